From an optimization exercise on the open Yosys and OpenROAD flow, aimed at small area; shortcuts taken in it are not production practice.
Only simulation tests tie the RTL to the original design; equivalence was not proved.
The runs stand in the order in which they began. Some may have run side by side, so a run need not build on the results above it, and the first need not be the original design.
Not every run is shown, and edits may drop behaviour that the tests do not exercise.
Power is estimated from default activity; no workload was simulated.

--- design/flow/design.v ---
module PE #(
	parameter DATA_WIDTH = 16
) (
	input                           clk          ,
	input                           rst_n        ,
	input                           reset_pe     ,
	input                           write_out_en ,
	input      [DATA_WIDTH - 1 : 0] top_in       ,
	input      [DATA_WIDTH - 1 : 0] left_in      ,
	input      [DATA_WIDTH - 1 : 0] mac_in       ,
	output reg [DATA_WIDTH - 1 : 0] bottom_out   ,
	output reg [DATA_WIDTH - 1 : 0] right_out    ,
	output reg [DATA_WIDTH - 1 : 0] mac_out
);
	reg  [DATA_WIDTH - 1 : 0] result ;
	wire [DATA_WIDTH - 1 : 0] mult   ;
	always @(posedge clk or negedge rst_n) begin
		if (!rst_n) begin
			result     <= {DATA_WIDTH{1'b0}} ;
			bottom_out <= {DATA_WIDTH{1'b0}} ;
			right_out  <= {DATA_WIDTH{1'b0}} ;
			mac_out    <= {DATA_WIDTH{1'b0}} ;
		end
		else begin
			result     <= (reset_pe) ? {DATA_WIDTH{1'b0}} : (mult + result) ;  
			bottom_out <= top_in                                            ;
			right_out  <= left_in                                           ;
			mac_out    <= (write_out_en) ? mac_in : result                  ;
		end
	end
	assign mult = $signed(top_in) * $signed(left_in) ;
endmodule
module PE_array #(
    parameter DATA_WIDTH    = 16 , 
    parameter SYSTOLIC_SIZE = 8
) (
    input                                       clk          ,
    input                                       rst_n        ,
    input                                       reset_pe     ,
    input                                       write_out_en ,
    input  [SYSTOLIC_SIZE * DATA_WIDTH - 1 : 0] wgt_in       ,
    input  [SYSTOLIC_SIZE * DATA_WIDTH - 1 : 0] ifm_in       ,
    output [SYSTOLIC_SIZE * DATA_WIDTH - 1 : 0] ofm_out
);
    wire [SYSTOLIC_SIZE * SYSTOLIC_SIZE * DATA_WIDTH - 1 : 0] right_out  ;  
    wire [SYSTOLIC_SIZE * SYSTOLIC_SIZE * DATA_WIDTH - 1 : 0] bottom_out ;
    wire [SYSTOLIC_SIZE * SYSTOLIC_SIZE * DATA_WIDTH - 1 : 0] mac_out    ;
    genvar i, j;
    generate
        for (i = 0; i < SYSTOLIC_SIZE; i = i + 1) begin : row
            for (j = 0; j < SYSTOLIC_SIZE; j = j + 1) begin : col
                PE #(.DATA_WIDTH (DATA_WIDTH)) pe_inst (
                    .clk          ( clk                                                                                                                                ) ,
                    .rst_n        ( rst_n                                                                                                                              ) ,
                    .write_out_en ( write_out_en                                                                                                                       ) , 
                    .reset_pe     ( reset_pe                                                                                                                           ) ,
                    .top_in       ( (i == 0                ) ? wgt_in [j*DATA_WIDTH +: DATA_WIDTH] : bottom_out [((i-1)*SYSTOLIC_SIZE + j) * DATA_WIDTH +: DATA_WIDTH] ) ,
                    .left_in      ( (j == 0                ) ? ifm_in [i*DATA_WIDTH +: DATA_WIDTH] : right_out  [(i*SYSTOLIC_SIZE + (j-1)) * DATA_WIDTH +: DATA_WIDTH] ) ,
                    .mac_in       ( (j == SYSTOLIC_SIZE - 1) ? {DATA_WIDTH{1'b0}}                  : mac_out    [(i*SYSTOLIC_SIZE + (j+1)) * DATA_WIDTH +: DATA_WIDTH] ) ,
                    .bottom_out   ( bottom_out [(i*SYSTOLIC_SIZE + j) * DATA_WIDTH +: DATA_WIDTH]                                                                      ) ,
                    .right_out    ( right_out  [(i*SYSTOLIC_SIZE + j) * DATA_WIDTH +: DATA_WIDTH]                                                                      ) ,
                    .mac_out      ( mac_out    [(i*SYSTOLIC_SIZE + j) * DATA_WIDTH +: DATA_WIDTH]                                                                      )
                );
            end
        end
    endgenerate
    generate
        for (i = 0; i < SYSTOLIC_SIZE; i = i + 1) begin : ofm
            assign ofm_out[i*DATA_WIDTH +: DATA_WIDTH] = mac_out[i*SYSTOLIC_SIZE*DATA_WIDTH +: DATA_WIDTH] ;
        end
    endgenerate
endmodule
--- design/flow/run.sh ---
#!/bin/bash
# synth_recipe.tcl (not shown) runs the flow's synth.tcl, then flattens the netlist and writes it again
# the make line also repeats each setting of config.mk as NAME=value (left out here)
make -C /OpenROAD-flow-scripts/flow DESIGN_CONFIG=/design/flow/config.mk WORK_HOME=/design/flow/orfs CLKGATE_MAP_FILE= SYNTH_SCRIPT=/design/flow/synth_recipe.tcl finish
--- design/flow/config.mk ---
export PLATFORM = sky130hd
export DESIGN_NAME = PE_array
export DESIGN_NICKNAME = PE_array
export VERILOG_FILES = /design/flow/design.v
export SDC_FILE = /design/flow/constraint.sdc
export NUM_CORES = 4
export LEC_CHECK = 0
export CAP_MARGIN = 20
export CORE_MARGIN = 2
export CORE_UTILIZATION = 40
export SLEW_MARGIN = 20
--- design/flow/constraint.sdc ---
create_clock -name core_clock -period 8.0 [get_ports {clk}]
set_input_delay 1.6000 -clock core_clock [delete_from_list [all_inputs] [get_ports {clk}]]
set_output_delay 1.6000 -clock core_clock [all_outputs]
set_load 0.01 [all_outputs]
==> results.toml, run 1 <==
[run_status]
status = "complete, no violations"

[worst_hold_path]
hold_class = "flop to flop"

[cells_and_area]
final_cells = 55860
drive_gt1_frac = 0.0474
syn_to_final_growth_pct = 8.20
fin_nets = 52165

[synthesis]
synthFlopType = "dfrtp_1"
yosysSeqAreaShare = 0.231
syn_area_um2 = 415000
syn_inst = 41870
synthArstFlopShare = 1.00
synth_warnings = 1
yosys.area.top_type_share = 0.287
synth_edf_count = 0
yosys_register_bits = 3840
yosysMostFrequentCell = "inv_1"
yosys-top-cells-area = "fa_1 29%, dfrtp_1 23%, ha_1 13%"
yosys.area.top_type = "fa_1"
avgSynthCellArea_um2 = 9.92
netlist_top_cells_count = "11,015 x inv_1, 5,952 x fa_1, 5,184 x and2_1"
synth.distinct_cells = 44

[clocking]
htreeDepth = 5
cts_tree = "done"
ctsHoldBuffers = 0
numCtsBuffers = 460
cts-root-buf = "clkbuf_16"
path_clk_slew_ps = 60
cts_num_sinks = 3840
cts_repair_resize_count = 0
clkLatencyLatePin_ps = 1080
cts_buffer_depth = 5
cts_setup_buffers = 0

[routing]
vias_per_cell = 4.86
detail_route.wl_per_cell_um = 20.0
postRouteAntennaNets = 0
num_vias = 271222
wirelength_mm = 1110
drt-pass1-iter-count = 6
drc = 0
first_iter_violations = 15077

[global_route]
grt_first_pass_wirelength_mm = 1780
grt_busiest_layer = "met2"
grt_max_degree = 169
grt_pass1_vias = 303340
use_met2 = 0.377
antenna_found_initial = 87
use_met1 = 0.287
grt_usage = 0.218
use_met3 = 0.0255
overflow = 0

[setup_path]
cpMaxStageDelayCell = "clkdlybuf4s50_1"
path_cells = "clkdlybuf4s50_1 > and2_1 > fa_1 > inv_1 > fa_1 > fa_1 > fa_1 > inv_1 > fa_1 > inv_1 > fa_1 > inv_1 > ha_1 > a21o_1 > a21o_1 > a21oi_1 > nor2b_1 > a211oi_1 > xnor2_1 > nor2_1"
crit_fanout = 16
crit_top_cell = "fa_1"
crit_type = "primary input to flop"
cpPeakStageDelay_ps = 700
worstSetupEndpointType = "flop"
cp.required_ps = 8950
cp_num_buf_inv = 5
critPathArrivalTime_ps = 7410
cp-start-kind = "primary input"
crit_family = "adder cells"

[floorplanning]
boundaryPins = 388
die_w_mm = 1.02
initial_core_util = 0.401
core_um2 = 1040000
dieArea_um2 = 1050000
die_h_mm = 1.02
fp-row-count = 374

[timing]
setup_violations = 0
drv_slew = 0
worst_pin_slew_ps = 1030
slew-limit-headroom = 0.311
skew_ps = 66.4
fin_crit_sh = 0.808
fmax_mhz = 155
finalHoldViolCount = 0
whs_ps = 381
tns_ps = 0
rsz0062_at_grt = "false"
period_needed_ps = 6460

[placed_design]
gp_congestion = 0.895
dp.cells = 54991
port_buffers = 387
post-dp-hpwl_mm = 876

[flow_run]
drv_cap = 0
## sequential cells by signal, summed over array words and instances (netlist names)
signal and count:
row.col.pe_inst.bottom_out 896, row.col.pe_inst.mac_out 1024, row.col.pe_inst.result 1024, row.col.pe_inst.right_out 896
## cells in the final DEF (no fill, tap or decap), types with 55 or more instances in the layout
master | netlist | layout
a21o_1 | 505 | 505
a21oi_1 | 479 | 479
a31oi_1 | 99 | 99
and2_1 | 5184 | 5184
and4_1 | 63 | 63
buf_4 | 129 | 171
bufinv_16 | 0 | 55
clkbuf_16 | 0 | 463
clkbuf_8 | 0 | 75
clkdlybuf4s50_1 | 0 | 384
clkinv_2 | 0 | 68
dfrtp_1 | 3840 | 3840
fa_1 | 5952 | 5952
ha_1 | 4224 | 4224
inv_1 | 11015 | 11015
mux2_2 | 896 | 896
nand2_1 | 3423 | 3423
nand2b_1 | 153 | 153
nand3_1 | 68 | 68
nor2_1 | 786 | 786
nor2b_1 | 509 | 509
nor3_1 | 62 | 62
o21ai_0 | 284 | 284
o311a_1 | 62 | 62
xnor2_1 | 1829 | 1829
xnor3_1 | 128 | 128
xor2_1 | 666 | 666
## through the flow
step	util	area [µm²]	worst slack [ps]
floorplan	-	415000	1490
global route	0.434	449000	1370
detailed placement	0.418	434000	482
global placement	0.418	434000	408
finish	0.434	449000	1540
CTS	0.434	449000	1600
## worst paths after layout
| path | startpoint | endpoint | depth (start not counted) | slack [ps] |
|---|---|---|---|---|
| max reg2reg | row[5].col[0].pe_inst.right_out[1]$_DFF_PN0_ | row[5].col[1].pe_inst.result[15]$_DFF_PN0_ | 19 | 1670 |
| min reg2reg | row[5].col[1].pe_inst.bottom_out[15]$_DFF_PN0_ | row[6].col[1].pe_inst.bottom_out[15]$_DFF_PN0_ | 0 | 380 |
| min | row[5].col[1].pe_inst.bottom_out[15]$_DFF_PN0_ | row[6].col[1].pe_inst.bottom_out[15]$_DFF_PN0_ | 0 | 380 |
| max | ifm_in[65] | row[4].col[0].pe_inst.result[15]$_DFF_PN0_ | 20 | 1540 |
| max in group asynchronous | rst_n | row[7].col[5].pe_inst.result[10]$_DFF_PN0_ | 3 | 5570 |
| min in group asynchronous | rst_n | row[3].col[3].pe_inst.result[2]$_DFF_PN0_ | 1 | 510 |
## cell families after synthesis
kind of cell / Yosys count / share of synthesized area
xor gates and xnor gates: 2624 / 0.0596
buffers and inverters: 12217 / 0.112
AOI/OAI and AO/OA: 1689 / 0.0267
DFF: 3840 / 0.231
muxes: 896 / 0.0243
adders and majority gates: 10176 / 0.414
and+or+nand+nor: 10428 / 0.132
## metal layers
metal  part of all wire  wire length (µm)  up-vias
met1               0.43            475000   141033
met2               0.49            550000     6305
met5            0.00011               119        -
met3              0.046             51200     1806
met4              0.035             39200       20
li1                   -                 -   122058
## area by class of cell
class / count / area, µm²
Clock buffer: 589 / 12800
Tap cell: 13724 / 17200
Fill cell: 99196 / 587000
Sequential cell: 3840 / 96100
Inverter: 11015 / 41300
Multi-Input combinational cell: 25813 / 273000
Timing Repair Buffer: 599 / 6010
Antenna cell: 41 / 103
Clock inverter: 239 / 3030
Power of run 1 is not shown: the default activity estimate is doubtful for this run.
==> inputs of run 2 (changes only) <==
==> design/flow/design.v (replaced) <==
module PE (
    input  [15:0] a   ,   
    input  [15:0] bn  ,   
    input  [15:0] acc ,
    input         clr ,
    output [15:0] d
);
    wire one_n0, two_n0;
    assign one_n0 = ~a[0];
    assign two_n0 = ~(a[1] & ~a[0]);
    wire p1;
    NR u2 (.a(one_n0), .b(bn[0]), .y(p1));
    wire x3;
    XR u4 (.a(p1), .b(a[1]), .y(x3));
    wire p5;
    BSEL u6 (.one_n(one_n0), .two_n(two_n0), .bn0(bn[1]), .bn1(bn[0]), .sel(p5));
    wire x7;
    XR u8 (.a(p5), .b(a[1]), .y(x7));
    wire p9;
    BSEL u10 (.one_n(one_n0), .two_n(two_n0), .bn0(bn[2]), .bn1(bn[1]), .sel(p9));
    wire x11;
    XR u12 (.a(p9), .b(a[1]), .y(x11));
    wire p13;
    BSEL u14 (.one_n(one_n0), .two_n(two_n0), .bn0(bn[3]), .bn1(bn[2]), .sel(p13));
    wire x15;
    XR u16 (.a(p13), .b(a[1]), .y(x15));
    wire p17;
    BSEL u18 (.one_n(one_n0), .two_n(two_n0), .bn0(bn[4]), .bn1(bn[3]), .sel(p17));
    wire x19;
    XR u20 (.a(p17), .b(a[1]), .y(x19));
    wire p21;
    BSEL u22 (.one_n(one_n0), .two_n(two_n0), .bn0(bn[5]), .bn1(bn[4]), .sel(p21));
    wire x23;
    XR u24 (.a(p21), .b(a[1]), .y(x23));
    wire p25;
    BSEL u26 (.one_n(one_n0), .two_n(two_n0), .bn0(bn[6]), .bn1(bn[5]), .sel(p25));
    wire x27;
    XR u28 (.a(p25), .b(a[1]), .y(x27));
    wire p29;
    BSEL u30 (.one_n(one_n0), .two_n(two_n0), .bn0(bn[7]), .bn1(bn[6]), .sel(p29));
    wire x31;
    XR u32 (.a(p29), .b(a[1]), .y(x31));
    wire p33;
    BSEL u34 (.one_n(one_n0), .two_n(two_n0), .bn0(bn[8]), .bn1(bn[7]), .sel(p33));
    wire x35;
    XR u36 (.a(p33), .b(a[1]), .y(x35));
    wire p37;
    BSEL u38 (.one_n(one_n0), .two_n(two_n0), .bn0(bn[9]), .bn1(bn[8]), .sel(p37));
    wire x39;
    XR u40 (.a(p37), .b(a[1]), .y(x39));
    wire p41;
    BSEL u42 (.one_n(one_n0), .two_n(two_n0), .bn0(bn[10]), .bn1(bn[9]), .sel(p41));
    wire x43;
    XR u44 (.a(p41), .b(a[1]), .y(x43));
    wire p45;
    BSEL u46 (.one_n(one_n0), .two_n(two_n0), .bn0(bn[11]), .bn1(bn[10]), .sel(p45));
    wire x47;
    XR u48 (.a(p45), .b(a[1]), .y(x47));
    wire p49;
    BSEL u50 (.one_n(one_n0), .two_n(two_n0), .bn0(bn[12]), .bn1(bn[11]), .sel(p49));
    wire x51;
    XR u52 (.a(p49), .b(a[1]), .y(x51));
    wire p53;
    BSEL u54 (.one_n(one_n0), .two_n(two_n0), .bn0(bn[13]), .bn1(bn[12]), .sel(p53));
    wire x55;
    XR u56 (.a(p53), .b(a[1]), .y(x55));
    wire p57;
    BSEL u58 (.one_n(one_n0), .two_n(two_n0), .bn0(bn[14]), .bn1(bn[13]), .sel(p57));
    wire x59;
    XR u60 (.a(p57), .b(a[1]), .y(x59));
    wire p61;
    BSEL u62 (.one_n(one_n0), .two_n(two_n0), .bn0(bn[15]), .bn1(bn[14]), .sel(p61));
    wire x63;
    XR u64 (.a(p61), .b(a[1]), .y(x63));
    wire one_n1, two_n1;
    BENC u65 (.hi(a[3]), .mid(a[2]), .lo(a[1]), .one_n(one_n1), .two_n(two_n1));
    wire p66;
    NR u67 (.a(one_n1), .b(bn[0]), .y(p66));
    wire x68;
    XR u69 (.a(p66), .b(a[3]), .y(x68));
    wire p70;
    BSEL u71 (.one_n(one_n1), .two_n(two_n1), .bn0(bn[1]), .bn1(bn[0]), .sel(p70));
    wire x72;
    XR u73 (.a(p70), .b(a[3]), .y(x72));
    wire p74;
    BSEL u75 (.one_n(one_n1), .two_n(two_n1), .bn0(bn[2]), .bn1(bn[1]), .sel(p74));
    wire x76;
    XR u77 (.a(p74), .b(a[3]), .y(x76));
    wire p78;
    BSEL u79 (.one_n(one_n1), .two_n(two_n1), .bn0(bn[3]), .bn1(bn[2]), .sel(p78));
    wire x80;
    XR u81 (.a(p78), .b(a[3]), .y(x80));
    wire p82;
    BSEL u83 (.one_n(one_n1), .two_n(two_n1), .bn0(bn[4]), .bn1(bn[3]), .sel(p82));
    wire x84;
    XR u85 (.a(p82), .b(a[3]), .y(x84));
    wire p86;
    BSEL u87 (.one_n(one_n1), .two_n(two_n1), .bn0(bn[5]), .bn1(bn[4]), .sel(p86));
    wire x88;
    XR u89 (.a(p86), .b(a[3]), .y(x88));
    wire p90;
    BSEL u91 (.one_n(one_n1), .two_n(two_n1), .bn0(bn[6]), .bn1(bn[5]), .sel(p90));
    wire x92;
    XR u93 (.a(p90), .b(a[3]), .y(x92));
    wire p94;
    BSEL u95 (.one_n(one_n1), .two_n(two_n1), .bn0(bn[7]), .bn1(bn[6]), .sel(p94));
    wire x96;
    XR u97 (.a(p94), .b(a[3]), .y(x96));
    wire p98;
    BSEL u99 (.one_n(one_n1), .two_n(two_n1), .bn0(bn[8]), .bn1(bn[7]), .sel(p98));
    wire x100;
    XR u101 (.a(p98), .b(a[3]), .y(x100));
    wire p102;
    BSEL u103 (.one_n(one_n1), .two_n(two_n1), .bn0(bn[9]), .bn1(bn[8]), .sel(p102));
    wire x104;
    XR u105 (.a(p102), .b(a[3]), .y(x104));
    wire p106;
    BSEL u107 (.one_n(one_n1), .two_n(two_n1), .bn0(bn[10]), .bn1(bn[9]), .sel(p106));
    wire x108;
    XR u109 (.a(p106), .b(a[3]), .y(x108));
    wire p110;
    BSEL u111 (.one_n(one_n1), .two_n(two_n1), .bn0(bn[11]), .bn1(bn[10]), .sel(p110));
    wire x112;
    XR u113 (.a(p110), .b(a[3]), .y(x112));
    wire p114;
    BSEL u115 (.one_n(one_n1), .two_n(two_n1), .bn0(bn[12]), .bn1(bn[11]), .sel(p114));
    wire x116;
    XR u117 (.a(p114), .b(a[3]), .y(x116));
    wire p118;
    BSEL u119 (.one_n(one_n1), .two_n(two_n1), .bn0(bn[13]), .bn1(bn[12]), .sel(p118));
    wire x120;
    XR u121 (.a(p118), .b(a[3]), .y(x120));
    wire one_n2, two_n2;
    BENC u122 (.hi(a[5]), .mid(a[4]), .lo(a[3]), .one_n(one_n2), .two_n(two_n2));
    wire p123;
    NR u124 (.a(one_n2), .b(bn[0]), .y(p123));
    wire x125;
    XR u126 (.a(p123), .b(a[5]), .y(x125));
    wire p127;
    BSEL u128 (.one_n(one_n2), .two_n(two_n2), .bn0(bn[1]), .bn1(bn[0]), .sel(p127));
    wire x129;
    XR u130 (.a(p127), .b(a[5]), .y(x129));
    wire p131;
    BSEL u132 (.one_n(one_n2), .two_n(two_n2), .bn0(bn[2]), .bn1(bn[1]), .sel(p131));
    wire x133;
    XR u134 (.a(p131), .b(a[5]), .y(x133));
    wire p135;
    BSEL u136 (.one_n(one_n2), .two_n(two_n2), .bn0(bn[3]), .bn1(bn[2]), .sel(p135));
    wire x137;
    XR u138 (.a(p135), .b(a[5]), .y(x137));
    wire p139;
    BSEL u140 (.one_n(one_n2), .two_n(two_n2), .bn0(bn[4]), .bn1(bn[3]), .sel(p139));
    wire x141;
    XR u142 (.a(p139), .b(a[5]), .y(x141));
    wire p143;
    BSEL u144 (.one_n(one_n2), .two_n(two_n2), .bn0(bn[5]), .bn1(bn[4]), .sel(p143));
    wire x145;
    XR u146 (.a(p143), .b(a[5]), .y(x145));
    wire p147;
    BSEL u148 (.one_n(one_n2), .two_n(two_n2), .bn0(bn[6]), .bn1(bn[5]), .sel(p147));
    wire x149;
    XR u150 (.a(p147), .b(a[5]), .y(x149));
    wire p151;
    BSEL u152 (.one_n(one_n2), .two_n(two_n2), .bn0(bn[7]), .bn1(bn[6]), .sel(p151));
    wire x153;
    XR u154 (.a(p151), .b(a[5]), .y(x153));
    wire p155;
    BSEL u156 (.one_n(one_n2), .two_n(two_n2), .bn0(bn[8]), .bn1(bn[7]), .sel(p155));
    wire x157;
    XR u158 (.a(p155), .b(a[5]), .y(x157));
    wire p159;
    BSEL u160 (.one_n(one_n2), .two_n(two_n2), .bn0(bn[9]), .bn1(bn[8]), .sel(p159));
    wire x161;
    XR u162 (.a(p159), .b(a[5]), .y(x161));
    wire p163;
    BSEL u164 (.one_n(one_n2), .two_n(two_n2), .bn0(bn[10]), .bn1(bn[9]), .sel(p163));
    wire x165;
    XR u166 (.a(p163), .b(a[5]), .y(x165));
    wire p167;
    BSEL u168 (.one_n(one_n2), .two_n(two_n2), .bn0(bn[11]), .bn1(bn[10]), .sel(p167));
    wire x169;
    XR u170 (.a(p167), .b(a[5]), .y(x169));
    wire one_n3, two_n3;
    BENC u171 (.hi(a[7]), .mid(a[6]), .lo(a[5]), .one_n(one_n3), .two_n(two_n3));
    wire p172;
    NR u173 (.a(one_n3), .b(bn[0]), .y(p172));
    wire x174;
    XR u175 (.a(p172), .b(a[7]), .y(x174));
    wire p176;
    BSEL u177 (.one_n(one_n3), .two_n(two_n3), .bn0(bn[1]), .bn1(bn[0]), .sel(p176));
    wire x178;
    XR u179 (.a(p176), .b(a[7]), .y(x178));
    wire p180;
    BSEL u181 (.one_n(one_n3), .two_n(two_n3), .bn0(bn[2]), .bn1(bn[1]), .sel(p180));
    wire x182;
    XR u183 (.a(p180), .b(a[7]), .y(x182));
    wire p184;
    BSEL u185 (.one_n(one_n3), .two_n(two_n3), .bn0(bn[3]), .bn1(bn[2]), .sel(p184));
    wire x186;
    XR u187 (.a(p184), .b(a[7]), .y(x186));
    wire p188;
    BSEL u189 (.one_n(one_n3), .two_n(two_n3), .bn0(bn[4]), .bn1(bn[3]), .sel(p188));
    wire x190;
    XR u191 (.a(p188), .b(a[7]), .y(x190));
    wire p192;
    BSEL u193 (.one_n(one_n3), .two_n(two_n3), .bn0(bn[5]), .bn1(bn[4]), .sel(p192));
    wire x194;
    XR u195 (.a(p192), .b(a[7]), .y(x194));
    wire p196;
    BSEL u197 (.one_n(one_n3), .two_n(two_n3), .bn0(bn[6]), .bn1(bn[5]), .sel(p196));
    wire x198;
    XR u199 (.a(p196), .b(a[7]), .y(x198));
    wire p200;
    BSEL u201 (.one_n(one_n3), .two_n(two_n3), .bn0(bn[7]), .bn1(bn[6]), .sel(p200));
    wire x202;
    XR u203 (.a(p200), .b(a[7]), .y(x202));
    wire p204;
    BSEL u205 (.one_n(one_n3), .two_n(two_n3), .bn0(bn[8]), .bn1(bn[7]), .sel(p204));
    wire x206;
    XR u207 (.a(p204), .b(a[7]), .y(x206));
    wire p208;
    BSEL u209 (.one_n(one_n3), .two_n(two_n3), .bn0(bn[9]), .bn1(bn[8]), .sel(p208));
    wire x210;
    XR u211 (.a(p208), .b(a[7]), .y(x210));
    wire one_n4, two_n4;
    BENC u212 (.hi(a[9]), .mid(a[8]), .lo(a[7]), .one_n(one_n4), .two_n(two_n4));
    wire p213;
    NR u214 (.a(one_n4), .b(bn[0]), .y(p213));
    wire x215;
    XR u216 (.a(p213), .b(a[9]), .y(x215));
    wire p217;
    BSEL u218 (.one_n(one_n4), .two_n(two_n4), .bn0(bn[1]), .bn1(bn[0]), .sel(p217));
    wire x219;
    XR u220 (.a(p217), .b(a[9]), .y(x219));
    wire p221;
    BSEL u222 (.one_n(one_n4), .two_n(two_n4), .bn0(bn[2]), .bn1(bn[1]), .sel(p221));
    wire x223;
    XR u224 (.a(p221), .b(a[9]), .y(x223));
    wire p225;
    BSEL u226 (.one_n(one_n4), .two_n(two_n4), .bn0(bn[3]), .bn1(bn[2]), .sel(p225));
    wire x227;
    XR u228 (.a(p225), .b(a[9]), .y(x227));
    wire p229;
    BSEL u230 (.one_n(one_n4), .two_n(two_n4), .bn0(bn[4]), .bn1(bn[3]), .sel(p229));
    wire x231;
    XR u232 (.a(p229), .b(a[9]), .y(x231));
    wire p233;
    BSEL u234 (.one_n(one_n4), .two_n(two_n4), .bn0(bn[5]), .bn1(bn[4]), .sel(p233));
    wire x235;
    XR u236 (.a(p233), .b(a[9]), .y(x235));
    wire p237;
    BSEL u238 (.one_n(one_n4), .two_n(two_n4), .bn0(bn[6]), .bn1(bn[5]), .sel(p237));
    wire x239;
    XR u240 (.a(p237), .b(a[9]), .y(x239));
    wire p241;
    BSEL u242 (.one_n(one_n4), .two_n(two_n4), .bn0(bn[7]), .bn1(bn[6]), .sel(p241));
    wire x243;
    XR u244 (.a(p241), .b(a[9]), .y(x243));
    wire one_n5, two_n5;
    BENC u245 (.hi(a[11]), .mid(a[10]), .lo(a[9]), .one_n(one_n5), .two_n(two_n5));
    wire p246;
    NR u247 (.a(one_n5), .b(bn[0]), .y(p246));
    wire x248;
    XR u249 (.a(p246), .b(a[11]), .y(x248));
    wire p250;
    BSEL u251 (.one_n(one_n5), .two_n(two_n5), .bn0(bn[1]), .bn1(bn[0]), .sel(p250));
    wire x252;
    XR u253 (.a(p250), .b(a[11]), .y(x252));
    wire p254;
    BSEL u255 (.one_n(one_n5), .two_n(two_n5), .bn0(bn[2]), .bn1(bn[1]), .sel(p254));
    wire x256;
    XR u257 (.a(p254), .b(a[11]), .y(x256));
    wire p258;
    BSEL u259 (.one_n(one_n5), .two_n(two_n5), .bn0(bn[3]), .bn1(bn[2]), .sel(p258));
    wire x260;
    XR u261 (.a(p258), .b(a[11]), .y(x260));
    wire p262;
    BSEL u263 (.one_n(one_n5), .two_n(two_n5), .bn0(bn[4]), .bn1(bn[3]), .sel(p262));
    wire x264;
    XR u265 (.a(p262), .b(a[11]), .y(x264));
    wire p266;
    BSEL u267 (.one_n(one_n5), .two_n(two_n5), .bn0(bn[5]), .bn1(bn[4]), .sel(p266));
    wire x268;
    XR u269 (.a(p266), .b(a[11]), .y(x268));
    wire one_n6, two_n6;
    BENC u270 (.hi(a[13]), .mid(a[12]), .lo(a[11]), .one_n(one_n6), .two_n(two_n6));
    wire p271;
    NR u272 (.a(one_n6), .b(bn[0]), .y(p271));
    wire x273;
    XR u274 (.a(p271), .b(a[13]), .y(x273));
    wire p275;
    BSEL u276 (.one_n(one_n6), .two_n(two_n6), .bn0(bn[1]), .bn1(bn[0]), .sel(p275));
    wire x277;
    XR u278 (.a(p275), .b(a[13]), .y(x277));
    wire p279;
    BSEL u280 (.one_n(one_n6), .two_n(two_n6), .bn0(bn[2]), .bn1(bn[1]), .sel(p279));
    wire x281;
    XR u282 (.a(p279), .b(a[13]), .y(x281));
    wire p283;
    BSEL u284 (.one_n(one_n6), .two_n(two_n6), .bn0(bn[3]), .bn1(bn[2]), .sel(p283));
    wire x285;
    XR u286 (.a(p283), .b(a[13]), .y(x285));
    wire one_n7, two_n7;
    BENC u287 (.hi(a[15]), .mid(a[14]), .lo(a[13]), .one_n(one_n7), .two_n(two_n7));
    wire p288;
    NR u289 (.a(one_n7), .b(bn[0]), .y(p288));
    wire x290;
    XR u291 (.a(p288), .b(a[15]), .y(x290));
    wire p292;
    BSEL u293 (.one_n(one_n7), .two_n(two_n7), .bn0(bn[1]), .bn1(bn[0]), .sel(p292));
    wire x294;
    XR u295 (.a(p292), .b(a[15]), .y(x294));
    wire s296, c297;
    FA u298 (.a(acc[0]), .b(a[1]), .c(x3), .s(s296), .co(c297));
    wire s299, c300;
    FA u301 (.a(acc[1]), .b(x7), .c(c297), .s(s299), .co(c300));
    wire s302, c303;
    FA u304 (.a(acc[2]), .b(a[3]), .c(x11), .s(s302), .co(c303));
    wire s305, c306;
    FA u307 (.a(x68), .b(s302), .c(c300), .s(s305), .co(c306));
    wire s308, c309;
    FA u310 (.a(acc[3]), .b(x15), .c(x72), .s(s308), .co(c309));
    wire s311, c312;
    FA u313 (.a(c303), .b(s308), .c(c306), .s(s311), .co(c312));
    wire s314, c315;
    FA u316 (.a(acc[4]), .b(a[5]), .c(x125), .s(s314), .co(c315));
    wire s317, c318;
    FA u319 (.a(x19), .b(x76), .c(c309), .s(s317), .co(c318));
    wire s320, c321;
    FA u322 (.a(s314), .b(s317), .c(c312), .s(s320), .co(c321));
    wire s323, c324;
    FA u325 (.a(acc[5]), .b(x129), .c(x23), .s(s323), .co(c324));
    wire s326, c327;
    FA u328 (.a(x80), .b(c315), .c(s323), .s(s326), .co(c327));
    wire s329, c330;
    FA u331 (.a(c318), .b(s326), .c(c321), .s(s329), .co(c330));
    wire s332, c333;
    FA u334 (.a(acc[6]), .b(a[7]), .c(x133), .s(s332), .co(c333));
    wire s335, c336;
    FA u337 (.a(x174), .b(x27), .c(x84), .s(s335), .co(c336));
    wire s338, c339;
    FA u340 (.a(c324), .b(s332), .c(s335), .s(s338), .co(c339));
    wire s341, c342;
    FA u343 (.a(c327), .b(s338), .c(c330), .s(s341), .co(c342));
    wire s344, c345;
    FA u346 (.a(acc[7]), .b(x137), .c(x178), .s(s344), .co(c345));
    wire s347, c348;
    FA u349 (.a(x31), .b(x88), .c(c333), .s(s347), .co(c348));
    wire s350, c351;
    FA u352 (.a(c336), .b(s344), .c(c339), .s(s350), .co(c351));
    wire s353, c354;
    FA u355 (.a(s347), .b(s350), .c(c342), .s(s353), .co(c354));
    wire s356, c357;
    FA u358 (.a(acc[8]), .b(a[9]), .c(x141), .s(s356), .co(c357));
    wire s359, c360;
    FA u361 (.a(x182), .b(x215), .c(x35), .s(s359), .co(c360));
    wire s362, c363;
    FA u364 (.a(x92), .b(c345), .c(s356), .s(s362), .co(c363));
    wire s365, c366;
    FA u367 (.a(s359), .b(c348), .c(s362), .s(s365), .co(c366));
    wire s368, c369;
    FA u370 (.a(c351), .b(s365), .c(c354), .s(s368), .co(c369));
    wire s371, c372;
    FA u373 (.a(acc[9]), .b(x145), .c(x186), .s(s371), .co(c372));
    wire s374, c375;
    FA u376 (.a(x219), .b(x39), .c(x96), .s(s374), .co(c375));
    wire s377, c378;
    FA u379 (.a(c357), .b(c360), .c(s371), .s(s377), .co(c378));
    wire s380, c381;
    FA u382 (.a(s374), .b(c363), .c(s377), .s(s380), .co(c381));
    wire s383, c384;
    FA u385 (.a(c366), .b(s380), .c(c369), .s(s383), .co(c384));
    wire s386, c387;
    FA u388 (.a(acc[10]), .b(a[11]), .c(x100), .s(s386), .co(c387));
    wire s389, c390;
    FA u391 (.a(x149), .b(x190), .c(x223), .s(s389), .co(c390));
    wire s392, c393;
    FA u394 (.a(x248), .b(x43), .c(c372), .s(s392), .co(c393));
    wire s395, c396;
    FA u397 (.a(c375), .b(s386), .c(s389), .s(s395), .co(c396));
    wire s398, c399;
    FA u400 (.a(c378), .b(s392), .c(s395), .s(s398), .co(c399));
    wire s401, c402;
    FA u403 (.a(c381), .b(s398), .c(c384), .s(s401), .co(c402));
    wire s404, c405;
    FA u406 (.a(acc[11]), .b(x104), .c(x153), .s(s404), .co(c405));
    wire s407, c408;
    FA u409 (.a(x194), .b(x227), .c(x252), .s(s407), .co(c408));
    wire s410, c411;
    FA u412 (.a(x47), .b(c387), .c(c390), .s(s410), .co(c411));
    wire s413, c414;
    FA u415 (.a(s404), .b(s407), .c(c393), .s(s413), .co(c414));
    wire s416, c417;
    FA u418 (.a(c396), .b(s410), .c(s413), .s(s416), .co(c417));
    wire s419, c420;
    FA u421 (.a(c399), .b(s416), .c(c402), .s(s419), .co(c420));
    wire s422, c423;
    FA u424 (.a(acc[12]), .b(a[13]), .c(x108), .s(s422), .co(c423));
    wire s425, c426;
    FA u427 (.a(x157), .b(x198), .c(x231), .s(s425), .co(c426));
    wire s428, c429;
    FA u430 (.a(x256), .b(x273), .c(x51), .s(s428), .co(c429));
    wire s431, c432;
    FA u433 (.a(c405), .b(c408), .c(s422), .s(s431), .co(c432));
    wire s434, c435;
    FA u436 (.a(s425), .b(s428), .c(c411), .s(s434), .co(c435));
    wire s437, c438;
    FA u439 (.a(s431), .b(c414), .c(s434), .s(s437), .co(c438));
    wire s440, c441;
    FA u442 (.a(c417), .b(s437), .c(c420), .s(s440), .co(c441));
    wire s443, c444;
    FA u445 (.a(acc[13]), .b(x112), .c(x161), .s(s443), .co(c444));
    wire s446, c447;
    FA u448 (.a(x202), .b(x235), .c(x260), .s(s446), .co(c447));
    wire s449, c450;
    FA u451 (.a(x277), .b(x55), .c(c423), .s(s449), .co(c450));
    wire s452, c453;
    FA u454 (.a(c426), .b(c429), .c(s443), .s(s452), .co(c453));
    wire s455, c456;
    FA u457 (.a(s446), .b(c432), .c(s449), .s(s455), .co(c456));
    wire s458, c459;
    FA u460 (.a(s452), .b(c435), .c(s455), .s(s458), .co(c459));
    wire s461, c462;
    FA u463 (.a(c438), .b(s458), .c(c441), .s(s461), .co(c462));
    wire s464, c465;
    FA u466 (.a(acc[14]), .b(a[15]), .c(x116), .s(s464), .co(c465));
    wire s467, c468;
    FA u469 (.a(x165), .b(x206), .c(x239), .s(s467), .co(c468));
    wire s470, c471;
    FA u472 (.a(x264), .b(x281), .c(x290), .s(s470), .co(c471));
    wire s473, c474;
    FA u475 (.a(x59), .b(c444), .c(c447), .s(s473), .co(c474));
    wire s476, c477;
    FA u478 (.a(s464), .b(s467), .c(s470), .s(s476), .co(c477));
    wire s479, c480;
    FA u481 (.a(c450), .b(c453), .c(s473), .s(s479), .co(c480));
    wire s482, c483;
    FA u484 (.a(s476), .b(c456), .c(s479), .s(s482), .co(c483));
    wire s485, c486;
    FA u487 (.a(c459), .b(s482), .c(c462), .s(s485), .co(c486));
    wire x488;
    XR u489 (.a(acc[15]), .b(x120), .y(x488));
    wire x490;
    XR u491 (.a(x169), .b(x210), .y(x490));
    wire x492;
    XR u493 (.a(x243), .b(x268), .y(x492));
    wire x494;
    XR u495 (.a(x285), .b(x294), .y(x494));
    wire x496;
    XR u497 (.a(x63), .b(x488), .y(x496));
    wire x498;
    XR u499 (.a(x490), .b(x492), .y(x498));
    wire x500;
    XR u501 (.a(x494), .b(x496), .y(x500));
    wire x502;
    XR u503 (.a(x498), .b(c465), .y(x502));
    wire x504;
    XR u505 (.a(c468), .b(c471), .y(x504));
    wire x506;
    XR u507 (.a(x500), .b(x502), .y(x506));
    wire x508;
    XR u509 (.a(x504), .b(x506), .y(x508));
    wire x510;
    XR u511 (.a(c474), .b(c477), .y(x510));
    wire x512;
    XR u513 (.a(x508), .b(x510), .y(x512));
    wire x514;
    XR u515 (.a(x512), .b(c480), .y(x514));
    wire x516;
    XR u517 (.a(x514), .b(c483), .y(x516));
    wire x518;
    XR u519 (.a(x516), .b(c486), .y(x518));
    wire [15:0] sum = {x518, s485, s461, s440, s419, s401, s383, s368, s353, s341, s329, s320, s311, s305, s299, s296};
    assign d = {16{~clr}} & sum;
endmodule
module PE_F (
    input  [15:0] a   ,   
    input  [15:0] bn  ,   
    input  [15:0] acc ,
    input         clr ,
    output [15:0] d
);
    wire one_n0, two_n0;
    assign one_n0 = ~a[0];
    assign two_n0 = ~(a[1] & ~a[0]);
    wire p1;
    NR u2 (.a(one_n0), .b(bn[0]), .y(p1));
    wire x3;
    XR u4 (.a(p1), .b(a[1]), .y(x3));
    wire p5;
    BSEL u6 (.one_n(one_n0), .two_n(two_n0), .bn0(bn[1]), .bn1(bn[0]), .sel(p5));
    wire x7;
    XR u8 (.a(p5), .b(a[1]), .y(x7));
    wire p9;
    BSEL u10 (.one_n(one_n0), .two_n(two_n0), .bn0(bn[2]), .bn1(bn[1]), .sel(p9));
    wire x11;
    XR u12 (.a(p9), .b(a[1]), .y(x11));
    wire p13;
    BSEL u14 (.one_n(one_n0), .two_n(two_n0), .bn0(bn[3]), .bn1(bn[2]), .sel(p13));
    wire x15;
    XR u16 (.a(p13), .b(a[1]), .y(x15));
    wire p17;
    BSEL u18 (.one_n(one_n0), .two_n(two_n0), .bn0(bn[4]), .bn1(bn[3]), .sel(p17));
    wire x19;
    XR u20 (.a(p17), .b(a[1]), .y(x19));
    wire p21;
    BSEL u22 (.one_n(one_n0), .two_n(two_n0), .bn0(bn[5]), .bn1(bn[4]), .sel(p21));
    wire x23;
    XR u24 (.a(p21), .b(a[1]), .y(x23));
    wire p25;
    BSEL u26 (.one_n(one_n0), .two_n(two_n0), .bn0(bn[6]), .bn1(bn[5]), .sel(p25));
    wire x27;
    XR u28 (.a(p25), .b(a[1]), .y(x27));
    wire p29;
    BSEL u30 (.one_n(one_n0), .two_n(two_n0), .bn0(bn[7]), .bn1(bn[6]), .sel(p29));
    wire x31;
    XR u32 (.a(p29), .b(a[1]), .y(x31));
    wire p33;
    BSEL u34 (.one_n(one_n0), .two_n(two_n0), .bn0(bn[8]), .bn1(bn[7]), .sel(p33));
    wire x35;
    XR u36 (.a(p33), .b(a[1]), .y(x35));
    wire p37;
    BSEL u38 (.one_n(one_n0), .two_n(two_n0), .bn0(bn[9]), .bn1(bn[8]), .sel(p37));
    wire x39;
    XR u40 (.a(p37), .b(a[1]), .y(x39));
    wire p41;
    BSEL u42 (.one_n(one_n0), .two_n(two_n0), .bn0(bn[10]), .bn1(bn[9]), .sel(p41));
    wire x43;
    XR u44 (.a(p41), .b(a[1]), .y(x43));
    wire p45;
    BSEL u46 (.one_n(one_n0), .two_n(two_n0), .bn0(bn[11]), .bn1(bn[10]), .sel(p45));
    wire x47;
    XR u48 (.a(p45), .b(a[1]), .y(x47));
    wire p49;
    BSEL u50 (.one_n(one_n0), .two_n(two_n0), .bn0(bn[12]), .bn1(bn[11]), .sel(p49));
    wire x51;
    XR u52 (.a(p49), .b(a[1]), .y(x51));
    wire p53;
    BSEL u54 (.one_n(one_n0), .two_n(two_n0), .bn0(bn[13]), .bn1(bn[12]), .sel(p53));
    wire x55;
    XR u56 (.a(p53), .b(a[1]), .y(x55));
    wire p57;
    BSEL u58 (.one_n(one_n0), .two_n(two_n0), .bn0(bn[14]), .bn1(bn[13]), .sel(p57));
    wire x59;
    XR u60 (.a(p57), .b(a[1]), .y(x59));
    wire p61;
    BSEL u62 (.one_n(one_n0), .two_n(two_n0), .bn0(bn[15]), .bn1(bn[14]), .sel(p61));
    wire x63;
    XR u64 (.a(p61), .b(a[1]), .y(x63));
    wire one_n1, two_n1;
    BENC u65 (.hi(a[3]), .mid(a[2]), .lo(a[1]), .one_n(one_n1), .two_n(two_n1));
    wire p66;
    NR u67 (.a(one_n1), .b(bn[0]), .y(p66));
    wire x68;
    XR u69 (.a(p66), .b(a[3]), .y(x68));
    wire p70;
    BSEL u71 (.one_n(one_n1), .two_n(two_n1), .bn0(bn[1]), .bn1(bn[0]), .sel(p70));
    wire x72;
    XR u73 (.a(p70), .b(a[3]), .y(x72));
    wire p74;
    BSEL u75 (.one_n(one_n1), .two_n(two_n1), .bn0(bn[2]), .bn1(bn[1]), .sel(p74));
    wire x76;
    XR u77 (.a(p74), .b(a[3]), .y(x76));
    wire p78;
    BSEL u79 (.one_n(one_n1), .two_n(two_n1), .bn0(bn[3]), .bn1(bn[2]), .sel(p78));
    wire x80;
    XR u81 (.a(p78), .b(a[3]), .y(x80));
    wire p82;
    BSEL u83 (.one_n(one_n1), .two_n(two_n1), .bn0(bn[4]), .bn1(bn[3]), .sel(p82));
    wire x84;
    XR u85 (.a(p82), .b(a[3]), .y(x84));
    wire p86;
    BSEL u87 (.one_n(one_n1), .two_n(two_n1), .bn0(bn[5]), .bn1(bn[4]), .sel(p86));
    wire x88;
    XR u89 (.a(p86), .b(a[3]), .y(x88));
    wire p90;
    BSEL u91 (.one_n(one_n1), .two_n(two_n1), .bn0(bn[6]), .bn1(bn[5]), .sel(p90));
    wire x92;
    XR u93 (.a(p90), .b(a[3]), .y(x92));
    wire p94;
    BSEL u95 (.one_n(one_n1), .two_n(two_n1), .bn0(bn[7]), .bn1(bn[6]), .sel(p94));
    wire x96;
    XR u97 (.a(p94), .b(a[3]), .y(x96));
    wire p98;
    BSEL u99 (.one_n(one_n1), .two_n(two_n1), .bn0(bn[8]), .bn1(bn[7]), .sel(p98));
    wire x100;
    XR u101 (.a(p98), .b(a[3]), .y(x100));
    wire p102;
    BSEL u103 (.one_n(one_n1), .two_n(two_n1), .bn0(bn[9]), .bn1(bn[8]), .sel(p102));
    wire x104;
    XR u105 (.a(p102), .b(a[3]), .y(x104));
    wire p106;
    BSEL u107 (.one_n(one_n1), .two_n(two_n1), .bn0(bn[10]), .bn1(bn[9]), .sel(p106));
    wire x108;
    XR u109 (.a(p106), .b(a[3]), .y(x108));
    wire p110;
    BSEL u111 (.one_n(one_n1), .two_n(two_n1), .bn0(bn[11]), .bn1(bn[10]), .sel(p110));
    wire x112;
    XR u113 (.a(p110), .b(a[3]), .y(x112));
    wire p114;
    BSEL u115 (.one_n(one_n1), .two_n(two_n1), .bn0(bn[12]), .bn1(bn[11]), .sel(p114));
    wire x116;
    XR u117 (.a(p114), .b(a[3]), .y(x116));
    wire p118;
    BSEL u119 (.one_n(one_n1), .two_n(two_n1), .bn0(bn[13]), .bn1(bn[12]), .sel(p118));
    wire x120;
    XR u121 (.a(p118), .b(a[3]), .y(x120));
    wire one_n2, two_n2;
    BENC u122 (.hi(a[5]), .mid(a[4]), .lo(a[3]), .one_n(one_n2), .two_n(two_n2));
    wire p123;
    NR u124 (.a(one_n2), .b(bn[0]), .y(p123));
    wire x125;
    XR u126 (.a(p123), .b(a[5]), .y(x125));
    wire p127;
    BSEL u128 (.one_n(one_n2), .two_n(two_n2), .bn0(bn[1]), .bn1(bn[0]), .sel(p127));
    wire x129;
    XR u130 (.a(p127), .b(a[5]), .y(x129));
    wire p131;
    BSEL u132 (.one_n(one_n2), .two_n(two_n2), .bn0(bn[2]), .bn1(bn[1]), .sel(p131));
    wire x133;
    XR u134 (.a(p131), .b(a[5]), .y(x133));
    wire p135;
    BSEL u136 (.one_n(one_n2), .two_n(two_n2), .bn0(bn[3]), .bn1(bn[2]), .sel(p135));
    wire x137;
    XR u138 (.a(p135), .b(a[5]), .y(x137));
    wire p139;
    BSEL u140 (.one_n(one_n2), .two_n(two_n2), .bn0(bn[4]), .bn1(bn[3]), .sel(p139));
    wire x141;
    XR u142 (.a(p139), .b(a[5]), .y(x141));
    wire p143;
    BSEL u144 (.one_n(one_n2), .two_n(two_n2), .bn0(bn[5]), .bn1(bn[4]), .sel(p143));
    wire x145;
    XR u146 (.a(p143), .b(a[5]), .y(x145));
    wire p147;
    BSEL u148 (.one_n(one_n2), .two_n(two_n2), .bn0(bn[6]), .bn1(bn[5]), .sel(p147));
    wire x149;
    XR u150 (.a(p147), .b(a[5]), .y(x149));
    wire p151;
    BSEL u152 (.one_n(one_n2), .two_n(two_n2), .bn0(bn[7]), .bn1(bn[6]), .sel(p151));
    wire x153;
    XR u154 (.a(p151), .b(a[5]), .y(x153));
    wire p155;
    BSEL u156 (.one_n(one_n2), .two_n(two_n2), .bn0(bn[8]), .bn1(bn[7]), .sel(p155));
    wire x157;
    XR u158 (.a(p155), .b(a[5]), .y(x157));
    wire p159;
    BSEL u160 (.one_n(one_n2), .two_n(two_n2), .bn0(bn[9]), .bn1(bn[8]), .sel(p159));
    wire x161;
    XR u162 (.a(p159), .b(a[5]), .y(x161));
    wire p163;
    BSEL u164 (.one_n(one_n2), .two_n(two_n2), .bn0(bn[10]), .bn1(bn[9]), .sel(p163));
    wire x165;
    XR u166 (.a(p163), .b(a[5]), .y(x165));
    wire p167;
    BSEL u168 (.one_n(one_n2), .two_n(two_n2), .bn0(bn[11]), .bn1(bn[10]), .sel(p167));
    wire x169;
    XR u170 (.a(p167), .b(a[5]), .y(x169));
    wire one_n3, two_n3;
    BENC u171 (.hi(a[7]), .mid(a[6]), .lo(a[5]), .one_n(one_n3), .two_n(two_n3));
    wire p172;
    NR u173 (.a(one_n3), .b(bn[0]), .y(p172));
    wire x174;
    XR u175 (.a(p172), .b(a[7]), .y(x174));
    wire p176;
    BSEL u177 (.one_n(one_n3), .two_n(two_n3), .bn0(bn[1]), .bn1(bn[0]), .sel(p176));
    wire x178;
    XR u179 (.a(p176), .b(a[7]), .y(x178));
    wire p180;
    BSEL u181 (.one_n(one_n3), .two_n(two_n3), .bn0(bn[2]), .bn1(bn[1]), .sel(p180));
    wire x182;
    XR u183 (.a(p180), .b(a[7]), .y(x182));
    wire p184;
    BSEL u185 (.one_n(one_n3), .two_n(two_n3), .bn0(bn[3]), .bn1(bn[2]), .sel(p184));
    wire x186;
    XR u187 (.a(p184), .b(a[7]), .y(x186));
    wire p188;
    BSEL u189 (.one_n(one_n3), .two_n(two_n3), .bn0(bn[4]), .bn1(bn[3]), .sel(p188));
    wire x190;
    XR u191 (.a(p188), .b(a[7]), .y(x190));
    wire p192;
    BSEL u193 (.one_n(one_n3), .two_n(two_n3), .bn0(bn[5]), .bn1(bn[4]), .sel(p192));
    wire x194;
    XR u195 (.a(p192), .b(a[7]), .y(x194));
    wire p196;
    BSEL u197 (.one_n(one_n3), .two_n(two_n3), .bn0(bn[6]), .bn1(bn[5]), .sel(p196));
    wire x198;
    XR u199 (.a(p196), .b(a[7]), .y(x198));
    wire p200;
    BSEL u201 (.one_n(one_n3), .two_n(two_n3), .bn0(bn[7]), .bn1(bn[6]), .sel(p200));
    wire x202;
    XR u203 (.a(p200), .b(a[7]), .y(x202));
    wire p204;
    BSEL u205 (.one_n(one_n3), .two_n(two_n3), .bn0(bn[8]), .bn1(bn[7]), .sel(p204));
    wire x206;
    XR u207 (.a(p204), .b(a[7]), .y(x206));
    wire p208;
    BSEL u209 (.one_n(one_n3), .two_n(two_n3), .bn0(bn[9]), .bn1(bn[8]), .sel(p208));
    wire x210;
    XR u211 (.a(p208), .b(a[7]), .y(x210));
    wire one_n4, two_n4;
    BENC u212 (.hi(a[9]), .mid(a[8]), .lo(a[7]), .one_n(one_n4), .two_n(two_n4));
    wire p213;
    NR u214 (.a(one_n4), .b(bn[0]), .y(p213));
    wire x215;
    XR u216 (.a(p213), .b(a[9]), .y(x215));
    wire p217;
    BSEL u218 (.one_n(one_n4), .two_n(two_n4), .bn0(bn[1]), .bn1(bn[0]), .sel(p217));
    wire x219;
    XR u220 (.a(p217), .b(a[9]), .y(x219));
    wire p221;
    BSEL u222 (.one_n(one_n4), .two_n(two_n4), .bn0(bn[2]), .bn1(bn[1]), .sel(p221));
    wire x223;
    XR u224 (.a(p221), .b(a[9]), .y(x223));
    wire p225;
    BSEL u226 (.one_n(one_n4), .two_n(two_n4), .bn0(bn[3]), .bn1(bn[2]), .sel(p225));
    wire x227;
    XR u228 (.a(p225), .b(a[9]), .y(x227));
    wire p229;
    BSEL u230 (.one_n(one_n4), .two_n(two_n4), .bn0(bn[4]), .bn1(bn[3]), .sel(p229));
    wire x231;
    XR u232 (.a(p229), .b(a[9]), .y(x231));
    wire p233;
    BSEL u234 (.one_n(one_n4), .two_n(two_n4), .bn0(bn[5]), .bn1(bn[4]), .sel(p233));
    wire x235;
    XR u236 (.a(p233), .b(a[9]), .y(x235));
    wire p237;
    BSEL u238 (.one_n(one_n4), .two_n(two_n4), .bn0(bn[6]), .bn1(bn[5]), .sel(p237));
    wire x239;
    XR u240 (.a(p237), .b(a[9]), .y(x239));
    wire p241;
    BSEL u242 (.one_n(one_n4), .two_n(two_n4), .bn0(bn[7]), .bn1(bn[6]), .sel(p241));
    wire x243;
    XR u244 (.a(p241), .b(a[9]), .y(x243));
    wire one_n5, two_n5;
    BENC u245 (.hi(a[11]), .mid(a[10]), .lo(a[9]), .one_n(one_n5), .two_n(two_n5));
    wire p246;
    NR u247 (.a(one_n5), .b(bn[0]), .y(p246));
    wire x248;
    XR u249 (.a(p246), .b(a[11]), .y(x248));
    wire p250;
    BSEL u251 (.one_n(one_n5), .two_n(two_n5), .bn0(bn[1]), .bn1(bn[0]), .sel(p250));
    wire x252;
    XR u253 (.a(p250), .b(a[11]), .y(x252));
    wire p254;
    BSEL u255 (.one_n(one_n5), .two_n(two_n5), .bn0(bn[2]), .bn1(bn[1]), .sel(p254));
    wire x256;
    XR u257 (.a(p254), .b(a[11]), .y(x256));
    wire p258;
    BSEL u259 (.one_n(one_n5), .two_n(two_n5), .bn0(bn[3]), .bn1(bn[2]), .sel(p258));
    wire x260;
    XR u261 (.a(p258), .b(a[11]), .y(x260));
    wire p262;
    BSEL u263 (.one_n(one_n5), .two_n(two_n5), .bn0(bn[4]), .bn1(bn[3]), .sel(p262));
    wire x264;
    XR u265 (.a(p262), .b(a[11]), .y(x264));
    wire p266;
    BSEL u267 (.one_n(one_n5), .two_n(two_n5), .bn0(bn[5]), .bn1(bn[4]), .sel(p266));
    wire x268;
    XR u269 (.a(p266), .b(a[11]), .y(x268));
    wire one_n6, two_n6;
    BENC u270 (.hi(a[13]), .mid(a[12]), .lo(a[11]), .one_n(one_n6), .two_n(two_n6));
    wire p271;
    NR u272 (.a(one_n6), .b(bn[0]), .y(p271));
    wire x273;
    XR u274 (.a(p271), .b(a[13]), .y(x273));
    wire p275;
    BSEL u276 (.one_n(one_n6), .two_n(two_n6), .bn0(bn[1]), .bn1(bn[0]), .sel(p275));
    wire x277;
    XR u278 (.a(p275), .b(a[13]), .y(x277));
    wire p279;
    BSEL u280 (.one_n(one_n6), .two_n(two_n6), .bn0(bn[2]), .bn1(bn[1]), .sel(p279));
    wire x281;
    XR u282 (.a(p279), .b(a[13]), .y(x281));
    wire p283;
    BSEL u284 (.one_n(one_n6), .two_n(two_n6), .bn0(bn[3]), .bn1(bn[2]), .sel(p283));
    wire x285;
    XR u286 (.a(p283), .b(a[13]), .y(x285));
    wire one_n7, two_n7;
    BENC u287 (.hi(a[15]), .mid(a[14]), .lo(a[13]), .one_n(one_n7), .two_n(two_n7));
    wire p288;
    NR u289 (.a(one_n7), .b(bn[0]), .y(p288));
    wire x290;
    XR u291 (.a(p288), .b(a[15]), .y(x290));
    wire p292;
    BSEL u293 (.one_n(one_n7), .two_n(two_n7), .bn0(bn[1]), .bn1(bn[0]), .sel(p292));
    wire x294;
    XR u295 (.a(p292), .b(a[15]), .y(x294));
    wire s296, c297;
    FA u298 (.a(acc[0]), .b(a[1]), .c(x3), .s(s296), .co(c297));
    wire s299, c300;
    FA u301 (.a(acc[1]), .b(x7), .c(c297), .s(s299), .co(c300));
    wire s302, c303;
    FA u304 (.a(acc[2]), .b(a[3]), .c(x11), .s(s302), .co(c303));
    wire s305, c306;
    FA u307 (.a(x68), .b(s302), .c(c300), .s(s305), .co(c306));
    wire s308, c309;
    FA u310 (.a(acc[3]), .b(x15), .c(x72), .s(s308), .co(c309));
    wire s311, c312;
    FA u313 (.a(c303), .b(s308), .c(c306), .s(s311), .co(c312));
    wire s314, c315;
    FA u316 (.a(acc[4]), .b(a[5]), .c(x125), .s(s314), .co(c315));
    wire s317, c318;
    FA u319 (.a(x19), .b(x76), .c(c309), .s(s317), .co(c318));
    wire s320, c321;
    FA u322 (.a(s314), .b(s317), .c(c312), .s(s320), .co(c321));
    wire s323, c324;
    FA u325 (.a(acc[5]), .b(x129), .c(x23), .s(s323), .co(c324));
    wire s326, c327;
    FA u328 (.a(x80), .b(c315), .c(s323), .s(s326), .co(c327));
    wire s329, c330;
    FA u331 (.a(c318), .b(s326), .c(c321), .s(s329), .co(c330));
    wire s332, c333;
    FA u334 (.a(acc[6]), .b(a[7]), .c(x133), .s(s332), .co(c333));
    wire s335, c336;
    FA u337 (.a(x174), .b(x27), .c(x84), .s(s335), .co(c336));
    wire s338, c339;
    FA u340 (.a(c324), .b(s332), .c(s335), .s(s338), .co(c339));
    wire s341, c342;
    FA u343 (.a(c327), .b(s338), .c(c330), .s(s341), .co(c342));
    wire s344, c345;
    FA u346 (.a(acc[7]), .b(x137), .c(x178), .s(s344), .co(c345));
    wire s347, c348;
    FA u349 (.a(x31), .b(x88), .c(c333), .s(s347), .co(c348));
    wire s350, c351;
    FA u352 (.a(c336), .b(s344), .c(c339), .s(s350), .co(c351));
    wire s353, c354;
    FA u355 (.a(s347), .b(s350), .c(c342), .s(s353), .co(c354));
    wire s356, c357;
    FA u358 (.a(acc[8]), .b(a[9]), .c(x141), .s(s356), .co(c357));
    wire s359, c360;
    FA u361 (.a(x182), .b(x215), .c(x35), .s(s359), .co(c360));
    wire s362, c363;
    FA u364 (.a(x92), .b(c345), .c(s356), .s(s362), .co(c363));
    wire s365, c366;
    FA u367 (.a(s359), .b(c348), .c(s362), .s(s365), .co(c366));
    wire s368, c369;
    FA u370 (.a(c351), .b(s365), .c(c354), .s(s368), .co(c369));
    wire s371, c372;
    FA u373 (.a(acc[9]), .b(x145), .c(x186), .s(s371), .co(c372));
    wire s374, c375;
    FA u376 (.a(x219), .b(x39), .c(x96), .s(s374), .co(c375));
    wire s377, c378;
    FA u379 (.a(c357), .b(c360), .c(s371), .s(s377), .co(c378));
    wire s380, c381;
    FA u382 (.a(s374), .b(c363), .c(s377), .s(s380), .co(c381));
    wire s383, c384;
    FA u385 (.a(c366), .b(s380), .c(c369), .s(s383), .co(c384));
    wire s386, c387;
    FA u388 (.a(acc[10]), .b(a[11]), .c(x100), .s(s386), .co(c387));
    wire s389, c390;
    FA u391 (.a(x149), .b(x190), .c(x223), .s(s389), .co(c390));
    wire s392, c393;
    FA u394 (.a(x248), .b(x43), .c(c372), .s(s392), .co(c393));
    wire s395, c396;
    FA u397 (.a(c375), .b(s386), .c(s389), .s(s395), .co(c396));
    wire s398, c399;
    FA u400 (.a(c378), .b(s392), .c(s395), .s(s398), .co(c399));
    wire s401, c402;
    FA u403 (.a(c381), .b(s398), .c(c384), .s(s401), .co(c402));
    wire s404, c405;
    FA u406 (.a(acc[11]), .b(x104), .c(x153), .s(s404), .co(c405));
    wire s407, c408;
    FA u409 (.a(x194), .b(x227), .c(x252), .s(s407), .co(c408));
    wire s410, c411;
    FA u412 (.a(x47), .b(c387), .c(c390), .s(s410), .co(c411));
    wire s413, c414;
    FA u415 (.a(s404), .b(s407), .c(c393), .s(s413), .co(c414));
    wire s416, c417;
    FA u418 (.a(c396), .b(s410), .c(s413), .s(s416), .co(c417));
    wire x419;
    XR u420 (.a(c399), .b(s416), .y(x419));
    wire g421;
    AN u422 (.a(c399), .b(s416), .y(g421));
    wire x423;
    XR u424 (.a(x419), .b(c402), .y(x423));
    wire c425;
    AO u426 (.a1(x419), .a2(c402), .b(g421), .y(c425));
    wire s427, c428;
    FA u429 (.a(acc[12]), .b(a[13]), .c(x108), .s(s427), .co(c428));
    wire s430, c431;
    FA u432 (.a(x157), .b(x198), .c(x231), .s(s430), .co(c431));
    wire s433, c434;
    FA u435 (.a(x256), .b(x273), .c(x51), .s(s433), .co(c434));
    wire s436, c437;
    FA u438 (.a(c405), .b(c408), .c(s427), .s(s436), .co(c437));
    wire s439, c440;
    FA u441 (.a(s430), .b(s433), .c(c411), .s(s439), .co(c440));
    wire s442, c443;
    FA u444 (.a(s436), .b(c414), .c(s439), .s(s442), .co(c443));
    wire x445;
    XR u446 (.a(c417), .b(s442), .y(x445));
    wire g447;
    AN u448 (.a(c417), .b(s442), .y(g447));
    wire x449;
    XR u450 (.a(x445), .b(c425), .y(x449));
    wire c451;
    AO u452 (.a1(x445), .a2(c425), .b(g447), .y(c451));
    wire s453, c454;
    FA u455 (.a(acc[13]), .b(x112), .c(x161), .s(s453), .co(c454));
    wire s456, c457;
    FA u458 (.a(x202), .b(x235), .c(x260), .s(s456), .co(c457));
    wire s459, c460;
    FA u461 (.a(x277), .b(x55), .c(c428), .s(s459), .co(c460));
    wire s462, c463;
    FA u464 (.a(c431), .b(c434), .c(s453), .s(s462), .co(c463));
    wire s465, c466;
    FA u467 (.a(s456), .b(c437), .c(s459), .s(s465), .co(c466));
    wire s468, c469;
    FA u470 (.a(s462), .b(c440), .c(s465), .s(s468), .co(c469));
    wire x471;
    XR u472 (.a(c443), .b(s468), .y(x471));
    wire g473;
    AN u474 (.a(c443), .b(s468), .y(g473));
    wire x475;
    XR u476 (.a(x471), .b(c451), .y(x475));
    wire c477;
    AO u478 (.a1(x471), .a2(c451), .b(g473), .y(c477));
    wire s479, c480;
    FA u481 (.a(acc[14]), .b(a[15]), .c(x116), .s(s479), .co(c480));
    wire s482, c483;
    FA u484 (.a(x165), .b(x206), .c(x239), .s(s482), .co(c483));
    wire s485, c486;
    FA u487 (.a(x264), .b(x281), .c(x290), .s(s485), .co(c486));
    wire s488, c489;
    FA u490 (.a(x59), .b(c454), .c(c457), .s(s488), .co(c489));
    wire s491, c492;
    FA u493 (.a(s479), .b(s482), .c(s485), .s(s491), .co(c492));
    wire s494, c495;
    FA u496 (.a(c460), .b(c463), .c(s488), .s(s494), .co(c495));
    wire s497, c498;
    FA u499 (.a(s491), .b(c466), .c(s494), .s(s497), .co(c498));
    wire x500;
    XR u501 (.a(c469), .b(s497), .y(x500));
    wire g502;
    AN u503 (.a(c469), .b(s497), .y(g502));
    wire x504;
    XR u505 (.a(x500), .b(c477), .y(x504));
    wire c506;
    AO u507 (.a1(x500), .a2(c477), .b(g502), .y(c506));
    wire x508;
    XR u509 (.a(acc[15]), .b(x120), .y(x508));
    wire x510;
    XR u511 (.a(x169), .b(x210), .y(x510));
    wire x512;
    XR u513 (.a(x243), .b(x268), .y(x512));
    wire x514;
    XR u515 (.a(x285), .b(x294), .y(x514));
    wire x516;
    XR u517 (.a(x63), .b(x508), .y(x516));
    wire x518;
    XR u519 (.a(x510), .b(x512), .y(x518));
    wire x520;
    XR u521 (.a(x514), .b(x516), .y(x520));
    wire x522;
    XR u523 (.a(x518), .b(c480), .y(x522));
    wire x524;
    XR u525 (.a(c483), .b(c486), .y(x524));
    wire x526;
    XR u527 (.a(x520), .b(x522), .y(x526));
    wire x528;
    XR u529 (.a(x524), .b(x526), .y(x528));
    wire x530;
    XR u531 (.a(c489), .b(c492), .y(x530));
    wire x532;
    XR u533 (.a(x528), .b(x530), .y(x532));
    wire x534;
    XR u535 (.a(x532), .b(c495), .y(x534));
    wire x536;
    XR u537 (.a(x534), .b(c498), .y(x536));
    wire x538;
    XR u539 (.a(x536), .b(c506), .y(x538));
    wire [15:0] sum = {x538, x504, x475, x449, x423, s401, s383, s368, s353, s341, s329, s320, s311, s305, s299, s296};
    assign d = {16{~clr}} & sum;
endmodule
module BENC (
    input  hi ,
    input  mid ,
    input  lo ,
    output one_n ,
    output two_n
);
    wire d ;
    XNR u_one (.a(mid), .b(lo), .y(one_n));
    XR  u_d   (.a(hi), .b(mid), .y(d));
    ND  u_two (.a(d), .b(one_n), .y(two_n));
endmodule
module BSEL (
    input  one_n ,
    input  two_n ,
    input  bn0 ,    
    input  bn1 ,    
    output sel
);
    assign sel = ~((one_n | bn0) & (two_n | bn1)) ;
endmodule
module XR (input a, input b, output y);
    assign y = a ^ b ;
endmodule
module XNR (input a, input b, output y);
    assign y = ~(a ^ b) ;
endmodule
module ND (input a, input b, output y);
    assign y = ~(a & b) ;
endmodule
module NR (input a, input b, output y);
    assign y = ~(a | b) ;
endmodule
module AN (input a, input b, output y);
    assign y = a & b ;
endmodule
module AO (input a1, input a2, input b, output y);
    assign y = (a1 & a2) | b ;
endmodule
module HA (input a, input b, output s, output co);
    assign s  = a ^ b ;
    assign co = a & b ;
endmodule
module FA (input a, input b, input c, output s, output co);
    assign s  = a ^ b ^ c ;
    assign co = (a & b) | (a & c) | (b & c) ;
endmodule
module PE_array #(
    parameter DATA_WIDTH    = 16 ,
    parameter SYSTOLIC_SIZE = 8
) (
    input                                       clk          ,
    input                                       rst_n        ,
    input                                       reset_pe     ,
    input                                       write_out_en ,
    input  [SYSTOLIC_SIZE * DATA_WIDTH - 1 : 0] wgt_in       ,
    input  [SYSTOLIC_SIZE * DATA_WIDTH - 1 : 0] ifm_in       ,
    output [SYSTOLIC_SIZE * DATA_WIDTH - 1 : 0] ofm_out
);
    localparam S  = SYSTOLIC_SIZE ;
    localparam DW = DATA_WIDTH ;
    reg  [2 : 0]     cnt ;
    reg  [S - 1 : 1] mac_ok ;
    wire             acc_ok = (cnt != 3'd0) ;
    always @(posedge clk or negedge rst_n) begin
        if (!rst_n) begin
            cnt    <= 3'd0 ;
            mac_ok <= {(S - 1){1'b0}} ;
        end
        else begin
            if (cnt != 3'd7) cnt <= cnt + 3'd1 ;
            mac_ok <= write_out_en ? {1'b1, mac_ok[S - 1 : 2]} : {(S - 1){acc_ok}} ;
        end
    end
    wire [S - 1 : 0] clr_m ;
    genvar i, j, k;
    generate
        for (i = 0; i < S; i = i + 1) begin : g_clr
            assign clr_m[i] = reset_pe | (cnt < i) ;
        end
    endgenerate
    wire sel_mac  = write_out_en ;
    wire sel_acc  = ~write_out_en ;
    wire sel_mac0 = write_out_en & mac_ok[1] ;
    wire sel_acc0 = ~write_out_en & acc_ok ;
    wire [S * S * DW - 1 : 0] bottom_q ;
    wire [S * S * DW - 1 : 0] right_q  ;
    wire [S * S * DW - 1 : 0] mac_q    ;
    generate
        for (i = 0; i < S; i = i + 1) begin : row
            for (j = 0; j < S; j = j + 1) begin : col
                reg  [DW - 1 : 0] bottom ;
                reg  [DW - 1 : 0] right ;
                reg  [DW - 1 : 0] acc ;
                reg  [DW - 1 : 0] mac ;
                wire [DW - 1 : 0] acc_d ;
                wire [DW - 1 : 0] mac_d ;
                wire [DW - 1 : 0] a      = (i == 0)     ? wgt_in[j*DW +: DW] : bottom_q[((i-1)*S + j)*DW +: DW] ;
                wire [DW - 1 : 0] bn     = (j == 0)     ? ~ifm_in[i*DW +: DW] : right_q[(i*S + j-1)*DW +: DW] ;
                assign bottom_q[(i*S + j)*DW +: DW] = bottom ;
                assign right_q[(i*S + j)*DW +: DW]  = right ;
                assign mac_q[(i*S + j)*DW +: DW]    = mac ;
                if (i == 0 || j == 0) begin : g_fast
                    PE_F pe_inst (.a (a), .bn (bn), .acc (acc), .clr (clr_m[(i > j) ? i : j]), .d (acc_d));
                end else begin : g_pe
                    PE   pe_inst (.a (a), .bn (bn), .acc (acc), .clr (clr_m[(i > j) ? i : j]), .d (acc_d));
                end
                if (j == S - 1) begin : g_sel_last
                    assign mac_d = {DW{sel_acc}} & acc ;
                end else begin : g_sel
                    wire [DW - 1 : 0] mac_in = mac_q[(i*S + j+1)*DW +: DW] ;
                    for (k = 0; k < DW; k = k + 1) begin : g_bit
                        MS u_ms (
                            .s1 ( (j == 0) ? sel_mac0 : sel_mac ) ,
                            .a1 ( mac_in[k] ) ,
                            .s2 ( (j == 0) ? sel_acc0 : sel_acc ) ,
                            .a2 ( acc[k] ) ,
                            .y  ( mac_d[k] )
                        );
                    end
                end
                always @(posedge clk) begin
                    bottom <= a ;
                    right  <= bn ;
                end
                if (i == 0 && j == 0) begin : g_acc_rst
                    always @(posedge clk or negedge rst_n)
                        if (!rst_n) acc <= {DW{1'b0}} ;
                        else        acc <= acc_d ;
                end else begin : g_acc
                    always @(posedge clk)
                        acc <= acc_d ;
                end
                if (j == 0) begin : g_mac_rst
                    always @(posedge clk or negedge rst_n)
                        if (!rst_n) mac <= {DW{1'b0}} ;
                        else        mac <= mac_d ;
                end else begin : g_mac
                    always @(posedge clk)
                        mac <= mac_d ;
                end
            end
        end
    endgenerate
    generate
        for (i = 0; i < S; i = i + 1) begin : ofm
            assign ofm_out[i*DW +: DW] = mac_q[i*S*DW +: DW] ;
        end
    endgenerate
endmodule
module MS (
    input  s1 ,
    input  a1 ,
    input  s2 ,
    input  a2 ,
    output y
);
    assign y = (s1 & a1) | (s2 & a2) ;
endmodule
--- a/design/flow/config.mk
+++ b/design/flow/config.mk
@@ -9,3 +9,5 @@
 export CORE_MARGIN = 2
 export CORE_UTILIZATION = 40
 export SLEW_MARGIN = 20
+export SYNTH_HIERARCHICAL = 1
+export SYNTH_MINIMUM_KEEP_SIZE = 0
==> run 2 against run 1 <==
The layout now fails its checks (antenna rules). Global-route usage rose by 0.66 points. Final area fell by 33%. Clock skew rose by 3.6 ps. Critical path depth fell by 1. First-iteration DRC count rose by 6.6%. Cell count fell by 41%. Count of clock-buffer cells in the layout fell by 52. Register-to-register slack got worse by 1200 ps. Non-clock buffer count rose by 820. Setup slack got worse by 1100 ps. Sequential share of layout area rose by 4.3 points. Hold slack got worse by 23 ps.
==> results.toml, run 2 <==
[setup_path]
crit_family = "adder cells"
crit_fanout = 15
crit_type = "flop to flop"
reg2reg_depth = 19
critPathArrivalTime_ps = 8470
cpPeakStageDelay_ps = 530
r2r_start = "row[3].col[1].bottom[1]$_DFF_P_"
crit_top_cell = "fa_1"
path_depth = 19
cpMaxStageDelayCell = "dfxtp_1"
worstSetupEndpointType = "flop"
cp_num_buf_inv = 0
rrSetupSlack_ps = 460
cp.required_ps = 8930
r2r-end = "row[4].col[1].acc[15]$_DFF_P_"
cp-start-kind = "flop"
path_cells = "nand2b_1 > o22ai_1 > xor2_1 > fa_1 > fa_1 > fa_1 > fa_1 > fa_1 > fa_1 > fa_1 > fa_1 > fa_1 > fa_1 > fa_1 > fa_1 > fa_1 > fa_1 > xor2_1 > and2b_2"

[power_and_ir_drop]
internal_power_mw = 84.4
p_sw_mw = 55.5
power_mw = 140
switching_share = 0.397
irDropWorstVdd_mv = 0.381
p_leak_nw = 123
powerDensity_nw_per_um2 = 462
seqPwrFrac = 0.207
combPwrFrac = 0.647
pwr-share-clk = 0.146

[global_route]
antenna_found_initial = 50
grt_max_degree = 149
overflow = 0
grt_pass1_vias = 191265
grt_first_pass_wirelength_mm = 1190
grt_usage = 0.224

[cells_and_area]
syn_to_final_growth_pct = 13.4
top_regs = "row.col.acc (1024), row.col.mac (1024)"
drive_gt1_frac = 0.106
num-fill-cells = 61190
fin_nets = 28168
final_cell_mix = "6,200 x xor2_1, 4,096 x o22ai_1, 4,036 x fa_1"
layout_commonest_cell = "xor2_1"

[clocking]
cts_tree = "done"
htreeDepth = 5
cts_repair_resize_count = 0
cts_buffer_depth = 4
path_clk_slew_ps = 60
cts_setup_buffers = 0
ctsHoldBuffers = 0
cts-root-buf = "clkbuf_16"
cts_num_sinks = 3850
clkLatencyLatePin_ps = 1050
numCtsBuffers = 399

[timing]
setup_violations = 0
rsz0062_at_grt = "false"
worst_pin_slew_ps = 1090
drv_slew = 0
whs_ps = 359
skew_ps = 70.0
period_needed_ps = 7540
slew-limit-headroom = 0.275
finalHoldViolCount = 0
fmax_mhz = 133
fin_crit_sh = 0.943

[synthesis]
yosys-top-cells-area = "fa_1 30%, dfxtp_1 28%, xor2_1 20%"
synth_warnings = 7
synthArstFlopShare = 0.0400
yosysSeqAreaShare = 0.291
netlist_top_cells_count = "6,200 x xor2_1, 4,096 x o22ai_1, 4,036 x fa_1"
syn_area_um2 = 267000
yosys.area.top_type_share = 0.302
yosysMostFrequentCell = "xor2_1"
syn_inst = 22256
yosys.area.top_type = "fa_1"
yosys_register_bits = 3850
synth.distinct_cells = 30
avgSynthCellArea_um2 = 12.0
synth_edf_count = 0
synthFlopType = "dfxtp_1"

[run_status]
status = "complete, but fails checks"
checkFailReasons = "antenna rules"

[floorplanning]
initial_core_util = 0.401
fp-row-count = 300
dieArea_um2 = 674000
boundaryPins = 388
core_um2 = 666000
die_w_um = 821
die_h_um = 821

[routing]
drc = 0
detail_route.wl_per_cell_um = 23.3
first_iter_violations = 16069
num_vias = 181686
vias_per_cell = 5.48
wirelength_mm = 772
drt-pass1-iter-count = 8
postRouteAntennaNets = 1

[flow_run]
drv_cap = 0

[worst_hold_path]
min_from = "row[3].col[3].right[15]$_DFF_P_"
hold_path_end = "row[3].col[4].right[15]$_DFF_P_"
whs_path_depth = 0
hold_class = "flop to flop"

[placed_design]
port_buffers = 387
post-dp-hpwl_mm = 586
gp_congestion = 0.894
run 2: changes by cell type after synthesis, moves of 3696 or more:
cell     change
inv_1    -10811
xor2_1    +5534
and2_1    -5123
ha_1      -4221
o22ai_1   +4096
dfxtp_1   +3696
run 2: worst max-delay path by stage:
stage,end,from
after floorplan,row[0].col[1].mac[0]$_DFF_P_,write_out_en
after global placement,row[0].col[7].acc[15]$_DFF_P_,wgt_in[112]
after detailed placement,row[0].col[2].acc[15]$_DFF_P_,wgt_in[32]
after CTS,row[4].col[1].acc[15]$_DFF_P_,row[3].col[1].bottom[1]$_DFF_P_
after global routing,row[1].col[7].acc[15]$_DFF_P_,row[0].col[7].bottom[3]$_DFF_P_
final,row[4].col[1].acc[15]$_DFF_P_,row[3].col[1].bottom[1]$_DFF_P_
run 2: cell families (layout without fill, tap and decap cells):
logic type	count (synthesis)	in the layout	share of synthesized area
AOI/OAI and AO/OA	5063	5063	0.127
xor gates and xnor gates	6649	6649	0.218
adders and majority gates	4039	4039	0.303
buffers and inverters	411	2370	0.00944
DFF	3850	3850	0.291
muxes	2	2	0.0000843
other	0	39	0
and+or+nand+nor	2242	2242	0.0513
run 2: stage by stage:
| step | TNS [ps] | area, µm² | setup slack [ps] | std cells | util |
|---|---|---|---|---|---|
| 2_1_floorplan | -1255470 | 267000 | -1630 | 22256 | - |
| 3_3_place_gp | -32.9 | 289000 | -32.9 | 32377 | 0.433 |
| 3_5_place_dp | -205 | 289000 | -71.7 | 32377 | 0.433 |
| 4_1_cts | 0 | 303000 | 493 | 33124 | 0.455 |
| 5_1_grt | 0 | 303000 | 78.8 | 33133 | 0.455 |
| 6_report | 0 | 303000 | 456 | 33163 | 0.455 |
run 2: modules after synthesis (local to each module, per instance), a selection:
module | flip-flops and latches | cells inside
PE | 0 | 19
PE_F | 0 | 19
XNR | 0 | 1
NR | 0 | 1
XR | 0 | 1
AN | 0 | 1
PE_array | 3850 | 4284
run 2: power groups by stage:
stage	Sequential, mW	Combinational, mW	Clock (mW)
after global routing	29.5	104	21.6
after CTS	29.1	91.5	20.9
after detailed placement	29.5	90.0	0
after floorplan	27.7	70.0	0
after global placement	29.4	88.6	0
final	28.9	90.5	20.5
run 2: final cells by class:
class | count | area, µm² | area share
clock buffers | 537 | 11400 | 0.0378
diodes | 39 | 97.6 | 0.000322
flip-flops and latches | 3850 | 77800 | 0.257
inverters | 204 | 774 | 0.00256
well taps | 8909 | 11100 | 0.0368
clock inverters | 210 | 2960 | 0.00977
repair buffers | 1419 | 11900 | 0.0392
multi-input cells | 17995 | 187000 | 0.617
run 2: metal layers:
layer  vias up  share of wire  routed length (µm)  track usage
met4         4          0.034               26400       0.0685
met3      1336          0.054               41300       0.0258
li1      80833              -                   -            -
met5         -       0.000039                  30            0
met2      6694           0.49              376000        0.379
met1     92819           0.42              328000        0.303
run 2: worst reg2reg max path, delay by kind of cell (launching register included):
family	cells	cell delay, ps
flops	1	530
simple gates	2	600
compound gates	1	280
xor+xnor	2	400
fa+ha+maj	14	5630
==> inputs of run 3 (changes only) <==
--- a/design/flow/config.mk
+++ b/design/flow/config.mk
@@ -8,6 +8,8 @@
 export CAP_MARGIN = 20
 export CORE_MARGIN = 2
 export CORE_UTILIZATION = 40
+export CTS_BUF_LIST = sky130_fd_sc_hd__clkbuf_4 sky130_fd_sc_hd__clkbuf_8
+export CTS_CLUSTER_SIZE = 30
 export SLEW_MARGIN = 20
 export SYNTH_HIERARCHICAL = 1
 export SYNTH_MINIMUM_KEEP_SIZE = 0
==> run 3 against run 2 <==
Still fails the layout checks on antenna rules. Hold slack worse by 78 ps. Maximum frequency up 0.20%. Final area about the same. Utilization about the same. Highest routed layer unchanged.
==> results.toml, run 3 <==
[global_route]
use_met3 = 0.0272
grt_busiest_layer = "met2"
grt_usage = 0.225
use_met1 = 0.303
use_met2 = 0.379
grt_first_pass_wirelength_mm = 1200
overflow = 0
antenna_found_initial = 57
grt_pass1_vias = 193722
grt_max_degree = 149

[setup_path]
worstSetupEndpointType = "flop"
crit_start = "row[3].col[1].bottom[1]$_DFF_P_"
cp.required_ps = 9200
cp_num_buf_inv = 0
cp-start-kind = "flop"
reg2reg_depth = 19
crit_top_cell = "fa_1"
crit_fanout = 15
crit_end = "row[4].col[1].acc[15]$_DFF_P_"
rrSetupSlack_ps = 470
path_cells = "nand2b_1 > o22ai_1 > xor2_1 > fa_1 > fa_1 > fa_1 > fa_1 > fa_1 > fa_1 > fa_1 > fa_1 > fa_1 > fa_1 > fa_1 > fa_1 > fa_1 > fa_1 > xor2_1 > and2b_2"
critPathArrivalTime_ps = 8730
r2r_start = "row[3].col[1].bottom[1]$_DFF_P_"
path_depth = 19
crit_type = "flop to flop"
r2r-end = "row[4].col[1].acc[15]$_DFF_P_"
crit_family = "adder cells"
cpMaxStageDelayCell = "dfxtp_1"
cpPeakStageDelay_ps = 530

[clocking]
htreeDepth = 6
clkLatencyLatePin_ps = 1320
cts_buffer_depth = 4
cts_tree = "done"
cts_setup_buffers = 0
numCtsBuffers = 629
cts-root-buf = "clkbuf_8"
path_clk_slew_ps = 60
ctsHoldBuffers = 0
cts_num_sinks = 3850
cts_repair_resize_count = 0

[placed_design]
port_buffers = 387
postPlaceCellArea_um2 = 289000
gp_congestion = 0.894
post-dp-hpwl_mm = 586

[synthesis]
yosys-top-cells-area = "fa_1 30%, dfxtp_1 28%, xor2_1 20%"
yosysMostFrequentCell = "xor2_1"
yosys_register_bits = 3850
synthArstFlopShare = 0.0400
yosys.area.top_type = "fa_1"
netlist_top_cells_count = "6,200 x xor2_1, 4,096 x o22ai_1, 4,036 x fa_1"
synth_warnings = 7
syn_area_um2 = 267000
synth.distinct_cells = 30
synth_edf_count = 0
synthFlopType = "dfxtp_1"
yosysSeqAreaShare = 0.291
yosys.area.top_type_share = 0.302
avgSynthCellArea_um2 = 12.0
syn_inst = 22256

[timing]
whs_ps = 280
drv_slew = 0
period_needed_ps = 7530
rsz0062_at_grt = "false"
fin_crit_sh = 0.941
finalHoldViolCount = 0
worst_pin_slew_ps = 1050
tns_ps = 0
skew_ps = 99.0
fmax_mhz = 133
setup_violations = 0
slew-limit-headroom = 0.303

[routing]
vias_per_cell = 5.46
wirelength_mm = 775
num_vias = 183166
first_iter_violations = 16411
drt-pass1-iter-count = 9
detail_route.wl_per_cell_um = 23.1
postRouteAntennaNets = 1
drc = 0

[cells_and_area]
utilization = 0.455
drive_gt1_frac = 0.122
fin_nets = 28398
syn_to_final_growth_pct = 13.5
top_regs = "row.col.acc (1024), row.col.mac (1024)"
finalInstanceArea_um2 = 303000
layout_commonest_cell = "xor2_1"
final_cell_mix = "6,200 x xor2_1, 4,096 x o22ai_1, 4,036 x fa_1"

[power_and_ir_drop]
p_leak_nw = 124
irDropWorstVdd_mv = 0.381
power_mw = 139
powerDensity_nw_per_um2 = 460

[flow_run]
drv_cap = 0

[floorplanning]
boundaryPins = 388
dieArea_um2 = 674000
die_h_um = 821
fp-row-count = 300
core_um2 = 666000
initial_core_util = 0.401
die_w_um = 821

[run_status]
status = "complete, but fails checks"
checkFailReasons = "antenna rules"

[worst_hold_path]
hold_class = "primary input to asynchronous set/reset pin"
run 3: through the flow:
stage | std cells | setup slack (ps)
finish | 33557 | 471
global route | 33521 | 106
CTS | 33512 | 497
detailed placement | 32377 | -71.7
global placement | 32377 | -32.9
floorplan | 22256 | -1630
run 3: cell families (layout without fill, tap and decap cells):
family / after synthesis / count (layout) / share of synthesized area
AO/OA/AOI/OAI: 5063 / 5063 / 0.127
multiplexers: 2 / 2 / 0.0000843
AND/OR/NAND/NOR: 2242 / 2242 / 0.0513
other: 0 / 45 / 0
flip-flops: 3850 / 3850 / 0.291
adder cells (fa/ha/maj): 4039 / 4039 / 0.303
XOR/XNOR: 6649 / 6649 / 0.218
buffers and inverters: 411 / 2758 / 0.00944
run 3: per-module statistics from Yosys, one instance, submodules excluded, a selection:
module / times used / area (µm²)
PE: 49 / 154
MS: 896 / 8.76
XR: 6200 / 8.76
XNR: 448 / 8.76
AN: 60 / 6.26
ND: 448 / 3.75
BSEL: 4096 / 6.26
PE_array: 1 / 80400
run 3: where the power goes:
part           switching, mW  total (mW)  internal [mW]
combinational           42.6        90.5           47.8
clock                   8.56        19.9           11.4
sequential              4.34        29.0           24.6
total                   55.5         139           83.8
run 3: layout make-up:
cell class                      count  area (µm²)
Fill cell                       61479      363000
Clock inverter                    233        2990
Clock buffer                      902       11600
Tap cell                         8909       11100
Inverter                          204         774
Antenna cell                       45         113
Timing Repair Buffer             1419       11900
Multi-Input combinational cell  17995      187000
Sequential cell                  3850       77800
run 3: worst min-delay path by stage:
stage                                       to  slack (ps)  cells after the start
3_3_place_gp   row[7].col[1].right[15]$_DFF_P_         350                      0
4_1_cts        row[7].col[0].mac[13]$_DFF_PN0_         170                      1
6_report       row[7].col[0].mac[13]$_DFF_PN0_         280                      1
2_1_floorplan  row[0].col[1].right[15]$_DFF_P_         330                      0
3_5_place_dp   row[7].col[1].right[15]$_DFF_P_         350                      0
5_1_grt         row[6].col[0].mac[0]$_DFF_PN0_         280                      1
run 3: worst register-to-register path: cells and delay by family (launching register included):
kind | cells | cell delay, ps
adders and majority gates | 14 | 5620
DFF | 1 | 530
and+or+nand+nor | 2 | 590
xor gates and xnor gates | 2 | 400
AOI/OAI and AO/OA | 1 | 270
run 3: routing by layer:
metal,up-vias,share of wire
li1,81358,-
met2,7033,0.49
met4,8,0.034
met3,1416,0.055
met5,-,0.000075
met1,93351,0.42
==> inputs of run 4 (changes only) <==
==> design/flow/config.mk (replaced) <==
export PLATFORM = sky130hd
export DESIGN_NAME = PE_array
export DESIGN_NICKNAME = PE_array
export VERILOG_FILES = /design/flow/design.v
export SDC_FILE = /design/flow/constraint.sdc
export NUM_CORES = 4
export LEC_CHECK = 0
export CAP_MARGIN = 20
export CORE_MARGIN = 2
export CORE_UTILIZATION = 55
export SLEW_MARGIN = 20
export SYNTH_HIERARCHICAL = 1
export SYNTH_MINIMUM_KEEP_SIZE = 0
==> run 4 against run 3 <==
The run now finishes clean. Die area is 27% lower. Count of clock-buffer cells in the layout shrank 366. Cell count shrank 8.4%. Setup slack improved by 0.80 ps. Via count shrank 1.5%. Sequential power is essentially flat. Maximum frequency about the same. Sequential cell count did not move. Critical path type unchanged.
==> results.toml, run 4 <==
[run_status]
status = "complete, no violations"

[synthesis]
yosysSeqAreaShare = 0.291
yosysMostFrequentCell = "xor2_1"
yosys.area.top_type_share = 0.302
synth_top_family_by_area = "adder cells"
synth-simple-area-share = 0.0513
synthArstFlopShare = 0.0400
synthFlopType = "dfxtp_1"
synth-xor-area-share = 0.218
avgSynthCellArea_um2 = 12.0
synth_mux_area_frac = 0.0000843
synthAdderAreaFrac = 0.303
synth_warnings = 7
synth.distinct_cells = 30
synth_compound_area_frac = 0.127
syn_inst = 22256
synth_edf_count = 0
yosys-top-cells-area = "fa_1 30%, dfxtp_1 28%, xor2_1 20%"
netlist_top_cells_count = "6,200 x xor2_1, 4,096 x o22ai_1, 4,036 x fa_1"
syn_area_um2 = 267000
yosys_register_bits = 3850
yosys.area.top_type = "fa_1"

[cells_and_area]
num-fill-cells = 39421
syn_to_final_growth_pct = 12.4
finalInstanceArea_um2 = 300000
register_area_um2 = 77800
multiInputGateArea_um2 = 187000
layout_commonest_cell = "xor2_1"
fin_nets = 28233
utilization = 0.622
drive_gt1_frac = 0.109
final_cell_mix = "6,200 x xor2_1, 4,096 x o22ai_1, 4,036 x fa_1"
top_regs = "row.col.acc (1024), row.col.mac (1024)"

[placed_design]
post-dp-hpwl_mm = 577
port_buffers = 387
postPlaceCellArea_um2 = 286000
gp_congestion = 0.903

[flow_run]
drv_cap = 0

[clocking]
cts_num_sinks = 3850
ctsHoldBuffers = 0
cts-root-buf = "clkbuf_16"
path_clk_slew_ps = 70
cts_tree = "done"
clkLatencyLatePin_ps = 1030
cts_setup_buffers = 0
htreeDepth = 5
cts_buffer_depth = 4
cts_repair_resize_count = 0
numCtsBuffers = 415

[worst_hold_path]
hold_class = "flop to flop"

[timing]
fin_crit_sh = 0.941
finalHoldViolCount = 0
slew-limit-headroom = 0.230
skew_ps = 39.7
setup_violations = 0
period_needed_ps = 7530
worst_pin_slew_ps = 1150
rsz0062_at_grt = "false"
drv_slew = 0
fmax_mhz = 133

[setup_path]
crit_type = "flop to flop"
crit_family = "adder cells"
cp-start-kind = "flop"
path_depth = 20
cp_num_buf_inv = 1
rrSetupSlack_ps = 470
crit_end = "row[1].col[6].acc[15]$_DFF_P_"
r2r_start = "row[0].col[6].bottom[1]$_DFF_P_"
crit_fanout = 15
crit_top_cell = "fa_1"
cpMaxStageDelayCell = "dfxtp_1"
cp.required_ps = 8910
path_cells = "nand2b_1 > buf_4 > o22ai_1 > xor2_1 > fa_1 > fa_1 > fa_1 > fa_1 > fa_1 > fa_1 > fa_1 > fa_1 > fa_1 > fa_1 > fa_1 > fa_1 > fa_1 > fa_1 > xor2_1 > and2b_2"
critPathArrivalTime_ps = 8430
r2r-end = "row[1].col[6].acc[15]$_DFF_P_"
cpPeakStageDelay_ps = 680
reg2reg_depth = 20
crit_start = "row[0].col[6].bottom[1]$_DFF_P_"
worstSetupEndpointType = "flop"

[global_route]
grt_usage = 0.308
grt_pass1_vias = 188490
antenna_found_initial = 28
grt_max_degree = 150
grt_first_pass_wirelength_mm = 1180
overflow = 0

[routing]
vias_per_cell = 5.87
first_iter_violations = 15052
num_vias = 180427
drt-pass1-iter-count = 6
wirelength_mm = 761
detail_route.wl_per_cell_um = 24.8
drc = 0
postRouteAntennaNets = 0

[floorplanning]
boundaryPins = 388
die_h_um = 701
initial_core_util = 0.553
die_w_um = 701
fp-row-count = 255
core_um2 = 483000
dieArea_um2 = 491000

[power_and_ir_drop]
p_leak_nw = 124
irDropWorstVdd_mv = 0.785
powerDensity_nw_per_um2 = 467
==> run 4: through the flow <==
step	total power [mW]	setup TNS, ps	cells	setup slack [ps]	hold WS [ps]
floorplan	97.7	-1255470	22256	-1630	331
finish	140	0	30730	471	354
global placement	118	-116	29942	-94.9	351
detailed placement	120	-299	29942	-182	356
global route	155	0	30717	111	360
CTS	142	0	30712	487	349
==> run 4: routing by layer <==
metal	up-vias	wire length [µm]	global-route usage
met4	8	26400	0.0947
li1	80856	-	-
met3	1254	35600	0.0280
met2	6245	385000	0.534
met5	-	74	0
met1	92064	315000	0.412
==> run 4: kinds of logic after synthesis <==
group	after synthesis
adders and majority gates	4039
AOI/OAI and AO/OA	5063
and+or+nand+nor	2242
DFF	3850
xor gates and xnor gates	6649
muxes	2
buffers and inverters	411
==> run 4: cell type report <==
type / count / area share
Multi-Input combinational cell: 17995 / 0.622
Sequential cell: 3850 / 0.259
Timing Repair Buffer: 1468 / 0.0405
Clock buffer: 536 / 0.0386
Tap cell: 6425 / 0.0268
Clock inverter: 234 / 0.0101
Inverter: 204 / 0.00258
Antenna cell: 18 / 0.000150
==> run 4: worst reg2reg max path, delay by kind of cell, from the launching register on <==
kind                     cells  cell delay [ps]
adder cells (fa/ha/maj)     14             5690
XOR/XNOR                     2              380
AND/OR/NAND/NOR              2              310
buffers and inverters        1              220
flip-flops                   1              680
AO/OA/AOI/OAI                1              160
==> run 4: worst min-delay path by stage <==
stage                                               start                         endpoint  depth (start not counted)
after floorplan           row[0].col[0].right[15]$_DFF_P_  row[0].col[1].right[15]$_DFF_P_                          0
after global placement    row[1].col[5].bottom[0]$_DFF_P_  row[2].col[5].bottom[0]$_DFF_P_                          0
after detailed placement  row[1].col[5].bottom[0]$_DFF_P_  row[2].col[5].bottom[0]$_DFF_P_                          0
after CTS                 row[4].col[0].right[15]$_DFF_P_  row[4].col[1].right[15]$_DFF_P_                          0
after global routing      row[4].col[0].right[15]$_DFF_P_  row[4].col[1].right[15]$_DFF_P_                          0
final                     row[3].col[0].right[15]$_DFF_P_  row[3].col[1].right[15]$_DFF_P_                          0
==> run 4: Yosys stat by module, one instance, submodules excluded, excerpt <==
module,area (µm²),times used,flops+latches
PE_F,154,15,0
FA,20.0,4036,0
XNR,8.76,448,0
XR,8.76,6200,0
AO,7.51,60,0
BSEL,6.26,4096,0
AN,6.26,60,0
NR,3.75,512,0
==> run 4: report_power, final <==
group | internal [mW] | total, mW | switching [mW]
sequential | 24.6 | 28.9 | 4.24
clock | 12.0 | 20.6 | 8.62
combinational | 48.0 | 90.8 | 42.8
total | 84.6 | 140 | 55.6
==> inputs of run 5 (changes only) <==
==> design/flow/design.v (replaced) <==
module PE (
    input  [7:0]  one_n ,   
    input  [7:0]  two_n ,   
    input  [7:0]  neg   ,   
    input  [15:0] bn    ,   
    input  [15:0] acc   ,
    input         clr   ,
    output [15:0] d
);
    wire p1;
    NR u2 (.a(one_n[0]), .b(bn[0]), .y(p1));
    wire x3;
    XR u4 (.a(p1), .b(neg[0]), .y(x3));
    wire p5;
    BSEL u6 (.one_n(one_n[0]), .two_n(two_n[0]), .bn0(bn[1]), .bn1(bn[0]), .sel(p5));
    wire x7;
    XR u8 (.a(p5), .b(neg[0]), .y(x7));
    wire p9;
    BSEL u10 (.one_n(one_n[0]), .two_n(two_n[0]), .bn0(bn[2]), .bn1(bn[1]), .sel(p9));
    wire x11;
    XR u12 (.a(p9), .b(neg[0]), .y(x11));
    wire p13;
    BSEL u14 (.one_n(one_n[0]), .two_n(two_n[0]), .bn0(bn[3]), .bn1(bn[2]), .sel(p13));
    wire x15;
    XR u16 (.a(p13), .b(neg[0]), .y(x15));
    wire p17;
    BSEL u18 (.one_n(one_n[0]), .two_n(two_n[0]), .bn0(bn[4]), .bn1(bn[3]), .sel(p17));
    wire x19;
    XR u20 (.a(p17), .b(neg[0]), .y(x19));
    wire p21;
    BSEL u22 (.one_n(one_n[0]), .two_n(two_n[0]), .bn0(bn[5]), .bn1(bn[4]), .sel(p21));
    wire x23;
    XR u24 (.a(p21), .b(neg[0]), .y(x23));
    wire p25;
    BSEL u26 (.one_n(one_n[0]), .two_n(two_n[0]), .bn0(bn[6]), .bn1(bn[5]), .sel(p25));
    wire x27;
    XR u28 (.a(p25), .b(neg[0]), .y(x27));
    wire p29;
    BSEL u30 (.one_n(one_n[0]), .two_n(two_n[0]), .bn0(bn[7]), .bn1(bn[6]), .sel(p29));
    wire x31;
    XR u32 (.a(p29), .b(neg[0]), .y(x31));
    wire p33;
    BSEL u34 (.one_n(one_n[0]), .two_n(two_n[0]), .bn0(bn[8]), .bn1(bn[7]), .sel(p33));
    wire x35;
    XR u36 (.a(p33), .b(neg[0]), .y(x35));
    wire p37;
    BSEL u38 (.one_n(one_n[0]), .two_n(two_n[0]), .bn0(bn[9]), .bn1(bn[8]), .sel(p37));
    wire x39;
    XR u40 (.a(p37), .b(neg[0]), .y(x39));
    wire p41;
    BSEL u42 (.one_n(one_n[0]), .two_n(two_n[0]), .bn0(bn[10]), .bn1(bn[9]), .sel(p41));
    wire x43;
    XR u44 (.a(p41), .b(neg[0]), .y(x43));
    wire p45;
    BSEL u46 (.one_n(one_n[0]), .two_n(two_n[0]), .bn0(bn[11]), .bn1(bn[10]), .sel(p45));
    wire x47;
    XR u48 (.a(p45), .b(neg[0]), .y(x47));
    wire p49;
    BSEL u50 (.one_n(one_n[0]), .two_n(two_n[0]), .bn0(bn[12]), .bn1(bn[11]), .sel(p49));
    wire x51;
    XR u52 (.a(p49), .b(neg[0]), .y(x51));
    wire p53;
    BSEL u54 (.one_n(one_n[0]), .two_n(two_n[0]), .bn0(bn[13]), .bn1(bn[12]), .sel(p53));
    wire x55;
    XR u56 (.a(p53), .b(neg[0]), .y(x55));
    wire p57;
    BSEL u58 (.one_n(one_n[0]), .two_n(two_n[0]), .bn0(bn[14]), .bn1(bn[13]), .sel(p57));
    wire x59;
    XR u60 (.a(p57), .b(neg[0]), .y(x59));
    wire p61;
    BSEL u62 (.one_n(one_n[0]), .two_n(two_n[0]), .bn0(bn[15]), .bn1(bn[14]), .sel(p61));
    wire x63;
    XR u64 (.a(p61), .b(neg[0]), .y(x63));
    wire p65;
    NR u66 (.a(one_n[1]), .b(bn[0]), .y(p65));
    wire x67;
    XR u68 (.a(p65), .b(neg[1]), .y(x67));
    wire p69;
    BSEL u70 (.one_n(one_n[1]), .two_n(two_n[1]), .bn0(bn[1]), .bn1(bn[0]), .sel(p69));
    wire x71;
    XR u72 (.a(p69), .b(neg[1]), .y(x71));
    wire p73;
    BSEL u74 (.one_n(one_n[1]), .two_n(two_n[1]), .bn0(bn[2]), .bn1(bn[1]), .sel(p73));
    wire x75;
    XR u76 (.a(p73), .b(neg[1]), .y(x75));
    wire p77;
    BSEL u78 (.one_n(one_n[1]), .two_n(two_n[1]), .bn0(bn[3]), .bn1(bn[2]), .sel(p77));
    wire x79;
    XR u80 (.a(p77), .b(neg[1]), .y(x79));
    wire p81;
    BSEL u82 (.one_n(one_n[1]), .two_n(two_n[1]), .bn0(bn[4]), .bn1(bn[3]), .sel(p81));
    wire x83;
    XR u84 (.a(p81), .b(neg[1]), .y(x83));
    wire p85;
    BSEL u86 (.one_n(one_n[1]), .two_n(two_n[1]), .bn0(bn[5]), .bn1(bn[4]), .sel(p85));
    wire x87;
    XR u88 (.a(p85), .b(neg[1]), .y(x87));
    wire p89;
    BSEL u90 (.one_n(one_n[1]), .two_n(two_n[1]), .bn0(bn[6]), .bn1(bn[5]), .sel(p89));
    wire x91;
    XR u92 (.a(p89), .b(neg[1]), .y(x91));
    wire p93;
    BSEL u94 (.one_n(one_n[1]), .two_n(two_n[1]), .bn0(bn[7]), .bn1(bn[6]), .sel(p93));
    wire x95;
    XR u96 (.a(p93), .b(neg[1]), .y(x95));
    wire p97;
    BSEL u98 (.one_n(one_n[1]), .two_n(two_n[1]), .bn0(bn[8]), .bn1(bn[7]), .sel(p97));
    wire x99;
    XR u100 (.a(p97), .b(neg[1]), .y(x99));
    wire p101;
    BSEL u102 (.one_n(one_n[1]), .two_n(two_n[1]), .bn0(bn[9]), .bn1(bn[8]), .sel(p101));
    wire x103;
    XR u104 (.a(p101), .b(neg[1]), .y(x103));
    wire p105;
    BSEL u106 (.one_n(one_n[1]), .two_n(two_n[1]), .bn0(bn[10]), .bn1(bn[9]), .sel(p105));
    wire x107;
    XR u108 (.a(p105), .b(neg[1]), .y(x107));
    wire p109;
    BSEL u110 (.one_n(one_n[1]), .two_n(two_n[1]), .bn0(bn[11]), .bn1(bn[10]), .sel(p109));
    wire x111;
    XR u112 (.a(p109), .b(neg[1]), .y(x111));
    wire p113;
    BSEL u114 (.one_n(one_n[1]), .two_n(two_n[1]), .bn0(bn[12]), .bn1(bn[11]), .sel(p113));
    wire x115;
    XR u116 (.a(p113), .b(neg[1]), .y(x115));
    wire p117;
    BSEL u118 (.one_n(one_n[1]), .two_n(two_n[1]), .bn0(bn[13]), .bn1(bn[12]), .sel(p117));
    wire x119;
    XR u120 (.a(p117), .b(neg[1]), .y(x119));
    wire p121;
    NR u122 (.a(one_n[2]), .b(bn[0]), .y(p121));
    wire x123;
    XR u124 (.a(p121), .b(neg[2]), .y(x123));
    wire p125;
    BSEL u126 (.one_n(one_n[2]), .two_n(two_n[2]), .bn0(bn[1]), .bn1(bn[0]), .sel(p125));
    wire x127;
    XR u128 (.a(p125), .b(neg[2]), .y(x127));
    wire p129;
    BSEL u130 (.one_n(one_n[2]), .two_n(two_n[2]), .bn0(bn[2]), .bn1(bn[1]), .sel(p129));
    wire x131;
    XR u132 (.a(p129), .b(neg[2]), .y(x131));
    wire p133;
    BSEL u134 (.one_n(one_n[2]), .two_n(two_n[2]), .bn0(bn[3]), .bn1(bn[2]), .sel(p133));
    wire x135;
    XR u136 (.a(p133), .b(neg[2]), .y(x135));
    wire p137;
    BSEL u138 (.one_n(one_n[2]), .two_n(two_n[2]), .bn0(bn[4]), .bn1(bn[3]), .sel(p137));
    wire x139;
    XR u140 (.a(p137), .b(neg[2]), .y(x139));
    wire p141;
    BSEL u142 (.one_n(one_n[2]), .two_n(two_n[2]), .bn0(bn[5]), .bn1(bn[4]), .sel(p141));
    wire x143;
    XR u144 (.a(p141), .b(neg[2]), .y(x143));
    wire p145;
    BSEL u146 (.one_n(one_n[2]), .two_n(two_n[2]), .bn0(bn[6]), .bn1(bn[5]), .sel(p145));
    wire x147;
    XR u148 (.a(p145), .b(neg[2]), .y(x147));
    wire p149;
    BSEL u150 (.one_n(one_n[2]), .two_n(two_n[2]), .bn0(bn[7]), .bn1(bn[6]), .sel(p149));
    wire x151;
    XR u152 (.a(p149), .b(neg[2]), .y(x151));
    wire p153;
    BSEL u154 (.one_n(one_n[2]), .two_n(two_n[2]), .bn0(bn[8]), .bn1(bn[7]), .sel(p153));
    wire x155;
    XR u156 (.a(p153), .b(neg[2]), .y(x155));
    wire p157;
    BSEL u158 (.one_n(one_n[2]), .two_n(two_n[2]), .bn0(bn[9]), .bn1(bn[8]), .sel(p157));
    wire x159;
    XR u160 (.a(p157), .b(neg[2]), .y(x159));
    wire p161;
    BSEL u162 (.one_n(one_n[2]), .two_n(two_n[2]), .bn0(bn[10]), .bn1(bn[9]), .sel(p161));
    wire x163;
    XR u164 (.a(p161), .b(neg[2]), .y(x163));
    wire p165;
    BSEL u166 (.one_n(one_n[2]), .two_n(two_n[2]), .bn0(bn[11]), .bn1(bn[10]), .sel(p165));
    wire x167;
    XR u168 (.a(p165), .b(neg[2]), .y(x167));
    wire p169;
    NR u170 (.a(one_n[3]), .b(bn[0]), .y(p169));
    wire x171;
    XR u172 (.a(p169), .b(neg[3]), .y(x171));
    wire p173;
    BSEL u174 (.one_n(one_n[3]), .two_n(two_n[3]), .bn0(bn[1]), .bn1(bn[0]), .sel(p173));
    wire x175;
    XR u176 (.a(p173), .b(neg[3]), .y(x175));
    wire p177;
    BSEL u178 (.one_n(one_n[3]), .two_n(two_n[3]), .bn0(bn[2]), .bn1(bn[1]), .sel(p177));
    wire x179;
    XR u180 (.a(p177), .b(neg[3]), .y(x179));
    wire p181;
    BSEL u182 (.one_n(one_n[3]), .two_n(two_n[3]), .bn0(bn[3]), .bn1(bn[2]), .sel(p181));
    wire x183;
    XR u184 (.a(p181), .b(neg[3]), .y(x183));
    wire p185;
    BSEL u186 (.one_n(one_n[3]), .two_n(two_n[3]), .bn0(bn[4]), .bn1(bn[3]), .sel(p185));
    wire x187;
    XR u188 (.a(p185), .b(neg[3]), .y(x187));
    wire p189;
    BSEL u190 (.one_n(one_n[3]), .two_n(two_n[3]), .bn0(bn[5]), .bn1(bn[4]), .sel(p189));
    wire x191;
    XR u192 (.a(p189), .b(neg[3]), .y(x191));
    wire p193;
    BSEL u194 (.one_n(one_n[3]), .two_n(two_n[3]), .bn0(bn[6]), .bn1(bn[5]), .sel(p193));
    wire x195;
    XR u196 (.a(p193), .b(neg[3]), .y(x195));
    wire p197;
    BSEL u198 (.one_n(one_n[3]), .two_n(two_n[3]), .bn0(bn[7]), .bn1(bn[6]), .sel(p197));
    wire x199;
    XR u200 (.a(p197), .b(neg[3]), .y(x199));
    wire p201;
    BSEL u202 (.one_n(one_n[3]), .two_n(two_n[3]), .bn0(bn[8]), .bn1(bn[7]), .sel(p201));
    wire x203;
    XR u204 (.a(p201), .b(neg[3]), .y(x203));
    wire p205;
    BSEL u206 (.one_n(one_n[3]), .two_n(two_n[3]), .bn0(bn[9]), .bn1(bn[8]), .sel(p205));
    wire x207;
    XR u208 (.a(p205), .b(neg[3]), .y(x207));
    wire p209;
    NR u210 (.a(one_n[4]), .b(bn[0]), .y(p209));
    wire x211;
    XR u212 (.a(p209), .b(neg[4]), .y(x211));
    wire p213;
    BSEL u214 (.one_n(one_n[4]), .two_n(two_n[4]), .bn0(bn[1]), .bn1(bn[0]), .sel(p213));
    wire x215;
    XR u216 (.a(p213), .b(neg[4]), .y(x215));
    wire p217;
    BSEL u218 (.one_n(one_n[4]), .two_n(two_n[4]), .bn0(bn[2]), .bn1(bn[1]), .sel(p217));
    wire x219;
    XR u220 (.a(p217), .b(neg[4]), .y(x219));
    wire p221;
    BSEL u222 (.one_n(one_n[4]), .two_n(two_n[4]), .bn0(bn[3]), .bn1(bn[2]), .sel(p221));
    wire x223;
    XR u224 (.a(p221), .b(neg[4]), .y(x223));
    wire p225;
    BSEL u226 (.one_n(one_n[4]), .two_n(two_n[4]), .bn0(bn[4]), .bn1(bn[3]), .sel(p225));
    wire x227;
    XR u228 (.a(p225), .b(neg[4]), .y(x227));
    wire p229;
    BSEL u230 (.one_n(one_n[4]), .two_n(two_n[4]), .bn0(bn[5]), .bn1(bn[4]), .sel(p229));
    wire x231;
    XR u232 (.a(p229), .b(neg[4]), .y(x231));
    wire p233;
    BSEL u234 (.one_n(one_n[4]), .two_n(two_n[4]), .bn0(bn[6]), .bn1(bn[5]), .sel(p233));
    wire x235;
    XR u236 (.a(p233), .b(neg[4]), .y(x235));
    wire p237;
    BSEL u238 (.one_n(one_n[4]), .two_n(two_n[4]), .bn0(bn[7]), .bn1(bn[6]), .sel(p237));
    wire x239;
    XR u240 (.a(p237), .b(neg[4]), .y(x239));
    wire p241;
    NR u242 (.a(one_n[5]), .b(bn[0]), .y(p241));
    wire x243;
    XR u244 (.a(p241), .b(neg[5]), .y(x243));
    wire p245;
    BSEL u246 (.one_n(one_n[5]), .two_n(two_n[5]), .bn0(bn[1]), .bn1(bn[0]), .sel(p245));
    wire x247;
    XR u248 (.a(p245), .b(neg[5]), .y(x247));
    wire p249;
    BSEL u250 (.one_n(one_n[5]), .two_n(two_n[5]), .bn0(bn[2]), .bn1(bn[1]), .sel(p249));
    wire x251;
    XR u252 (.a(p249), .b(neg[5]), .y(x251));
    wire p253;
    BSEL u254 (.one_n(one_n[5]), .two_n(two_n[5]), .bn0(bn[3]), .bn1(bn[2]), .sel(p253));
    wire x255;
    XR u256 (.a(p253), .b(neg[5]), .y(x255));
    wire p257;
    BSEL u258 (.one_n(one_n[5]), .two_n(two_n[5]), .bn0(bn[4]), .bn1(bn[3]), .sel(p257));
    wire x259;
    XR u260 (.a(p257), .b(neg[5]), .y(x259));
    wire p261;
    BSEL u262 (.one_n(one_n[5]), .two_n(two_n[5]), .bn0(bn[5]), .bn1(bn[4]), .sel(p261));
    wire x263;
    XR u264 (.a(p261), .b(neg[5]), .y(x263));
    wire p265;
    NR u266 (.a(one_n[6]), .b(bn[0]), .y(p265));
    wire x267;
    XR u268 (.a(p265), .b(neg[6]), .y(x267));
    wire p269;
    BSEL u270 (.one_n(one_n[6]), .two_n(two_n[6]), .bn0(bn[1]), .bn1(bn[0]), .sel(p269));
    wire x271;
    XR u272 (.a(p269), .b(neg[6]), .y(x271));
    wire p273;
    BSEL u274 (.one_n(one_n[6]), .two_n(two_n[6]), .bn0(bn[2]), .bn1(bn[1]), .sel(p273));
    wire x275;
    XR u276 (.a(p273), .b(neg[6]), .y(x275));
    wire p277;
    BSEL u278 (.one_n(one_n[6]), .two_n(two_n[6]), .bn0(bn[3]), .bn1(bn[2]), .sel(p277));
    wire x279;
    XR u280 (.a(p277), .b(neg[6]), .y(x279));
    wire p281;
    NR u282 (.a(one_n[7]), .b(bn[0]), .y(p281));
    wire x283;
    XR u284 (.a(p281), .b(neg[7]), .y(x283));
    wire p285;
    BSEL u286 (.one_n(one_n[7]), .two_n(two_n[7]), .bn0(bn[1]), .bn1(bn[0]), .sel(p285));
    wire x287;
    XR u288 (.a(p285), .b(neg[7]), .y(x287));
    wire s289, c290;
    FA u291 (.a(acc[0]), .b(neg[0]), .c(x3), .s(s289), .co(c290));
    wire s292, c293;
    FA u294 (.a(acc[1]), .b(x7), .c(c290), .s(s292), .co(c293));
    wire s295, c296;
    FA u297 (.a(acc[2]), .b(neg[1]), .c(x11), .s(s295), .co(c296));
    wire s298, c299;
    FA u300 (.a(x67), .b(s295), .c(c293), .s(s298), .co(c299));
    wire s301, c302;
    FA u303 (.a(acc[3]), .b(x15), .c(x71), .s(s301), .co(c302));
    wire s304, c305;
    FA u306 (.a(c296), .b(s301), .c(c299), .s(s304), .co(c305));
    wire s307, c308;
    FA u309 (.a(acc[4]), .b(neg[2]), .c(x123), .s(s307), .co(c308));
    wire s310, c311;
    FA u312 (.a(x19), .b(x75), .c(c302), .s(s310), .co(c311));
    wire s313, c314;
    FA u315 (.a(s307), .b(s310), .c(c305), .s(s313), .co(c314));
    wire s316, c317;
    FA u318 (.a(acc[5]), .b(x127), .c(x23), .s(s316), .co(c317));
    wire s319, c320;
    FA u321 (.a(x79), .b(c308), .c(s316), .s(s319), .co(c320));
    wire s322, c323;
    FA u324 (.a(c311), .b(s319), .c(c314), .s(s322), .co(c323));
    wire s325, c326;
    FA u327 (.a(acc[6]), .b(neg[3]), .c(x131), .s(s325), .co(c326));
    wire s328, c329;
    FA u330 (.a(x171), .b(x27), .c(x83), .s(s328), .co(c329));
    wire s331, c332;
    FA u333 (.a(c317), .b(s325), .c(s328), .s(s331), .co(c332));
    wire s334, c335;
    FA u336 (.a(c320), .b(s331), .c(c323), .s(s334), .co(c335));
    wire s337, c338;
    FA u339 (.a(acc[7]), .b(x135), .c(x175), .s(s337), .co(c338));
    wire s340, c341;
    FA u342 (.a(x31), .b(x87), .c(c326), .s(s340), .co(c341));
    wire s343, c344;
    FA u345 (.a(c329), .b(s337), .c(c332), .s(s343), .co(c344));
    wire s346, c347;
    FA u348 (.a(s340), .b(s343), .c(c335), .s(s346), .co(c347));
    wire s349, c350;
    FA u351 (.a(acc[8]), .b(neg[4]), .c(x139), .s(s349), .co(c350));
    wire s352, c353;
    FA u354 (.a(x179), .b(x211), .c(x35), .s(s352), .co(c353));
    wire s355, c356;
    FA u357 (.a(x91), .b(c338), .c(s349), .s(s355), .co(c356));
    wire s358, c359;
    FA u360 (.a(s352), .b(c341), .c(s355), .s(s358), .co(c359));
    wire s361, c362;
    FA u363 (.a(c344), .b(s358), .c(c347), .s(s361), .co(c362));
    wire s364, c365;
    FA u366 (.a(acc[9]), .b(x143), .c(x183), .s(s364), .co(c365));
    wire s367, c368;
    FA u369 (.a(x215), .b(x39), .c(x95), .s(s367), .co(c368));
    wire s370, c371;
    FA u372 (.a(c350), .b(c353), .c(s364), .s(s370), .co(c371));
    wire s373, c374;
    FA u375 (.a(s367), .b(c356), .c(s370), .s(s373), .co(c374));
    wire s376, c377;
    FA u378 (.a(c359), .b(s373), .c(c362), .s(s376), .co(c377));
    wire s379, c380;
    FA u381 (.a(acc[10]), .b(neg[5]), .c(x147), .s(s379), .co(c380));
    wire s382, c383;
    FA u384 (.a(x187), .b(x219), .c(x243), .s(s382), .co(c383));
    wire s385, c386;
    FA u387 (.a(x43), .b(x99), .c(c365), .s(s385), .co(c386));
    wire s388, c389;
    FA u390 (.a(c368), .b(s379), .c(s382), .s(s388), .co(c389));
    wire s391, c392;
    FA u393 (.a(c371), .b(s385), .c(s388), .s(s391), .co(c392));
    wire s394, c395;
    FA u396 (.a(c374), .b(s391), .c(c377), .s(s394), .co(c395));
    wire s397, c398;
    FA u399 (.a(acc[11]), .b(x103), .c(x151), .s(s397), .co(c398));
    wire s400, c401;
    FA u402 (.a(x191), .b(x223), .c(x247), .s(s400), .co(c401));
    wire s403, c404;
    FA u405 (.a(x47), .b(c380), .c(c383), .s(s403), .co(c404));
    wire s406, c407;
    FA u408 (.a(s397), .b(s400), .c(c386), .s(s406), .co(c407));
    wire s409, c410;
    FA u411 (.a(c389), .b(s403), .c(s406), .s(s409), .co(c410));
    wire s412, c413;
    FA u414 (.a(c392), .b(s409), .c(c395), .s(s412), .co(c413));
    wire s415, c416;
    FA u417 (.a(acc[12]), .b(neg[6]), .c(x107), .s(s415), .co(c416));
    wire s418, c419;
    FA u420 (.a(x155), .b(x195), .c(x227), .s(s418), .co(c419));
    wire s421, c422;
    FA u423 (.a(x251), .b(x267), .c(x51), .s(s421), .co(c422));
    wire s424, c425;
    FA u426 (.a(c398), .b(c401), .c(s415), .s(s424), .co(c425));
    wire s427, c428;
    FA u429 (.a(s418), .b(s421), .c(c404), .s(s427), .co(c428));
    wire s430, c431;
    FA u432 (.a(s424), .b(c407), .c(s427), .s(s430), .co(c431));
    wire s433, c434;
    FA u435 (.a(c410), .b(s430), .c(c413), .s(s433), .co(c434));
    wire s436, c437;
    FA u438 (.a(acc[13]), .b(x111), .c(x159), .s(s436), .co(c437));
    wire s439, c440;
    FA u441 (.a(x199), .b(x231), .c(x255), .s(s439), .co(c440));
    wire s442, c443;
    FA u444 (.a(x271), .b(x55), .c(c416), .s(s442), .co(c443));
    wire s445, c446;
    FA u447 (.a(c419), .b(c422), .c(s436), .s(s445), .co(c446));
    wire s448, c449;
    FA u450 (.a(s439), .b(c425), .c(s442), .s(s448), .co(c449));
    wire s451, c452;
    FA u453 (.a(s445), .b(c428), .c(s448), .s(s451), .co(c452));
    wire s454, c455;
    FA u456 (.a(c431), .b(s451), .c(c434), .s(s454), .co(c455));
    wire s457, c458;
    FA u459 (.a(acc[14]), .b(neg[7]), .c(x115), .s(s457), .co(c458));
    wire s460, c461;
    FA u462 (.a(x163), .b(x203), .c(x235), .s(s460), .co(c461));
    wire s463, c464;
    FA u465 (.a(x259), .b(x275), .c(x283), .s(s463), .co(c464));
    wire s466, c467;
    FA u468 (.a(x59), .b(c437), .c(c440), .s(s466), .co(c467));
    wire s469, c470;
    FA u471 (.a(s457), .b(s460), .c(s463), .s(s469), .co(c470));
    wire s472, c473;
    FA u474 (.a(c443), .b(c446), .c(s466), .s(s472), .co(c473));
    wire s475, c476;
    FA u477 (.a(s469), .b(c449), .c(s472), .s(s475), .co(c476));
    wire s478, c479;
    FA u480 (.a(c452), .b(s475), .c(c455), .s(s478), .co(c479));
    wire x481;
    XR u482 (.a(acc[15]), .b(x119), .y(x481));
    wire x483;
    XR u484 (.a(x167), .b(x207), .y(x483));
    wire x485;
    XR u486 (.a(x239), .b(x263), .y(x485));
    wire x487;
    XR u488 (.a(x279), .b(x287), .y(x487));
    wire x489;
    XR u490 (.a(x63), .b(x481), .y(x489));
    wire x491;
    XR u492 (.a(x483), .b(x485), .y(x491));
    wire x493;
    XR u494 (.a(x487), .b(x489), .y(x493));
    wire x495;
    XR u496 (.a(x491), .b(c458), .y(x495));
    wire x497;
    XR u498 (.a(c461), .b(c464), .y(x497));
    wire x499;
    XR u500 (.a(x493), .b(x495), .y(x499));
    wire x501;
    XR u502 (.a(x497), .b(x499), .y(x501));
    wire x503;
    XR u504 (.a(c467), .b(c470), .y(x503));
    wire x505;
    XR u506 (.a(x501), .b(x503), .y(x505));
    wire x507;
    XR u508 (.a(x505), .b(c473), .y(x507));
    wire x509;
    XR u510 (.a(x507), .b(c476), .y(x509));
    wire x511;
    XR u512 (.a(x509), .b(c479), .y(x511));
    wire [15:0] sum = {x511, s478, s454, s433, s412, s394, s376, s361, s346, s334, s322, s313, s304, s298, s292, s289};
    assign d = {16{~clr}} & sum;
endmodule
module PE_F (
    input  [7:0]  one_n ,   
    input  [7:0]  two_n ,   
    input  [7:0]  neg   ,   
    input  [15:0] bn    ,   
    input  [15:0] acc   ,
    input         clr   ,
    output [15:0] d
);
    wire p1;
    NR u2 (.a(one_n[0]), .b(bn[0]), .y(p1));
    wire x3;
    XR u4 (.a(p1), .b(neg[0]), .y(x3));
    wire p5;
    BSEL u6 (.one_n(one_n[0]), .two_n(two_n[0]), .bn0(bn[1]), .bn1(bn[0]), .sel(p5));
    wire x7;
    XR u8 (.a(p5), .b(neg[0]), .y(x7));
    wire p9;
    BSEL u10 (.one_n(one_n[0]), .two_n(two_n[0]), .bn0(bn[2]), .bn1(bn[1]), .sel(p9));
    wire x11;
    XR u12 (.a(p9), .b(neg[0]), .y(x11));
    wire p13;
    BSEL u14 (.one_n(one_n[0]), .two_n(two_n[0]), .bn0(bn[3]), .bn1(bn[2]), .sel(p13));
    wire x15;
    XR u16 (.a(p13), .b(neg[0]), .y(x15));
    wire p17;
    BSEL u18 (.one_n(one_n[0]), .two_n(two_n[0]), .bn0(bn[4]), .bn1(bn[3]), .sel(p17));
    wire x19;
    XR u20 (.a(p17), .b(neg[0]), .y(x19));
    wire p21;
    BSEL u22 (.one_n(one_n[0]), .two_n(two_n[0]), .bn0(bn[5]), .bn1(bn[4]), .sel(p21));
    wire x23;
    XR u24 (.a(p21), .b(neg[0]), .y(x23));
    wire p25;
    BSEL u26 (.one_n(one_n[0]), .two_n(two_n[0]), .bn0(bn[6]), .bn1(bn[5]), .sel(p25));
    wire x27;
    XR u28 (.a(p25), .b(neg[0]), .y(x27));
    wire p29;
    BSEL u30 (.one_n(one_n[0]), .two_n(two_n[0]), .bn0(bn[7]), .bn1(bn[6]), .sel(p29));
    wire x31;
    XR u32 (.a(p29), .b(neg[0]), .y(x31));
    wire p33;
    BSEL u34 (.one_n(one_n[0]), .two_n(two_n[0]), .bn0(bn[8]), .bn1(bn[7]), .sel(p33));
    wire x35;
    XR u36 (.a(p33), .b(neg[0]), .y(x35));
    wire p37;
    BSEL u38 (.one_n(one_n[0]), .two_n(two_n[0]), .bn0(bn[9]), .bn1(bn[8]), .sel(p37));
    wire x39;
    XR u40 (.a(p37), .b(neg[0]), .y(x39));
    wire p41;
    BSEL u42 (.one_n(one_n[0]), .two_n(two_n[0]), .bn0(bn[10]), .bn1(bn[9]), .sel(p41));
    wire x43;
    XR u44 (.a(p41), .b(neg[0]), .y(x43));
    wire p45;
    BSEL u46 (.one_n(one_n[0]), .two_n(two_n[0]), .bn0(bn[11]), .bn1(bn[10]), .sel(p45));
    wire x47;
    XR u48 (.a(p45), .b(neg[0]), .y(x47));
    wire p49;
    BSEL u50 (.one_n(one_n[0]), .two_n(two_n[0]), .bn0(bn[12]), .bn1(bn[11]), .sel(p49));
    wire x51;
    XR u52 (.a(p49), .b(neg[0]), .y(x51));
    wire p53;
    BSEL u54 (.one_n(one_n[0]), .two_n(two_n[0]), .bn0(bn[13]), .bn1(bn[12]), .sel(p53));
    wire x55;
    XR u56 (.a(p53), .b(neg[0]), .y(x55));
    wire p57;
    BSEL u58 (.one_n(one_n[0]), .two_n(two_n[0]), .bn0(bn[14]), .bn1(bn[13]), .sel(p57));
    wire x59;
    XR u60 (.a(p57), .b(neg[0]), .y(x59));
    wire p61;
    BSEL u62 (.one_n(one_n[0]), .two_n(two_n[0]), .bn0(bn[15]), .bn1(bn[14]), .sel(p61));
    wire x63;
    XR u64 (.a(p61), .b(neg[0]), .y(x63));
    wire p65;
    NR u66 (.a(one_n[1]), .b(bn[0]), .y(p65));
    wire x67;
    XR u68 (.a(p65), .b(neg[1]), .y(x67));
    wire p69;
    BSEL u70 (.one_n(one_n[1]), .two_n(two_n[1]), .bn0(bn[1]), .bn1(bn[0]), .sel(p69));
    wire x71;
    XR u72 (.a(p69), .b(neg[1]), .y(x71));
    wire p73;
    BSEL u74 (.one_n(one_n[1]), .two_n(two_n[1]), .bn0(bn[2]), .bn1(bn[1]), .sel(p73));
    wire x75;
    XR u76 (.a(p73), .b(neg[1]), .y(x75));
    wire p77;
    BSEL u78 (.one_n(one_n[1]), .two_n(two_n[1]), .bn0(bn[3]), .bn1(bn[2]), .sel(p77));
    wire x79;
    XR u80 (.a(p77), .b(neg[1]), .y(x79));
    wire p81;
    BSEL u82 (.one_n(one_n[1]), .two_n(two_n[1]), .bn0(bn[4]), .bn1(bn[3]), .sel(p81));
    wire x83;
    XR u84 (.a(p81), .b(neg[1]), .y(x83));
    wire p85;
    BSEL u86 (.one_n(one_n[1]), .two_n(two_n[1]), .bn0(bn[5]), .bn1(bn[4]), .sel(p85));
    wire x87;
    XR u88 (.a(p85), .b(neg[1]), .y(x87));
    wire p89;
    BSEL u90 (.one_n(one_n[1]), .two_n(two_n[1]), .bn0(bn[6]), .bn1(bn[5]), .sel(p89));
    wire x91;
    XR u92 (.a(p89), .b(neg[1]), .y(x91));
    wire p93;
    BSEL u94 (.one_n(one_n[1]), .two_n(two_n[1]), .bn0(bn[7]), .bn1(bn[6]), .sel(p93));
    wire x95;
    XR u96 (.a(p93), .b(neg[1]), .y(x95));
    wire p97;
    BSEL u98 (.one_n(one_n[1]), .two_n(two_n[1]), .bn0(bn[8]), .bn1(bn[7]), .sel(p97));
    wire x99;
    XR u100 (.a(p97), .b(neg[1]), .y(x99));
    wire p101;
    BSEL u102 (.one_n(one_n[1]), .two_n(two_n[1]), .bn0(bn[9]), .bn1(bn[8]), .sel(p101));
    wire x103;
    XR u104 (.a(p101), .b(neg[1]), .y(x103));
    wire p105;
    BSEL u106 (.one_n(one_n[1]), .two_n(two_n[1]), .bn0(bn[10]), .bn1(bn[9]), .sel(p105));
    wire x107;
    XR u108 (.a(p105), .b(neg[1]), .y(x107));
    wire p109;
    BSEL u110 (.one_n(one_n[1]), .two_n(two_n[1]), .bn0(bn[11]), .bn1(bn[10]), .sel(p109));
    wire x111;
    XR u112 (.a(p109), .b(neg[1]), .y(x111));
    wire p113;
    BSEL u114 (.one_n(one_n[1]), .two_n(two_n[1]), .bn0(bn[12]), .bn1(bn[11]), .sel(p113));
    wire x115;
    XR u116 (.a(p113), .b(neg[1]), .y(x115));
    wire p117;
    BSEL u118 (.one_n(one_n[1]), .two_n(two_n[1]), .bn0(bn[13]), .bn1(bn[12]), .sel(p117));
    wire x119;
    XR u120 (.a(p117), .b(neg[1]), .y(x119));
    wire p121;
    NR u122 (.a(one_n[2]), .b(bn[0]), .y(p121));
    wire x123;
    XR u124 (.a(p121), .b(neg[2]), .y(x123));
    wire p125;
    BSEL u126 (.one_n(one_n[2]), .two_n(two_n[2]), .bn0(bn[1]), .bn1(bn[0]), .sel(p125));
    wire x127;
    XR u128 (.a(p125), .b(neg[2]), .y(x127));
    wire p129;
    BSEL u130 (.one_n(one_n[2]), .two_n(two_n[2]), .bn0(bn[2]), .bn1(bn[1]), .sel(p129));
    wire x131;
    XR u132 (.a(p129), .b(neg[2]), .y(x131));
    wire p133;
    BSEL u134 (.one_n(one_n[2]), .two_n(two_n[2]), .bn0(bn[3]), .bn1(bn[2]), .sel(p133));
    wire x135;
    XR u136 (.a(p133), .b(neg[2]), .y(x135));
    wire p137;
    BSEL u138 (.one_n(one_n[2]), .two_n(two_n[2]), .bn0(bn[4]), .bn1(bn[3]), .sel(p137));
    wire x139;
    XR u140 (.a(p137), .b(neg[2]), .y(x139));
    wire p141;
    BSEL u142 (.one_n(one_n[2]), .two_n(two_n[2]), .bn0(bn[5]), .bn1(bn[4]), .sel(p141));
    wire x143;
    XR u144 (.a(p141), .b(neg[2]), .y(x143));
    wire p145;
    BSEL u146 (.one_n(one_n[2]), .two_n(two_n[2]), .bn0(bn[6]), .bn1(bn[5]), .sel(p145));
    wire x147;
    XR u148 (.a(p145), .b(neg[2]), .y(x147));
    wire p149;
    BSEL u150 (.one_n(one_n[2]), .two_n(two_n[2]), .bn0(bn[7]), .bn1(bn[6]), .sel(p149));
    wire x151;
    XR u152 (.a(p149), .b(neg[2]), .y(x151));
    wire p153;
    BSEL u154 (.one_n(one_n[2]), .two_n(two_n[2]), .bn0(bn[8]), .bn1(bn[7]), .sel(p153));
    wire x155;
    XR u156 (.a(p153), .b(neg[2]), .y(x155));
    wire p157;
    BSEL u158 (.one_n(one_n[2]), .two_n(two_n[2]), .bn0(bn[9]), .bn1(bn[8]), .sel(p157));
    wire x159;
    XR u160 (.a(p157), .b(neg[2]), .y(x159));
    wire p161;
    BSEL u162 (.one_n(one_n[2]), .two_n(two_n[2]), .bn0(bn[10]), .bn1(bn[9]), .sel(p161));
    wire x163;
    XR u164 (.a(p161), .b(neg[2]), .y(x163));
    wire p165;
    BSEL u166 (.one_n(one_n[2]), .two_n(two_n[2]), .bn0(bn[11]), .bn1(bn[10]), .sel(p165));
    wire x167;
    XR u168 (.a(p165), .b(neg[2]), .y(x167));
    wire p169;
    NR u170 (.a(one_n[3]), .b(bn[0]), .y(p169));
    wire x171;
    XR u172 (.a(p169), .b(neg[3]), .y(x171));
    wire p173;
    BSEL u174 (.one_n(one_n[3]), .two_n(two_n[3]), .bn0(bn[1]), .bn1(bn[0]), .sel(p173));
    wire x175;
    XR u176 (.a(p173), .b(neg[3]), .y(x175));
    wire p177;
    BSEL u178 (.one_n(one_n[3]), .two_n(two_n[3]), .bn0(bn[2]), .bn1(bn[1]), .sel(p177));
    wire x179;
    XR u180 (.a(p177), .b(neg[3]), .y(x179));
    wire p181;
    BSEL u182 (.one_n(one_n[3]), .two_n(two_n[3]), .bn0(bn[3]), .bn1(bn[2]), .sel(p181));
    wire x183;
    XR u184 (.a(p181), .b(neg[3]), .y(x183));
    wire p185;
    BSEL u186 (.one_n(one_n[3]), .two_n(two_n[3]), .bn0(bn[4]), .bn1(bn[3]), .sel(p185));
    wire x187;
    XR u188 (.a(p185), .b(neg[3]), .y(x187));
    wire p189;
    BSEL u190 (.one_n(one_n[3]), .two_n(two_n[3]), .bn0(bn[5]), .bn1(bn[4]), .sel(p189));
    wire x191;
    XR u192 (.a(p189), .b(neg[3]), .y(x191));
    wire p193;
    BSEL u194 (.one_n(one_n[3]), .two_n(two_n[3]), .bn0(bn[6]), .bn1(bn[5]), .sel(p193));
    wire x195;
    XR u196 (.a(p193), .b(neg[3]), .y(x195));
    wire p197;
    BSEL u198 (.one_n(one_n[3]), .two_n(two_n[3]), .bn0(bn[7]), .bn1(bn[6]), .sel(p197));
    wire x199;
    XR u200 (.a(p197), .b(neg[3]), .y(x199));
    wire p201;
    BSEL u202 (.one_n(one_n[3]), .two_n(two_n[3]), .bn0(bn[8]), .bn1(bn[7]), .sel(p201));
    wire x203;
    XR u204 (.a(p201), .b(neg[3]), .y(x203));
    wire p205;
    BSEL u206 (.one_n(one_n[3]), .two_n(two_n[3]), .bn0(bn[9]), .bn1(bn[8]), .sel(p205));
    wire x207;
    XR u208 (.a(p205), .b(neg[3]), .y(x207));
    wire p209;
    NR u210 (.a(one_n[4]), .b(bn[0]), .y(p209));
    wire x211;
    XR u212 (.a(p209), .b(neg[4]), .y(x211));
    wire p213;
    BSEL u214 (.one_n(one_n[4]), .two_n(two_n[4]), .bn0(bn[1]), .bn1(bn[0]), .sel(p213));
    wire x215;
    XR u216 (.a(p213), .b(neg[4]), .y(x215));
    wire p217;
    BSEL u218 (.one_n(one_n[4]), .two_n(two_n[4]), .bn0(bn[2]), .bn1(bn[1]), .sel(p217));
    wire x219;
    XR u220 (.a(p217), .b(neg[4]), .y(x219));
    wire p221;
    BSEL u222 (.one_n(one_n[4]), .two_n(two_n[4]), .bn0(bn[3]), .bn1(bn[2]), .sel(p221));
    wire x223;
    XR u224 (.a(p221), .b(neg[4]), .y(x223));
    wire p225;
    BSEL u226 (.one_n(one_n[4]), .two_n(two_n[4]), .bn0(bn[4]), .bn1(bn[3]), .sel(p225));
    wire x227;
    XR u228 (.a(p225), .b(neg[4]), .y(x227));
    wire p229;
    BSEL u230 (.one_n(one_n[4]), .two_n(two_n[4]), .bn0(bn[5]), .bn1(bn[4]), .sel(p229));
    wire x231;
    XR u232 (.a(p229), .b(neg[4]), .y(x231));
    wire p233;
    BSEL u234 (.one_n(one_n[4]), .two_n(two_n[4]), .bn0(bn[6]), .bn1(bn[5]), .sel(p233));
    wire x235;
    XR u236 (.a(p233), .b(neg[4]), .y(x235));
    wire p237;
    BSEL u238 (.one_n(one_n[4]), .two_n(two_n[4]), .bn0(bn[7]), .bn1(bn[6]), .sel(p237));
    wire x239;
    XR u240 (.a(p237), .b(neg[4]), .y(x239));
    wire p241;
    NR u242 (.a(one_n[5]), .b(bn[0]), .y(p241));
    wire x243;
    XR u244 (.a(p241), .b(neg[5]), .y(x243));
    wire p245;
    BSEL u246 (.one_n(one_n[5]), .two_n(two_n[5]), .bn0(bn[1]), .bn1(bn[0]), .sel(p245));
    wire x247;
    XR u248 (.a(p245), .b(neg[5]), .y(x247));
    wire p249;
    BSEL u250 (.one_n(one_n[5]), .two_n(two_n[5]), .bn0(bn[2]), .bn1(bn[1]), .sel(p249));
    wire x251;
    XR u252 (.a(p249), .b(neg[5]), .y(x251));
    wire p253;
    BSEL u254 (.one_n(one_n[5]), .two_n(two_n[5]), .bn0(bn[3]), .bn1(bn[2]), .sel(p253));
    wire x255;
    XR u256 (.a(p253), .b(neg[5]), .y(x255));
    wire p257;
    BSEL u258 (.one_n(one_n[5]), .two_n(two_n[5]), .bn0(bn[4]), .bn1(bn[3]), .sel(p257));
    wire x259;
    XR u260 (.a(p257), .b(neg[5]), .y(x259));
    wire p261;
    BSEL u262 (.one_n(one_n[5]), .two_n(two_n[5]), .bn0(bn[5]), .bn1(bn[4]), .sel(p261));
    wire x263;
    XR u264 (.a(p261), .b(neg[5]), .y(x263));
    wire p265;
    NR u266 (.a(one_n[6]), .b(bn[0]), .y(p265));
    wire x267;
    XR u268 (.a(p265), .b(neg[6]), .y(x267));
    wire p269;
    BSEL u270 (.one_n(one_n[6]), .two_n(two_n[6]), .bn0(bn[1]), .bn1(bn[0]), .sel(p269));
    wire x271;
    XR u272 (.a(p269), .b(neg[6]), .y(x271));
    wire p273;
    BSEL u274 (.one_n(one_n[6]), .two_n(two_n[6]), .bn0(bn[2]), .bn1(bn[1]), .sel(p273));
    wire x275;
    XR u276 (.a(p273), .b(neg[6]), .y(x275));
    wire p277;
    BSEL u278 (.one_n(one_n[6]), .two_n(two_n[6]), .bn0(bn[3]), .bn1(bn[2]), .sel(p277));
    wire x279;
    XR u280 (.a(p277), .b(neg[6]), .y(x279));
    wire p281;
    NR u282 (.a(one_n[7]), .b(bn[0]), .y(p281));
    wire x283;
    XR u284 (.a(p281), .b(neg[7]), .y(x283));
    wire p285;
    BSEL u286 (.one_n(one_n[7]), .two_n(two_n[7]), .bn0(bn[1]), .bn1(bn[0]), .sel(p285));
    wire x287;
    XR u288 (.a(p285), .b(neg[7]), .y(x287));
    wire s289, c290;
    FA u291 (.a(acc[0]), .b(neg[0]), .c(x3), .s(s289), .co(c290));
    wire s292, c293;
    FA u294 (.a(acc[1]), .b(x7), .c(c290), .s(s292), .co(c293));
    wire s295, c296;
    FA u297 (.a(acc[2]), .b(neg[1]), .c(x11), .s(s295), .co(c296));
    wire s298, c299;
    FA u300 (.a(x67), .b(s295), .c(c293), .s(s298), .co(c299));
    wire s301, c302;
    FA u303 (.a(acc[3]), .b(x15), .c(x71), .s(s301), .co(c302));
    wire s304, c305;
    FA u306 (.a(c296), .b(s301), .c(c299), .s(s304), .co(c305));
    wire s307, c308;
    FA u309 (.a(acc[4]), .b(neg[2]), .c(x123), .s(s307), .co(c308));
    wire s310, c311;
    FA u312 (.a(x19), .b(x75), .c(c302), .s(s310), .co(c311));
    wire s313, c314;
    FA u315 (.a(s307), .b(s310), .c(c305), .s(s313), .co(c314));
    wire s316, c317;
    FA u318 (.a(acc[5]), .b(x127), .c(x23), .s(s316), .co(c317));
    wire s319, c320;
    FA u321 (.a(x79), .b(c308), .c(s316), .s(s319), .co(c320));
    wire s322, c323;
    FA u324 (.a(c311), .b(s319), .c(c314), .s(s322), .co(c323));
    wire s325, c326;
    FA u327 (.a(acc[6]), .b(neg[3]), .c(x131), .s(s325), .co(c326));
    wire s328, c329;
    FA u330 (.a(x171), .b(x27), .c(x83), .s(s328), .co(c329));
    wire s331, c332;
    FA u333 (.a(c317), .b(s325), .c(s328), .s(s331), .co(c332));
    wire s334, c335;
    FA u336 (.a(c320), .b(s331), .c(c323), .s(s334), .co(c335));
    wire s337, c338;
    FA u339 (.a(acc[7]), .b(x135), .c(x175), .s(s337), .co(c338));
    wire s340, c341;
    FA u342 (.a(x31), .b(x87), .c(c326), .s(s340), .co(c341));
    wire s343, c344;
    FA u345 (.a(c329), .b(s337), .c(c332), .s(s343), .co(c344));
    wire s346, c347;
    FA u348 (.a(s340), .b(s343), .c(c335), .s(s346), .co(c347));
    wire s349, c350;
    FA u351 (.a(acc[8]), .b(neg[4]), .c(x139), .s(s349), .co(c350));
    wire s352, c353;
    FA u354 (.a(x179), .b(x211), .c(x35), .s(s352), .co(c353));
    wire s355, c356;
    FA u357 (.a(x91), .b(c338), .c(s349), .s(s355), .co(c356));
    wire s358, c359;
    FA u360 (.a(s352), .b(c341), .c(s355), .s(s358), .co(c359));
    wire s361, c362;
    FA u363 (.a(c344), .b(s358), .c(c347), .s(s361), .co(c362));
    wire s364, c365;
    FA u366 (.a(acc[9]), .b(x143), .c(x183), .s(s364), .co(c365));
    wire s367, c368;
    FA u369 (.a(x215), .b(x39), .c(x95), .s(s367), .co(c368));
    wire s370, c371;
    FA u372 (.a(c350), .b(c353), .c(s364), .s(s370), .co(c371));
    wire s373, c374;
    FA u375 (.a(s367), .b(c356), .c(s370), .s(s373), .co(c374));
    wire s376, c377;
    FA u378 (.a(c359), .b(s373), .c(c362), .s(s376), .co(c377));
    wire s379, c380;
    FA u381 (.a(acc[10]), .b(neg[5]), .c(x147), .s(s379), .co(c380));
    wire s382, c383;
    FA u384 (.a(x187), .b(x219), .c(x243), .s(s382), .co(c383));
    wire s385, c386;
    FA u387 (.a(x43), .b(x99), .c(c365), .s(s385), .co(c386));
    wire s388, c389;
    FA u390 (.a(c368), .b(s379), .c(s382), .s(s388), .co(c389));
    wire s391, c392;
    FA u393 (.a(c371), .b(s385), .c(s388), .s(s391), .co(c392));
    wire s394, c395;
    FA u396 (.a(c374), .b(s391), .c(c377), .s(s394), .co(c395));
    wire s397, c398;
    FA u399 (.a(acc[11]), .b(x103), .c(x151), .s(s397), .co(c398));
    wire s400, c401;
    FA u402 (.a(x191), .b(x223), .c(x247), .s(s400), .co(c401));
    wire s403, c404;
    FA u405 (.a(x47), .b(c380), .c(c383), .s(s403), .co(c404));
    wire s406, c407;
    FA u408 (.a(s397), .b(s400), .c(c386), .s(s406), .co(c407));
    wire s409, c410;
    FA u411 (.a(c389), .b(s403), .c(s406), .s(s409), .co(c410));
    wire x412;
    XR u413 (.a(c392), .b(s409), .y(x412));
    wire g414;
    AN u415 (.a(c392), .b(s409), .y(g414));
    wire x416;
    XR u417 (.a(x412), .b(c395), .y(x416));
    wire c418;
    AO u419 (.a1(x412), .a2(c395), .b(g414), .y(c418));
    wire s420, c421;
    FA u422 (.a(acc[12]), .b(neg[6]), .c(x107), .s(s420), .co(c421));
    wire s423, c424;
    FA u425 (.a(x155), .b(x195), .c(x227), .s(s423), .co(c424));
    wire s426, c427;
    FA u428 (.a(x251), .b(x267), .c(x51), .s(s426), .co(c427));
    wire s429, c430;
    FA u431 (.a(c398), .b(c401), .c(s420), .s(s429), .co(c430));
    wire s432, c433;
    FA u434 (.a(s423), .b(s426), .c(c404), .s(s432), .co(c433));
    wire s435, c436;
    FA u437 (.a(s429), .b(c407), .c(s432), .s(s435), .co(c436));
    wire x438;
    XR u439 (.a(c410), .b(s435), .y(x438));
    wire g440;
    AN u441 (.a(c410), .b(s435), .y(g440));
    wire x442;
    XR u443 (.a(x438), .b(c418), .y(x442));
    wire c444;
    AO u445 (.a1(x438), .a2(c418), .b(g440), .y(c444));
    wire s446, c447;
    FA u448 (.a(acc[13]), .b(x111), .c(x159), .s(s446), .co(c447));
    wire s449, c450;
    FA u451 (.a(x199), .b(x231), .c(x255), .s(s449), .co(c450));
    wire s452, c453;
    FA u454 (.a(x271), .b(x55), .c(c421), .s(s452), .co(c453));
    wire s455, c456;
    FA u457 (.a(c424), .b(c427), .c(s446), .s(s455), .co(c456));
    wire s458, c459;
    FA u460 (.a(s449), .b(c430), .c(s452), .s(s458), .co(c459));
    wire s461, c462;
    FA u463 (.a(s455), .b(c433), .c(s458), .s(s461), .co(c462));
    wire x464;
    XR u465 (.a(c436), .b(s461), .y(x464));
    wire g466;
    AN u467 (.a(c436), .b(s461), .y(g466));
    wire x468;
    XR u469 (.a(x464), .b(c444), .y(x468));
    wire c470;
    AO u471 (.a1(x464), .a2(c444), .b(g466), .y(c470));
    wire s472, c473;
    FA u474 (.a(acc[14]), .b(neg[7]), .c(x115), .s(s472), .co(c473));
    wire s475, c476;
    FA u477 (.a(x163), .b(x203), .c(x235), .s(s475), .co(c476));
    wire s478, c479;
    FA u480 (.a(x259), .b(x275), .c(x283), .s(s478), .co(c479));
    wire s481, c482;
    FA u483 (.a(x59), .b(c447), .c(c450), .s(s481), .co(c482));
    wire s484, c485;
    FA u486 (.a(s472), .b(s475), .c(s478), .s(s484), .co(c485));
    wire s487, c488;
    FA u489 (.a(c453), .b(c456), .c(s481), .s(s487), .co(c488));
    wire s490, c491;
    FA u492 (.a(s484), .b(c459), .c(s487), .s(s490), .co(c491));
    wire x493;
    XR u494 (.a(c462), .b(s490), .y(x493));
    wire g495;
    AN u496 (.a(c462), .b(s490), .y(g495));
    wire x497;
    XR u498 (.a(x493), .b(c470), .y(x497));
    wire c499;
    AO u500 (.a1(x493), .a2(c470), .b(g495), .y(c499));
    wire x501;
    XR u502 (.a(acc[15]), .b(x119), .y(x501));
    wire x503;
    XR u504 (.a(x167), .b(x207), .y(x503));
    wire x505;
    XR u506 (.a(x239), .b(x263), .y(x505));
    wire x507;
    XR u508 (.a(x279), .b(x287), .y(x507));
    wire x509;
    XR u510 (.a(x63), .b(x501), .y(x509));
    wire x511;
    XR u512 (.a(x503), .b(x505), .y(x511));
    wire x513;
    XR u514 (.a(x507), .b(x509), .y(x513));
    wire x515;
    XR u516 (.a(x511), .b(c473), .y(x515));
    wire x517;
    XR u518 (.a(c476), .b(c479), .y(x517));
    wire x519;
    XR u520 (.a(x513), .b(x515), .y(x519));
    wire x521;
    XR u522 (.a(x517), .b(x519), .y(x521));
    wire x523;
    XR u524 (.a(c482), .b(c485), .y(x523));
    wire x525;
    XR u526 (.a(x521), .b(x523), .y(x525));
    wire x527;
    XR u528 (.a(x525), .b(c488), .y(x527));
    wire x529;
    XR u530 (.a(x527), .b(c491), .y(x529));
    wire x531;
    XR u532 (.a(x529), .b(c499), .y(x531));
    wire [15:0] sum = {x531, x497, x468, x442, x416, s394, s376, s361, s346, s334, s322, s313, s304, s298, s292, s289};
    assign d = {16{~clr}} & sum;
endmodule
module ENC (
    input  [15:0] a ,
    output [7:0]  one_n ,
    output [7:0]  two_n ,
    output [7:0]  neg
);
    assign one_n[0] = ~a[0] ;
    assign two_n[0] = ~(a[1] & ~a[0]) ;
    genvar r ;
    generate
        for (r = 1; r < 8; r = r + 1) begin : g_digit
            BENC u_enc (.hi(a[2*r+1]), .mid(a[2*r]), .lo(a[2*r-1]), .one_n(one_n[r]), .two_n(two_n[r]));
        end
        for (r = 0; r < 8; r = r + 1) begin : g_neg
            assign neg[r] = a[2*r+1] ;
        end
    endgenerate
endmodule
module BENC (
    input  hi ,
    input  mid ,
    input  lo ,
    output one_n ,
    output two_n
);
    wire d ;
    XNR u_one (.a(mid), .b(lo), .y(one_n));
    XR  u_d   (.a(hi), .b(mid), .y(d));
    ND  u_two (.a(d), .b(one_n), .y(two_n));
endmodule
module BSEL (
    input  one_n ,
    input  two_n ,
    input  bn0 ,    
    input  bn1 ,    
    output sel
);
    assign sel = ~((one_n | bn0) & (two_n | bn1)) ;
endmodule
module XR (input a, input b, output y);
    assign y = a ^ b ;
endmodule
module XNR (input a, input b, output y);
    assign y = ~(a ^ b) ;
endmodule
module ND (input a, input b, output y);
    assign y = ~(a & b) ;
endmodule
module NR (input a, input b, output y);
    assign y = ~(a | b) ;
endmodule
module AN (input a, input b, output y);
    assign y = a & b ;
endmodule
module AO (input a1, input a2, input b, output y);
    assign y = (a1 & a2) | b ;
endmodule
module HA (input a, input b, output s, output co);
    assign s  = a ^ b ;
    assign co = a & b ;
endmodule
module FA (input a, input b, input c, output s, output co);
    assign s  = a ^ b ^ c ;
    assign co = (a & b) | (a & c) | (b & c) ;
endmodule
module PE_array #(
    parameter DATA_WIDTH    = 16 ,
    parameter SYSTOLIC_SIZE = 8
) (
    input                                       clk          ,
    input                                       rst_n        ,
    input                                       reset_pe     ,
    input                                       write_out_en ,
    input  [SYSTOLIC_SIZE * DATA_WIDTH - 1 : 0] wgt_in       ,
    input  [SYSTOLIC_SIZE * DATA_WIDTH - 1 : 0] ifm_in       ,
    output [SYSTOLIC_SIZE * DATA_WIDTH - 1 : 0] ofm_out
);
    localparam S  = SYSTOLIC_SIZE ;
    localparam DW = DATA_WIDTH ;
    reg  [2 : 0]     cnt ;
    reg  [S - 1 : 1] mac_ok ;
    wire             acc_ok = (cnt != 3'd0) ;
    always @(posedge clk or negedge rst_n) begin
        if (!rst_n) begin
            cnt    <= 3'd0 ;
            mac_ok <= {(S - 1){1'b0}} ;
        end
        else begin
            if (cnt != 3'd7) cnt <= cnt + 3'd1 ;
            mac_ok <= write_out_en ? {1'b1, mac_ok[S - 1 : 2]} : {(S - 1){acc_ok}} ;
        end
    end
    wire [S - 1 : 0] clr_m ;
    genvar i, j, k;
    generate
        for (i = 0; i < S; i = i + 1) begin : g_clr
            assign clr_m[i] = reset_pe | (cnt < i) ;
        end
    endgenerate
    wire sel_mac  = write_out_en ;
    wire sel_acc  = ~write_out_en ;
    wire sel_mac0 = write_out_en & mac_ok[1] ;
    wire sel_acc0 = ~write_out_en & acc_ok ;
    localparam EW = 24 ;   
    wire [S * S * EW - 1 : 0] bottom_q ;
    wire [S * S * DW - 1 : 0] right_q  ;
    wire [S * S * DW - 1 : 0] mac_q    ;
    generate
        for (i = 0; i < S; i = i + 1) begin : row
            for (j = 0; j < S; j = j + 1) begin : col
                reg  [EW - 1 : 0] bottom ;
                reg  [DW - 1 : 0] right ;
                reg  [DW - 1 : 0] acc ;
                reg  [DW - 1 : 0] mac ;
                wire [DW - 1 : 0] acc_d ;
                wire [DW - 1 : 0] mac_d ;
                wire [EW - 1 : 0] enc ;
                if (i == 0) begin : g_enc
                    ENC u_enc (.a (wgt_in[j*DW +: DW]), .one_n (enc[7:0]), .two_n (enc[15:8]), .neg (enc[23:16]));
                end else begin : g_enc_q
                    assign enc = bottom_q[((i-1)*S + j)*EW +: EW] ;
                end
                wire [DW - 1 : 0] bn     = (j == 0)     ? ~ifm_in[i*DW +: DW] : right_q[(i*S + j-1)*DW +: DW] ;
                assign bottom_q[(i*S + j)*EW +: EW] = bottom ;
                assign right_q[(i*S + j)*DW +: DW]  = right ;
                assign mac_q[(i*S + j)*DW +: DW]    = mac ;
                if (i == 0 || j == 0) begin : g_fast
                    PE_F pe_inst (.one_n (enc[7:0]), .two_n (enc[15:8]), .neg (enc[23:16]), .bn (bn), .acc (acc), .clr (clr_m[(i > j) ? i : j]), .d (acc_d));
                end else begin : g_pe
                    PE   pe_inst (.one_n (enc[7:0]), .two_n (enc[15:8]), .neg (enc[23:16]), .bn (bn), .acc (acc), .clr (clr_m[(i > j) ? i : j]), .d (acc_d));
                end
                if (j == S - 1) begin : g_sel_last
                    assign mac_d = {DW{sel_acc}} & acc ;
                end else begin : g_sel
                    wire [DW - 1 : 0] mac_in = mac_q[(i*S + j+1)*DW +: DW] ;
                    for (k = 0; k < DW; k = k + 1) begin : g_bit
                        MS u_ms (
                            .s1 ( (j == 0) ? sel_mac0 : sel_mac ) ,
                            .a1 ( mac_in[k] ) ,
                            .s2 ( (j == 0) ? sel_acc0 : sel_acc ) ,
                            .a2 ( acc[k] ) ,
                            .y  ( mac_d[k] )
                        );
                    end
                end
                always @(posedge clk) begin
                    bottom <= enc ;
                    right  <= bn ;
                end
                if (i == 0 && j == 0) begin : g_acc_rst
                    always @(posedge clk or negedge rst_n)
                        if (!rst_n) acc <= {DW{1'b0}} ;
                        else        acc <= acc_d ;
                end else begin : g_acc
                    always @(posedge clk)
                        acc <= acc_d ;
                end
                if (j == 0) begin : g_mac_rst
                    always @(posedge clk or negedge rst_n)
                        if (!rst_n) mac <= {DW{1'b0}} ;
                        else        mac <= mac_d ;
                end else begin : g_mac
                    always @(posedge clk)
                        mac <= mac_d ;
                end
            end
        end
    endgenerate
    generate
        for (i = 0; i < S; i = i + 1) begin : ofm
            assign ofm_out[i*DW +: DW] = mac_q[i*S*DW +: DW] ;
        end
    endgenerate
endmodule
module MS (
    input  s1 ,
    input  a1 ,
    input  s2 ,
    input  a2 ,
    output y
);
    assign y = (s1 & a1) | (s2 & a2) ;
endmodule
==> run 5 against run 4 <==
Register-to-register slack gained 80 ps. Clock skew is 8.8 ps higher. Count of clock-buffer cells in the layout is 69 higher. Cell count shrank 2.6%. Critical path depth is 2 lower. Sequential share of layout area up 2.9 points. Combinational power is 1% higher. Die area grew 0.21%. Highest routed layer unchanged.
==> results.toml, run 5 <==
[timing]
slew-limit-headroom = 0.238
fin_crit_sh = 0.931
worst_slack_ps = 552
tns_ps = 0
whs_ps = 345
period_needed_ps = 7450
fmax_mhz = 134
setup_violations = 0
rsz0062_at_grt = "false"
finalHoldViolCount = 0
skew_ps = 48.5
drv_slew = 0
worst_pin_slew_ps = 1130

[global_route]
antenna_found_initial = 17
grt_first_pass_wirelength_mm = 1230
grt_pass1_vias = 191972
grt_max_degree = 152
overflow = 0
grt_usage = 0.324

[setup_path]
r2r-end = "row[1].col[1].acc[15]$_DFF_P_"
reg2reg_depth = 18
rrSetupSlack_ps = 550
cpPeakStageDelay_ps = 710
cp.required_ps = 8920
path_cells = "xor2_1 > fa_1 > fa_1 > fa_1 > fa_1 > fa_1 > fa_1 > fa_1 > fa_1 > fa_1 > fa_1 > fa_1 > fa_1 > fa_1 > fa_1 > fa_1 > xor2_1 > and2b_2"
critPathArrivalTime_ps = 8360
worstSetupEndpointType = "flop"
crit_type = "flop to flop"
crit_fanout = 7
r2r_start = "row[0].col[1].bottom[16]$_DFF_P_"
crit_top_cell = "fa_1"
cpMaxStageDelayCell = "dfxtp_1"
cp-start-kind = "flop"

[synthesis]
avgSynthCellArea_um2 = 12.5
netlist_top_cells_count = "5,808 x xor2_1, 4,144 x dfxtp_1, 4,096 x o22ai_1"
synthFlopType = "dfxtp_1"
yosysMostFrequentCell = "xor2_1"
synth_warnings = 7
synth.distinct_cells = 30
yosys_register_bits = 4298
yosysSeqAreaShare = 0.324
syn_inst = 21480
yosys.area.top_type_share = 0.310
syn_area_um2 = 268000
yosys.area.top_type = "dfxtp_1"
synthArstFlopShare = 0.0358
yosys-top-cells-area = "dfxtp_1 31%, fa_1 30%, xor2_1 19%"
synth_edf_count = 0

[clocking]
cts_repair_resize_count = 0
htreeDepth = 5
cts_setup_buffers = 0
cts-root-buf = "clkbuf_16"
clkLatencyLatePin_ps = 1040
cts_buffer_depth = 4
path_clk_slew_ps = 70
cts_num_sinks = 4298
ctsHoldBuffers = 0
numCtsBuffers = 446
cts_tree = "done"

[cells_and_area]
top_register = "row.col.bottom"
finalInstanceArea_um2 = 301000
utilization = 0.620
fin_nets = 27373
layout_commonest_cell = "xor2_1"
drive_gt1_frac = 0.113
num-fill-cells = 39151
final_cells = 29921
top_regs = "row.col.bottom (1344), row.col.acc (1024), row.col.mac (1024)"
largest_reg_flops = 1344
final_cell_mix = "5,808 x xor2_1, 4,144 x dfxtp_1, 4,096 x o22ai_1"
syn_to_final_growth_pct = 12.5

[routing]
num_vias = 180864
vias_per_cell = 6.04
detail_route.wl_per_cell_um = 26.8
wirelength_mm = 802
drt-pass1-iter-count = 6
first_iter_violations = 16380
postRouteAntennaNets = 0
drc = 0

[floorplanning]
die_h_um = 702
initial_core_util = 0.551
dieArea_um2 = 492000
core_um2 = 486000
fp-row-count = 256
boundaryPins = 388
die_w_um = 702

[worst_hold_path]
min_from = "row[3].col[0].right[15]$_DFF_P_"
hold_path_end = "row[3].col[1].right[15]$_DFF_P_"
hold_class = "flop to flop"
whs_path_depth = 0

[placed_design]
postPlaceCellArea_um2 = 285000
post-place-ws_ps = -114
dp.cells = 29075
port_buffers = 387
gp_congestion = 0.919
post-dp-hpwl_mm = 590

[power_and_ir_drop]
power_mw = 146
irDropWorstVdd_mv = 0.933
p_leak_nw = 124
powerDensity_nw_per_um2 = 485

[run_status]
status = "complete, no violations"

[flow_run]
drv_cap = 0
run 5: layout make-up:
class,instances,area (µm²),share of cell area
Inverter,148,564,0.00187
Timing Repair Buffer,1417,11900,0.0395
Clock inverter,224,2650,0.00880
Tap cell,6450,8070,0.0268
Antenna cell,16,40.0,0.000133
Multi-Input combinational cell,16763,178000,0.592
Clock buffer,605,12900,0.0429
Sequential cell,4298,86800,0.288
run 5: logic make-up (layout without fill, tap and decap cells):
family	count (synthesis)	after routing	share of synthesized area
AO/OA/AOI/OAI	5063	5063	0.127
buffers and inverters	419	2394	0.0104
multiplexers	2	2	0.0000841
AND/OR/NAND/NOR	1794	1794	0.0444
other	0	16	0
XOR/XNOR	5865	5865	0.192
flip-flops	4298	4298	0.324
adder cells (fa/ha/maj)	4039	4039	0.302
run 5: worst max-delay path by stage:
stage,from,slack (ps),end,depth (start not counted)
floorplan,write_out_en,-1630,row[0].col[1].mac[0]$_DFF_P_,4
global placement,wgt_in[0],-10,row[0].col[0].acc[15]$_DFF_PN0_,21
detailed placement,wgt_in[1],-110,row[0].col[0].acc[15]$_DFF_PN0_,20
CTS,row[0].col[1].bottom[16]$_DFF_P_,570,row[1].col[1].acc[15]$_DFF_P_,18
global route,row[0].col[7].bottom[0]$_DFF_P_,400,row[1].col[7].acc[15]$_DFF_P_,19
finish,row[0].col[1].bottom[16]$_DFF_P_,550,row[1].col[1].acc[15]$_DFF_P_,18
run 5: modules after synthesis (local to each module, per instance), excerpt:
module	copies in the design	cell area [µm²]	cells inside
PE_array	1	89400	4732
ENC	8	70.1	10
FA	4036	20.0	1
XR	5808	8.76	1
MS	896	8.76	1
XNR	56	8.76	1
AO	60	7.51	1
AN	60	6.26	1
NR	512	3.75	1
run 5: routing by layer:
metal,global-route usage,vias up,share of wire
met5,0,-,0.000040
met4,0.138,4,0.049
met3,0.0359,1698,0.057
met2,0.537,7591,0.49
met1,0.435,93262,0.41
li1,-,78309,-
run 5: power by group:
group,internal [mW],switching [mW]
clock network,12.8,9.18
registers,27.2,5.00
logic,48.4,43.6
total,88.3,57.8
run 5: worst max-delay path, delay by kind of cell, from the launching register on:
kind                       cells  cell delay (ps)
xor gates and xnor gates       2              340
adders and majority gates     15             6100
DFF                            1              710
and+or+nand+nor                1              190
==> inputs of run 6 (changes only) <==
==> design/flow/design.v (replaced) <==
module PE (
    input  [7:0]  one_n ,   
    input  [7:0]  two_n ,   
    input  [7:0]  neg   ,   
    input         negp  ,   
    input  [15:0] bn    ,   
    input  [15:0] acc   ,
    input         clr   ,
    output [15:0] d
);
    wire p1;
    NR u2 (.a(one_n[0]), .b(bn[0]), .y(p1));
    wire x3;
    XR u4 (.a(p1), .b(neg[0]), .y(x3));
    wire p5;
    BSEL u6 (.one_n(one_n[0]), .two_n(two_n[0]), .bn0(bn[1]), .bn1(bn[0]), .sel(p5));
    wire x7;
    XR u8 (.a(p5), .b(neg[0]), .y(x7));
    wire p9;
    BSEL u10 (.one_n(one_n[0]), .two_n(two_n[0]), .bn0(bn[2]), .bn1(bn[1]), .sel(p9));
    wire x11;
    XR u12 (.a(p9), .b(neg[0]), .y(x11));
    wire p13;
    BSEL u14 (.one_n(one_n[0]), .two_n(two_n[0]), .bn0(bn[3]), .bn1(bn[2]), .sel(p13));
    wire x15;
    XR u16 (.a(p13), .b(neg[0]), .y(x15));
    wire p17;
    BSEL u18 (.one_n(one_n[0]), .two_n(two_n[0]), .bn0(bn[4]), .bn1(bn[3]), .sel(p17));
    wire x19;
    XR u20 (.a(p17), .b(neg[0]), .y(x19));
    wire p21;
    BSEL u22 (.one_n(one_n[0]), .two_n(two_n[0]), .bn0(bn[5]), .bn1(bn[4]), .sel(p21));
    wire x23;
    XR u24 (.a(p21), .b(neg[0]), .y(x23));
    wire p25;
    BSEL u26 (.one_n(one_n[0]), .two_n(two_n[0]), .bn0(bn[6]), .bn1(bn[5]), .sel(p25));
    wire x27;
    XR u28 (.a(p25), .b(neg[0]), .y(x27));
    wire p29;
    BSEL u30 (.one_n(one_n[0]), .two_n(two_n[0]), .bn0(bn[7]), .bn1(bn[6]), .sel(p29));
    wire x31;
    XR u32 (.a(p29), .b(neg[0]), .y(x31));
    wire p33;
    BSEL u34 (.one_n(one_n[0]), .two_n(two_n[0]), .bn0(bn[8]), .bn1(bn[7]), .sel(p33));
    wire x35;
    XR u36 (.a(p33), .b(neg[0]), .y(x35));
    wire p37;
    BSEL u38 (.one_n(one_n[0]), .two_n(two_n[0]), .bn0(bn[9]), .bn1(bn[8]), .sel(p37));
    wire x39;
    XR u40 (.a(p37), .b(neg[0]), .y(x39));
    wire p41;
    BSEL u42 (.one_n(one_n[0]), .two_n(two_n[0]), .bn0(bn[10]), .bn1(bn[9]), .sel(p41));
    wire x43;
    XR u44 (.a(p41), .b(neg[0]), .y(x43));
    wire p45;
    BSEL u46 (.one_n(one_n[0]), .two_n(two_n[0]), .bn0(bn[11]), .bn1(bn[10]), .sel(p45));
    wire x47;
    XR u48 (.a(p45), .b(neg[0]), .y(x47));
    wire p49;
    BSEL u50 (.one_n(one_n[0]), .two_n(two_n[0]), .bn0(bn[12]), .bn1(bn[11]), .sel(p49));
    wire x51;
    XR u52 (.a(p49), .b(neg[0]), .y(x51));
    wire p53;
    BSEL u54 (.one_n(one_n[0]), .two_n(two_n[0]), .bn0(bn[13]), .bn1(bn[12]), .sel(p53));
    wire x55;
    XR u56 (.a(p53), .b(neg[0]), .y(x55));
    wire p57;
    BSEL u58 (.one_n(one_n[0]), .two_n(two_n[0]), .bn0(bn[14]), .bn1(bn[13]), .sel(p57));
    wire x59;
    XR u60 (.a(p57), .b(neg[0]), .y(x59));
    wire p61;
    BSEL u62 (.one_n(one_n[0]), .two_n(two_n[0]), .bn0(bn[15]), .bn1(bn[14]), .sel(p61));
    wire p63;
    NR u64 (.a(one_n[1]), .b(bn[0]), .y(p63));
    wire x65;
    XR u66 (.a(p63), .b(neg[1]), .y(x65));
    wire p67;
    BSEL u68 (.one_n(one_n[1]), .two_n(two_n[1]), .bn0(bn[1]), .bn1(bn[0]), .sel(p67));
    wire x69;
    XR u70 (.a(p67), .b(neg[1]), .y(x69));
    wire p71;
    BSEL u72 (.one_n(one_n[1]), .two_n(two_n[1]), .bn0(bn[2]), .bn1(bn[1]), .sel(p71));
    wire x73;
    XR u74 (.a(p71), .b(neg[1]), .y(x73));
    wire p75;
    BSEL u76 (.one_n(one_n[1]), .two_n(two_n[1]), .bn0(bn[3]), .bn1(bn[2]), .sel(p75));
    wire x77;
    XR u78 (.a(p75), .b(neg[1]), .y(x77));
    wire p79;
    BSEL u80 (.one_n(one_n[1]), .two_n(two_n[1]), .bn0(bn[4]), .bn1(bn[3]), .sel(p79));
    wire x81;
    XR u82 (.a(p79), .b(neg[1]), .y(x81));
    wire p83;
    BSEL u84 (.one_n(one_n[1]), .two_n(two_n[1]), .bn0(bn[5]), .bn1(bn[4]), .sel(p83));
    wire x85;
    XR u86 (.a(p83), .b(neg[1]), .y(x85));
    wire p87;
    BSEL u88 (.one_n(one_n[1]), .two_n(two_n[1]), .bn0(bn[6]), .bn1(bn[5]), .sel(p87));
    wire x89;
    XR u90 (.a(p87), .b(neg[1]), .y(x89));
    wire p91;
    BSEL u92 (.one_n(one_n[1]), .two_n(two_n[1]), .bn0(bn[7]), .bn1(bn[6]), .sel(p91));
    wire x93;
    XR u94 (.a(p91), .b(neg[1]), .y(x93));
    wire p95;
    BSEL u96 (.one_n(one_n[1]), .two_n(two_n[1]), .bn0(bn[8]), .bn1(bn[7]), .sel(p95));
    wire x97;
    XR u98 (.a(p95), .b(neg[1]), .y(x97));
    wire p99;
    BSEL u100 (.one_n(one_n[1]), .two_n(two_n[1]), .bn0(bn[9]), .bn1(bn[8]), .sel(p99));
    wire x101;
    XR u102 (.a(p99), .b(neg[1]), .y(x101));
    wire p103;
    BSEL u104 (.one_n(one_n[1]), .two_n(two_n[1]), .bn0(bn[10]), .bn1(bn[9]), .sel(p103));
    wire x105;
    XR u106 (.a(p103), .b(neg[1]), .y(x105));
    wire p107;
    BSEL u108 (.one_n(one_n[1]), .two_n(two_n[1]), .bn0(bn[11]), .bn1(bn[10]), .sel(p107));
    wire x109;
    XR u110 (.a(p107), .b(neg[1]), .y(x109));
    wire p111;
    BSEL u112 (.one_n(one_n[1]), .two_n(two_n[1]), .bn0(bn[12]), .bn1(bn[11]), .sel(p111));
    wire x113;
    XR u114 (.a(p111), .b(neg[1]), .y(x113));
    wire p115;
    BSEL u116 (.one_n(one_n[1]), .two_n(two_n[1]), .bn0(bn[13]), .bn1(bn[12]), .sel(p115));
    wire p117;
    NR u118 (.a(one_n[2]), .b(bn[0]), .y(p117));
    wire x119;
    XR u120 (.a(p117), .b(neg[2]), .y(x119));
    wire p121;
    BSEL u122 (.one_n(one_n[2]), .two_n(two_n[2]), .bn0(bn[1]), .bn1(bn[0]), .sel(p121));
    wire x123;
    XR u124 (.a(p121), .b(neg[2]), .y(x123));
    wire p125;
    BSEL u126 (.one_n(one_n[2]), .two_n(two_n[2]), .bn0(bn[2]), .bn1(bn[1]), .sel(p125));
    wire x127;
    XR u128 (.a(p125), .b(neg[2]), .y(x127));
    wire p129;
    BSEL u130 (.one_n(one_n[2]), .two_n(two_n[2]), .bn0(bn[3]), .bn1(bn[2]), .sel(p129));
    wire x131;
    XR u132 (.a(p129), .b(neg[2]), .y(x131));
    wire p133;
    BSEL u134 (.one_n(one_n[2]), .two_n(two_n[2]), .bn0(bn[4]), .bn1(bn[3]), .sel(p133));
    wire x135;
    XR u136 (.a(p133), .b(neg[2]), .y(x135));
    wire p137;
    BSEL u138 (.one_n(one_n[2]), .two_n(two_n[2]), .bn0(bn[5]), .bn1(bn[4]), .sel(p137));
    wire x139;
    XR u140 (.a(p137), .b(neg[2]), .y(x139));
    wire p141;
    BSEL u142 (.one_n(one_n[2]), .two_n(two_n[2]), .bn0(bn[6]), .bn1(bn[5]), .sel(p141));
    wire x143;
    XR u144 (.a(p141), .b(neg[2]), .y(x143));
    wire p145;
    BSEL u146 (.one_n(one_n[2]), .two_n(two_n[2]), .bn0(bn[7]), .bn1(bn[6]), .sel(p145));
    wire x147;
    XR u148 (.a(p145), .b(neg[2]), .y(x147));
    wire p149;
    BSEL u150 (.one_n(one_n[2]), .two_n(two_n[2]), .bn0(bn[8]), .bn1(bn[7]), .sel(p149));
    wire x151;
    XR u152 (.a(p149), .b(neg[2]), .y(x151));
    wire p153;
    BSEL u154 (.one_n(one_n[2]), .two_n(two_n[2]), .bn0(bn[9]), .bn1(bn[8]), .sel(p153));
    wire x155;
    XR u156 (.a(p153), .b(neg[2]), .y(x155));
    wire p157;
    BSEL u158 (.one_n(one_n[2]), .two_n(two_n[2]), .bn0(bn[10]), .bn1(bn[9]), .sel(p157));
    wire x159;
    XR u160 (.a(p157), .b(neg[2]), .y(x159));
    wire p161;
    BSEL u162 (.one_n(one_n[2]), .two_n(two_n[2]), .bn0(bn[11]), .bn1(bn[10]), .sel(p161));
    wire p163;
    NR u164 (.a(one_n[3]), .b(bn[0]), .y(p163));
    wire x165;
    XR u166 (.a(p163), .b(neg[3]), .y(x165));
    wire p167;
    BSEL u168 (.one_n(one_n[3]), .two_n(two_n[3]), .bn0(bn[1]), .bn1(bn[0]), .sel(p167));
    wire x169;
    XR u170 (.a(p167), .b(neg[3]), .y(x169));
    wire p171;
    BSEL u172 (.one_n(one_n[3]), .two_n(two_n[3]), .bn0(bn[2]), .bn1(bn[1]), .sel(p171));
    wire x173;
    XR u174 (.a(p171), .b(neg[3]), .y(x173));
    wire p175;
    BSEL u176 (.one_n(one_n[3]), .two_n(two_n[3]), .bn0(bn[3]), .bn1(bn[2]), .sel(p175));
    wire x177;
    XR u178 (.a(p175), .b(neg[3]), .y(x177));
    wire p179;
    BSEL u180 (.one_n(one_n[3]), .two_n(two_n[3]), .bn0(bn[4]), .bn1(bn[3]), .sel(p179));
    wire x181;
    XR u182 (.a(p179), .b(neg[3]), .y(x181));
    wire p183;
    BSEL u184 (.one_n(one_n[3]), .two_n(two_n[3]), .bn0(bn[5]), .bn1(bn[4]), .sel(p183));
    wire x185;
    XR u186 (.a(p183), .b(neg[3]), .y(x185));
    wire p187;
    BSEL u188 (.one_n(one_n[3]), .two_n(two_n[3]), .bn0(bn[6]), .bn1(bn[5]), .sel(p187));
    wire x189;
    XR u190 (.a(p187), .b(neg[3]), .y(x189));
    wire p191;
    BSEL u192 (.one_n(one_n[3]), .two_n(two_n[3]), .bn0(bn[7]), .bn1(bn[6]), .sel(p191));
    wire x193;
    XR u194 (.a(p191), .b(neg[3]), .y(x193));
    wire p195;
    BSEL u196 (.one_n(one_n[3]), .two_n(two_n[3]), .bn0(bn[8]), .bn1(bn[7]), .sel(p195));
    wire x197;
    XR u198 (.a(p195), .b(neg[3]), .y(x197));
    wire p199;
    BSEL u200 (.one_n(one_n[3]), .two_n(two_n[3]), .bn0(bn[9]), .bn1(bn[8]), .sel(p199));
    wire p201;
    NR u202 (.a(one_n[4]), .b(bn[0]), .y(p201));
    wire x203;
    XR u204 (.a(p201), .b(neg[4]), .y(x203));
    wire p205;
    BSEL u206 (.one_n(one_n[4]), .two_n(two_n[4]), .bn0(bn[1]), .bn1(bn[0]), .sel(p205));
    wire x207;
    XR u208 (.a(p205), .b(neg[4]), .y(x207));
    wire p209;
    BSEL u210 (.one_n(one_n[4]), .two_n(two_n[4]), .bn0(bn[2]), .bn1(bn[1]), .sel(p209));
    wire x211;
    XR u212 (.a(p209), .b(neg[4]), .y(x211));
    wire p213;
    BSEL u214 (.one_n(one_n[4]), .two_n(two_n[4]), .bn0(bn[3]), .bn1(bn[2]), .sel(p213));
    wire x215;
    XR u216 (.a(p213), .b(neg[4]), .y(x215));
    wire p217;
    BSEL u218 (.one_n(one_n[4]), .two_n(two_n[4]), .bn0(bn[4]), .bn1(bn[3]), .sel(p217));
    wire x219;
    XR u220 (.a(p217), .b(neg[4]), .y(x219));
    wire p221;
    BSEL u222 (.one_n(one_n[4]), .two_n(two_n[4]), .bn0(bn[5]), .bn1(bn[4]), .sel(p221));
    wire x223;
    XR u224 (.a(p221), .b(neg[4]), .y(x223));
    wire p225;
    BSEL u226 (.one_n(one_n[4]), .two_n(two_n[4]), .bn0(bn[6]), .bn1(bn[5]), .sel(p225));
    wire x227;
    XR u228 (.a(p225), .b(neg[4]), .y(x227));
    wire p229;
    BSEL u230 (.one_n(one_n[4]), .two_n(two_n[4]), .bn0(bn[7]), .bn1(bn[6]), .sel(p229));
    wire p231;
    NR u232 (.a(one_n[5]), .b(bn[0]), .y(p231));
    wire x233;
    XR u234 (.a(p231), .b(neg[5]), .y(x233));
    wire p235;
    BSEL u236 (.one_n(one_n[5]), .two_n(two_n[5]), .bn0(bn[1]), .bn1(bn[0]), .sel(p235));
    wire x237;
    XR u238 (.a(p235), .b(neg[5]), .y(x237));
    wire p239;
    BSEL u240 (.one_n(one_n[5]), .two_n(two_n[5]), .bn0(bn[2]), .bn1(bn[1]), .sel(p239));
    wire x241;
    XR u242 (.a(p239), .b(neg[5]), .y(x241));
    wire p243;
    BSEL u244 (.one_n(one_n[5]), .two_n(two_n[5]), .bn0(bn[3]), .bn1(bn[2]), .sel(p243));
    wire x245;
    XR u246 (.a(p243), .b(neg[5]), .y(x245));
    wire p247;
    BSEL u248 (.one_n(one_n[5]), .two_n(two_n[5]), .bn0(bn[4]), .bn1(bn[3]), .sel(p247));
    wire x249;
    XR u250 (.a(p247), .b(neg[5]), .y(x249));
    wire p251;
    BSEL u252 (.one_n(one_n[5]), .two_n(two_n[5]), .bn0(bn[5]), .bn1(bn[4]), .sel(p251));
    wire p253;
    NR u254 (.a(one_n[6]), .b(bn[0]), .y(p253));
    wire x255;
    XR u256 (.a(p253), .b(neg[6]), .y(x255));
    wire p257;
    BSEL u258 (.one_n(one_n[6]), .two_n(two_n[6]), .bn0(bn[1]), .bn1(bn[0]), .sel(p257));
    wire x259;
    XR u260 (.a(p257), .b(neg[6]), .y(x259));
    wire p261;
    BSEL u262 (.one_n(one_n[6]), .two_n(two_n[6]), .bn0(bn[2]), .bn1(bn[1]), .sel(p261));
    wire x263;
    XR u264 (.a(p261), .b(neg[6]), .y(x263));
    wire p265;
    BSEL u266 (.one_n(one_n[6]), .two_n(two_n[6]), .bn0(bn[3]), .bn1(bn[2]), .sel(p265));
    wire p267;
    NR u268 (.a(one_n[7]), .b(bn[0]), .y(p267));
    wire x269;
    XR u270 (.a(p267), .b(neg[7]), .y(x269));
    wire p271;
    BSEL u272 (.one_n(one_n[7]), .two_n(two_n[7]), .bn0(bn[1]), .bn1(bn[0]), .sel(p271));
    wire s273, c274;
    FA u275 (.a(acc[0]), .b(neg[0]), .c(x3), .s(s273), .co(c274));
    wire s276, c277;
    FA u278 (.a(acc[1]), .b(x7), .c(c274), .s(s276), .co(c277));
    wire s279, c280;
    FA u281 (.a(acc[2]), .b(neg[1]), .c(x11), .s(s279), .co(c280));
    wire s282, c283;
    FA u284 (.a(x65), .b(s279), .c(c277), .s(s282), .co(c283));
    wire s285, c286;
    FA u287 (.a(acc[3]), .b(x15), .c(x69), .s(s285), .co(c286));
    wire s288, c289;
    FA u290 (.a(c280), .b(s285), .c(c283), .s(s288), .co(c289));
    wire s291, c292;
    FA u293 (.a(acc[4]), .b(neg[2]), .c(x119), .s(s291), .co(c292));
    wire s294, c295;
    FA u296 (.a(x19), .b(x73), .c(c286), .s(s294), .co(c295));
    wire s297, c298;
    FA u299 (.a(s291), .b(s294), .c(c289), .s(s297), .co(c298));
    wire s300, c301;
    FA u302 (.a(acc[5]), .b(x123), .c(x23), .s(s300), .co(c301));
    wire s303, c304;
    FA u305 (.a(x77), .b(c292), .c(s300), .s(s303), .co(c304));
    wire s306, c307;
    FA u308 (.a(c295), .b(s303), .c(c298), .s(s306), .co(c307));
    wire s309, c310;
    FA u311 (.a(acc[6]), .b(neg[3]), .c(x127), .s(s309), .co(c310));
    wire s312, c313;
    FA u314 (.a(x165), .b(x27), .c(x81), .s(s312), .co(c313));
    wire s315, c316;
    FA u317 (.a(c301), .b(s309), .c(s312), .s(s315), .co(c316));
    wire s318, c319;
    FA u320 (.a(c304), .b(s315), .c(c307), .s(s318), .co(c319));
    wire s321, c322;
    FA u323 (.a(acc[7]), .b(x131), .c(x169), .s(s321), .co(c322));
    wire s324, c325;
    FA u326 (.a(x31), .b(x85), .c(c310), .s(s324), .co(c325));
    wire s327, c328;
    FA u329 (.a(c313), .b(s321), .c(c316), .s(s327), .co(c328));
    wire s330, c331;
    FA u332 (.a(s324), .b(s327), .c(c319), .s(s330), .co(c331));
    wire s333, c334;
    FA u335 (.a(acc[8]), .b(neg[4]), .c(x135), .s(s333), .co(c334));
    wire s336, c337;
    FA u338 (.a(x173), .b(x203), .c(x35), .s(s336), .co(c337));
    wire s339, c340;
    FA u341 (.a(x89), .b(c322), .c(s333), .s(s339), .co(c340));
    wire s342, c343;
    FA u344 (.a(s336), .b(c325), .c(s339), .s(s342), .co(c343));
    wire s345, c346;
    FA u347 (.a(c328), .b(s342), .c(c331), .s(s345), .co(c346));
    wire s348, c349;
    FA u350 (.a(acc[9]), .b(x139), .c(x177), .s(s348), .co(c349));
    wire s351, c352;
    FA u353 (.a(x207), .b(x39), .c(x93), .s(s351), .co(c352));
    wire s354, c355;
    FA u356 (.a(c334), .b(c337), .c(s348), .s(s354), .co(c355));
    wire s357, c358;
    FA u359 (.a(s351), .b(c340), .c(s354), .s(s357), .co(c358));
    wire s360, c361;
    FA u362 (.a(c343), .b(s357), .c(c346), .s(s360), .co(c361));
    wire s363, c364;
    FA u365 (.a(acc[10]), .b(neg[5]), .c(x143), .s(s363), .co(c364));
    wire s366, c367;
    FA u368 (.a(x181), .b(x211), .c(x233), .s(s366), .co(c367));
    wire s369, c370;
    FA u371 (.a(x43), .b(x97), .c(c349), .s(s369), .co(c370));
    wire s372, c373;
    FA u374 (.a(c352), .b(s363), .c(s366), .s(s372), .co(c373));
    wire s375, c376;
    FA u377 (.a(c355), .b(s369), .c(s372), .s(s375), .co(c376));
    wire s378, c379;
    FA u380 (.a(c358), .b(s375), .c(c361), .s(s378), .co(c379));
    wire s381, c382;
    FA u383 (.a(acc[11]), .b(x101), .c(x147), .s(s381), .co(c382));
    wire s384, c385;
    FA u386 (.a(x185), .b(x215), .c(x237), .s(s384), .co(c385));
    wire s387, c388;
    FA u389 (.a(x47), .b(c364), .c(c367), .s(s387), .co(c388));
    wire s390, c391;
    FA u392 (.a(s381), .b(s384), .c(c370), .s(s390), .co(c391));
    wire s393, c394;
    FA u395 (.a(c373), .b(s387), .c(s390), .s(s393), .co(c394));
    wire x396;
    XR u397 (.a(c376), .b(s393), .y(x396));
    wire g398;
    AN u399 (.a(c376), .b(s393), .y(g398));
    wire x400;
    XR u401 (.a(x396), .b(c379), .y(x400));
    wire c402;
    AO u403 (.a1(x396), .a2(c379), .b(g398), .y(c402));
    wire s404, c405;
    FA u406 (.a(acc[12]), .b(neg[6]), .c(x105), .s(s404), .co(c405));
    wire s407, c408;
    FA u409 (.a(x151), .b(x189), .c(x219), .s(s407), .co(c408));
    wire s410, c411;
    FA u412 (.a(x241), .b(x255), .c(x51), .s(s410), .co(c411));
    wire s413, c414;
    FA u415 (.a(c382), .b(c385), .c(s404), .s(s413), .co(c414));
    wire s416, c417;
    FA u418 (.a(s407), .b(s410), .c(c388), .s(s416), .co(c417));
    wire s419, c420;
    FA u421 (.a(s413), .b(c391), .c(s416), .s(s419), .co(c420));
    wire x422;
    XR u423 (.a(c394), .b(s419), .y(x422));
    wire g424;
    AN u425 (.a(c394), .b(s419), .y(g424));
    wire x426;
    XR u427 (.a(x422), .b(c402), .y(x426));
    wire c428;
    AO u429 (.a1(x422), .a2(c402), .b(g424), .y(c428));
    wire s430, c431;
    FA u432 (.a(acc[13]), .b(x109), .c(x155), .s(s430), .co(c431));
    wire s433, c434;
    FA u435 (.a(x193), .b(x223), .c(x245), .s(s433), .co(c434));
    wire s436, c437;
    FA u438 (.a(x259), .b(x55), .c(c405), .s(s436), .co(c437));
    wire s439, c440;
    FA u441 (.a(c408), .b(c411), .c(s430), .s(s439), .co(c440));
    wire s442, c443;
    FA u444 (.a(s433), .b(c414), .c(s436), .s(s442), .co(c443));
    wire s445, c446;
    FA u447 (.a(s439), .b(c417), .c(s442), .s(s445), .co(c446));
    wire x448;
    XR u449 (.a(c420), .b(s445), .y(x448));
    wire g450;
    AN u451 (.a(c420), .b(s445), .y(g450));
    wire x452;
    XR u453 (.a(x448), .b(c428), .y(x452));
    wire c454;
    AO u455 (.a1(x448), .a2(c428), .b(g450), .y(c454));
    wire s456, c457;
    FA u458 (.a(acc[14]), .b(neg[7]), .c(x113), .s(s456), .co(c457));
    wire s459, c460;
    FA u461 (.a(x159), .b(x197), .c(x227), .s(s459), .co(c460));
    wire s462, c463;
    FA u464 (.a(x249), .b(x263), .c(x269), .s(s462), .co(c463));
    wire s465, c466;
    FA u467 (.a(x59), .b(c431), .c(c434), .s(s465), .co(c466));
    wire s468, c469;
    FA u470 (.a(s456), .b(s459), .c(s462), .s(s468), .co(c469));
    wire s471, c472;
    FA u473 (.a(c437), .b(c440), .c(s465), .s(s471), .co(c472));
    wire s474, c475;
    FA u476 (.a(s468), .b(c443), .c(s471), .s(s474), .co(c475));
    wire x477;
    XR u478 (.a(c446), .b(s474), .y(x477));
    wire g479;
    AN u480 (.a(c446), .b(s474), .y(g479));
    wire x481;
    XR u482 (.a(x477), .b(c454), .y(x481));
    wire c483;
    AO u484 (.a1(x477), .a2(c454), .b(g479), .y(c483));
    wire x485;
    XR u486 (.a(acc[15]), .b(negp), .y(x485));
    wire x487;
    XR u488 (.a(x485), .b(p115), .y(x487));
    wire x489;
    XR u490 (.a(p161), .b(p199), .y(x489));
    wire x491;
    XR u492 (.a(p229), .b(p251), .y(x491));
    wire x493;
    XR u494 (.a(p265), .b(p271), .y(x493));
    wire x495;
    XR u496 (.a(p61), .b(x487), .y(x495));
    wire x497;
    XR u498 (.a(x489), .b(x491), .y(x497));
    wire x499;
    XR u500 (.a(x493), .b(x495), .y(x499));
    wire x501;
    XR u502 (.a(x497), .b(x499), .y(x501));
    wire x503;
    XR u504 (.a(c457), .b(c460), .y(x503));
    wire x505;
    XR u506 (.a(c463), .b(x501), .y(x505));
    wire x507;
    XR u508 (.a(x503), .b(x505), .y(x507));
    wire x509;
    XR u510 (.a(c466), .b(x507), .y(x509));
    wire x511;
    XR u512 (.a(c469), .b(x509), .y(x511));
    wire x513;
    XR u514 (.a(x511), .b(c472), .y(x513));
    wire x515;
    XR u516 (.a(x513), .b(c475), .y(x515));
    wire x517;
    XR u518 (.a(x515), .b(c483), .y(x517));
    wire [15:0] sum = {x517, x481, x452, x426, x400, s378, s360, s345, s330, s318, s306, s297, s288, s282, s276, s273};
    assign d = {16{~clr}} & sum;
endmodule
module PE_F (
    input  [7:0]  one_n ,   
    input  [7:0]  two_n ,   
    input  [7:0]  neg   ,   
    input         negp  ,   
    input  [15:0] bn    ,   
    input  [15:0] acc   ,
    input         clr   ,
    output [15:0] d
);
    wire p1;
    NR u2 (.a(one_n[0]), .b(bn[0]), .y(p1));
    wire x3;
    XR u4 (.a(p1), .b(neg[0]), .y(x3));
    wire p5;
    BSEL u6 (.one_n(one_n[0]), .two_n(two_n[0]), .bn0(bn[1]), .bn1(bn[0]), .sel(p5));
    wire x7;
    XR u8 (.a(p5), .b(neg[0]), .y(x7));
    wire p9;
    BSEL u10 (.one_n(one_n[0]), .two_n(two_n[0]), .bn0(bn[2]), .bn1(bn[1]), .sel(p9));
    wire x11;
    XR u12 (.a(p9), .b(neg[0]), .y(x11));
    wire p13;
    BSEL u14 (.one_n(one_n[0]), .two_n(two_n[0]), .bn0(bn[3]), .bn1(bn[2]), .sel(p13));
    wire x15;
    XR u16 (.a(p13), .b(neg[0]), .y(x15));
    wire p17;
    BSEL u18 (.one_n(one_n[0]), .two_n(two_n[0]), .bn0(bn[4]), .bn1(bn[3]), .sel(p17));
    wire x19;
    XR u20 (.a(p17), .b(neg[0]), .y(x19));
    wire p21;
    BSEL u22 (.one_n(one_n[0]), .two_n(two_n[0]), .bn0(bn[5]), .bn1(bn[4]), .sel(p21));
    wire x23;
    XR u24 (.a(p21), .b(neg[0]), .y(x23));
    wire p25;
    BSEL u26 (.one_n(one_n[0]), .two_n(two_n[0]), .bn0(bn[6]), .bn1(bn[5]), .sel(p25));
    wire x27;
    XR u28 (.a(p25), .b(neg[0]), .y(x27));
    wire p29;
    BSEL u30 (.one_n(one_n[0]), .two_n(two_n[0]), .bn0(bn[7]), .bn1(bn[6]), .sel(p29));
    wire x31;
    XR u32 (.a(p29), .b(neg[0]), .y(x31));
    wire p33;
    BSEL u34 (.one_n(one_n[0]), .two_n(two_n[0]), .bn0(bn[8]), .bn1(bn[7]), .sel(p33));
    wire x35;
    XR u36 (.a(p33), .b(neg[0]), .y(x35));
    wire p37;
    BSEL u38 (.one_n(one_n[0]), .two_n(two_n[0]), .bn0(bn[9]), .bn1(bn[8]), .sel(p37));
    wire x39;
    XR u40 (.a(p37), .b(neg[0]), .y(x39));
    wire p41;
    BSEL u42 (.one_n(one_n[0]), .two_n(two_n[0]), .bn0(bn[10]), .bn1(bn[9]), .sel(p41));
    wire x43;
    XR u44 (.a(p41), .b(neg[0]), .y(x43));
    wire p45;
    BSEL u46 (.one_n(one_n[0]), .two_n(two_n[0]), .bn0(bn[11]), .bn1(bn[10]), .sel(p45));
    wire x47;
    XR u48 (.a(p45), .b(neg[0]), .y(x47));
    wire p49;
    BSEL u50 (.one_n(one_n[0]), .two_n(two_n[0]), .bn0(bn[12]), .bn1(bn[11]), .sel(p49));
    wire x51;
    XR u52 (.a(p49), .b(neg[0]), .y(x51));
    wire p53;
    BSEL u54 (.one_n(one_n[0]), .two_n(two_n[0]), .bn0(bn[13]), .bn1(bn[12]), .sel(p53));
    wire x55;
    XR u56 (.a(p53), .b(neg[0]), .y(x55));
    wire p57;
    BSEL u58 (.one_n(one_n[0]), .two_n(two_n[0]), .bn0(bn[14]), .bn1(bn[13]), .sel(p57));
    wire x59;
    XR u60 (.a(p57), .b(neg[0]), .y(x59));
    wire p61;
    BSEL u62 (.one_n(one_n[0]), .two_n(two_n[0]), .bn0(bn[15]), .bn1(bn[14]), .sel(p61));
    wire p63;
    NR u64 (.a(one_n[1]), .b(bn[0]), .y(p63));
    wire x65;
    XR u66 (.a(p63), .b(neg[1]), .y(x65));
    wire p67;
    BSEL u68 (.one_n(one_n[1]), .two_n(two_n[1]), .bn0(bn[1]), .bn1(bn[0]), .sel(p67));
    wire x69;
    XR u70 (.a(p67), .b(neg[1]), .y(x69));
    wire p71;
    BSEL u72 (.one_n(one_n[1]), .two_n(two_n[1]), .bn0(bn[2]), .bn1(bn[1]), .sel(p71));
    wire x73;
    XR u74 (.a(p71), .b(neg[1]), .y(x73));
    wire p75;
    BSEL u76 (.one_n(one_n[1]), .two_n(two_n[1]), .bn0(bn[3]), .bn1(bn[2]), .sel(p75));
    wire x77;
    XR u78 (.a(p75), .b(neg[1]), .y(x77));
    wire p79;
    BSEL u80 (.one_n(one_n[1]), .two_n(two_n[1]), .bn0(bn[4]), .bn1(bn[3]), .sel(p79));
    wire x81;
    XR u82 (.a(p79), .b(neg[1]), .y(x81));
    wire p83;
    BSEL u84 (.one_n(one_n[1]), .two_n(two_n[1]), .bn0(bn[5]), .bn1(bn[4]), .sel(p83));
    wire x85;
    XR u86 (.a(p83), .b(neg[1]), .y(x85));
    wire p87;
    BSEL u88 (.one_n(one_n[1]), .two_n(two_n[1]), .bn0(bn[6]), .bn1(bn[5]), .sel(p87));
    wire x89;
    XR u90 (.a(p87), .b(neg[1]), .y(x89));
    wire p91;
    BSEL u92 (.one_n(one_n[1]), .two_n(two_n[1]), .bn0(bn[7]), .bn1(bn[6]), .sel(p91));
    wire x93;
    XR u94 (.a(p91), .b(neg[1]), .y(x93));
    wire p95;
    BSEL u96 (.one_n(one_n[1]), .two_n(two_n[1]), .bn0(bn[8]), .bn1(bn[7]), .sel(p95));
    wire x97;
    XR u98 (.a(p95), .b(neg[1]), .y(x97));
    wire p99;
    BSEL u100 (.one_n(one_n[1]), .two_n(two_n[1]), .bn0(bn[9]), .bn1(bn[8]), .sel(p99));
    wire x101;
    XR u102 (.a(p99), .b(neg[1]), .y(x101));
    wire p103;
    BSEL u104 (.one_n(one_n[1]), .two_n(two_n[1]), .bn0(bn[10]), .bn1(bn[9]), .sel(p103));
    wire x105;
    XR u106 (.a(p103), .b(neg[1]), .y(x105));
    wire p107;
    BSEL u108 (.one_n(one_n[1]), .two_n(two_n[1]), .bn0(bn[11]), .bn1(bn[10]), .sel(p107));
    wire x109;
    XR u110 (.a(p107), .b(neg[1]), .y(x109));
    wire p111;
    BSEL u112 (.one_n(one_n[1]), .two_n(two_n[1]), .bn0(bn[12]), .bn1(bn[11]), .sel(p111));
    wire x113;
    XR u114 (.a(p111), .b(neg[1]), .y(x113));
    wire p115;
    BSEL u116 (.one_n(one_n[1]), .two_n(two_n[1]), .bn0(bn[13]), .bn1(bn[12]), .sel(p115));
    wire p117;
    NR u118 (.a(one_n[2]), .b(bn[0]), .y(p117));
    wire x119;
    XR u120 (.a(p117), .b(neg[2]), .y(x119));
    wire p121;
    BSEL u122 (.one_n(one_n[2]), .two_n(two_n[2]), .bn0(bn[1]), .bn1(bn[0]), .sel(p121));
    wire x123;
    XR u124 (.a(p121), .b(neg[2]), .y(x123));
    wire p125;
    BSEL u126 (.one_n(one_n[2]), .two_n(two_n[2]), .bn0(bn[2]), .bn1(bn[1]), .sel(p125));
    wire x127;
    XR u128 (.a(p125), .b(neg[2]), .y(x127));
    wire p129;
    BSEL u130 (.one_n(one_n[2]), .two_n(two_n[2]), .bn0(bn[3]), .bn1(bn[2]), .sel(p129));
    wire x131;
    XR u132 (.a(p129), .b(neg[2]), .y(x131));
    wire p133;
    BSEL u134 (.one_n(one_n[2]), .two_n(two_n[2]), .bn0(bn[4]), .bn1(bn[3]), .sel(p133));
    wire x135;
    XR u136 (.a(p133), .b(neg[2]), .y(x135));
    wire p137;
    BSEL u138 (.one_n(one_n[2]), .two_n(two_n[2]), .bn0(bn[5]), .bn1(bn[4]), .sel(p137));
    wire x139;
    XR u140 (.a(p137), .b(neg[2]), .y(x139));
    wire p141;
    BSEL u142 (.one_n(one_n[2]), .two_n(two_n[2]), .bn0(bn[6]), .bn1(bn[5]), .sel(p141));
    wire x143;
    XR u144 (.a(p141), .b(neg[2]), .y(x143));
    wire p145;
    BSEL u146 (.one_n(one_n[2]), .two_n(two_n[2]), .bn0(bn[7]), .bn1(bn[6]), .sel(p145));
    wire x147;
    XR u148 (.a(p145), .b(neg[2]), .y(x147));
    wire p149;
    BSEL u150 (.one_n(one_n[2]), .two_n(two_n[2]), .bn0(bn[8]), .bn1(bn[7]), .sel(p149));
    wire x151;
    XR u152 (.a(p149), .b(neg[2]), .y(x151));
    wire p153;
    BSEL u154 (.one_n(one_n[2]), .two_n(two_n[2]), .bn0(bn[9]), .bn1(bn[8]), .sel(p153));
    wire x155;
    XR u156 (.a(p153), .b(neg[2]), .y(x155));
    wire p157;
    BSEL u158 (.one_n(one_n[2]), .two_n(two_n[2]), .bn0(bn[10]), .bn1(bn[9]), .sel(p157));
    wire x159;
    XR u160 (.a(p157), .b(neg[2]), .y(x159));
    wire p161;
    BSEL u162 (.one_n(one_n[2]), .two_n(two_n[2]), .bn0(bn[11]), .bn1(bn[10]), .sel(p161));
    wire p163;
    NR u164 (.a(one_n[3]), .b(bn[0]), .y(p163));
    wire x165;
    XR u166 (.a(p163), .b(neg[3]), .y(x165));
    wire p167;
    BSEL u168 (.one_n(one_n[3]), .two_n(two_n[3]), .bn0(bn[1]), .bn1(bn[0]), .sel(p167));
    wire x169;
    XR u170 (.a(p167), .b(neg[3]), .y(x169));
    wire p171;
    BSEL u172 (.one_n(one_n[3]), .two_n(two_n[3]), .bn0(bn[2]), .bn1(bn[1]), .sel(p171));
    wire x173;
    XR u174 (.a(p171), .b(neg[3]), .y(x173));
    wire p175;
    BSEL u176 (.one_n(one_n[3]), .two_n(two_n[3]), .bn0(bn[3]), .bn1(bn[2]), .sel(p175));
    wire x177;
    XR u178 (.a(p175), .b(neg[3]), .y(x177));
    wire p179;
    BSEL u180 (.one_n(one_n[3]), .two_n(two_n[3]), .bn0(bn[4]), .bn1(bn[3]), .sel(p179));
    wire x181;
    XR u182 (.a(p179), .b(neg[3]), .y(x181));
    wire p183;
    BSEL u184 (.one_n(one_n[3]), .two_n(two_n[3]), .bn0(bn[5]), .bn1(bn[4]), .sel(p183));
    wire x185;
    XR u186 (.a(p183), .b(neg[3]), .y(x185));
    wire p187;
    BSEL u188 (.one_n(one_n[3]), .two_n(two_n[3]), .bn0(bn[6]), .bn1(bn[5]), .sel(p187));
    wire x189;
    XR u190 (.a(p187), .b(neg[3]), .y(x189));
    wire p191;
    BSEL u192 (.one_n(one_n[3]), .two_n(two_n[3]), .bn0(bn[7]), .bn1(bn[6]), .sel(p191));
    wire x193;
    XR u194 (.a(p191), .b(neg[3]), .y(x193));
    wire p195;
    BSEL u196 (.one_n(one_n[3]), .two_n(two_n[3]), .bn0(bn[8]), .bn1(bn[7]), .sel(p195));
    wire x197;
    XR u198 (.a(p195), .b(neg[3]), .y(x197));
    wire p199;
    BSEL u200 (.one_n(one_n[3]), .two_n(two_n[3]), .bn0(bn[9]), .bn1(bn[8]), .sel(p199));
    wire p201;
    NR u202 (.a(one_n[4]), .b(bn[0]), .y(p201));
    wire x203;
    XR u204 (.a(p201), .b(neg[4]), .y(x203));
    wire p205;
    BSEL u206 (.one_n(one_n[4]), .two_n(two_n[4]), .bn0(bn[1]), .bn1(bn[0]), .sel(p205));
    wire x207;
    XR u208 (.a(p205), .b(neg[4]), .y(x207));
    wire p209;
    BSEL u210 (.one_n(one_n[4]), .two_n(two_n[4]), .bn0(bn[2]), .bn1(bn[1]), .sel(p209));
    wire x211;
    XR u212 (.a(p209), .b(neg[4]), .y(x211));
    wire p213;
    BSEL u214 (.one_n(one_n[4]), .two_n(two_n[4]), .bn0(bn[3]), .bn1(bn[2]), .sel(p213));
    wire x215;
    XR u216 (.a(p213), .b(neg[4]), .y(x215));
    wire p217;
    BSEL u218 (.one_n(one_n[4]), .two_n(two_n[4]), .bn0(bn[4]), .bn1(bn[3]), .sel(p217));
    wire x219;
    XR u220 (.a(p217), .b(neg[4]), .y(x219));
    wire p221;
    BSEL u222 (.one_n(one_n[4]), .two_n(two_n[4]), .bn0(bn[5]), .bn1(bn[4]), .sel(p221));
    wire x223;
    XR u224 (.a(p221), .b(neg[4]), .y(x223));
    wire p225;
    BSEL u226 (.one_n(one_n[4]), .two_n(two_n[4]), .bn0(bn[6]), .bn1(bn[5]), .sel(p225));
    wire x227;
    XR u228 (.a(p225), .b(neg[4]), .y(x227));
    wire p229;
    BSEL u230 (.one_n(one_n[4]), .two_n(two_n[4]), .bn0(bn[7]), .bn1(bn[6]), .sel(p229));
    wire p231;
    NR u232 (.a(one_n[5]), .b(bn[0]), .y(p231));
    wire x233;
    XR u234 (.a(p231), .b(neg[5]), .y(x233));
    wire p235;
    BSEL u236 (.one_n(one_n[5]), .two_n(two_n[5]), .bn0(bn[1]), .bn1(bn[0]), .sel(p235));
    wire x237;
    XR u238 (.a(p235), .b(neg[5]), .y(x237));
    wire p239;
    BSEL u240 (.one_n(one_n[5]), .two_n(two_n[5]), .bn0(bn[2]), .bn1(bn[1]), .sel(p239));
    wire x241;
    XR u242 (.a(p239), .b(neg[5]), .y(x241));
    wire p243;
    BSEL u244 (.one_n(one_n[5]), .two_n(two_n[5]), .bn0(bn[3]), .bn1(bn[2]), .sel(p243));
    wire x245;
    XR u246 (.a(p243), .b(neg[5]), .y(x245));
    wire p247;
    BSEL u248 (.one_n(one_n[5]), .two_n(two_n[5]), .bn0(bn[4]), .bn1(bn[3]), .sel(p247));
    wire x249;
    XR u250 (.a(p247), .b(neg[5]), .y(x249));
    wire p251;
    BSEL u252 (.one_n(one_n[5]), .two_n(two_n[5]), .bn0(bn[5]), .bn1(bn[4]), .sel(p251));
    wire p253;
    NR u254 (.a(one_n[6]), .b(bn[0]), .y(p253));
    wire x255;
    XR u256 (.a(p253), .b(neg[6]), .y(x255));
    wire p257;
    BSEL u258 (.one_n(one_n[6]), .two_n(two_n[6]), .bn0(bn[1]), .bn1(bn[0]), .sel(p257));
    wire x259;
    XR u260 (.a(p257), .b(neg[6]), .y(x259));
    wire p261;
    BSEL u262 (.one_n(one_n[6]), .two_n(two_n[6]), .bn0(bn[2]), .bn1(bn[1]), .sel(p261));
    wire x263;
    XR u264 (.a(p261), .b(neg[6]), .y(x263));
    wire p265;
    BSEL u266 (.one_n(one_n[6]), .two_n(two_n[6]), .bn0(bn[3]), .bn1(bn[2]), .sel(p265));
    wire p267;
    NR u268 (.a(one_n[7]), .b(bn[0]), .y(p267));
    wire x269;
    XR u270 (.a(p267), .b(neg[7]), .y(x269));
    wire p271;
    BSEL u272 (.one_n(one_n[7]), .two_n(two_n[7]), .bn0(bn[1]), .bn1(bn[0]), .sel(p271));
    wire s273, c274;
    FA u275 (.a(acc[0]), .b(neg[0]), .c(x3), .s(s273), .co(c274));
    wire s276, c277;
    FA u278 (.a(acc[1]), .b(x7), .c(c274), .s(s276), .co(c277));
    wire s279, c280;
    FA u281 (.a(acc[2]), .b(neg[1]), .c(x11), .s(s279), .co(c280));
    wire s282, c283;
    FA u284 (.a(x65), .b(s279), .c(c277), .s(s282), .co(c283));
    wire s285, c286;
    FA u287 (.a(acc[3]), .b(x15), .c(x69), .s(s285), .co(c286));
    wire s288, c289;
    FA u290 (.a(c280), .b(s285), .c(c283), .s(s288), .co(c289));
    wire s291, c292;
    FA u293 (.a(acc[4]), .b(neg[2]), .c(x119), .s(s291), .co(c292));
    wire s294, c295;
    FA u296 (.a(x19), .b(x73), .c(c286), .s(s294), .co(c295));
    wire s297, c298;
    FA u299 (.a(s291), .b(s294), .c(c289), .s(s297), .co(c298));
    wire s300, c301;
    FA u302 (.a(acc[5]), .b(x123), .c(x23), .s(s300), .co(c301));
    wire s303, c304;
    FA u305 (.a(x77), .b(c292), .c(s300), .s(s303), .co(c304));
    wire s306, c307;
    FA u308 (.a(c295), .b(s303), .c(c298), .s(s306), .co(c307));
    wire s309, c310;
    FA u311 (.a(acc[6]), .b(neg[3]), .c(x127), .s(s309), .co(c310));
    wire s312, c313;
    FA u314 (.a(x165), .b(x27), .c(x81), .s(s312), .co(c313));
    wire s315, c316;
    FA u317 (.a(c301), .b(s309), .c(s312), .s(s315), .co(c316));
    wire s318, c319;
    FA u320 (.a(c304), .b(s315), .c(c307), .s(s318), .co(c319));
    wire s321, c322;
    FA u323 (.a(acc[7]), .b(x131), .c(x169), .s(s321), .co(c322));
    wire s324, c325;
    FA u326 (.a(x31), .b(x85), .c(c310), .s(s324), .co(c325));
    wire s327, c328;
    FA u329 (.a(c313), .b(s321), .c(c316), .s(s327), .co(c328));
    wire s330, c331;
    FA u332 (.a(s324), .b(s327), .c(c319), .s(s330), .co(c331));
    wire s333, c334;
    FA u335 (.a(acc[8]), .b(neg[4]), .c(x135), .s(s333), .co(c334));
    wire s336, c337;
    FA u338 (.a(x173), .b(x203), .c(x35), .s(s336), .co(c337));
    wire s339, c340;
    FA u341 (.a(x89), .b(c322), .c(s333), .s(s339), .co(c340));
    wire s342, c343;
    FA u344 (.a(s336), .b(c325), .c(s339), .s(s342), .co(c343));
    wire x345;
    XR u346 (.a(c328), .b(s342), .y(x345));
    wire g347;
    AN u348 (.a(c328), .b(s342), .y(g347));
    wire x349;
    XR u350 (.a(x345), .b(c331), .y(x349));
    wire c351;
    AO u352 (.a1(x345), .a2(c331), .b(g347), .y(c351));
    wire s353, c354;
    FA u355 (.a(acc[9]), .b(x139), .c(x177), .s(s353), .co(c354));
    wire s356, c357;
    FA u358 (.a(x207), .b(x39), .c(x93), .s(s356), .co(c357));
    wire s359, c360;
    FA u361 (.a(c334), .b(c337), .c(s353), .s(s359), .co(c360));
    wire s362, c363;
    FA u364 (.a(s356), .b(c340), .c(s359), .s(s362), .co(c363));
    wire x365;
    XR u366 (.a(c343), .b(s362), .y(x365));
    wire g367;
    AN u368 (.a(c343), .b(s362), .y(g367));
    wire x369;
    XR u370 (.a(x365), .b(c351), .y(x369));
    wire c371;
    AO u372 (.a1(x365), .a2(c351), .b(g367), .y(c371));
    wire s373, c374;
    FA u375 (.a(acc[10]), .b(neg[5]), .c(x143), .s(s373), .co(c374));
    wire s376, c377;
    FA u378 (.a(x181), .b(x211), .c(x233), .s(s376), .co(c377));
    wire s379, c380;
    FA u381 (.a(x43), .b(x97), .c(c354), .s(s379), .co(c380));
    wire s382, c383;
    FA u384 (.a(c357), .b(s373), .c(s376), .s(s382), .co(c383));
    wire s385, c386;
    FA u387 (.a(c360), .b(s379), .c(s382), .s(s385), .co(c386));
    wire x388;
    XR u389 (.a(c363), .b(s385), .y(x388));
    wire g390;
    AN u391 (.a(c363), .b(s385), .y(g390));
    wire x392;
    XR u393 (.a(x388), .b(c371), .y(x392));
    wire c394;
    AO u395 (.a1(x388), .a2(c371), .b(g390), .y(c394));
    wire s396, c397;
    FA u398 (.a(acc[11]), .b(x101), .c(x147), .s(s396), .co(c397));
    wire s399, c400;
    FA u401 (.a(x185), .b(x215), .c(x237), .s(s399), .co(c400));
    wire s402, c403;
    FA u404 (.a(x47), .b(c374), .c(c377), .s(s402), .co(c403));
    wire s405, c406;
    FA u407 (.a(s396), .b(s399), .c(c380), .s(s405), .co(c406));
    wire s408, c409;
    FA u410 (.a(c383), .b(s402), .c(s405), .s(s408), .co(c409));
    wire x411;
    XR u412 (.a(c386), .b(s408), .y(x411));
    wire g413;
    AN u414 (.a(c386), .b(s408), .y(g413));
    wire x415;
    XR u416 (.a(x411), .b(c394), .y(x415));
    wire c417;
    AO u418 (.a1(x411), .a2(c394), .b(g413), .y(c417));
    wire s419, c420;
    FA u421 (.a(acc[12]), .b(neg[6]), .c(x105), .s(s419), .co(c420));
    wire s422, c423;
    FA u424 (.a(x151), .b(x189), .c(x219), .s(s422), .co(c423));
    wire s425, c426;
    FA u427 (.a(x241), .b(x255), .c(x51), .s(s425), .co(c426));
    wire s428, c429;
    FA u430 (.a(c397), .b(c400), .c(s419), .s(s428), .co(c429));
    wire s431, c432;
    FA u433 (.a(s422), .b(s425), .c(c403), .s(s431), .co(c432));
    wire s434, c435;
    FA u436 (.a(s428), .b(c406), .c(s431), .s(s434), .co(c435));
    wire x437;
    XR u438 (.a(c409), .b(s434), .y(x437));
    wire g439;
    AN u440 (.a(c409), .b(s434), .y(g439));
    wire x441;
    XR u442 (.a(x437), .b(c417), .y(x441));
    wire c443;
    AO u444 (.a1(x437), .a2(c417), .b(g439), .y(c443));
    wire s445, c446;
    FA u447 (.a(acc[13]), .b(x109), .c(x155), .s(s445), .co(c446));
    wire s448, c449;
    FA u450 (.a(x193), .b(x223), .c(x245), .s(s448), .co(c449));
    wire s451, c452;
    FA u453 (.a(x259), .b(x55), .c(c420), .s(s451), .co(c452));
    wire s454, c455;
    FA u456 (.a(c423), .b(c426), .c(s445), .s(s454), .co(c455));
    wire s457, c458;
    FA u459 (.a(s448), .b(c429), .c(s451), .s(s457), .co(c458));
    wire s460, c461;
    FA u462 (.a(s454), .b(c432), .c(s457), .s(s460), .co(c461));
    wire x463;
    XR u464 (.a(c435), .b(s460), .y(x463));
    wire g465;
    AN u466 (.a(c435), .b(s460), .y(g465));
    wire x467;
    XR u468 (.a(x463), .b(c443), .y(x467));
    wire c469;
    AO u470 (.a1(x463), .a2(c443), .b(g465), .y(c469));
    wire s471, c472;
    FA u473 (.a(acc[14]), .b(neg[7]), .c(x113), .s(s471), .co(c472));
    wire s474, c475;
    FA u476 (.a(x159), .b(x197), .c(x227), .s(s474), .co(c475));
    wire s477, c478;
    FA u479 (.a(x249), .b(x263), .c(x269), .s(s477), .co(c478));
    wire s480, c481;
    FA u482 (.a(x59), .b(c446), .c(c449), .s(s480), .co(c481));
    wire s483, c484;
    FA u485 (.a(s471), .b(s474), .c(s477), .s(s483), .co(c484));
    wire s486, c487;
    FA u488 (.a(c452), .b(c455), .c(s480), .s(s486), .co(c487));
    wire s489, c490;
    FA u491 (.a(s483), .b(c458), .c(s486), .s(s489), .co(c490));
    wire x492;
    XR u493 (.a(c461), .b(s489), .y(x492));
    wire g494;
    AN u495 (.a(c461), .b(s489), .y(g494));
    wire x496;
    XR u497 (.a(x492), .b(c469), .y(x496));
    wire c498;
    AO u499 (.a1(x492), .a2(c469), .b(g494), .y(c498));
    wire x500;
    XR u501 (.a(acc[15]), .b(negp), .y(x500));
    wire x502;
    XR u503 (.a(x500), .b(p115), .y(x502));
    wire x504;
    XR u505 (.a(p161), .b(p199), .y(x504));
    wire x506;
    XR u507 (.a(p229), .b(p251), .y(x506));
    wire x508;
    XR u509 (.a(p265), .b(p271), .y(x508));
    wire x510;
    XR u511 (.a(p61), .b(x502), .y(x510));
    wire x512;
    XR u513 (.a(x504), .b(x506), .y(x512));
    wire x514;
    XR u515 (.a(x508), .b(x510), .y(x514));
    wire x516;
    XR u517 (.a(x512), .b(x514), .y(x516));
    wire x518;
    XR u519 (.a(c472), .b(c475), .y(x518));
    wire x520;
    XR u521 (.a(c478), .b(x516), .y(x520));
    wire x522;
    XR u523 (.a(x518), .b(x520), .y(x522));
    wire x524;
    XR u525 (.a(c481), .b(x522), .y(x524));
    wire x526;
    XR u527 (.a(c484), .b(x524), .y(x526));
    wire x528;
    XR u529 (.a(x526), .b(c487), .y(x528));
    wire x530;
    XR u531 (.a(x528), .b(c490), .y(x530));
    wire x532;
    XR u533 (.a(x530), .b(c498), .y(x532));
    wire [15:0] sum = {x532, x496, x467, x441, x415, x392, x369, x349, s330, s318, s306, s297, s288, s282, s276, s273};
    assign d = {16{~clr}} & sum;
endmodule
module ENC (
    input  [15:0] a ,
    output [7:0]  one_n ,
    output [7:0]  two_n ,
    output [7:0]  neg ,
    output        negp    
);
    assign one_n[0] = ~a[0] ;
    assign two_n[0] = ~(a[1] & ~a[0]) ;
    genvar r ;
    generate
        for (r = 1; r < 8; r = r + 1) begin : g_digit
            BENC u_enc (.hi(a[2*r+1]), .mid(a[2*r]), .lo(a[2*r-1]), .one_n(one_n[r]), .two_n(two_n[r]));
        end
        for (r = 0; r < 8; r = r + 1) begin : g_neg
            assign neg[r] = a[2*r+1] ;
        end
    endgenerate
    wire [6:0] p ;
    XR u_p0 (.a(a[1]),  .b(a[3]),  .y(p[0]));
    XR u_p1 (.a(a[5]),  .b(a[7]),  .y(p[1]));
    XR u_p2 (.a(a[9]),  .b(a[11]), .y(p[2]));
    XR u_p3 (.a(a[13]), .b(a[15]), .y(p[3]));
    XR u_p4 (.a(p[0]),  .b(p[1]),  .y(p[4]));
    XR u_p5 (.a(p[2]),  .b(p[3]),  .y(p[5]));
    XR u_p6 (.a(p[4]),  .b(p[5]),  .y(negp));
endmodule
module BENC (
    input  hi ,
    input  mid ,
    input  lo ,
    output one_n ,
    output two_n
);
    wire d ;
    XNR u_one (.a(mid), .b(lo), .y(one_n));
    XR  u_d   (.a(hi), .b(mid), .y(d));
    ND  u_two (.a(d), .b(one_n), .y(two_n));
endmodule
module BSEL (
    input  one_n ,
    input  two_n ,
    input  bn0 ,    
    input  bn1 ,    
    output sel
);
    assign sel = ~((one_n | bn0) & (two_n | bn1)) ;
endmodule
module XR (input a, input b, output y);
    assign y = a ^ b ;
endmodule
module XNR (input a, input b, output y);
    assign y = ~(a ^ b) ;
endmodule
module ND (input a, input b, output y);
    assign y = ~(a & b) ;
endmodule
module NR (input a, input b, output y);
    assign y = ~(a | b) ;
endmodule
module AN (input a, input b, output y);
    assign y = a & b ;
endmodule
module AO (input a1, input a2, input b, output y);
    assign y = (a1 & a2) | b ;
endmodule
module HA (input a, input b, output s, output co);
    assign s  = a ^ b ;
    assign co = a & b ;
endmodule
module FA (input a, input b, input c, output s, output co);
    assign s  = a ^ b ^ c ;
    assign co = (a & b) | (a & c) | (b & c) ;
endmodule
module PE_array #(
    parameter DATA_WIDTH    = 16 ,
    parameter SYSTOLIC_SIZE = 8
) (
    input                                       clk          ,
    input                                       rst_n        ,
    input                                       reset_pe     ,
    input                                       write_out_en ,
    input  [SYSTOLIC_SIZE * DATA_WIDTH - 1 : 0] wgt_in       ,
    input  [SYSTOLIC_SIZE * DATA_WIDTH - 1 : 0] ifm_in       ,
    output [SYSTOLIC_SIZE * DATA_WIDTH - 1 : 0] ofm_out
);
    localparam S  = SYSTOLIC_SIZE ;
    localparam DW = DATA_WIDTH ;
    reg  [2 : 0]     cnt ;
    reg  [S - 1 : 1] mac_ok ;
    wire             acc_ok = (cnt != 3'd0) ;
    always @(posedge clk or negedge rst_n) begin
        if (!rst_n) begin
            cnt    <= 3'd0 ;
            mac_ok <= {(S - 1){1'b0}} ;
        end
        else begin
            if (cnt != 3'd7) cnt <= cnt + 3'd1 ;
            mac_ok <= write_out_en ? {1'b1, mac_ok[S - 1 : 2]} : {(S - 1){acc_ok}} ;
        end
    end
    wire [S - 1 : 0] clr_m ;
    genvar i, j, k;
    generate
        for (i = 0; i < S; i = i + 1) begin : g_clr
            assign clr_m[i] = reset_pe | (cnt < i) ;
        end
    endgenerate
    wire sel_mac  = write_out_en ;
    wire sel_acc  = ~write_out_en ;
    wire sel_mac0 = write_out_en & mac_ok[1] ;
    wire sel_acc0 = ~write_out_en & acc_ok ;
    localparam EW = 25 ;   
    wire [S * S * EW - 1 : 0] bottom_q ;
    wire [S * S * DW - 1 : 0] right_q  ;
    wire [S * S * DW - 1 : 0] mac_q    ;
    generate
        for (i = 0; i < S; i = i + 1) begin : row
            for (j = 0; j < S; j = j + 1) begin : col
                reg  [EW - 1 : 0] bottom ;
                reg  [DW - 1 : 0] right ;
                reg  [DW - 1 : 0] acc ;
                reg  [DW - 1 : 0] mac ;
                wire [DW - 1 : 0] acc_d ;
                wire [DW - 1 : 0] mac_d ;
                wire [EW - 1 : 0] enc ;
                if (i == 0) begin : g_enc
                    ENC u_enc (.a (wgt_in[j*DW +: DW]), .one_n (enc[7:0]), .two_n (enc[15:8]), .neg (enc[23:16]), .negp (enc[24]));
                end else begin : g_enc_q
                    assign enc = bottom_q[((i-1)*S + j)*EW +: EW] ;
                end
                wire [DW - 1 : 0] bn     = (j == 0)     ? ~ifm_in[i*DW +: DW] : right_q[(i*S + j-1)*DW +: DW] ;
                assign bottom_q[(i*S + j)*EW +: EW] = bottom ;
                assign right_q[(i*S + j)*DW +: DW]  = right ;
                assign mac_q[(i*S + j)*DW +: DW]    = mac ;
                if (i == 0 || j == 0) begin : g_fast
                    PE_F pe_inst (.one_n (enc[7:0]), .two_n (enc[15:8]), .neg (enc[23:16]), .negp (enc[24]), .bn (bn), .acc (acc), .clr (clr_m[(i > j) ? i : j]), .d (acc_d));
                end else begin : g_pe
                    PE   pe_inst (.one_n (enc[7:0]), .two_n (enc[15:8]), .neg (enc[23:16]), .negp (enc[24]), .bn (bn), .acc (acc), .clr (clr_m[(i > j) ? i : j]), .d (acc_d));
                end
                if (j == S - 1) begin : g_sel_last
                    assign mac_d = {DW{sel_acc}} & acc ;
                end else begin : g_sel
                    wire [DW - 1 : 0] mac_in = mac_q[(i*S + j+1)*DW +: DW] ;
                    for (k = 0; k < DW; k = k + 1) begin : g_bit
                        MS u_ms (
                            .s1 ( (j == 0) ? sel_mac0 : sel_mac ) ,
                            .a1 ( mac_in[k] ) ,
                            .s2 ( (j == 0) ? sel_acc0 : sel_acc ) ,
                            .a2 ( acc[k] ) ,
                            .y  ( mac_d[k] )
                        );
                    end
                end
                always @(posedge clk) begin
                    bottom <= enc ;
                    right  <= bn ;
                end
                if (i == 0 && j == 0) begin : g_acc_rst
                    always @(posedge clk or negedge rst_n)
                        if (!rst_n) acc <= {DW{1'b0}} ;
                        else        acc <= acc_d ;
                end else begin : g_acc
                    always @(posedge clk)
                        acc <= acc_d ;
                end
                if (j == 0) begin : g_mac_rst
                    always @(posedge clk or negedge rst_n)
                        if (!rst_n) mac <= {DW{1'b0}} ;
                        else        mac <= mac_d ;
                end else begin : g_mac
                    always @(posedge clk)
                        mac <= mac_d ;
                end
            end
        end
    endgenerate
    generate
        for (i = 0; i < S; i = i + 1) begin : ofm
            assign ofm_out[i*DW +: DW] = mac_q[i*S*DW +: DW] ;
        end
    endgenerate
endmodule
module MS (
    input  s1 ,
    input  a1 ,
    input  s2 ,
    input  a2 ,
    output y
);
    assign y = (s1 & a1) | (s2 & a2) ;
endmodule
--- a/design/flow/config.mk
+++ b/design/flow/config.mk
@@ -8,6 +8,9 @@
 export CAP_MARGIN = 20
 export CORE_MARGIN = 2
 export CORE_UTILIZATION = 55
+export CTS_CLUSTER_DIAMETER = 100
+export CTS_CLUSTER_SIZE = 24
+export GPL_TIMING_DRIVEN = 0
 export SLEW_MARGIN = 20
 export SYNTH_HIERARCHICAL = 1
 export SYNTH_MINIMUM_KEEP_SIZE = 0
==> run 6 against run 5 <==
Still clean. Die area grew 0.15%. Via count shrank 1.5%. Count of clock-buffer cells in the layout shrank 345. Utilization shrank 2.6 points. Global-route usage shrank 0.83 points. Final area shrank 4.1%. Hold slack gained 11 ps. First-iteration DRC count shrank 3.7%. Setup slack gained 120 ps. Clock skew shrank 8.7 ps. Sequential share of layout area grew 1.6 points. Critical path type is now primary input to flop. Critical endpoint is now row[0].col[1].acc[15]$_DFF_P_. Largest cell class unchanged.
==> results.toml, run 6 <==
[clocking]
clkLatencyLatePin_ps = 1020
cts_tree = "done"
ctsHoldBuffers = 0
cts-root-buf = "clkbuf_16"
htreeDepth = 4
cts_num_sinks = 4354
cts_setup_buffers = 0
cts_repair_resize_count = 0
cts_buffer_depth = 4
path_clk_slew_ps = 90
numCtsBuffers = 225

[floorplanning]
dieArea_um2 = 493000
fp-row-count = 256
boundaryPins = 388
initial_core_util = 0.552
core_um2 = 486000
die_h_um = 702
die_w_um = 702

[timing]
drv_slew = 0
skew_ps = 39.8
setup_violations = 0
fmax_mhz = 136
whs_ps = 356
worst_pin_slew_ps = 1230
rsz0062_at_grt = "false"
finalHoldViolCount = 0
period_needed_ps = 7330
slew-limit-headroom = 0.176
worst_slack_ps = 668
fin_crit_sh = 0.917

[synthesis]
avgSynthCellArea_um2 = 12.3
synth_edf_count = 0
synth.distinct_cells = 30
yosysMostFrequentCell = "xor2_1"
netlist_top_cells_count = "5,898 x xor2_1, 4,200 x dfxtp_1, 4,096 x o22ai_1"
synth_warnings = 7
synthFlopType = "dfxtp_1"
syn_area_um2 = 268000
yosys.area.top_type_share = 0.314
yosys-top-cells-area = "dfxtp_1 31%, fa_1 28%, xor2_1 19%"
synthArstFlopShare = 0.0354
syn_inst = 21867
yosys_register_bits = 4354
yosysSeqAreaShare = 0.328
yosys.area.top_type = "dfxtp_1"

[routing]
drt-pass1-iter-count = 8
detail_route.wl_per_cell_um = 27.0
vias_per_cell = 6.12
first_iter_violations = 15771
postRouteAntennaNets = 0
drc = 0
wirelength_mm = 785
num_vias = 178198

[setup_path]
critPathArrivalTime_ps = 8220
path_cells = "clkdlybuf4s50_1 > xnor2_2 > nand2_1 > o22ai_1 > xor2_1 > fa_1 > fa_1 > fa_1 > fa_1 > fa_1 > fa_1 > a21o_1 > a21o_1 > a21o_1 > a21o_1 > a21o_1 > a21o_1 > a21o_1 > xor2_1 > and2b_2"
crit_type = "primary input to flop"
worstSetupEndpointType = "flop"
crit_fanout = 16
cp-start-kind = "primary input"
reg2reg_depth = 18
cpPeakStageDelay_ps = 790
rrSetupSlack_ps = 1040
cp.required_ps = 8890
crit_top_cell = "a21o_1"
cpMaxStageDelayCell = "xnor2_2"

[cells_and_area]
top_register = "row.col.bottom"
layout_commonest_cell = "xor2_1"
fin_nets = 26608
top_regs = "row.col.bottom (1400), row.col.acc (1024), row.col.mac (1024)"
drive_gt1_frac = 0.0665
final_cell_mix = "5,898 x xor2_1, 4,200 x dfxtp_1, 4,096 x o22ai_1"
utilization = 0.594
syn_to_final_growth_pct = 7.69
largest_reg_flops = 1400

[global_route]
grt_first_pass_wirelength_mm = 1200
grt_usage = 0.316
grt_max_degree = 127
antenna_found_initial = 25
grt_pass1_vias = 187589
overflow = 0

[placed_design]
gp_congestion = 0.903
port_buffers = 387
post-dp-hpwl_mm = 580
post-place-ws_ps = -237

[flow_run]
drv_cap = 0

[run_status]
status = "complete, no violations"

[worst_hold_path]
whs_path_depth = 0
hold_class = "flop to flop"
## run 6: path summary, 6_finish.rpt
check | start | end
worst max-delay path | wgt_in[17] | row[0].col[1].acc[15]$_DFF_P_
worst min-delay path | row[5].col[2].bottom[15]$_DFF_P_ | row[6].col[2].bottom[15]$_DFF_P_
worst max register to register | row[0].col[1].bottom[16]$_DFF_P_ | row[1].col[1].acc[15]$_DFF_P_
worst min register to register | row[5].col[2].bottom[15]$_DFF_P_ | row[6].col[2].bottom[15]$_DFF_P_
max in group asynchronous | rst_n | mac_ok[2]$_DFF_PN0_
min in group asynchronous | rst_n | row[7].col[0].mac[1]$_DFF_PN0_
## run 6: kinds of logic (layout without fill, tap and decap cells)
family / after synthesis / count (layout) / synth area share
xor gates and xnor gates: 5955 / 5955 / 0.195
other: 0 / 17 / 0
and+or+nand+nor: 2035 / 2035 / 0.0500
muxes: 2 / 2 / 0.0000840
AOI/OAI and AO/OA: 5304 / 5304 / 0.134
adders and majority gates: 3798 / 3798 / 0.284
DFF: 4354 / 4354 / 0.328
buffers and inverters: 419 / 1200 / 0.0104
## run 6: area by class of cell
type,count,area (µm²)
Antenna cell,17,42.5
Buffer,271,2250
Clock buffer,260,5960
Clock inverter,65,952
Fill cell,40056,197000
Inverter,148,562
Multi-Input combinational cell,17094,178000
Sequential cell,4354,87900
Tap cell,6450,8070
Timing Repair Buffer,456,5360
## run 6: Yosys stat by module (local to each module, per instance), excerpt
module,cells inside,times used,area (µm²)
ND,1,56,3.75
AO,1,301,7.51
AN,1,301,6.26
PE_array,4788,1,90500
XR,1,5898,8.76
FA,1,3795,20.0
MS,1,896,8.76
PE_F,17,15,144
NR,1,512,3.75
ENC,10,8,70.1
XNR,1,56,8.76
BSEL,1,4096,6.26
PE,17,49,144
## run 6: per-stage QoR
stage / std cells / instance area, µm² / setup TNS [ps]
after floorplan: 21867 / 268000 / -1255470
after global placement: 28704 / 280000 / -
after detailed placement: 28773 / 282000 / -448
after global routing: 29104 / 289000 / 0
final: 29115 / 289000 / 0
after CTS: 29098 / 289000 / 0
## run 6: routing by layer
| metal | part of all wire | GRT usage | vias up |
|---|---|---|---|
| li1 | - | - | 77562 |
| met1 | 0.41 | 0.427 | 92102 |
| met2 | 0.49 | 0.530 | 7136 |
| met3 | 0.053 | 0.0295 | 1394 |
| met4 | 0.044 | 0.120 | 4 |
| met5 | 0.000043 | 0 | - |
## run 6: critical path: cells and delay by family
family	cells	cell delay, ps
buffers and inverters	1	540
AND/OR/NAND/NOR	2	790
XOR/XNOR	3	1150
adder cells (fa/ha/maj)	6	2450
AO/OA/AOI/OAI	8	1690
Power of run 6 is not shown: the default activity estimate is doubtful for this run.
==> inputs of run 7 (changes only) <==
--- a/design/flow/config.mk
+++ b/design/flow/config.mk
@@ -9,7 +9,7 @@
 export CORE_MARGIN = 2
 export CORE_UTILIZATION = 55
 export CTS_CLUSTER_DIAMETER = 100
-export CTS_CLUSTER_SIZE = 24
+export CTS_CLUSTER_SIZE = 30
 export GPL_TIMING_DRIVEN = 0
 export SLEW_MARGIN = 20
 export SYNTH_HIERARCHICAL = 1
==> run 7 against run 6 <==
Largest cell class unchanged. Area after synthesis unchanged. Critical endpoint unchanged. Highest routed layer is now met4. Synthesized cell count unchanged. Setup slack got worse by 21 ps. Global-route usage about the same. Critical path depth unchanged.
==> results.toml, run 7 <==
[run_status]
status = "complete, no violations"

[setup_path]
r2r_start = "row[0].col[1].bottom[16]$_DFF_P_"
crit_end = "row[0].col[1].acc[15]$_DFF_P_"
rrSetupSlack_ps = 1030
cp-start-kind = "primary input"
cp.required_ps = 8870
crit_type = "primary input to flop"
r2r-end = "row[1].col[1].acc[15]$_DFF_P_"
crit_fanout = 16
worstSetupEndpointType = "flop"
reg2reg_depth = 18
critPathArrivalTime_ps = 8230
crit_start = "wgt_in[17]"

[synthesis]
syn_inst = 21867
yosys.area.top_type = "dfxtp_1"
yosys_register_bits = 4354
syn_area_um2 = 268000
avgSynthCellArea_um2 = 12.3
yosysSeqAreaShare = 0.328
synthArstFlopShare = 0.0354
synth_warnings = 7
synthFlopType = "dfxtp_1"
synth.distinct_cells = 30
yosys-top-cells-area = "dfxtp_1 31%, fa_1 28%, xor2_1 19%"
yosysMostFrequentCell = "xor2_1"
synth_edf_count = 0
netlist_top_cells_count = "5,898 x xor2_1, 4,200 x dfxtp_1, 4,096 x o22ai_1"
yosys.area.top_type_share = 0.314

[timing]
skew_ps = 37.9
fmax_mhz = 136
slew-limit-headroom = 0.154
finalHoldViolCount = 0
drv_slew = 0
period_needed_ps = 7350
fin_crit_sh = 0.919
rsz0062_at_grt = "false"
worst_pin_slew_ps = 1260
setup_violations = 0

[placed_design]
post-dp-hpwl_mm = 580
gp_congestion = 0.903
postPlaceCellArea_um2 = 282000
port_buffers = 387

[clocking]
cts_tree = "done"
clkLatencyLatePin_ps = 1000
ctsHoldBuffers = 0
htreeDepth = 4
cts-root-buf = "clkbuf_16"
cts_repair_resize_count = 0
cts_setup_buffers = 0
cts_num_sinks = 4354
cts_buffer_depth = 4
numCtsBuffers = 202
path_clk_slew_ps = 110

[worst_hold_path]
hold_class = "flop to flop"
min_from = "row[0].col[7].bottom[7]$_DFF_P_"

[routing]
postRouteAntennaNets = 0
detail_route.wl_per_cell_um = 26.9
vias_per_cell = 6.12
drc = 0
drt-pass1-iter-count = 6
num_vias = 178284
wirelength_mm = 784
first_iter_violations = 15650

[floorplanning]
die_w_um = 702
dieArea_um2 = 493000
core_um2 = 486000
initial_core_util = 0.552
boundaryPins = 388
die_h_um = 702
fp-row-count = 256

[cells_and_area]
top_register = "row.col.bottom"
layout_commonest_cell = "xor2_1"
drive_gt1_frac = 0.0669
syn_to_final_growth_pct = 7.65
largest_reg_flops = 1400
final_cell_mix = "5,898 x xor2_1, 4,200 x dfxtp_1, 4,096 x o22ai_1"
top_regs = "row.col.bottom (1400), row.col.acc (1024), row.col.mac (1024)"
fin_nets = 26585
finalInstanceArea_um2 = 289000

[global_route]
grt_max_degree = 127
overflow = 0
grt_pass1_vias = 187343
grt_usage = 0.316
grt_first_pass_wirelength_mm = 1200
antenna_found_initial = 26

[flow_run]
drv_cap = 0
==> run 7: cell counts after synthesis <==
Identical to the previous run, type by type.
==> run 7: worst min-delay path by stage <==
stage / to / slack, ps / depth (start not counted)
final: row[1].col[7].bottom[7]$_DFF_P_ / 350 / 0
after global routing: row[7].col[0].mac[1]$_DFF_PN0_ / 320 / 1
after CTS: row[7].col[0].mac[1]$_DFF_PN0_ / 270 / 1
after detailed placement: row[6].col[2].bottom[15]$_DFF_P_ / 340 / 0
after global placement: row[6].col[0].bottom[15]$_DFF_P_ / 340 / 0
after floorplan: row[0].col[1].right[15]$_DFF_P_ / 330 / 0
==> run 7: layout make-up <==
type	instances	area, µm²
diodes	15	37.5
plain buffers	271	2250
clock buffers	228	5330
clock inverters	98	1470
fillers	40034	197000
inverters	148	562
multi-input cells	17094	178000
flip-flops and latches	4354	87900
well taps	6450	8070
repair buffers	456	5360
==> run 7: worst max-delay path, cell delays in order <==
cell	delay, ps
clkdlybuf4s50_1	540
xnor2_2	790
nand2_1	610
o22ai_1	320
xor2_1	200
fa_1	450
fa_1	420
fa_1	390
fa_1	380
fa_1	400
fa_1	410
a21o_1	210
a21o_1	190
a21o_1	190
a21o_1	190
a21o_1	210
a21o_1	200
a21o_1	170
xor2_1	160
and2b_2	190
==> run 7: per-module statistics from Yosys (local to each module, per instance), excerpt <==
| module | area (µm²) | cells | flip-flops and latches | copies in the design |
|---|---|---|---|---|
| PE_array | 90500 | 4788 | 4354 | 1 |
| PE | 144 | 17 | 0 | 49 |
| PE_F | 144 | 17 | 0 | 15 |
| ENC | 70.1 | 10 | 0 | 8 |
| FA | 20.0 | 1 | 0 | 3795 |
| MS | 8.76 | 1 | 0 | 896 |
| XNR | 8.76 | 1 | 0 | 56 |
| XR | 8.76 | 1 | 0 | 5898 |
| AO | 7.51 | 1 | 0 | 301 |
| AN | 6.26 | 1 | 0 | 301 |
| BSEL | 6.26 | 1 | 0 | 4096 |
| ND | 3.75 | 1 | 0 | 56 |
| NR | 3.75 | 1 | 0 | 512 |
==> run 7: cells by family (layout without fill, tap and decap cells) <==
kind of cell	after synthesis	count (layout)	share of synthesized area
AND/OR/NAND/NOR	2035	2035	0.0500
adder cells (fa/ha/maj)	3798	3798	0.284
buffers and inverters	419	1201	0.0104
flip-flops	4354	4354	0.328
other	0	15	0
AO/OA/AOI/OAI	5304	5304	0.134
XOR/XNOR	5955	5955	0.195
multiplexers	2	2	0.0000840
==> run 7: stage by stage <==
| stage | setup slack (ps) | cells | hold slack (ps) | setup TNS (ps) | util |
|---|---|---|---|---|---|
| 6_report | 647 | 29114 | 349 | 0 | 0.594 |
| 5_1_grt | 462 | 29105 | 318 | 0 | 0.594 |
| 4_1_cts | 834 | 29099 | 274 | 0 | 0.594 |
| 3_5_place_dp | -237 | 28773 | 337 | -448 | 0.580 |
| 3_3_place_gp | -40190 | 28704 | 336 | - | 0.576 |
| 2_1_floorplan | -1630 | 21867 | 331 | -1255470 | - |
==> run 7: per-layer routing <==
metal,GRT usage,part of all wire
met5,0,0
met4,0.117,0.043
met3,0.0306,0.052
met2,0.531,0.49
met1,0.426,0.41
Power of run 7 is not shown: the default activity estimate is doubtful for this run.
==> inputs of run 8 (changes only) <==
==> design/flow/flow/run.sh (new file) <==
#!/bin/bash
set -euo pipefail
export BUFFER_PORTS_ARGS="-buffer_cell sky130_fd_sc_hd__buf_1"
export CTS_ARGS="-sink_clustering_enable -repair_clock_nets -dont_use_dummy_load -sink_clustering_size 24 -sink_clustering_max_diameter 100"
export REMOVE_ABC_BUFFERS=1
bash standard.sh > standard.log 2>&1
==> design/flow/standard.sh (new file) <==
#!/bin/bash
# synth_recipe.tcl (not shown) runs the flow's synth.tcl, then flattens the netlist and writes it again
# the make line also repeats each setting of config.mk as NAME=value (left out here)
make -C /OpenROAD-flow-scripts/flow DESIGN_CONFIG=/design/flow/config.mk WORK_HOME=/design/flow/orfs CLKGATE_MAP_FILE= SYNTH_SCRIPT=/design/flow/synth_recipe.tcl "${@:-finish}"
--- a/design/flow/config.mk
+++ b/design/flow/config.mk
@@ -9,7 +9,7 @@
 export CORE_MARGIN = 2
 export CORE_UTILIZATION = 55
 export CTS_CLUSTER_DIAMETER = 100
-export CTS_CLUSTER_SIZE = 30
+export CTS_CLUSTER_SIZE = 24
 export GPL_TIMING_DRIVEN = 0
 export SLEW_MARGIN = 20
 export SYNTH_HIERARCHICAL = 1
removed: design/flow/run.sh
==> run 8 against run 7 <==
Global-route usage decreased by 0.42 points. Synthesized cell count is the same. Routed wire length down 1.5%. First-iteration DRC count increased by 3.0%. Via count fell by 0.98%. Maximum frequency increased by 3.0%. Setup slack better by 210 ps. Critical endpoint is now row[0].col[5].acc[15]$_DFF_P_. Largest cell class unchanged.
==> results.toml, run 8 <==
[run_status]
status = "complete, no violations"

[global_route]
grt_max_degree = 98
grt_usage = 0.312
grt_busiest_layer = "met2"
grt_pass1_vias = 186136
overflow = 0
use_met2 = 0.520
antenna_found_initial = 24
use_met1 = 0.423
use_met3 = 0.0300
grt_first_pass_wirelength_mm = 1190

[setup_path]
cp-start-kind = "primary input"
reg2reg_depth = 18
rrSetupSlack_ps = 1020
crit_type = "primary input to flop"
crit_start = "wgt_in[81]"
worstSetupEndpointType = "flop"
r2r-end = "row[1].col[3].acc[15]$_DFF_P_"
critPathArrivalTime_ps = 7980
crit_fanout = 20
cp.required_ps = 8840
r2r_start = "row[0].col[3].bottom[16]$_DFF_P_"

[clocking]
cts_setup_buffers = 0
ctsHoldBuffers = 0
cts_repair_resize_count = 0
cts_buffer_depth = 4
cts_tree = "done"
clkLatencyLatePin_ps = 1010
htreeDepth = 4
path_clk_slew_ps = 90
cts-root-buf = "clkbuf_16"
cts_num_sinks = 4354
numCtsBuffers = 228

[synthesis]
yosys.area.top_type_share = 0.314
yosys_register_bits = 4354
synth.distinct_cells = 30
yosysMostFrequentCell = "xor2_1"
synthFlopType = "dfxtp_1"
yosys-top-cells-area = "dfxtp_1 31%, fa_1 28%, xor2_1 19%"
synth_warnings = 7
synthArstFlopShare = 0.0354
synth_edf_count = 0
netlist_top_cells_count = "5,898 x xor2_1, 4,200 x dfxtp_1, 4,096 x o22ai_1"
syn_area_um2 = 268000
syn_inst = 21867
yosys.area.top_type = "dfxtp_1"
yosysSeqAreaShare = 0.328
avgSynthCellArea_um2 = 12.3

[routing]
drc = 0
first_iter_violations = 16117
vias_per_cell = 6.13
wirelength_mm = 772
num_vias = 176533
drt-pass1-iter-count = 5
postRouteAntennaNets = 0
detail_route.wl_per_cell_um = 26.8

[cells_and_area]
drive_gt1_frac = 0.0549
top_register = "row.col.bottom"
syn_to_final_growth_pct = 5.81
fin_nets = 26368
top_regs = "row.col.bottom (1400), row.col.acc (1024), row.col.mac (1024)"
finalInstanceArea_um2 = 284000
layout_commonest_cell = "xor2_1"
num-fill-cells = 40472
final_cell_mix = "5,898 x xor2_1, 4,200 x dfxtp_1, 4,096 x o22ai_1"
largest_reg_flops = 1400

[placed_design]
gp_congestion = 0.916
port_buffers = 387
postPlaceCellArea_um2 = 278000
post-dp-hpwl_mm = 569

[timing]
setup_violations = 0
rsz0062_at_grt = "false"
fin_crit_sh = 0.893
worst_pin_slew_ps = 1170
skew_ps = 118
period_needed_ps = 7140
fmax_mhz = 140
slew-limit-headroom = 0.214
finalHoldViolCount = 0
drv_slew = 0

[floorplanning]
fp-row-count = 256
core_um2 = 486000
die_h_um = 702
dieArea_um2 = 493000
initial_core_util = 0.552
boundaryPins = 388
die_w_um = 702

[worst_hold_path]
hold_path_end = "row[1].col[7].bottom[15]$_DFF_P_"
min_from = "row[0].col[7].bottom[15]$_DFF_P_"
hold_class = "flop to flop"
whs_path_depth = 0

[flow_run]
drv_cap = 0
## run 8: cell counts after synthesis
Identical to the previous run, type by type.
## run 8: worst max-delay path, cell delays in order
cell	delay (ps)
buf_2	320
xnor2_2	630
nand2_1	650
o22ai_1	340
xor2_1	200
fa_1	460
fa_1	420
fa_1	390
fa_1	400
fa_1	420
fa_1	430
a21o_1	200
a21o_1	180
a21o_1	190
a21o_1	190
a21o_1	180
a21o_1	220
a21o_1	180
xor2_1	160
and2b_2	190
## run 8: layout make-up
class / instances / area, µm² / share of cell area
Clock buffer: 228 / 5710 / 0.0201
Sequential cell: 4354 / 87900 / 0.310
Multi-Input combinational cell: 17094 / 178000 / 0.626
Inverter: 148 / 571 / 0.00201
Timing Repair Buffer: 484 / 3740 / 0.0132
Antenna cell: 19 / 47.5 / 0.000168
Tap cell: 6450 / 8070 / 0.0284
## run 8: routing by layer
| layer | vias to the layer above | part of all wire | wire length (µm) |
|---|---|---|---|
| met4 | 0 | 0.043 | 32900 |
| met1 | 91202 | 0.41 | 318000 |
| met5 | - | 0 | 0 |
| li1 | 76941 | - | - |
| met2 | 7051 | 0.49 | 379000 |
| met3 | 1339 | 0.054 | 41600 |
## run 8: worst max path at each step
stage | end | slack (ps)
4_1_cts | row[0].col[5].acc[15]$_DFF_P_ | 980
5_1_grt | row[0].col[7].acc[15]$_DFF_P_ | 590
3_3_place_gp | row[6].col[1].mac[1]$_DFF_P_ | -273320
6_report | row[0].col[5].acc[15]$_DFF_P_ | 860
3_5_place_dp | row[0].col[5].acc[15]$_DFF_P_ | -50
2_1_floorplan | row[0].col[1].mac[0]$_DFF_P_ | -5410
## run 8: logic make-up after synthesis
| logic type | after synthesis | share of synthesized area |
|---|---|---|
| muxes | 2 | 0.0000840 |
| adders and majority gates | 3798 | 0.284 |
| xor gates and xnor gates | 5955 | 0.195 |
| and+or+nand+nor | 2035 | 0.0500 |
| buffers and inverters | 419 | 0.0104 |
| DFF | 4354 | 0.328 |
| AOI/OAI and AO/OA | 5304 | 0.134 |
## run 8: metrics by stage
| step | utilization | setup WS, ps | setup TNS [ps] | instances | hold WS [ps] |
|---|---|---|---|---|---|
| after floorplan | - | -5410 | -4862280 | 21596 | 331 |
| after detailed placement | 0.572 | -46.8 | -77.0 | 28529 | 355 |
| after global placement | 0.567 | -273320 | - | 28433 | 339 |
| after global routing | 0.584 | 589 | 0 | 28769 | 319 |
| after CTS | 0.584 | 984 | 0 | 28757 | 302 |
| final | 0.584 | 860 | 0 | 28777 | 312 |
## run 8: modules after synthesis (local to each module, per instance), a selection
module | area [µm²] | flip-flops and latches | times used | cells inside
MS | 8.76 | 0 | 896 | 1
PE | 144 | 0 | 49 | 17
AN | 6.26 | 0 | 301 | 1
FA | 20.0 | 0 | 3795 | 1
XR | 8.76 | 0 | 5898 | 1
BSEL | 6.26 | 0 | 4096 | 1
ND | 3.75 | 0 | 56 | 1
ENC | 70.1 | 0 | 8 | 10
AO | 7.51 | 0 | 301 | 1
XNR | 8.76 | 0 | 56 | 1
NR | 3.75 | 0 | 512 | 1
PE_array | 90500 | 4354 | 1 | 4788
Power of run 8 is not shown: the default activity estimate is doubtful for this run.
==> inputs of run 9 (changes only) <==
--- a/design/flow/design.v
+++ b/design/flow/design.v
@@ -5,7 +5,7 @@
     input         negp  ,   
     input  [15:0] bn    ,   
     input  [15:0] acc   ,
-    input         clr   ,
+    input         keep  ,   
     output [15:0] d
 );
     wire p1;
@@ -467,7 +467,12 @@
     wire x517;
     XR u518 (.a(x515), .b(c483), .y(x517));
     wire [15:0] sum = {x517, x481, x452, x426, x400, s378, s360, s345, s330, s318, s306, s297, s288, s282, s276, s273};
-    assign d = {16{~clr}} & sum;
+    genvar k;
+    generate
+        for (k = 0; k < 16; k = k + 1) begin : g_d
+            AN u_d (.a(sum[k]), .b(keep), .y(d[k]));
+        end
+    endgenerate
 endmodule
 module PE_F (
     input  [7:0]  one_n ,   
@@ -476,7 +481,7 @@
     input         negp  ,   
     input  [15:0] bn    ,   
     input  [15:0] acc   ,
-    input         clr   ,
+    input         keep  ,   
     output [15:0] d
 );
     wire p1;
@@ -956,7 +961,12 @@
     wire x532;
     XR u533 (.a(x530), .b(c498), .y(x532));
     wire [15:0] sum = {x532, x496, x467, x441, x415, x392, x369, x349, s330, s318, s306, s297, s288, s282, s276, s273};
-    assign d = {16{~clr}} & sum;
+    genvar k;
+    generate
+        for (k = 0; k < 16; k = k + 1) begin : g_d
+            AN u_d (.a(sum[k]), .b(keep), .y(d[k]));
+        end
+    endgenerate
 endmodule
 module ENC (
     input  [15:0] a ,
@@ -1059,11 +1069,11 @@
             mac_ok <= write_out_en ? {1'b1, mac_ok[S - 1 : 2]} : {(S - 1){acc_ok}} ;
         end
     end
-    wire [S - 1 : 0] clr_m ;
+    wire [S - 1 : 0] keep_m ;
     genvar i, j, k;
     generate
         for (i = 0; i < S; i = i + 1) begin : g_clr
-            assign clr_m[i] = reset_pe | (cnt < i) ;
+            assign keep_m[i] = ~(reset_pe | (cnt < i)) ;
         end
     endgenerate
     wire sel_mac  = write_out_en ;
@@ -1094,9 +1104,9 @@
                 assign right_q[(i*S + j)*DW +: DW]  = right ;
                 assign mac_q[(i*S + j)*DW +: DW]    = mac ;
                 if (i == 0 || j == 0) begin : g_fast
-                    PE_F pe_inst (.one_n (enc[7:0]), .two_n (enc[15:8]), .neg (enc[23:16]), .negp (enc[24]), .bn (bn), .acc (acc), .clr (clr_m[(i > j) ? i : j]), .d (acc_d));
+                    PE_F pe_inst (.one_n (enc[7:0]), .two_n (enc[15:8]), .neg (enc[23:16]), .negp (enc[24]), .bn (bn), .acc (acc), .keep (keep_m[(i > j) ? i : j]), .d (acc_d));
                 end else begin : g_pe
-                    PE   pe_inst (.one_n (enc[7:0]), .two_n (enc[15:8]), .neg (enc[23:16]), .negp (enc[24]), .bn (bn), .acc (acc), .clr (clr_m[(i > j) ? i : j]), .d (acc_d));
+                    PE   pe_inst (.one_n (enc[7:0]), .two_n (enc[15:8]), .neg (enc[23:16]), .negp (enc[24]), .bn (bn), .acc (acc), .keep (keep_m[(i > j) ? i : j]), .d (acc_d));
                 end
                 if (j == S - 1) begin : g_sel_last
                     assign mac_d = {DW{sel_acc}} & acc ;
==> design/flow/run.sh (new file) <==
#!/bin/bash
# synth_recipe.tcl (not shown) runs the flow's synth.tcl, then flattens the netlist and writes it again
# the make line also repeats each setting of config.mk as NAME=value (left out here)
make -C /OpenROAD-flow-scripts/flow DESIGN_CONFIG=/design/flow/config.mk WORK_HOME=/design/flow/orfs CLKGATE_MAP_FILE= SYNTH_SCRIPT=/design/flow/synth_recipe.tcl finish
removed: design/flow/flow/run.sh
removed: design/flow/standard.sh
==> run 9 against run 8 <==
Count of clock-buffer cells in the layout grew 30. Area after synthesis shrank 1.0%. Via count grew 0.63%. Die area shrank 1.0%. Synthesized cell count shrank 0.29%. Maximum frequency shrank 2.3%. Hold slack gained 40 ps. Utilization grew 1.1 points. Clock skew shrank 81 ps. Setup slack lost 170 ps. Sequential cell count is the same. Critical path type unchanged. Largest cell class unchanged.
==> results.toml, run 9 <==
[synthesis]
yosys.area.top_type_share = 0.317
syn_area_um2 = 265000
syn_inst = 21803
yosys.area.top_type = "dfxtp_1"
synth_warnings = 7
avgSynthCellArea_um2 = 12.2
synthFlopType = "dfxtp_1"
synth.distinct_cells = 26
yosys-top-cells-area = "dfxtp_1 32%, fa_1 29%, xor2_1 19%"
yosys_register_bits = 4354
netlist_top_cells_count = "5,898 x xor2_1, 4,200 x dfxtp_1, 4,096 x o22ai_1"
yosysSeqAreaShare = 0.331
synth_edf_count = 0
yosysMostFrequentCell = "xor2_1"
synthArstFlopShare = 0.0354

[clocking]
cts-root-buf = "clkbuf_16"
ctsHoldBuffers = 0
cts_num_sinks = 4354
cts_tree = "done"
numCtsBuffers = 226
cts_buffer_depth = 4
htreeDepth = 4
path_clk_slew_ps = 90
clkLatencyLatePin_ps = 1000
cts_setup_buffers = 0
cts_repair_resize_count = 0

[timing]
slew-limit-headroom = 0.137
drv_slew = 0
period_needed_ps = 7310
fmax_mhz = 137
fin_crit_sh = 0.913
finalHoldViolCount = 0
setup_violations = 0
skew_ps = 36.8
whs_ps = 353
worst_pin_slew_ps = 1280
tns_ps = 0
rsz0062_at_grt = "false"

[setup_path]
crit_type = "primary input to flop"
cp.required_ps = 8890
crit_fanout = 16
critPathArrivalTime_ps = 8200
worstSetupEndpointType = "flop"
cp-start-kind = "primary input"

[routing]
detail_route.wl_per_cell_um = 26.8
postRouteAntennaNets = 0
drc = 0
num_vias = 177653
drt-pass1-iter-count = 8
first_iter_violations = 15001
vias_per_cell = 6.11
wirelength_mm = 779

[placed_design]
port_buffers = 387
dp.cells = 28723
postPlaceCellArea_um2 = 280000
gp_congestion = 0.909
post-dp-hpwl_mm = 579

[flow_run]
drv_cap = 0

[floorplanning]
initial_core_util = 0.551
die_w_um = 699
core_um2 = 481000
fp-row-count = 255
boundaryPins = 388
dieArea_um2 = 488000
die_h_um = 699

[cells_and_area]
largest_reg_flops = 1400
layout_commonest_cell = "xor2_1"
multiInputGateArea_um2 = 176000
syn_to_final_growth_pct = 7.90
top_register = "row.col.bottom"
final_cell_mix = "5,898 x xor2_1, 4,200 x dfxtp_1, 4,096 x o22ai_1"
num-fill-cells = 39730
final_cells = 29060
drive_gt1_frac = 0.0285
fin_nets = 26584
finalInstanceArea_um2 = 286000
register_area_um2 = 87900
top_regs = "row.col.bottom (1400), row.col.acc (1024), row.col.mac (1024)"

[global_route]
antenna_found_initial = 20
grt_usage = 0.317
overflow = 0
grt_first_pass_wirelength_mm = 1200
grt_pass1_vias = 186828
grt_max_degree = 128

[run_status]
status = "complete, no violations"

[worst_hold_path]
hold_class = "flop to flop"
==> run 9: cell count changes after synthesis, sizes merged, moves of 64 or more <==
cell,before,now
and2,302,1326
buf,268,204
and2b,394,10
nor2b,759,119
==> run 9: kinds of logic (layout without fill, tap and decap cells) <==
group                      Yosys count  count (layout)  share of synthesized area
AOI/OAI and AO/OA                 5304            5304                      0.135
xor gates and xnor gates          5955            5955                      0.197
adders and majority gates         3798            3798                      0.287
buffers and inverters              355            1171                    0.00781
DFF                               4354            4354                      0.331
muxes                                2               2                  0.0000849
other                                0              16                          0
and+or+nand+nor                   2035            2035                     0.0427
==> run 9: final cells by class <==
class | instances | share of cell area
multi-input cells | 17094 | 0.613
clock inverters | 63 | 0.00273
diodes | 16 | 0.000140
inverters | 148 | 0.00195
repair buffers | 495 | 0.0208
clock buffers | 258 | 0.0205
well taps | 6425 | 0.0281
flip-flops and latches | 4354 | 0.307
plain buffers | 207 | 0.00534
==> run 9: per-module statistics from Yosys (local to each module, per instance), a selection <==
module    times used  cells
AN              1325      1
AO               301      1
BSEL            4096      1
ENC                8     10
FA              3795      1
MS               896      1
NR               512      1
PE_array           1   4788
XNR               56      1
XR              5898      1
==> run 9: final timing paths <==
path | depth (start not counted) | startpoint | end | slack [ps]
min in group asynchronous | 1 | rst_n | row[7].col[0].mac[15]$_DFF_PN0_ | 450
min | 0 | row[0].col[7].bottom[15]$_DFF_P_ | row[1].col[7].bottom[15]$_DFF_P_ | 350
min reg2reg | 0 | row[0].col[7].bottom[15]$_DFF_P_ | row[1].col[7].bottom[15]$_DFF_P_ | 350
max reg2reg | 18 | row[3].col[4].bottom[16]$_DFF_P_ | row[4].col[4].acc[15]$_DFF_P_ | 1030
max | 20 | wgt_in[17] | row[0].col[1].acc[15]$_DFF_P_ | 690
max in group asynchronous | 3 | rst_n | row[0].col[0].acc[8]$_DFF_PN0_ | 6440
==> run 9: routing by layer <==
metal	GRT usage	wire [µm]
met3	0.0280	39100
met5	0	0
met4	0.115	32700
met1	0.431	325000
met2	0.531	382000
==> run 9: worst max-delay path: stages <==
cell	delay [ps]
clkdlybuf4s50_1	530
xnor2_2	770
nand2_1	610
o22ai_1	320
xor2_1	200
fa_1	460
fa_1	430
fa_1	390
fa_1	390
fa_1	400
fa_1	430
a21o_1	200
a21o_1	180
a21o_1	200
a21o_1	210
a21o_1	190
a21o_1	200
a21o_1	170
xor2_1	150
and2_1	150
==> run 9: stage by stage <==
| stage | setup WS, ps | util |
|---|---|---|
| 2_1_floorplan | -1630 | - |
| 3_3_place_gp | -39370 | 0.576 |
| 3_5_place_dp | -217 | 0.581 |
| 4_1_cts | 875 | 0.594 |
| 5_1_grt | 503 | 0.595 |
| 6_report | 695 | 0.595 |
Power of run 9 is not shown: the default activity estimate is doubtful for this run.
==> inputs of run 10 (changes only) <==
==> design/flow/flow/run.sh (new file) <==
#!/bin/bash
set -euo pipefail
export BUFFER_PORTS_ARGS="-buffer_cell sky130_fd_sc_hd__buf_1"
export CTS_ARGS="-sink_clustering_enable -repair_clock_nets -dont_use_dummy_load -sink_clustering_size 24 -sink_clustering_max_diameter 100"
export REMOVE_ABC_BUFFERS=1
bash standard.sh > standard.log 2>&1
==> design/flow/standard.sh (new file) <==
#!/bin/bash
# synth_recipe.tcl (not shown) runs the flow's synth.tcl, then flattens the netlist and writes it again
# the make line also repeats each setting of config.mk as NAME=value (left out here)
make -C /OpenROAD-flow-scripts/flow DESIGN_CONFIG=/design/flow/config.mk WORK_HOME=/design/flow/orfs CLKGATE_MAP_FILE= SYNTH_SCRIPT=/design/flow/synth_recipe.tcl "${@:-finish}"
removed: design/flow/run.sh
==> run 10 against run 9 <==
Still clean. Cell count is 0.99% lower. Die area stayed put. Utilization is 0.98 points lower. Maximum frequency is 1.6% higher. Synthesized cell count stayed put. Clock skew is 46 ps higher. Critical path type unchanged. Largest cell class unchanged.
==> results.toml, run 10 <==
[worst_hold_path]
hold_class = "flop to flop"
whs_path_depth = 0

[cells_and_area]
top_register = "row.col.bottom"
largest_reg_flops = 1400
fin_nets = 26385
final_cell_mix = "5,898 x xor2_1, 4,199 x dfxtp_1, 4,096 x o22ai_1"
drive_gt1_frac = 0.0181
finalInstanceArea_um2 = 282000
top_regs = "row.col.bottom (1400), row.col.acc (1024), row.col.mac (1024)"
syn_to_final_growth_pct = 6.13
layout_commonest_cell = "xor2_1"
utilization = 0.585

[timing]
slew-limit-headroom = 0.176
rsz0062_at_grt = "false"
finalHoldViolCount = 0
setup_violations = 0
worst_pin_slew_ps = 1230
fin_crit_sh = 0.899
whs_ps = 312
skew_ps = 82.8
fmax_mhz = 139
period_needed_ps = 7190
drv_slew = 0

[setup_path]
cp-start-kind = "primary input"
worstSetupEndpointType = "flop"
cp.required_ps = 8850
path_cells = "buf_2 > xnor2_2 > nand2_1 > o22ai_1 > xor2_1 > fa_1 > fa_1 > fa_1 > fa_1 > fa_1 > fa_1 > a21o_1 > a21o_1 > a21o_1 > a21o_1 > a21o_1 > a21o_1 > a21o_1 > xor2_1 > and2_1"
cpMaxStageDelayCell = "xnor2_2"
reg2reg_depth = 18
crit_top_cell = "a21o_1"
crit_type = "primary input to flop"
cpPeakStageDelay_ps = 690
crit_fanout = 20
critPathArrivalTime_ps = 8040

[floorplanning]
initial_core_util = 0.551
die_w_um = 699
boundaryPins = 388
core_um2 = 481000
dieArea_um2 = 488000
die_h_um = 699
fp-row-count = 255

[clocking]
htreeDepth = 4
clkLatencyLatePin_ps = 990
path_clk_slew_ps = 100
numCtsBuffers = 224
cts_repair_resize_count = 0
cts-root-buf = "clkbuf_16"
cts_tree = "done"
cts_num_sinks = 4354
ctsHoldBuffers = 0
cts_buffer_depth = 4
cts_setup_buffers = 0

[synthesis]
netlist_top_cells_count = "5,898 x xor2_1, 4,200 x dfxtp_1, 4,096 x o22ai_1"
yosysSeqAreaShare = 0.331
yosys.area.top_type = "dfxtp_1"
syn_inst = 21803
yosysMostFrequentCell = "xor2_1"
yosys-top-cells-area = "dfxtp_1 32%, fa_1 29%, xor2_1 19%"
synth.distinct_cells = 26
synth_edf_count = 0
syn_area_um2 = 265000
synth_warnings = 7
avgSynthCellArea_um2 = 12.2
yosys_register_bits = 4354
yosys.area.top_type_share = 0.317
synthFlopType = "dfxtp_1"
synthArstFlopShare = 0.0354

[routing]
wl_met1_mm = 321
postRouteAntennaNets = 0
drt-pass1-iter-count = 6
top_layer = "met5"
drc = 0
wl_met3_mm = 39.3
detail_route.wl_per_cell_um = 26.8
wirelength_mm = 772
num_vias = 176591
first_iter_violations = 15718
dr_wl_met2_mm = 381
vias_per_cell = 6.14

[placed_design]
post-dp-hpwl_mm = 571
gp_congestion = 0.904
port_buffers = 387
postPlaceCellArea_um2 = 276000

[global_route]
antenna_found_initial = 20
grt_max_degree = 97
overflow = 0
grt_usage = 0.314
grt_pass1_vias = 184987
grt_first_pass_wirelength_mm = 1190

[run_status]
status = "complete, no violations"

[flow_run]
drv_cap = 0
run 10: cell types whose count changed in the layout (fill, tap and decap cells not counted), sizes merged:
cell | previous run | this run
clkinv | 25 | 0
clkdlybuf4s50 | 385 | 0
bufinv | 3 | 0
inv | 180 | 148
clkbuf | 261 | 227
diode | 16 | 22
buf | 314 | 502
clkinvlp | 3 | 0
run 10: kinds of logic (layout without fill, tap and decap cells):
logic type / after synthesis / count (layout) / share of synthesized area
xor+xnor: 5955 / 5955 / 0.197
compound gates: 5304 / 5304 / 0.135
flops: 4354 / 4354 / 0.331
fa+ha+maj: 3798 / 3798 / 0.287
simple gates: 2035 / 2035 / 0.0427
buf+inv: 355 / 877 / 0.00781
mux: 2 / 2 / 0.0000849
other cells: 0 / 22 / 0
run 10: final cells by class:
cell class,count,area (µm²)
Sequential cell,4354,87900
Clock buffer,224,5610
Antenna cell,22,55.1
Timing Repair Buffer,505,3810
Multi-Input combinational cell,17094,176000
Tap cell,6425,8040
Fill cell,40099,200000
Inverter,148,563
run 10: path summary, 6_finish.rpt:
check                                            startpoint                          endpoint  slack, ps
hold reg to reg            row[0].col[7].bottom[15]$_DFF_P_  row[1].col[7].bottom[15]$_DFF_P_        310
max in group asynchronous                             rst_n   row[1].col[0].mac[14]$_DFF_PN0_       5940
setup / recovery                                 wgt_in[97]     row[0].col[6].acc[15]$_DFF_P_        810
hold / removal             row[0].col[7].bottom[15]$_DFF_P_  row[1].col[7].bottom[15]$_DFF_P_        310
min in group asynchronous                             rst_n   row[7].col[0].mac[10]$_DFF_PN0_        510
setup reg to reg           row[3].col[3].bottom[16]$_DFF_P_     row[4].col[3].acc[15]$_DFF_P_       1010
run 10: Yosys stat by module (local to each module, per instance), a selection:
module	cells inside	area, µm²	flip-flops and latches
PE_array	4788	90500	4354
AN	1	6.26	0
ENC	10	70.1	0
XNR	1	8.76	0
NR	1	3.75	0
FA	1	20.0	0
ND	1	3.75	0
AO	1	7.51	0
BSEL	1	6.26	0
XR	1	8.76	0
run 10: critical path, delay by kind of cell:
family,cells,cell delay (ps)
AO/OA/AOI/OAI,8,1660
XOR/XNOR,3,1050
buffers and inverters,1,320
AND/OR/NAND/NOR,2,840
adder cells (fa/ha/maj),6,2510
run 10: routing by layer:
layer	GRT usage	vias to the layer above
met5	0	-
met4	0.111	2
met3	0.0270	1278
met2	0.528	6733
met1	0.427	91576
li1	-	77002
run 10: stage by stage:
stage / setup TNS [ps] / std cells / setup WS, ps
floorplan: -4742570 / 21596 / -5410
global placement: - / 28408 / -269030
detailed placement: -150 / 28526 / -69.6
CTS: 0 / 28750 / 966
global route: 0 / 28757 / 631
finish: 0 / 28772 / 807
Power of run 10 is not shown: the default activity estimate is doubtful for this run.
==> inputs of run 11 (changes only) <==
--- a/design/flow/design.v
+++ b/design/flow/design.v
@@ -362,111 +362,105 @@
     FA u392 (.a(s381), .b(s384), .c(c370), .s(s390), .co(c391));
     wire s393, c394;
     FA u395 (.a(c373), .b(s387), .c(s390), .s(s393), .co(c394));
-    wire x396;
-    XR u397 (.a(c376), .b(s393), .y(x396));
-    wire g398;
-    AN u399 (.a(c376), .b(s393), .y(g398));
-    wire x400;
-    XR u401 (.a(x396), .b(c379), .y(x400));
-    wire c402;
-    AO u403 (.a1(x396), .a2(c379), .b(g398), .y(c402));
-    wire s404, c405;
-    FA u406 (.a(acc[12]), .b(neg[6]), .c(x105), .s(s404), .co(c405));
-    wire s407, c408;
-    FA u409 (.a(x151), .b(x189), .c(x219), .s(s407), .co(c408));
-    wire s410, c411;
-    FA u412 (.a(x241), .b(x255), .c(x51), .s(s410), .co(c411));
-    wire s413, c414;
-    FA u415 (.a(c382), .b(c385), .c(s404), .s(s413), .co(c414));
-    wire s416, c417;
-    FA u418 (.a(s407), .b(s410), .c(c388), .s(s416), .co(c417));
-    wire s419, c420;
-    FA u421 (.a(s413), .b(c391), .c(s416), .s(s419), .co(c420));
-    wire x422;
-    XR u423 (.a(c394), .b(s419), .y(x422));
-    wire g424;
-    AN u425 (.a(c394), .b(s419), .y(g424));
-    wire x426;
-    XR u427 (.a(x422), .b(c402), .y(x426));
-    wire c428;
-    AO u429 (.a1(x422), .a2(c402), .b(g424), .y(c428));
-    wire s430, c431;
-    FA u432 (.a(acc[13]), .b(x109), .c(x155), .s(s430), .co(c431));
-    wire s433, c434;
-    FA u435 (.a(x193), .b(x223), .c(x245), .s(s433), .co(c434));
-    wire s436, c437;
-    FA u438 (.a(x259), .b(x55), .c(c405), .s(s436), .co(c437));
-    wire s439, c440;
-    FA u441 (.a(c408), .b(c411), .c(s430), .s(s439), .co(c440));
-    wire s442, c443;
-    FA u444 (.a(s433), .b(c414), .c(s436), .s(s442), .co(c443));
-    wire s445, c446;
-    FA u447 (.a(s439), .b(c417), .c(s442), .s(s445), .co(c446));
-    wire x448;
-    XR u449 (.a(c420), .b(s445), .y(x448));
-    wire g450;
-    AN u451 (.a(c420), .b(s445), .y(g450));
-    wire x452;
-    XR u453 (.a(x448), .b(c428), .y(x452));
-    wire c454;
-    AO u455 (.a1(x448), .a2(c428), .b(g450), .y(c454));
-    wire s456, c457;
-    FA u458 (.a(acc[14]), .b(neg[7]), .c(x113), .s(s456), .co(c457));
-    wire s459, c460;
-    FA u461 (.a(x159), .b(x197), .c(x227), .s(s459), .co(c460));
-    wire s462, c463;
-    FA u464 (.a(x249), .b(x263), .c(x269), .s(s462), .co(c463));
-    wire s465, c466;
-    FA u467 (.a(x59), .b(c431), .c(c434), .s(s465), .co(c466));
-    wire s468, c469;
-    FA u470 (.a(s456), .b(s459), .c(s462), .s(s468), .co(c469));
-    wire s471, c472;
-    FA u473 (.a(c437), .b(c440), .c(s465), .s(s471), .co(c472));
-    wire s474, c475;
-    FA u476 (.a(s468), .b(c443), .c(s471), .s(s474), .co(c475));
-    wire x477;
-    XR u478 (.a(c446), .b(s474), .y(x477));
-    wire g479;
-    AN u480 (.a(c446), .b(s474), .y(g479));
-    wire x481;
-    XR u482 (.a(x477), .b(c454), .y(x481));
-    wire c483;
-    AO u484 (.a1(x477), .a2(c454), .b(g479), .y(c483));
-    wire x485;
-    XR u486 (.a(acc[15]), .b(negp), .y(x485));
-    wire x487;
-    XR u488 (.a(x485), .b(p115), .y(x487));
-    wire x489;
-    XR u490 (.a(p161), .b(p199), .y(x489));
-    wire x491;
-    XR u492 (.a(p229), .b(p251), .y(x491));
-    wire x493;
-    XR u494 (.a(p265), .b(p271), .y(x493));
-    wire x495;
-    XR u496 (.a(p61), .b(x487), .y(x495));
-    wire x497;
-    XR u498 (.a(x489), .b(x491), .y(x497));
-    wire x499;
-    XR u500 (.a(x493), .b(x495), .y(x499));
-    wire x501;
-    XR u502 (.a(x497), .b(x499), .y(x501));
-    wire x503;
-    XR u504 (.a(c457), .b(c460), .y(x503));
-    wire x505;
-    XR u506 (.a(c463), .b(x501), .y(x505));
-    wire x507;
-    XR u508 (.a(x503), .b(x505), .y(x507));
-    wire x509;
-    XR u510 (.a(c466), .b(x507), .y(x509));
-    wire x511;
-    XR u512 (.a(c469), .b(x509), .y(x511));
-    wire x513;
-    XR u514 (.a(x511), .b(c472), .y(x513));
-    wire x515;
-    XR u516 (.a(x513), .b(c475), .y(x515));
-    wire x517;
-    XR u518 (.a(x515), .b(c483), .y(x517));
-    wire [15:0] sum = {x517, x481, x452, x426, x400, s378, s360, s345, s330, s318, s306, s297, s288, s282, s276, s273};
+    wire s396, c397;
+    FA u398 (.a(c376), .b(s393), .c(c379), .s(s396), .co(c397));
+    wire s399, c400;
+    FA u401 (.a(acc[12]), .b(neg[6]), .c(x105), .s(s399), .co(c400));
+    wire s402, c403;
+    FA u404 (.a(x151), .b(x189), .c(x219), .s(s402), .co(c403));
+    wire s405, c406;
+    FA u407 (.a(x241), .b(x255), .c(x51), .s(s405), .co(c406));
+    wire s408, c409;
+    FA u410 (.a(c382), .b(c385), .c(s399), .s(s408), .co(c409));
+    wire s411, c412;
+    FA u413 (.a(s402), .b(s405), .c(c388), .s(s411), .co(c412));
+    wire s414, c415;
+    FA u416 (.a(s408), .b(c391), .c(s411), .s(s414), .co(c415));
+    wire x417;
+    XR u418 (.a(c394), .b(s414), .y(x417));
+    wire g419;
+    AN u420 (.a(c394), .b(s414), .y(g419));
+    wire x421;
+    XR u422 (.a(x417), .b(c397), .y(x421));
+    wire c423;
+    AO u424 (.a1(x417), .a2(c397), .b(g419), .y(c423));
+    wire s425, c426;
+    FA u427 (.a(acc[13]), .b(x109), .c(x155), .s(s425), .co(c426));
+    wire s428, c429;
+    FA u430 (.a(x193), .b(x223), .c(x245), .s(s428), .co(c429));
+    wire s431, c432;
+    FA u433 (.a(x259), .b(x55), .c(c400), .s(s431), .co(c432));
+    wire s434, c435;
+    FA u436 (.a(c403), .b(c406), .c(s425), .s(s434), .co(c435));
+    wire s437, c438;
+    FA u439 (.a(s428), .b(c409), .c(s431), .s(s437), .co(c438));
+    wire s440, c441;
+    FA u442 (.a(s434), .b(c412), .c(s437), .s(s440), .co(c441));
+    wire x443;
+    XR u444 (.a(c415), .b(s440), .y(x443));
+    wire g445;
+    AN u446 (.a(c415), .b(s440), .y(g445));
+    wire x447;
+    XR u448 (.a(x443), .b(c423), .y(x447));
+    wire c449;
+    AO u450 (.a1(x443), .a2(c423), .b(g445), .y(c449));
+    wire s451, c452;
+    FA u453 (.a(acc[14]), .b(neg[7]), .c(x113), .s(s451), .co(c452));
+    wire s454, c455;
+    FA u456 (.a(x159), .b(x197), .c(x227), .s(s454), .co(c455));
+    wire s457, c458;
+    FA u459 (.a(x249), .b(x263), .c(x269), .s(s457), .co(c458));
+    wire s460, c461;
+    FA u462 (.a(x59), .b(c426), .c(c429), .s(s460), .co(c461));
+    wire s463, c464;
+    FA u465 (.a(s451), .b(s454), .c(s457), .s(s463), .co(c464));
+    wire s466, c467;
+    FA u468 (.a(c432), .b(c435), .c(s460), .s(s466), .co(c467));
+    wire s469, c470;
+    FA u471 (.a(s463), .b(c438), .c(s466), .s(s469), .co(c470));
+    wire x472;
+    XR u473 (.a(c441), .b(s469), .y(x472));
+    wire g474;
+    AN u475 (.a(c441), .b(s469), .y(g474));
+    wire x476;
+    XR u477 (.a(x472), .b(c449), .y(x476));
+    wire c478;
+    AO u479 (.a1(x472), .a2(c449), .b(g474), .y(c478));
+    wire x480;
+    XR u481 (.a(acc[15]), .b(negp), .y(x480));
+    wire x482;
+    XR u483 (.a(x480), .b(p115), .y(x482));
+    wire x484;
+    XR u485 (.a(p161), .b(p199), .y(x484));
+    wire x486;
+    XR u487 (.a(p229), .b(p251), .y(x486));
+    wire x488;
+    XR u489 (.a(p265), .b(p271), .y(x488));
+    wire x490;
+    XR u491 (.a(p61), .b(x482), .y(x490));
+    wire x492;
+    XR u493 (.a(x484), .b(x486), .y(x492));
+    wire x494;
+    XR u495 (.a(x488), .b(x490), .y(x494));
+    wire x496;
+    XR u497 (.a(x492), .b(x494), .y(x496));
+    wire x498;
+    XR u499 (.a(c452), .b(c455), .y(x498));
+    wire x500;
+    XR u501 (.a(c458), .b(x496), .y(x500));
+    wire x502;
+    XR u503 (.a(x498), .b(x500), .y(x502));
+    wire x504;
+    XR u505 (.a(c461), .b(x502), .y(x504));
+    wire x506;
+    XR u507 (.a(c464), .b(x504), .y(x506));
+    wire x508;
+    XR u509 (.a(x506), .b(c467), .y(x508));
+    wire x510;
+    XR u511 (.a(x508), .b(c470), .y(x510));
+    wire x512;
+    XR u513 (.a(x510), .b(c478), .y(x512));
+    wire [15:0] sum = {x512, x476, x447, x421, s396, s378, s360, s345, s330, s318, s306, s297, s288, s282, s276, s273};
     genvar k;
     generate
         for (k = 0; k < 16; k = k + 1) begin : g_d
==> run 11 against run 10 <==
Still clean on timing, DRC and antenna. Area after synthesis decreased by 0.21%. Global-route usage decreased by 0.19 points. Clock skew decreased by 5.9 ps. Register-to-register slack got worse by 210 ps. Sequential share of layout area increased by 0.059 points. Via count decreased by 0.40%. Count of clock-buffer cells in the layout unchanged. Critical path type unchanged. Critical endpoint is now row[0].col[7].acc[15]$_DFF_P_. Largest cell class unchanged.
==> results.toml, run 11 <==
[timing]
fin_crit_sh = 0.906
drv_slew = 0
worst_pin_slew_ps = 1170
fmax_mhz = 138
skew_ps = 76.9
period_needed_ps = 7250
finalHoldViolCount = 0
slew-limit-headroom = 0.213
rsz0062_at_grt = "false"
setup_violations = 0

[clocking]
cts_setup_buffers = 0
cts_repair_resize_count = 0
path_clk_slew_ps = 90
ctsHoldBuffers = 0
cts_tree = "done"
htreeDepth = 4
numCtsBuffers = 224
clkLatencyLatePin_ps = 1000
cts_buffer_depth = 4
cts-root-buf = "clkbuf_16"
cts_num_sinks = 4354

[cells_and_area]
layout_commonest_cell = "xor2_1"
num-fill-cells = 39932
fin_nets = 26291
top_register = "row.col.bottom"
final_cell_mix = "5,800 x xor2_1, 4,200 x dfxtp_1, 4,096 x o22ai_1"
drive_gt1_frac = 0.0185
largest_reg_flops = 1400
top_regs = "row.col.bottom (1400), row.col.acc (1024), row.col.mac (1024)"
multiInputGateArea_um2 = 175000
syn_to_final_growth_pct = 6.15
register_area_um2 = 87900
utilization = 0.587

[synthesis]
yosys.area.top_type_share = 0.318
yosys.area.top_type = "dfxtp_1"
synth-xor-area-share = 0.194
yosys-top-cells-area = "dfxtp_1 32%, fa_1 29%, xor2_1 19%"
synthAdderAreaFrac = 0.291
synthArstFlopShare = 0.0354
yosysSeqAreaShare = 0.332
syn_inst = 21656
avgSynthCellArea_um2 = 12.2
synth_mux_area_frac = 0.0000851
synth_warnings = 7
syn_area_um2 = 265000
synth_edf_count = 0
yosys_register_bits = 4354
netlist_top_cells_count = "5,800 x xor2_1, 4,200 x dfxtp_1, 4,096 x o22ai_1"
synth-simple-area-share = 0.0416
synth.distinct_cells = 26
synth_top_family_by_area = "adder cells"
synthFlopType = "dfxtp_1"
synth_compound_area_frac = 0.134
yosysMostFrequentCell = "xor2_1"

[routing]
num_vias = 175887
drt-pass1-iter-count = 6
detail_route.wl_per_cell_um = 26.8
first_iter_violations = 15796
vias_per_cell = 6.15
postRouteAntennaNets = 0
wirelength_mm = 766
drc = 0

[global_route]
grt_first_pass_wirelength_mm = 1180
grt_pass1_vias = 184580
grt_max_degree = 89
use_met2 = 0.520
use_met1 = 0.425
use_met3 = 0.0282
overflow = 0
grt_usage = 0.312
antenna_found_initial = 24
grt_busiest_layer = "met2"

[floorplanning]
fp-row-count = 254
initial_core_util = 0.553
core_um2 = 479000
boundaryPins = 388
die_h_um = 698
die_w_um = 698
dieArea_um2 = 487000

[setup_path]
crit_family = "adder cells"
cp-start-kind = "primary input"
worstSetupEndpointType = "flop"
crit_type = "primary input to flop"
crit_top_cell = "a21o_1"
cp.required_ps = 8830
critPathArrivalTime_ps = 8070
crit_fanout = 20
cp_num_buf_inv = 1
path_cells = "buf_2 > xnor2_2 > nand2_1 > o22ai_1 > xor2_1 > fa_1 > fa_1 > fa_1 > fa_1 > fa_1 > fa_1 > a21o_1 > a21o_1 > a21o_1 > a21o_1 > a21o_1 > a21o_1 > a21o_1 > xor2_1 > and2_1"
cpMaxStageDelayCell = "xnor2_2"
cpPeakStageDelay_ps = 810

[flow_run]
drv_cap = 0

[placed_design]
port_buffers = 387
post-dp-hpwl_mm = 569
gp_congestion = 0.909

[worst_hold_path]
hold_class = "flop to flop"

[run_status]
status = "complete, no violations"
[run 11: cell count changes after synthesis, sizes merged]
cell,delta
and2,-49
a21o,-49
xor2,-98
fa,+49
[run 11: worst reg2reg max path, stage by stage, from the launching register on]
cell and delay, ps:
dfxtp_1 1050, xor2_1 200, fa_1 430, fa_1 410
fa_1 410, fa_1 430, fa_1 410, fa_1 390
fa_1 400, fa_1 410, fa_1 390, fa_1 400
fa_1 390, fa_1 460, a21o_1 210, a21o_1 180
a21o_1 170, xor2_1 160, and2_1 160
[run 11: cell families (layout without fill, tap and decap cells)]
kind of cell	Yosys count	count (layout)
AOI/OAI and AO/OA	5255	5255
xor gates and xnor gates	5857	5857
adders and majority gates	3847	3847
buffers and inverters	355	881
DFF	4354	4354
muxes	2	2
other	0	16
and+or+nand+nor	1986	1986
[run 11: final cells by class]
class	count	area share
Multi-Input combinational cell	16947	0.623
Sequential cell	4354	0.313
Tap cell	6400	0.0285
Clock buffer	224	0.0199
Timing Repair Buffer	509	0.0138
Inverter	148	0.00200
Antenna cell	16	0.000142
[run 11: per-stage QoR]
stage	cells	setup TNS, ps	setup WS (ps)	cell area [µm²]	hold WS, ps
6_report	28598	0	754	281000	339
4_1_cts	28581	0	797	281000	343
3_5_place_dp	28357	-162	-160	275000	343
3_3_place_gp	28236	-	-270950	273000	339
5_1_grt	28591	0	578	281000	351
2_1_floorplan	21449	-4742570	-5410	263000	331
[run 11: final timing paths]
path,end,depth (start not counted),startpoint,slack [ps]
worst max-delay path,row[0].col[7].acc[15]$_DFF_P_,20,wgt_in[113],750
worst min-delay path,row[6].col[7].bottom[24]$_DFF_P_,0,row[5].col[7].bottom[24]$_DFF_P_,340
worst max register to register,row[6].col[1].acc[15]$_DFF_P_,18,row[5].col[1].bottom[16]$_DFF_P_,800
worst min register to register,row[6].col[7].bottom[24]$_DFF_P_,0,row[5].col[7].bottom[24]$_DFF_P_,340
max in group asynchronous,row[0].col[0].acc[11]$_DFF_PN0_,5,rst_n,6180
min in group asynchronous,row[7].col[0].mac[7]$_DFF_PN0_,1,rst_n,510
[run 11: Yosys stat by module (local to each module, per instance), a selection]
module	cells inside	area (µm²)	times used	flops+latches
XNR	1	8.76	56	0
ND	1	3.75	56	0
BSEL	1	6.26	4096	0
PE_array	4788	90500	1	4354
AO	1	7.51	252	0
XR	1	8.76	5800	0
ENC	10	70.1	8	0
MS	1	8.76	896	0
NR	1	3.75	512	0
FA	1	20.0	3844	0
AN	1	6.26	1276	0
[run 11: layer usage]
layer,vias up,share of wire
met2,6986,0.49
met3,1361,0.052
met4,0,0.043
met1,91067,0.41
met5,-,0
li1,76473,-
Power of run 11 is not shown: the default activity estimate is doubtful for this run.

[what the ideal ports hide]
The flow's constraints put no driver on any port. The routed layouts listed below were extracted and timed again, unchanged, in two steps. Step 1, drivers: a clkbuf_16 drives clk and a buf_2 each remaining input, both assumed. Step 2, shift: input delay + t, output delay - t, t = (earliest + latest rising clock arrival at the registers) / 2. This alone moves slack from input paths to output paths. a / b / c = ideal / step 1 / step 2; a / b = the first two.
run | t (ns) | setup WS [ns] | worst hold slack (ns)
run 1 | 1.202 | 1.539 / 1.654 / 0.452 | 0.381 / 0.381 / 0.381
run 2 | 1.139 | 0.456 / 0.456 / -0.297 | 0.359 / 0.359 / 0.359
run 3 | 1.397 | 0.471 / 0.471 / -0.258 | 0.280 / 0.195 / 0.356
run 4 | 1.134 | 0.471 / 0.471 / -0.247 | 0.354 / 0.354 / 0.354
run 5 | 1.163 | 0.552 / 0.552 / -0.062 | 0.345 / 0.345 / 0.345
run 6 | 1.121 | 0.668 / 0.771 / -0.350 | 0.356 / 0.356 / 0.356
run 7 | 1.114 | 0.647 / 0.766 / -0.348 | 0.349 / 0.349 / 0.349
run 8 | 1.086 | 0.860 / 0.964 / -0.122 | 0.312 / 0.312 / 0.312
run 9 | 1.108 | 0.695 / 0.799 / -0.310 | 0.353 / 0.353 / 0.353
run 10 | 1.093 | 0.807 / 0.914 / -0.178 | 0.312 / 0.312 / 0.312
run 11 | 1.088 | 0.754 / 0.797 / -0.234 | 0.339 / 0.339 / 0.339
The setup slack of run 1, which loses most, moves by +0.115 ns with the drivers and by -1.087 ns with both steps.
